What follows belongs to an exercise in optimizing a design on an open flow for small area and a short achievable clock period; a production flow would make more cautious choices.
RTL that was checked went through simulation tests only; none was proved equivalent to the original.
Runs are listed by start time; runs that overlapped did not see each other's results, and the first one shown may already differ from the original design.
Some runs may be left out. An edit can pass the tests and still lose a function that they never use.
The RTL of runs 29, 30 and 32 was laid out without a check of its function.
The clock cells of runs 27 to 36 come from the design's own scripts or RTL, not from TritonCTS.
The flow treats the clock pin as an ideal source. Dropping or thinning the clock tree relies on that and would not hold on a real chip.

==> design.v <==
module Conway(
    input clk,
    input load,
    input [255:0] data,
    output reg [255:0] q
);
reg [15:0] q_2d[15:0];
reg [255:0] q_rt;
integer i, j;
integer cnt;
integer u, d, l, r;
always @(*) begin
    for (i = 0; i < 16; i = i + 1)
        q_2d[i] = q[16*i +: 16];
    for (i = 0; i < 16; i = i + 1)
        for (j = 0; j < 16; j = j + 1) begin
            u = i == 15 ? 0 : i + 1;
            d = i == 0 ? 15 : i - 1;
            l = j == 15 ? 0 : j + 1;
            r = j == 0 ? 15 : j - 1;
            cnt = q_2d[u][l] + q_2d[u][j] + q_2d[u][r] +
                  q_2d[i][l] +            + q_2d[i][r] +
                  q_2d[d][l] + q_2d[d][j] + q_2d[d][r];
            case (cnt)
                2: q_rt[16*i+j] = q_2d[i][j];
                3: q_rt[16*i+j] = 1;
                default: q_rt[16*i+j] = 0;
            endcase
        end
end
always @(posedge clk)
    if (load) q <= data;
    else q <= q_rt;
endmodule
==> run.sh <==
#!/bin/bash
# synth_recipe.tcl (not shown) runs the flow's synth.tcl, then flattens the netlist and writes it again
# the make line also repeats each setting of config.mk as NAME=value (left out here)
make -C /OpenROAD-flow-scripts/flow DESIGN_CONFIG=/design/flow/config.mk WORK_HOME=/design/flow/orfs CLKGATE_MAP_FILE= SYNTH_SCRIPT=/design/flow/synth_recipe.tcl finish
==> config.mk <==
export PLATFORM = sky130hd
export DESIGN_NAME = Conway
export DESIGN_NICKNAME = Conway
export VERILOG_FILES = /design/flow/design.v
export SDC_FILE = /design/flow/constraint.sdc
export NUM_CORES = 4
export LEC_CHECK = 0
export CAP_MARGIN = 20
export CORE_MARGIN = 2
export CORE_UTILIZATION = 40
export SLEW_MARGIN = 20
==> constraint.sdc <==
create_clock -name core_clock -period 5.0 [get_ports {clk}]
set_input_delay 1.0000 -clock core_clock [delete_from_list [all_inputs] [get_ports {clk}]]
set_output_delay 1.0000 -clock core_clock [all_outputs]
set_load 0.01 [all_outputs]
==> summary.txt, run 1 <==
Syn Nets=7496; WL/cell=20.2 um; Max FO, Critical Path=6; Routed Antenna Nets=0; largest net degree at the start of global routing=129; port bufs=513; clock buffer count from CTS=43; Worst setup EP type=flip-flop; fin crit period=4.12 ns; Largest Register=q; share of the core filled with cells=46.6%; routing usage on met3=5.83%; CTS H-Tree Depth=2; Sink Count=256; Yosys reg bits=256; Max Root-Sink Buffers=3; DR iter-0 viols=2064; CTS root buf=clkbuf_16; final hold vios=0; share of the synthesized area in the top cell type=37.4%; GPL Wtd Cong=0.850; Worst-path clk slew=0.06 ns; gr usage total=23.0%; Fillers=12700; largest registers=q x256; grt ovf=0; RSZ-0062 raised after global routing=no; most frequent cells in the layout=inv_1 (1279), fa_1 (1023), ha_1 (768), clkdlybuf4s50_1 (512), nand2_1 (500); period utilization=82.4%; Syn Area/Cell=10.0 um^2; synthesized area=0.0547 mm^2; vias in the first global route=41700; Ys Warns=2; vias per inst=5.10; outcome=no timing/DRC/antenna violations; CP startpoint=q[13]; Die Y-Extent=374 um; most common cell after layout, fill and taps aside=inv_1; Setup Viol. Count Final=0; core footprint=0.136 mm^2; total number of vias=39700; Clock Latency Late Sink=0.63 ns; drt first pass iters=7; GR Util met1=30.2%; fin. max-slew vios=0; Starting Density=40.3%; area delta synth->final=15.5%; IO Count=514; WS Path Type=reg -> reg; HP Class=reg -> reg; Startpoint Class=flip-flop; fmax=243 MHz; first-pass GRT wire length=244 mm; hpwl dp=134 mm; max FFs per register=256; # diodes=0; RR Startpoint=q[13]; nets=8011; Residual DRC=0; area leader, netlist=fa_1; Routed WL=157 mm; design area=0.0632 mm^2; Area contributors post-synth=fa_1 (37%), ha_1 (18%), edfxtp_1 (14%); Hold WS=0.764 ns; gr busiest metal=met2; Die W=374 um; fraction of final layout cells sized beyond drive strength 1=1.77%; Hold Path Origin=q[179]; Max transition margin=38.3%; Sum Neg Setup Slack=0 ns; worst clock skew=0.0172 ns; Die Area=0.140 mm^2; count of cell types in the netlist=20; cts hold-fix bufs=0; FP Rows=135; max_cap viols=0; Critical Path RT=5.37 ns; Post-Synthesis Cells=5447; Seq/Total Area, Yosys=14.1%; Slew @ Worst Pin=0.925 ns; Critical Path AT=4.49 ns; post-CTS setup buffers=0; CTS tree=yes; Post-DP Area=0.0619 mm^2; post-CTS sizing=0; grt met2 use=37.5%; antenna violations before repair=4
-- area by class of cell --
cell class	instances	area [um^2]	area share, %
tap	1781	2230	3.53
timing repair buffer	554	5540	8.76
clock inverter	16	95.1	0.151
inverter	1279	4800	7.60
multi-input combinational	3828	41600	65.9
clock buffer	62	1190	1.88
sequential	256	7690	12.2
-- worst max-delay path, stage by stage, from the launching register on --
cell	delay [ns]
edfxtp_1	0.56
inv_1	0.51
fa_1	0.54
fa_1	0.46
fa_1	0.49
inv_1	0.04
ha_1	0.20
fa_1	0.38
nor2_1	0.12
a21oi_1	0.06
or4b_1	0.50
-- per-stage QoR --
| stage | std cells | setup WS (ns) |
|---|---|---|
| after CTS | 7776 | 0.861 |
| after global routing | 7776 | 0.690 |
| final | 7776 | 0.882 |
| after global placement | 7698 | 0.922 |
| after floorplan | 5447 | 1.34 |
| after detailed placement | 7698 | 0.888 |
-- cells in the mapped netlist --
cell type,count
inv_1,1279
fa_1,1023
ha_1,768
nand2_1,500
a21oi_1,490
edfxtp_1,256
and2_1,245
nor2_1,245
or4b_1,245
o31ai_1,244
buf_2,44
buf_6,21
nand3b_1,12
o21ai_0,12
a21o_1,11
a32o_1,11
nor2b_1,11
or2_2,11
buf_4,10
clkbuf_1,9
-- kinds of logic after synthesis --
family	synth area share, %
AOI/OAI and AO/OA	8.30
buffers and inverters	9.81
DFF	14.1
and+or+nand+nor	12.8
adders and majority gates	55.0
-- per-layer routing --
layer / up-vias / share of wire [%]
li1: 18700 / -
met1: 19800 / 43
met2: 924 / 46
met3: 223 / 7.3
met4: 4 / 3.4
met5: - / 0.013
-- path summary, 6_finish.rpt --
kind,to,slack (ns),depth (start not counted)
min,q[194],0.76,2
min reg2reg,q[194],0.76,2
max reg2reg,q[253],0.88,10
max,q[253],0.88,10
Power of run 1 is not shown: default switching activity piles up to over one toggle a cycle in this logic, so the estimate is an artifact.
==> run 2: changes to the inputs <==
==> design.v (replaced) <==
module Conway(
    input clk,
    input load,
    input [255:0] data,
    output reg [255:0] q
);
wire [255:0] vs, vc, nxt;
genvar i, j;
generate
for (i = 0; i < 16; i = i + 1) begin : row
    for (j = 0; j < 16; j = j + 1) begin : col
        conway_fa fv (.a(q[16*((i+15)%16) + j]), .b(q[16*i + j]), .c(q[16*((i+1)%16) + j]),
                      .s(vs[16*i+j]), .co(vc[16*i+j]));
    end
end
for (i = 0; i < 16; i = i + 1) begin : row2
    for (j = 0; j < 16; j = j + 1) begin : col2
        wire t0, t1, n0, t2, e0, e1;
        conway_fa f1 (.a(vs[16*i + (j+15)%16]), .b(vs[16*i + (j+1)%16]), .c(q[16*((i+15)%16) + j]), .s(t0), .co(t1));
        conway_ha h1 (.a(t0), .b(q[16*((i+1)%16) + j]), .s(n0), .co(t2));
        conway_fa f2 (.a(vc[16*i + (j+15)%16]), .b(vc[16*i + (j+1)%16]), .c(t1), .s(e0), .co(e1));
        conway_glue g (.n0(n0), .e0(e0), .e1(e1), .t2(t2), .x(q[16*i+j]), .load(load), .d(data[16*i+j]), .y(nxt[16*i+j]));
    end
end
endgenerate
always @(posedge clk) q <= nxt;
endmodule
module conway_fa(input a, input b, input c, output s, output co);
    assign {co, s} = a + b + c;
endmodule
module conway_ha(input a, input b, output s, output co);
    assign {co, s} = a + b;
endmodule
module conway_glue(input n0, input e0, input e1, input t2, input x, input load, input d, output y);
    wire life = ~e1 & (e0 ^ t2) & (n0 | x);
    assign y = load ? d : life;
endmodule
--- a/config.mk
+++ b/config.mk
@@ -9,3 +9,5 @@
 export CORE_MARGIN = 2
 export CORE_UTILIZATION = 40
 export SLEW_MARGIN = 20
+export SYNTH_HIERARCHICAL = 1
+export SYNTH_MINIMUM_KEEP_SIZE = 0
==> run 2 against run 1 <==
Effect of this change:
- synthesized cell count fell by 58%
- global-route usage rose by 2.8 points
- design area fell by 37%
- hold slack got worse by 0.047 ns
- sequential share of layout area rose by 0.68 points
- register-to-register slack improved by 1.3 ns
- first-iteration DRC count fell by 56%
- highest routed layer unchanged
==> summary.txt, run 2 <==
grt ovf=0 (unchanged); hpwl dp=87.4 mm (was 134 mm); DR top layer=met5 (unchanged); outcome=no timing/DRC/antenna violations (unchanged); fin crit period=2.97 ns (was 4.12 ns); Post-Synthesis Cells=2304 (was 5447); GPL Wtd Cong=0.897 (was 0.850); max incr delay on CP=0.73 ns (was 0.56 ns); Yosys reg bits=256 (unchanged); Routed Antenna Nets=0 (unchanged); Routed WL=103 mm (was 157 mm); R2R Setup Slk=2.22 ns (was 0.88 ns); Async SR Flop Fraction=0% (unchanged); Max Root-Sink Buffers=3 (unchanged); Max transition margin=37.5% (was 38.3%); Worst setup EP type=output port (was flip-flop); Ys Warns=7 (was 2); met3 WL=6.52 mm (was 11.4 mm); RSZ-0062 raised after global routing=no (unchanged); fraction of final layout cells sized beyond drive strength 1=11.3% (was 1.77%); CP bufs+invs=1 (was 2); largest net degree at the start of global routing=88 (was 129); HP Class=reg -> reg (unchanged); Critical Path AT=1.97 ns (was 4.49 ns); max_cap viols=0 (unchanged); clock buffer count from CTS=40 (was 43); Syn Area/Cell=13.9 um^2 (was 10.0 um^2); first-pass GRT wire length=158 mm (was 244 mm); post-CTS sizing=0 (unchanged); FP Rows=103 (was 135); most frequent cells in the layout=fa_1 (768), clkdlybuf4s50_1 (512) (was inv_1 (1279), fa_1 (1023), ha_1 (768), clkdlybuf4s50_1 (512), nand2_1 (500)); Die W=287 um (was 374 um); Startpoint Class=flip-flop (unchanged); drt first pass iters=5 (was 7); total number of vias=21400 (was 39700); port bufs=513 (unchanged); cts hold-fix bufs=0 (unchanged); Seq/Total Area, Yosys=16.0% (was 14.1%); Die Y-Extent=287 um (was 374 um); Critical Path RT=4.00 ns (was 5.37 ns); # diodes=0 (unchanged); final hold vios=0 (unchanged); max FFs per register=256 (unchanged); Top FF cell, synth=dfxtp_1 (was edfxtp_1); slowest CP cell=dfxtp_1 (was edfxtp_1); most common cell after layout, fill and taps aside=fa_1 (was inv_1); CTS H-Tree Depth=2 (unchanged); WL/cell=26.1 um (was 20.2 um); CTS root buf=clkbuf_16 (unchanged); met2 wire len=50.4 mm (was 72.4 mm); crit-path cells=clkdlybuf4s50_1 (was inv_1, fa_1, fa_1, fa_1, inv_1, ha_1, fa_1, nor2_1, a21oi_1, or4b_1); fin. max-slew vios=0 (unchanged); Post-synth EDFFs=0 (was 256); synthesized area=0.0320 mm^2 (was 0.0547 mm^2); Syn Nets=3586 (was 7496); WS Path Type=reg -> out (was reg -> reg); Sink Count=256 (unchanged); Sum Neg Setup Slack=0 ns (unchanged); gr usage total=25.9% (was 23.0%); Fillers=6838 (was 12700); DR iter-0 viols=905 (was 2064); fmax=336 MHz (was 243 MHz); Worst-path clk slew=0.05 ns (was 0.06 ns); period utilization=59.5% (was 82.4%); area leader, netlist=fa_1 (unchanged); largest registers=q x256 (unchanged); count of cell types in the netlist=7 (was 20); IO Count=514 (unchanged); Area contributors post-synth=fa_1 (48%), dfxtp_1 (16%), o41ai_2 (13%) (was fa_1 (37%), ha_1 (18%), edfxtp_1 (14%)); vias in the first global route=25400 (was 41700); share of the synthesized area in the top cell type=48.0% (was 37.4%); area delta synth->final=24.5% (was 15.5%); antenna violations before repair=7 (was 4); top-count cell post-synth=fa_1 (was inv_1); Metal-1 WL=42.0 mm (was 68.2 mm); Largest Register=q (unchanged); nets=4152 (was 8011); Die Area=0.0824 mm^2 (was 0.140 mm^2); worst clock skew=0.00807 ns (was 0.0172 ns); vias per inst=5.42 (was 5.10); Starting Density=40.5% (was 40.3%); CTS tree=yes (unchanged); Setup Viol. Count Final=0 (unchanged); Clock Latency Late Sink=0.56 ns (was 0.63 ns); post-CTS setup buffers=0 (unchanged); Crit path max-delay family=flip-flops (was adder cells); core footprint=0.0791 mm^2 (was 0.136 mm^2); Slew @ Worst Pin=0.938 ns (was 0.925 ns); Residual DRC=0 (unchanged); Max FO, Critical Path=7 (was 6)
## run 2: cell types whose count changed in the layout (fill, tap and decap cells not counted), sizes merged, moves of 255 or more
cell,previous run,this run
a21oi,490,0
dfxtp,0,256
edfxtp,256,0
fa,1023,768
ha,768,256
inv,1279,0
o41ai,0,256
xnor2,0,256
## run 2: Yosys stat by module, one instance, submodules excluded
module | cells inside | area (um^2) | flops+latches
conway_fa | 1 | 20.0 | 0
conway_glue | 4 | 32.5 | 0
conway_ha | 1 | 12.5 | 0
Conway | 256 | 5120 | 256
## run 2: kinds of logic (layout without fill, tap and decap cells)
logic type               Yosys count  in the layout  share of synthesized area, %
adder cells (fa/ha/maj)         1024           1024                          58.0
AND/OR/NAND/NOR                  512            512                          6.00
AO/OA/AOI/OAI                    256            256                          13.0
XOR/XNOR                         256            256                          7.00
flip-flops                       256            256                          16.0
buffers and inverters              0            592                             0
## run 2: path summary, 6_finish.rpt
| check | start | end | cells past startpoint |
|---|---|---|---|
| setup reg to reg | q[163] | q[148] | 5 |
| hold reg to reg | q[9] | q[9] | 2 |
| hold / removal | q[9] | q[9] | 2 |
| setup / recovery | q[69] | q[69] | 1 |
## run 2: metrics by stage
stage	hold slack (ns)	setup WS (ns)	util, %	instances	area (um^2)
after floorplan	0.677	2.58	-	2304	32000
after global placement	0.704	2.30	48.8	3878	38600
after detailed placement	0.722	2.23	48.8	3878	38600
after CTS	0.720	2.01	50.4	3946	39900
after global routing	0.761	1.96	50.4	3946	39900
final	0.717	2.03	50.4	3946	39900
## run 2: layout make-up
type                       count  area (um^2)  area share, %
clock inverter                 6         30.0         0.0753
multi-input combinational   2048        26900           67.5
clock buffer                  62         1210           3.05
timing repair buffer         524         5290           13.3
sequential                   256         5120           12.9
tap                         1050         1310           3.29
## run 2: layer usage
layer / vias up / track usage, %
met1: 11400 / 32.8
met2: 599 / 43.2
li1: 9193 / -
met4: 14 / 9.38
met3: 200 / 6.06
met5: - / 0
Power of run 2 is left out for the same reason.
==> run 3: changes to the inputs <==
==> flow/run.sh (new file) <==
#!/bin/bash
# Standard ORFS layout, except that the port buffers are plain buf_1 cells
# instead of the delay-buffer cells buffer_ports picks by default.
set -euo pipefail
export BUFFER_PORTS_ARGS="-buffer_cell sky130_fd_sc_hd__buf_1"
bash standard.sh > standard.log 2>&1
==> standard.sh (new file) <==
#!/bin/bash
# synth_recipe.tcl (not shown) runs the flow's synth.tcl, then flattens the netlist and writes it again
# the make line also repeats each setting of config.mk as NAME=value (left out here)
make -C /OpenROAD-flow-scripts/flow DESIGN_CONFIG=/design/flow/config.mk WORK_HOME=/design/flow/orfs CLKGATE_MAP_FILE= SYNTH_SCRIPT=/design/flow/synth_recipe.tcl "${@:-finish}"
removed: run.sh
==> run 3 against run 2 <==
Effect of this change:
- non-clock buffer count decreased by 1
- synthesized cell count unchanged
- die area unchanged
- critical path depth increased by 4
- utilization decreased by 4.2 points
- sequential share of layout area increased by 1.2 points
- hold slack got worse by 0.098 ns
- design area decreased by 8.2%
- critical path type is now reg -> reg
==> summary.txt, run 3 <==
final hold vios=0 (unchanged); clock buffer count from CTS=38 (was 40); Post-synth EDFFs=0 (unchanged); area delta synth->final=14.2% (was 24.5%); first-pass GRT wire length=158 mm (about the same); Hold WS=0.619 ns (was 0.717 ns); Critical Path RT=5.46 ns (was 4.00 ns); HP Class=in -> reg (was reg -> reg); Worst-path clk slew=0.06 ns (was 0.05 ns); WS Path Type=reg -> reg (was reg -> out); Max FO, Critical Path=7 (unchanged); Critical Path AT=3.21 ns (was 1.97 ns); Startpoint Class=flip-flop (unchanged); area leader, netlist=fa_1 (unchanged); FP Rows=103 (unchanged); largest net degree at the start of global routing=117 (was 88); r2r worst-path depth=5 (unchanged); most frequent cells in the layout=fa_1 (768), buf_1 (512) (was fa_1 (768), clkdlybuf4s50_1 (512)); Area contributors post-synth=fa_1 (48%), dfxtp_1 (16%), o41ai_2 (13%) (unchanged); CTS H-Tree Depth=2 (unchanged); Slew @ Worst Pin=0.868 ns (was 0.938 ns); port bufs=513 (unchanged); Die W=287 um (unchanged); post-CTS setup buffers=0 (unchanged); dpl cells=3877 (was 3878); Fillers=7245 (was 6838); share of the synthesized area in the top cell type=48.0% (unchanged); Sink Count=256 (unchanged); Starting Density=40.5% (unchanged); hpwl dp=86.4 mm (was 87.4 mm); Syn Area/Cell=13.9 um^2 (unchanged); antenna violations before repair=3 (was 7); total number of vias=21800 (was 21400); most common cell after layout, fill and taps aside=fa_1 (unchanged); worst clock skew=0.0117 ns (was 0.00807 ns); Routed WL=102 mm (was 103 mm); synthesized area=0.0320 mm^2 (unchanged); vias in the first global route=25800 (was 25400); hold depth=3 (was 2); hold path endpoint=q[198] (was q[9]); GPL Wtd Cong=0.911 (was 0.897); RSZ-0062 raised after global routing=no (unchanged); Yosys reg bits=256 (unchanged); Routed Antenna Nets=0 (unchanged); Die Area=0.0824 mm^2 (unchanged); top-count cell post-synth=fa_1 (unchanged); Sum Neg Setup Slack=0 ns (unchanged); RR Startpoint=q[44] (was q[163]); largest registers=q x256 (unchanged); post-CTS sizing=0 (unchanged); Residual DRC=0 (unchanged); Async SR Flop Fraction=0% (unchanged); DR iter-0 viols=1160 (was 905); Setup Viol. Count Final=0 (unchanged); period utilization=55.1% (was 59.5%); core footprint=0.0791 mm^2 (unchanged); Largest Register=q (unchanged); Ys Warns=7 (unchanged); IO Count=514 (unchanged); Seq/Total Area, Yosys=16.0% (unchanged); max_cap viols=0 (unchanged); fin crit period=2.75 ns (was 2.97 ns); share of the core filled with cells=46.2% (was 50.4%); Syn Nets=3586 (unchanged); R2R Setup Slk=2.25 ns (was 2.22 ns); Max Root-Sink Buffers=3 (unchanged); cts hold-fix bufs=0 (unchanged); # diodes=0 (unchanged); fmax=363 MHz (was 336 MHz); Hold Path Origin=data[198] (was q[9]); RR Endpoint=q[45] (was q[148]); CTS root buf=clkbuf_16 (unchanged); drt first pass iters=5 (unchanged); Max transition margin=42.1% (was 37.5%); vias per inst=5.53 (was 5.42); outcome=no timing/DRC/antenna violations (unchanged); fin. max-slew vios=0 (unchanged); Worst setup EP type=flip-flop (was output port); Final Non-Filler Cells=3938 (was 3946); CTS tree=yes (unchanged); max FFs per register=256 (unchanged); Post-Synthesis Cells=2304 (unchanged); Top FF cell, synth=dfxtp_1 (unchanged); Clock Latency Late Sink=0.57 ns (was 0.56 ns); count of cell types in the netlist=7 (unchanged); grt ovf=0 (unchanged); WL/cell=25.9 um (was 26.1 um); nets=4149 (was 4152); fraction of final layout cells sized beyond drive strength 1=11.0% (was 11.3%); gr usage total=25.6% (was 25.9%); Die Y-Extent=287 um (unchanged)
==> run 3: routing by layer <==
| layer | vias to the layer above | GRT usage, % | part of all wire, % |
|---|---|---|---|
| li1 | 9195 | - | - |
| met3 | 205 | 5.46 | 6.6 |
| met2 | 756 | 43.0 | 49 |
| met1 | 11600 | 32.3 | 40 |
| met5 | - | 0 | 0.038 |
| met4 | 6 | 9.86 | 4.1 |
==> run 3: final cells by class <==
type | count | area [um^2] | area share (%)
multi-input combinational | 2048 | 26900 | 73.5
sequential | 256 | 5120 | 14.0
timing repair buffer | 523 | 2040 | 5.58
tap | 1050 | 1310 | 3.59
clock buffer | 60 | 1200 | 3.27
clock inverter | 1 | 5.00 | 0.0137
==> run 3: stage by stage <==
step                      area, um^2  setup WS, ns
after floorplan                32000          2.58
after global placement         35400          2.21
after detailed placement       35400          2.18
after CTS                      36600          2.21
after global routing           36600          2.11
final                          36600          2.25
==> run 3: Yosys stat by module (local to each module, per instance) <==
module	cells	times used
conway_fa	1	768
conway_ha	1	256
conway_glue	4	256
Conway	256	1
==> run 3: worst max-delay path, stage by stage (launching register included) <==
cell and delay [ns]:
dfxtp_1 0.67, fa_1 0.58, fa_1 0.46, fa_1 0.47, xnor2_1 0.16, o41ai_2 0.31
==> run 3: how the worst max path moves through the flow <==
stage | end | cells past startpoint | from
after floorplan | q[0] | 5 | q[31]
after global routing | q[154] | 5 | q[153]
final | q[45] | 5 | q[44]
after global placement | q[64] | 4 | load
after detailed placement | q[73] | 4 | load
after CTS | q[162] | 5 | q[163]
==> run 3: logic make-up after synthesis <==
group	count (synthesis)	share of synthesized area, %
fa+ha+maj	1024	58.0
xor+xnor	256	7.00
flops	256	16.0
simple gates	512	6.00
compound gates	256	13.0
Power of run 3 is left out for the same reason.
==> run 4: changes to the inputs <==
--- a/config.mk
+++ b/config.mk
@@ -8,6 +8,7 @@
 export CAP_MARGIN = 20
 export CORE_MARGIN = 2
 export CORE_UTILIZATION = 40
+export SETUP_SLACK_MARGIN = 2.5
 export SLEW_MARGIN = 20
 export SYNTH_HIERARCHICAL = 1
 export SYNTH_MINIMUM_KEEP_SIZE = 0
==> run 4 against run 3 <==
Effect of this change:
- setup slack improved by 0.28 ns
- non-clock buffer count rose by 42
- synthesized area stayed put
- via count grew 0.30%
- die area stayed put
- final cell count up 1.1%
- clock skew rose by 0.0011 ns
- still clean
- critical path depth unchanged
- sequential share of layout area increased by 1.9 points
- critical endpoint is now q[251]
- routed wire length is 1.5% higher
- first-iteration DRC count increased by 1.3%
==> summary.txt, run 4 <==
vias per inst=5.49 (was 5.53); area delta synth->final=19.3% (was 14.2%); share of the synthesized area in the top cell type=48.0% (unchanged); RR Endpoint=q[251] (was q[45]); IO Count=514 (unchanged); RSZ-0062 raised after global routing=yes (was no); CP startpoint=q[236] (was q[44]); gr usage total=25.7% (was 25.6%); Post-Synthesis Cells=2304 (unchanged); Startpoint Class=flip-flop (unchanged); outcome=no timing/DRC/antenna violations (unchanged); R2R Setup Slk=2.53 ns (was 2.25 ns); WL/cell=26.0 um (was 25.9 um); Routed WL=104 mm (was 102 mm); fmax=404 MHz (was 363 MHz); HP Class=in -> reg (unchanged); Sum Neg Setup Slack=0 ns (unchanged); CTS tree=yes (unchanged); slowest CP cell=fa_2 (was dfxtp_1); crit-path cells=fa_2, fa_1, fa_1, xnor2_1, o41ai_2 (was fa_1, fa_1, fa_1, xnor2_1, o41ai_2); Fillers=7068 (was 7245); CTS root buf=clkbuf_16 (unchanged); vias in the first global route=25900 (was 25800); fraction of final layout cells sized beyond drive strength 1=25.6% (was 11.0%); Die Area=0.0824 mm^2 (unchanged); WS Path Type=reg -> reg (unchanged); fin crit period=2.47 ns (was 2.75 ns); period utilization=49.5% (was 55.1%); grt ovf=0 (unchanged); Worst setup EP type=flip-flop (unchanged); hpwl dp=86.4 mm (unchanged); Die Y-Extent=287 um (unchanged); CTS H-Tree Depth=2 (unchanged); area leader, netlist=fa_1 (unchanged); Die W=287 um (unchanged); register area=0.00609 mm^2 (was 0.00512 mm^2); max FFs per register=256 (unchanged); most common cell after layout, fill and taps aside=fa_1 (unchanged); Ys Warns=7 (unchanged); clock buffer count from CTS=38 (unchanged); DR iter-0 viols=1175 (was 1160); Max FO, Critical Path=7 (unchanged); Syn Area/Cell=13.9 um^2 (unchanged); Seq/Total Area, Yosys=16.0% (unchanged); Area contributors post-synth=fa_1 (48%), dfxtp_1 (16%), o41ai_2 (13%) (unchanged); r2r worst-path depth=5 (unchanged); Worst path most repeated cell=fa_1 (unchanged); FP Rows=103 (unchanged); Async SR Flop Fraction=0% (unchanged); CP bufs+invs=0 (unchanged); Post-synth EDFFs=0 (unchanged); core footprint=0.0791 mm^2 (unchanged); fin. max-slew vios=0 (unchanged); Worst-path clk slew=0.06 ns (about the same); antenna violations before repair=3 (unchanged); met2 wire len=51.5 mm (was 50.3 mm); Slew @ Worst Pin=0.893 ns (was 0.868 ns); Yosys reg bits=256 (unchanged); largest registers=q x256 (unchanged); Crit path max-delay family=adder cells (unchanged); largest net degree at the start of global routing=117 (unchanged); met3 WL=6.48 mm (was 6.76 mm); most frequent cells in the layout=fa_1 (636), buf_1 (512) (was fa_1 (768), buf_1 (512)); Residual DRC=0 (unchanged); Setup Viol. Count Final=0 (unchanged); Syn Nets=3586 (unchanged); Sink Count=256 (unchanged); drt first pass iters=5 (unchanged); CP Capture Point=q[251] (was q[45]); port bufs=513 (unchanged); Clock Latency Late Sink=0.57 ns (about the same); Critical Path RT=5.44 ns (was 5.46 ns); nets=4191 (was 4149); top-count cell post-synth=fa_1 (unchanged); total number of vias=21800 (about the same); DR top layer=met5 (unchanged); count of cell types in the netlist=7 (unchanged); worst clock skew=0.0128 ns (was 0.0117 ns); Max transition margin=40.5% (was 42.1%); Top FF cell, synth=dfxtp_1 (unchanged); hold depth=3 (unchanged); RR Startpoint=q[236] (was q[44]); Routed Antenna Nets=0 (unchanged); Critical Path AT=2.91 ns (was 3.21 ns); Multi-input gate area=0.0272 mm^2 (was 0.0269 mm^2); GPL Wtd Cong=0.911 (unchanged); Metal-1 WL=41.4 mm (was 40.7 mm); WP depth=5 (unchanged); Starting Density=40.5% (unchanged); max_cap viols=0 (unchanged); synthesized area=0.0320 mm^2 (unchanged); Max Root-Sink Buffers=3 (unchanged); Largest Register=q (unchanged); first-pass GRT wire length=159 mm (was 158 mm); final hold vios=0 (unchanged); max incr delay on CP=0.50 ns (was 0.67 ns)
==> run 4: layout make-up <==
class / instances / area share [%]
repair buffers: 565 / 6.17
diodes: 1 / 0.00655
clock inverters: 1 / 0.0131
multi-input cells: 2048 / 71.3
flip-flops and latches: 256 / 15.9
well taps: 1050 / 3.44
clock buffers: 60 / 3.13
==> run 4: through the flow <==
step           utilization [%]  setup slack [ns]  instances  cell area, um^2  hold slack (ns)
5_1_grt                   48.3              2.44       3980            38200            0.612
6_report                  48.3              2.53       3981            38200            0.618
3_5_place_dp              44.7              2.18       3877            35400            0.731
2_1_floorplan                -              2.58       2304            32000            0.677
3_3_place_gp              44.7              2.21       3877            35400            0.710
4_1_cts                   46.9              2.44       3938            37100            0.589
==> run 4: repair_timing <==
item                       4_1_cts  5_1_grt
gates cloned                     0        0
setup endpoints to repair      289      253
hold buffers                     0        0
buffers inserted                 0       42
pin swaps                        0       16
gates resized for setup        323      321
==> run 4: kinds of logic (layout without fill, tap and decap cells) <==
logic type      after synthesis  count (layout)  share of synthesized area, %
fa+ha+maj                  1024            1024                          58.0
xor+xnor                    256             256                          7.00
simple gates                512             512                          6.00
buf+inv                       0             626                             0
flops                       256             256                          16.0
compound gates              256             256                          13.0
other cells                   0               1                             0
==> run 4: worst min path at each step <==
stage,slack [ns],to,from
6_report,0.62,q[198],data[198]
2_1_floorplan,0.68,q[0],q[0]
4_1_cts,0.59,q[46],data[46]
5_1_grt,0.61,q[229],data[229]
3_5_place_dp,0.73,q[72],q[72]
3_3_place_gp,0.71,q[57],q[57]
==> run 4: per-module statistics from Yosys (local to each module, per instance) <==
module / cell area, um^2 / times used / flops+latches / cells
Conway: 5120 / 1 / 256 / 256
conway_fa: 20.0 / 768 / 0 / 1
conway_glue: 32.5 / 256 / 0 / 4
conway_ha: 12.5 / 256 / 0 / 1
==> run 4: metal layers <==
layer / vias to the layer above / GRT usage (%)
li1: 9320 / -
met1: 11600 / 32.3
met4: 6 / 9.64
met2: 676 / 43.3
met5: - / 0
met3: 209 / 5.61
==> run 4: worst register-to-register path: cells and delay by family (launching register included) <==
family          cells  cell delay (ns)
xor+xnor            1             0.16
compound gates      1             0.34
fa+ha+maj           3             1.40
flops               1             0.44
Power of run 4 is left out for the same reason.
==> run 5: changes to the inputs <==
--- a/config.mk
+++ b/config.mk
@@ -8,7 +8,7 @@
 export CAP_MARGIN = 20
 export CORE_MARGIN = 2
 export CORE_UTILIZATION = 40
-export SETUP_SLACK_MARGIN = 2.5
+export SETUP_SLACK_MARGIN = 3.0
 export SLEW_MARGIN = 20
 export SYNTH_HIERARCHICAL = 1
 export SYNTH_MINIMUM_KEEP_SIZE = 0
==> run 5 against run 4 <==
Effect of this change:
- critical path depth did not move
- sequential share of layout area fell by 3.1 points
- register-to-register slack improved by 0.06 ns
- maximum frequency rose by 2.3%
- design area increased by 24%
- critical path type unchanged
- highest routed layer unchanged
==> summary.txt, run 5 <==
Startpoint Class=flip-flop (unchanged); vias per inst=5.39 (was 5.49); synthesized area=0.0320 mm^2 (unchanged); Setup Viol. Count Final=0 (unchanged); outcome=no timing/DRC/antenna violations (unchanged); Residual DRC=0 (unchanged); Seq/Total Area, Yosys=16.0% (unchanged); Critical Path AT=2.84 ns (was 2.91 ns); crit-path cells=fa_2, fa_2, fa_1, xnor2_1, o41ai_2 (was fa_2, fa_1, fa_1, xnor2_1, o41ai_2); fmax=414 MHz (was 404 MHz); area delta synth->final=47.7% (was 19.3%); final hold vios=0 (unchanged); max FFs per register=256 (unchanged); Post-Synthesis Cells=2304 (unchanged); max_cap viols=0 (unchanged); top-count cell post-synth=fa_1 (unchanged); antenna violations before repair=6 (was 3); Worst path most repeated cell=fa_2 (was fa_1); Fillers=5970 (was 7068); Starting Density=40.5% (unchanged); Max Root-Sink Buffers=3 (unchanged); Post-DP Area=0.0354 mm^2 (about the same); total number of vias=24800 (was 21800); Async SR Flop Fraction=0% (unchanged); Critical Path RT=5.43 ns (was 5.44 ns); share of the synthesized area in the top cell type=48.0% (unchanged); worst clock skew=0.0130 ns (was 0.0128 ns); RR Endpoint=q[21] (was q[251]); slowest CP cell=fa_2 (unchanged); Crit path max-delay family=adder cells (unchanged); CP startpoint=q[38] (was q[236]); RR Startpoint=q[38] (was q[236]); R2R Setup Slk=2.58 ns (was 2.53 ns); nets=4796 (was 4191); Worst-path clk slew=0.06 ns (about the same); Post-synth EDFFs=0 (unchanged); WP depth=5 (unchanged); Top FF cell, synth=dfxtp_1 (unchanged); drt first pass iters=7 (was 5); Worst setup EP type=flip-flop (unchanged); cts hold-fix bufs=0 (unchanged); Die Y-Extent=287 um (unchanged); count of cell types in the netlist=7 (unchanged); port bufs=513 (unchanged); largest registers=q x256 (unchanged); gr usage total=27.7% (was 25.7%); core footprint=0.0791 mm^2 (unchanged); Yosys reg bits=256 (unchanged); Clock Latency Late Sink=0.56 ns (was 0.57 ns); fin crit period=2.42 ns (was 2.47 ns); period utilization=48.3% (was 49.5%); WL/cell=25.4 um (was 26.0 um); most common cell after layout, fill and taps aside=fa_2 (was fa_1); Max FO, Critical Path=6 (was 7); design area=0.0473 mm^2 (was 0.0382 mm^2); Syn Area/Cell=13.9 um^2 (unchanged); CTS tree=yes (unchanged); Die Area=0.0824 mm^2 (unchanged); Multi-input gate area=0.0287 mm^2 (was 0.0272 mm^2); Sink Count=256 (unchanged); Slew @ Worst Pin=0.711 ns (was 0.893 ns); register area=0.00609 mm^2 (unchanged); fraction of final layout cells sized beyond drive strength 1=58.5% (was 25.6%); Die W=287 um (unchanged); WS Path Type=reg -> reg (unchanged); CP Capture Point=q[21] (was q[251]); Syn Nets=3586 (unchanged); GPL Wtd Cong=0.898 (was 0.911); first-pass GRT wire length=170 mm (was 159 mm); Routed WL=117 mm (was 104 mm); IO Count=514 (unchanged); HP Class=in -> reg (unchanged); grt ovf=0 (unchanged); most frequent cells in the layout=fa_2 (517), buf_6 (488), buf_4 (399) (was fa_1 (636), buf_1 (512)); Sum Neg Setup Slack=0 ns (unchanged); largest net degree at the start of global routing=111 (was 117); Area contributors post-synth=fa_1 (48%), dfxtp_1 (16%), o41ai_2 (13%) (unchanged); r2r worst-path depth=5 (unchanged); CTS root buf=clkbuf_16 (unchanged); Ys Warns=7 (unchanged); vias in the first global route=27900 (was 25900); area leader, netlist=fa_1 (unchanged); clock buffer count from CTS=39 (was 38); fin. max-slew vios=0 (unchanged); Largest Register=q (unchanged); DR iter-0 viols=1355 (was 1175); hpwl dp=85.3 mm (was 86.4 mm); FP Rows=103 (unchanged); CTS H-Tree Depth=2 (unchanged); Max transition margin=52.6% (was 40.5%); CP bufs+invs=0 (unchanged); max incr delay on CP=0.50 ns (about the same); RSZ-0062 raised after global routing=yes (unchanged); Routed Antenna Nets=0 (unchanged)
## run 5: cell types whose count changed in the layout (fill, tap and decap cells not counted), moves of 2 or more
cell,delta
xnor2_1,-71
diode_2,+2
buf_6,+488
fa_1,-385
clkbuf_8,-4
buf_1,-256
xnor2_2,+71
buf_4,+350
buf_12,+22
clkinv_2,+11
fa_2,+385
## run 5: metrics by stage
step                      util, %  cells  worst slack (ns)  hold slack [ns]
after floorplan                 -   2304              2.58            0.677
after global placement       44.7   3878              2.12            0.709
after detailed placement     44.7   3878              2.06            0.714
after CTS                    56.3   4340              2.65            0.581
after global routing         59.8   4592              2.56            0.612
final                        59.8   4593              2.58            0.617
## run 5: cell type report
class	count	share of cell area, %
Clock buffer	54	2.38
Clock inverter	13	0.190
Antenna cell	3	0.0159
Sequential cell	256	12.9
Tap cell	1050	2.78
Multi-Input combinational cell	2048	60.7
Timing Repair Buffer	1169	21.1
## run 5: worst min path at each step
stage | start | end | slack [ns] | cells after the start
2_1_floorplan | q[0] | q[0] | 0.68 | 2
3_3_place_gp | q[53] | q[53] | 0.71 | 2
3_5_place_dp | q[53] | q[53] | 0.71 | 2
4_1_cts | data[179] | q[179] | 0.58 | 3
5_1_grt | data[224] | q[224] | 0.61 | 3
6_report | data[179] | q[179] | 0.62 | 3
## run 5: per-module statistics from Yosys (local to each module, per instance)
| module | cells inside | flip-flops and latches |
|---|---|---|
| Conway | 256 | 256 |
| conway_glue | 4 | 0 |
| conway_fa | 1 | 0 |
| conway_ha | 1 | 0 |
## run 5: worst min-delay path, delay by kind of cell
family	cells	cell delay, ns
AO/OA/AOI/OAI	1	0.04
buffers and inverters	1	0.06
AND/OR/NAND/NOR	1	0.05
## run 5: cells by family (layout without fill, tap and decap cells)
| kind of cell | Yosys count | in the layout | share of synthesized area [%] |
|---|---|---|---|
| AND/OR/NAND/NOR | 512 | 512 | 6.00 |
| flip-flops | 256 | 256 | 16.0 |
| AO/OA/AOI/OAI | 256 | 256 | 13.0 |
| adder cells (fa/ha/maj) | 1024 | 1024 | 58.0 |
| other | 0 | 3 | 0 |
| buffers and inverters | 0 | 1236 | 0 |
| XOR/XNOR | 256 | 256 | 7.00 |
## run 5: repair_timing
action | 4_1_cts | 5_1_grt
pin swaps | 1024 | 474
setup endpoints to repair | 512 | 512
gates resized for setup | 1803 | 159
buffers inserted | 395 | 250
## run 5: metal layers
layer	up-vias	wire length (um)	share of wire, %	global-route usage [%]
li1	10500	-	-	-
met2	916	57600	49	46.5
met1	13100	45300	39	34.2
met4	6	5580	4.8	11.9
met3	257	7930	6.8	6.51
met5	-	41	0.035	0
Power of run 5 is left out for the same reason.
==> run 6: changes to the inputs <==
==> design.v (replaced) <==
module Conway(
    input clk,
    input load,
    input [255:0] data,
    output reg [255:0] q
);
wire [255:0] vs, vc, nxt;
genvar i, j;
generate
for (i = 0; i < 16; i = i + 1) begin : row
    for (j = 0; j < 16; j = j + 1) begin : col
        conway_fa fv (.a(q[16*((i+15)%16) + j]), .b(q[16*i + j]), .c(q[16*((i+1)%16) + j]),
                      .s(vs[16*i+j]), .co(vc[16*i+j]));
    end
end
for (i = 0; i < 16; i = i + 1) begin : row2
    for (j = 0; j < 16; j = j + 1) begin : col2
        wire p, g, n0, k, e0, e1;
        conway_ha h1 (.a(q[16*((i+15)%16) + j]), .b(q[16*((i+1)%16) + j]), .s(p), .co(g));
        conway_fa f1 (.a(vs[16*i + (j+15)%16]), .b(vs[16*i + (j+1)%16]), .c(p), .s(n0), .co(k));
        conway_fa f2 (.a(vc[16*i + (j+15)%16]), .b(vc[16*i + (j+1)%16]), .c(g), .s(e0), .co(e1));
        conway_glue gl (.n0(n0), .k(k), .e0(e0), .e1(e1), .x(q[16*i+j]), .load(load), .d(data[16*i+j]), .y(nxt[16*i+j]));
    end
end
endgenerate
always @(posedge clk) q <= nxt;
endmodule
module conway_fa(input a, input b, input c, output s, output co);
    assign {co, s} = a + b + c;
endmodule
module conway_ha(input a, input b, output s, output co);
    assign {co, s} = a + b;
endmodule
module conway_glue(input n0, input k, input e0, input e1, input x, input load, input d, output y);
    wire life = ~e1 & (e0 ^ k) & (n0 | x);
    assign y = load ? d : life;
endmodule
--- a/config.mk
+++ b/config.mk
@@ -8,7 +8,6 @@
 export CAP_MARGIN = 20
 export CORE_MARGIN = 2
 export CORE_UTILIZATION = 40
-export SETUP_SLACK_MARGIN = 3.0
 export SLEW_MARGIN = 20
 export SYNTH_HIERARCHICAL = 1
 export SYNTH_MINIMUM_KEEP_SIZE = 0
==> run 6 against run 5 <==
Effect of this change:
- still clean
- flip-flop and latch count is the same
- hold slack better by 0.012 ns
- global-route usage shrank 1.9 points
- utilization decreased by 13 points
- synthesized area stayed put
- final cell count is 14% lower
- maximum frequency decreased by 3.7%
- routed wire length is 11% lower
- critical endpoint is now q[90]
==> summary.txt, run 6 <==
final hold vios=0 (unchanged); Largest Register=q (unchanged); most common cell after layout, fill and taps aside=fa_1 (was fa_2); outcome=no timing/DRC/antenna violations (unchanged); gr usage total=25.7% (was 27.7%); max incr delay on CP=0.63 ns (was 0.50 ns); CTS H-Tree Depth=2 (unchanged); count of cell types in the netlist=7 (unchanged); area leader, netlist=fa_1 (unchanged); fin. max-slew vios=0 (unchanged); most frequent cells in the layout=fa_1 (768), buf_1 (512) (was fa_2 (517), buf_6 (488), buf_4 (399)); Setup Viol. Count Final=0 (unchanged); slowest CP cell=dfxtp_1 (was fa_2); Ys Warns=7 (unchanged); fraction of final layout cells sized beyond drive strength 1=11.1% (was 58.5%); largest net degree at the start of global routing=130 (was 111); Residual DRC=0 (unchanged); Max transition margin=36.9% (was 52.6%); RR Startpoint=q[71] (was q[38]); vias in the first global route=25700 (was 27900); IO Count=514 (unchanged); Syn Area/Cell=13.9 um^2 (unchanged); synthesized area=0.0320 mm^2 (unchanged); Hold WS=0.629 ns (was 0.617 ns); Syn Nets=3586 (unchanged); max FFs per register=256 (unchanged); fmax=398 MHz (was 414 MHz); Critical Path AT=1.51 ns (was 2.84 ns); Die W=287 um (unchanged); area delta synth->final=14.4% (was 47.7%); cts hold-fix bufs=0 (unchanged); Post-synth EDFFs=0 (unchanged); Critical Path RT=4.00 ns (was 5.43 ns); fin crit period=2.51 ns (was 2.42 ns); Sum Neg Setup Slack=0 ns (unchanged); port bufs=513 (unchanged); CP bufs+invs=1 (was 0); Crit path max-delay family=flip-flops (was adder cells); Clock Latency Late Sink=0.56 ns (about the same); Die Area=0.0824 mm^2 (unchanged); CTS tree=yes (unchanged); drt first pass iters=5 (was 7); Max Root-Sink Buffers=3 (unchanged); Sink Count=256 (unchanged); Top FF cell, synth=dfxtp_1 (unchanged); worst clock skew=0.0128 ns (was 0.0130 ns); Max FO, Critical Path=7 (was 6); HP Class=in -> reg (unchanged); core footprint=0.0791 mm^2 (unchanged); hpwl dp=87.6 mm (was 85.3 mm); GPL Wtd Cong=0.919 (was 0.898); hold depth=3 (unchanged); post-CTS setup buffers=0 (was 395); RSZ-0062 raised after global routing=no (was yes); Worst-path clk slew=0.06 ns (about the same); grt ovf=0 (unchanged); post-CTS sizing=0 (was 1803); top-count cell post-synth=fa_1 (unchanged); nets=4155 (was 4796); Fillers=7222 (was 5970); r2r worst-path depth=4 (was 5); Post-Synthesis Cells=2304 (unchanged); Die Y-Extent=287 um (unchanged); CTS root buf=clkbuf_16 (unchanged); Hold Path Origin=data[209] (was data[179]); clock buffer count from CTS=38 (was 39); Starting Density=40.5% (unchanged); RR Endpoint=q[54] (was q[21]); largest registers=q x256 (unchanged); WS Path Type=reg -> out (was reg -> reg); crit-path cells=buf_1 (was fa_2, fa_2, fa_1, xnor2_1, o41ai_2); Yosys reg bits=256 (unchanged); Routed Antenna Nets=0 (unchanged); total number of vias=22000 (was 24800); Startpoint Class=flip-flop (unchanged); max_cap viols=0 (unchanged); Seq/Total Area, Yosys=16.0% (unchanged); DR iter-0 viols=1192 (was 1355); Area contributors post-synth=fa_1 (48%), dfxtp_1 (16%), o41ai_2 (13%) (unchanged); period utilization=50.2% (was 48.3%); antenna violations before repair=6 (unchanged); Routed WL=103 mm (was 117 mm); Async SR Flop Fraction=0% (unchanged); share of the synthesized area in the top cell type=48.0% (unchanged); vias per inst=5.56 (was 5.39); Worst setup EP type=output port (was flip-flop); hold path endpoint=q[209] (was q[179]); first-pass GRT wire length=159 mm (was 170 mm); FP Rows=103 (unchanged); R2R Setup Slk=2.69 ns (was 2.58 ns); Slew @ Worst Pin=0.946 ns (was 0.711 ns); WL/cell=26.1 um (was 25.4 um)
## run 6: cell counts after synthesis
Identical to the previous run, type by type.
## run 6: area by class of cell
type	count	area, um^2	share of cell area (%)
antenna	5	12.5	0.0341
clock buffer	61	1160	3.17
clock inverter	2	35.0	0.0956
multi-input combinational	2048	26900	73.4
sequential	256	5120	14.0
tap	1050	1310	3.58
timing repair buffer	529	2100	5.73
## run 6: Yosys stat by module, one instance, submodules excluded
module | copies in the design | cells inside | flops+latches
conway_fa | 768 | 1 | 0
Conway | 1 | 256 | 256
conway_glue | 256 | 4 | 0
conway_ha | 256 | 1 | 0
## run 6: per-stage QoR
step	setup slack (ns)	area [um^2]	utilization, %	std cells
after detailed placement	2.05	35400	44.8	3883
after CTS	2.43	36600	46.3	3946
final	2.49	36700	46.3	3951
after global placement	2.14	35400	44.8	3883
after floorplan	3.04	32000	-	2304
after global routing	2.40	36700	46.3	3951
## run 6: per-layer routing
metal / global-route usage [%] / vias to the layer above / wire length (um)
met5: 0 / - / 13
met4: 10.9 / 2 / 4740
met3: 4.97 / 208 / 6260
met2: 42.7 / 782 / 50400
met1: 32.9 / 11800 / 41700
li1: - / 9217 / -
## run 6: worst max-delay path by stage
stage	depth (start not counted)	slack (ns)	start	to
after CTS	1	2.43	q[90]	q[90]
after global placement	5	2.14	load	q[91]
final	1	2.49	q[90]	q[90]
after detailed placement	5	2.05	load	q[0]
after floorplan	4	3.04	q[31]	q[0]
after global routing	1	2.40	q[90]	q[90]
## run 6: logic make-up after synthesis
logic type / count (synthesis) / share of synthesized area, %
fa+ha+maj: 1024 / 58.0
compound gates: 256 / 13.0
xor+xnor: 256 / 7.00
flops: 256 / 16.0
simple gates: 512 / 6.00
Power of run 6 is left out for the same reason.
==> run 7: changes to the inputs <==
--- a/config.mk
+++ b/config.mk
@@ -7,7 +7,8 @@
 export LEC_CHECK = 0
 export CAP_MARGIN = 20
 export CORE_MARGIN = 2
-export CORE_UTILIZATION = 40
+export CORE_UTILIZATION = 65
+export SETUP_SLACK_MARGIN = 2.7
 export SLEW_MARGIN = 20
 export SYNTH_HIERARCHICAL = 1
 export SYNTH_MINIMUM_KEEP_SIZE = 0
==> run 7 against run 6 <==
Effect of this change:
- design area is 0.46% lower
- setup slack better by 0.22 ns
- routed wire length is 5.9% lower
- first-iteration DRC count is 24% higher
- critical path depth stayed put
- still clean on timing, DRC and antenna
- die area is 38% lower
- clock-buffer cell count is 2 lower
- non-clock buffer count is 9 lower
==> summary.txt, run 7 <==
outcome=no timing/DRC/antenna violations (unchanged); most frequent cells in the layout=fa_1 (768), buf_1 (488) (was fa_1 (768), buf_1 (512)); Async SR Flop Fraction=0% (unchanged); top-count cell post-synth=fa_1 (unchanged); fin crit period=2.29 ns (was 2.51 ns); drt first pass iters=5 (unchanged); most common cell after layout, fill and taps aside=fa_1 (unchanged); cts hold-fix bufs=0 (unchanged); max FFs per register=256 (unchanged); Largest Register=q (unchanged); Die Area=0.0511 mm^2 (was 0.0824 mm^2); RSZ-0062 raised after global routing=no (unchanged); Clock Latency Late Sink=0.56 ns (about the same); antenna violations before repair=25 (was 6); Routed Antenna Nets=0 (unchanged); IO Count=514 (unchanged); WL/cell=27.2 um (was 26.1 um); Worst setup EP type=output port (unchanged); met3 WL=7.77 mm (was 6.26 mm); Yosys reg bits=256 (unchanged); Max transition margin=44.6% (was 36.9%); area delta synth->final=13.9% (was 14.4%); grt ovf=0 (unchanged); clock buffer count from CTS=37 (was 38); vias in the first global route=25500 (was 25700); core footprint=0.0487 mm^2 (was 0.0791 mm^2); FP Rows=81 (was 103); vias per inst=6.32 (was 5.56); first-pass GRT wire length=149 mm (was 159 mm); Sum Neg Setup Slack=0 ns (unchanged); CTS root buf=clkbuf_16 (unchanged); Fillers=3323 (was 7222); Sink Count=256 (unchanged); Crit path max-delay family=flip-flops (unchanged); port bufs=513 (unchanged); fraction of final layout cells sized beyond drive strength 1=20.6% (was 11.1%); Critical Path AT=1.29 ns (was 1.51 ns); Seq/Total Area, Yosys=16.0% (unchanged); Metal-1 WL=37.0 mm (was 41.7 mm); Die Y-Extent=226 um (was 287 um); Residual DRC=0 (unchanged); count of cell types in the netlist=7 (unchanged); slowest CP cell=dfxtp_2 (was dfxtp_1); Startpoint Class=flip-flop (unchanged); worst clock skew=0.0186 ns (was 0.0128 ns); Setup Viol. Count Final=0 (unchanged); Syn Nets=3586 (unchanged); Top FF cell, synth=dfxtp_1 (unchanged); met2 wire len=47.0 mm (was 50.4 mm); Ys Warns=7 (unchanged); Syn Area/Cell=13.9 um^2 (unchanged); Post-Synthesis Cells=2304 (unchanged); Critical Path RT=4.00 ns (about the same); Slew @ Worst Pin=0.831 ns (was 0.946 ns); gr usage total=39.6% (was 25.7%); Worst-path clk slew=0.05 ns (was 0.06 ns); max incr delay on CP=0.47 ns (was 0.63 ns); final hold vios=0 (unchanged); Multi-input gate area=0.0269 mm^2 (unchanged); hpwl dp=81.2 mm (was 87.6 mm); synthesized area=0.0320 mm^2 (unchanged); total number of vias=22500 (was 22000); period utilization=45.8% (was 50.2%); Max FO, Critical Path=7 (unchanged); nets=4145 (was 4155); crit-path cells=buf_1 (unchanged); DR iter-0 viols=1481 (was 1192); fmax=436 MHz (was 398 MHz); largest registers=q x256 (unchanged); largest net degree at the start of global routing=114 (was 130); area leader, netlist=fa_1 (unchanged); max_cap viols=0 (unchanged); Max Root-Sink Buffers=3 (unchanged); fin. max-slew vios=0 (unchanged); WS Path Type=reg -> out (unchanged); post-CTS setup buffers=0 (unchanged); HP Class=in -> reg (unchanged); Routed WL=97.0 mm (was 103 mm); share of the synthesized area in the top cell type=48.0% (unchanged); Starting Density=65.7% (was 40.5%); CP bufs+invs=1 (unchanged); register area=0.00548 mm^2 (was 0.00512 mm^2); Area contributors post-synth=fa_1 (48%), dfxtp_1 (16%), o41ai_2 (13%) (unchanged); Post-synth EDFFs=0 (unchanged); Die W=226 um (was 287 um); CTS tree=yes (unchanged); DR top layer=met5 (unchanged); CTS H-Tree Depth=2 (unchanged); GPL Wtd Cong=0.966 (was 0.919)
-- run 7: changes by cell type in the layout (fill, tap and decap cells not counted), moves of 10 or more --
cell / change
dfxtp_1: -256
dfxtp_2: +242
buf_1: -24
buf_2: +17
dfxtp_4: +14
diode_2: +10
-- run 7: metrics by stage --
stage	utilization [%]	instance area (um^2)	setup slack [ns]	hold slack (ns)	cells
after floorplan	-	32000	3.04	0.670	2304
after CTS	74.7	36400	2.68	0.603	3552
after global routing	74.8	36500	2.70	0.629	3564
after detailed placement	71.6	34900	2.18	0.702	3488
final	74.8	36500	2.71	0.621	3567
after global placement	71.6	34900	2.28	0.690	3488
-- run 7: worst paths after layout --
kind | startpoint | endpoint | slack [ns] | cells after the start
worst max register to register | q[205] | q[190] | 2.88 | 4
worst min-delay path | data[81] | q[81] | 0.62 | 3
worst max-delay path | q[154] | q[154] | 2.71 | 1
worst min register to register | q[236] | q[236] | 0.63 | 2
-- run 7: cell type report --
| class | instances | share of cell area (%) |
|---|---|---|
| flip-flops and latches | 256 | 15.0 |
| clock buffers | 59 | 3.07 |
| well taps | 664 | 2.28 |
| clock inverters | 5 | 0.147 |
| multi-input cells | 2048 | 73.7 |
| repair buffers | 520 | 5.63 |
| diodes | 15 | 0.103 |
-- run 7: routing by layer --
layer	global-route usage, %	vias to the layer above
met5	0	-
met2	63.2	1064
met1	51.6	12000
met3	8.57	286
met4	19.8	20
li1	-	9194
-- run 7: tightest hold or removal path: stages --
cell and delay [ns]:
buf_1 0.06, nand2_1 0.05, o41ai_2 0.04
-- run 7: cells by family after synthesis --
kind of cell	Yosys count	share of synthesized area (%)
flip-flops	256	16.0
AO/OA/AOI/OAI	256	13.0
AND/OR/NAND/NOR	512	6.00
adder cells (fa/ha/maj)	1024	58.0
XOR/XNOR	256	7.00
-- run 7: repair_timing --
action                                  CTS  global route
cloned                                    0             0
gates resized for setup                 279            16
endpoints found under the setup margin  259            27
pin swaps                                 0             0
-- run 7: modules after synthesis, one instance, submodules excluded --
module	copies in the design	area [um^2]	cells inside	flops+latches
conway_ha	256	12.5	1	0
conway_fa	768	20.0	1	0
conway_glue	256	32.5	4	0
Conway	1	5120	256	256
Power of run 7 is left out for the same reason.
==> run 8: changes to the inputs <==
--- a/config.mk
+++ b/config.mk
@@ -8,7 +8,6 @@
 export CAP_MARGIN = 20
 export CORE_MARGIN = 2
 export CORE_UTILIZATION = 65
-export SETUP_SLACK_MARGIN = 2.7
 export SLEW_MARGIN = 20
 export SYNTH_HIERARCHICAL = 1
 export SYNTH_MINIMUM_KEEP_SIZE = 0
==> run 8 against run 7 <==
Effect of this change:
- via count is 0.47% lower
- global-route usage down 0.22 points
- design area down 1.1%
- register-to-register slack worse by 0.26 ns
- critical path depth is the same
- first-iteration DRC count decreased by 6.2%
- synthesized cell count stayed put
- sequential share of layout area fell by 0.82 points
- hold slack worse by 0.0030 ns
- clock skew hardly changed
- setup slack worse by 0.24 ns
- critical endpoint is now q[83]
==> summary.txt, run 8 <==
HP Class=in -> reg (unchanged); vias in the first global route=25400 (was 25500); IO Count=514 (unchanged); Residual DRC=0 (unchanged); period utilization=50.7% (was 45.8%); CTS root buf=clkbuf_16 (unchanged); max incr delay on CP=0.75 ns (was 0.47 ns); drt first pass iters=5 (unchanged); Die Area=0.0511 mm^2 (unchanged); Max Root-Sink Buffers=3 (unchanged); Syn Nets=3586 (unchanged); post-CTS sizing=0 (was 279); post-CTS setup buffers=0 (unchanged); Yosys reg bits=256 (unchanged); Crit path max-delay family=flip-flops (unchanged); Starting Density=65.7% (unchanged); CP bufs+invs=1 (unchanged); fin. max-slew vios=0 (unchanged); first-pass GRT wire length=148 mm (was 149 mm); total number of vias=22400 (was 22500); max FFs per register=256 (unchanged); Sum Neg Setup Slack=0 ns (unchanged); largest net degree at the start of global routing=114 (unchanged); Largest Register=q (unchanged); Async SR Flop Fraction=0% (unchanged); top-count cell post-synth=fa_1 (unchanged); worst clock skew=0.0186 ns (about the same); nets=4145 (unchanged); Top FF cell, synth=dfxtp_1 (unchanged); Area contributors post-synth=fa_1 (48%), dfxtp_1 (16%), o41ai_2 (13%) (unchanged); max_cap viols=0 (unchanged); FP Rows=81 (unchanged); Max transition margin=45.4% (was 44.6%); Seq/Total Area, Yosys=16.0% (unchanged); antenna violations before repair=26 (was 25); Setup Viol. Count Final=0 (unchanged); synthesized area=0.0320 mm^2 (unchanged); Routed WL=96.6 mm (was 97.0 mm); Routed Antenna Nets=0 (unchanged); count of cell types in the netlist=7 (unchanged); clock buffer count from CTS=37 (unchanged); grt ovf=0 (unchanged); CTS tree=yes (unchanged); fin crit period=2.54 ns (was 2.29 ns); fmax=394 MHz (was 436 MHz); vias per inst=6.29 (was 6.32); WS Path Type=reg -> out (unchanged); Max FO, Critical Path=7 (unchanged); cts hold-fix bufs=0 (unchanged); Clock Latency Late Sink=0.57 ns (was 0.56 ns); area delta synth->final=12.7% (was 13.9%); most common cell after layout, fill and taps aside=fa_1 (unchanged); Post-Synthesis Cells=2304 (unchanged); RSZ-0062 raised after global routing=no (unchanged); hpwl dp=81.2 mm (unchanged); GPL Wtd Cong=0.966 (unchanged); DR iter-0 viols=1389 (was 1481); Sink Count=256 (unchanged); Critical Path AT=1.54 ns (was 1.29 ns); Die Y-Extent=226 um (unchanged); Post-synth EDFFs=0 (unchanged); gr usage total=39.3% (was 39.6%); Slew @ Worst Pin=0.819 ns (was 0.831 ns); Startpoint Class=flip-flop (unchanged); port bufs=513 (unchanged); Worst setup EP type=output port (unchanged); area leader, netlist=fa_1 (unchanged); slowest CP cell=dfxtp_1 (was dfxtp_2); WL/cell=27.1 um (was 27.2 um); Worst-path clk slew=0.06 ns (was 0.05 ns); share of the synthesized area in the top cell type=48.0% (unchanged); most frequent cells in the layout=fa_1 (768), buf_1 (512) (was fa_1 (768), buf_1 (488)); core footprint=0.0487 mm^2 (unchanged); outcome=no timing/DRC/antenna violations (unchanged); CTS H-Tree Depth=2 (unchanged); crit-path cells=buf_1 (unchanged); Die W=226 um (unchanged); Syn Area/Cell=13.9 um^2 (unchanged); Critical Path RT=4.00 ns (about the same); fraction of final layout cells sized beyond drive strength 1=10.9% (was 20.6%); final hold vios=0 (unchanged); Ys Warns=7 (unchanged); largest registers=q x256 (unchanged); Fillers=3365 (was 3323)
[run 8: final timing paths]
kind | from | endpoint | slack, ns | depth (start not counted)
setup / recovery | q[83] | q[83] | 2.46 | 1
hold / removal | data[70] | q[70] | 0.62 | 3
setup reg to reg | q[83] | q[84] | 2.62 | 4
hold reg to reg | q[250] | q[250] | 0.72 | 2
[run 8: metal layers]
metal | global-route usage (%) | vias up | part of all wire (%)
met3 | 8.55 | 272 | 7.6
li1 | - | 9197 | -
met2 | 62.9 | 989 | 48
met1 | 51.4 | 11900 | 38
met5 | 0 | - | 0.12
met4 | 19.2 | 20 | 5.3
[run 8: layout make-up]
cell class | count | area (um^2) | area share [%]
diodes | 15 | 37.5 | 0.104
clock buffers | 59 | 1120 | 3.11
clock inverters | 5 | 53.8 | 0.149
multi-input cells | 2048 | 26900 | 74.5
flip-flops and latches | 256 | 5120 | 14.2
well taps | 664 | 831 | 2.30
repair buffers | 520 | 2020 | 5.60
[run 8: stage by stage]
stage,cells,cell area (um^2),worst slack [ns],utilization (%),hold slack (ns)
2_1_floorplan,2304,32000,3.04,-,0.670
5_1_grt,3565,36100,2.45,74.0,0.627
6_report,3567,36100,2.46,74.0,0.619
3_3_place_gp,3488,34900,2.28,71.6,0.690
4_1_cts,3552,36100,2.47,74.0,0.603
3_5_place_dp,3488,34900,2.18,71.6,0.702
[run 8: logic make-up after synthesis]
group	after synthesis	synth area share, %
flip-flops	256	16.0
adder cells (fa/ha/maj)	1024	58.0
XOR/XNOR	256	7.00
AO/OA/AOI/OAI	256	13.0
AND/OR/NAND/NOR	512	6.00
[run 8: per-module statistics from Yosys, one instance, submodules excluded]
module	flip-flops and latches	cells	times used	cell area (um^2)
Conway	256	256	1	5120
conway_fa	0	1	768	20.0
conway_glue	0	4	256	32.5
conway_ha	0	1	256	12.5
Power of run 8 is left out for the same reason.
==> run 9: changes to the inputs <==
--- a/config.mk
+++ b/config.mk
@@ -8,6 +8,9 @@
 export CAP_MARGIN = 20
 export CORE_MARGIN = 2
 export CORE_UTILIZATION = 65
+export CTS_CLUSTER_DIAMETER = 100
+export CTS_CLUSTER_SIZE = 32
+export SETUP_SLACK_MARGIN = 2.7
 export SLEW_MARGIN = 20
 export SYNTH_HIERARCHICAL = 1
 export SYNTH_MINIMUM_KEEP_SIZE = 0
==> run 9 against run 8 <==
Effect of this change:
- still clean on timing, DRC and antenna
- largest cell class unchanged
- clock skew up 0.00052 ns
- setup slack better by 0.26 ns
- register-to-register slack better by 0.25 ns
- utilization down 0.26 points
- routed wire length down 0.41%
- first-iteration DRC count up 8.7%
- via count down 1.2%
- flip-flop and latch count unchanged
- hold slack better by 0.019 ns
- critical path type unchanged
==> summary.txt, run 9 <==
Routed Antenna Nets=0 (unchanged); Max FO, Critical Path=7 (unchanged); period utilization=45.6% (was 50.7%); Post-Synth XOR/XNOR Area=7.00% (unchanged); Die Y-Extent=226 um (unchanged); grt ovf=0 (unchanged); RSZ-0062 raised after global routing=no (unchanged); fin. max-slew vios=0 (unchanged); Yosys reg bits=256 (unchanged); largest net degree at the start of global routing=114 (unchanged); CTS H-Tree Depth=1 (was 2); hpwl dp=81.2 mm (unchanged); total number of vias=22200 (was 22400); fmax=439 MHz (was 394 MHz); WS Path Type=reg -> out (unchanged); Max transition margin=45.2% (was 45.4%); Async SR Flop Fraction=0% (unchanged); Ys Warns=7 (unchanged); worst clock skew=0.0191 ns (was 0.0186 ns); vias in the first global route=25200 (was 25400); vias per inst=6.27 (was 6.29); Worst setup EP type=output port (unchanged); HP Class=reg -> reg (was in -> reg); Routed WL=96.2 mm (was 96.6 mm); drt first pass iters=5 (unchanged); gr usage total=39.1% (was 39.3%); max_cap viols=0 (unchanged); Die W=226 um (unchanged); Worst-path clk slew=0.10 ns (was 0.06 ns); r2r worst-path depth=4 (unchanged); slowest CP cell=dfxtp_2 (was dfxtp_1); Clock Latency Late Sink=0.54 ns (was 0.57 ns); Top FF cell, synth=dfxtp_1 (unchanged); post-CTS setup buffers=0 (unchanged); max incr delay on CP=0.48 ns (was 0.75 ns); fin crit period=2.28 ns (was 2.54 ns); synthesized area=0.0320 mm^2 (unchanged); Critical Path RT=4.00 ns (about the same); RR Startpoint=q[82] (was q[83]); area leader, netlist=fa_1 (unchanged); Slew @ Worst Pin=0.822 ns (was 0.819 ns); cts hold-fix bufs=0 (unchanged); Post-Synthesis Cells=2304 (unchanged); most frequent cells in the layout=fa_1 (768), buf_1 (498) (was fa_1 (768), buf_1 (512)); Die Area=0.0511 mm^2 (unchanged); clock buffer count from CTS=18 (was 37); Residual DRC=0 (unchanged); Critical Path AT=1.28 ns (was 1.54 ns); Sum Neg Setup Slack=0 ns (unchanged); CTS root buf=clkbuf_16 (unchanged); complex-gate fraction of the synthesized area=13.0% (unchanged); R2R Setup Slk=2.87 ns (was 2.62 ns); Seq/Total Area, Yosys=16.0% (unchanged); DR iter-0 viols=1510 (was 1389); WL/cell=27.2 um (was 27.1 um); mux contribution to synthesized area=0% (unchanged); Largest Register=q (unchanged); GPL Wtd Cong=0.966 (unchanged); Hold WS=0.638 ns (was 0.619 ns); hold depth=2 (was 3); top-count cell post-synth=fa_1 (unchanged); area delta synth->final=12.3% (was 12.7%); Multi-input gate area=0.0269 mm^2 (unchanged); Sink Count=256 (unchanged); RR Endpoint=q[67] (was q[84]); largest registers=q x256 (unchanged); outcome=no timing/DRC/antenna violations (unchanged); Fillers=3417 (was 3365); port bufs=513 (unchanged); fraction of final layout cells sized beyond drive strength 1=19.8% (was 10.9%); IO Count=514 (unchanged); fraction of the mapped netlist area in adder cells=58.0% (unchanged); Hold Path Origin=q[175] (was data[70]); final hold vios=0 (unchanged); nets=4126 (was 4145); FP Rows=81 (unchanged); largest family of logic cells by synthesized area=adder cells (unchanged); CTS tree=yes (unchanged); CP bufs+invs=1 (unchanged); crit-path cells=buf_1 (unchanged); Syn Area/Cell=13.9 um^2 (unchanged); Crit path max-delay family=flip-flops (unchanged); hold path endpoint=q[175] (was q[70]); share of the synthesized area in the top cell type=48.0% (unchanged); most common cell after layout, fill and taps aside=fa_1 (unchanged); Syn Nets=3586 (unchanged); first-pass GRT wire length=148 mm (about the same); Area contributors post-synth=fa_1 (48%), dfxtp_1 (16%), o41ai_2 (13%) (unchanged); Post-synth EDFFs=0 (unchanged); count of cell types in the netlist=7 (unchanged); core footprint=0.0487 mm^2 (unchanged); register area=0.00550 mm^2 (was 0.00512 mm^2); Max Root-Sink Buffers=3 (unchanged); antenna violations before repair=25 (was 26); simple-gate share of the synthesized area=6.00% (unchanged); Starting Density=65.7% (unchanged); Setup Viol. Count Final=0 (unchanged); Startpoint Class=flip-flop (unchanged); max FFs per register=256 (unchanged); post-CTS sizing=266 (was 0)
[run 9: cell counts after synthesis]
No cell type changed its count.
[run 9: per-module statistics from Yosys, one instance, submodules excluded]
module	cell area [um^2]	copies in the design	flops+latches
Conway	5120	1	256
conway_glue	32.5	256	0
conway_fa	20.0	768	0
conway_ha	12.5	256	0
[run 9: worst max path at each step]
stage	start	to	slack, ns	depth (start not counted)
after floorplan	q[31]	q[0]	3.04	4
after global placement	load	q[93]	2.28	4
after detailed placement	load	q[105]	2.18	4
after CTS	q[70]	q[70]	2.70	1
after global routing	q[176]	q[176]	2.70	1
final	q[223]	q[223]	2.72	1
[run 9: kinds of logic after synthesis]
logic type | after synthesis
AO/OA/AOI/OAI | 256
XOR/XNOR | 256
adder cells (fa/ha/maj) | 1024
flip-flops | 256
AND/OR/NAND/NOR | 512
[run 9: cell type report]
type / instances / share of cell area (%)
multi-input combinational: 2048 / 74.8
sequential: 256 / 15.3
antenna: 13 / 0.0905
timing repair buffer: 520 / 5.67
clock buffer: 23 / 1.45
tap: 664 / 2.31
clock inverter: 9 / 0.376
[run 9: routing by layer]
metal,wire (um),track usage (%),vias to the layer above
met4,4440,16.7,22
met3,7150,8.12,236
met2,47400,64.0,934
li1,-,-,9154
met1,37100,51.1,11800
met5,134,0,-
[run 9: stage by stage]
| stage | instances | instance area [um^2] | util [%] | setup slack (ns) |
|---|---|---|---|---|
| finish | 3533 | 36000 | 73.8 | 2.72 |
| global placement | 3488 | 34900 | 71.6 | 2.28 |
| global route | 3532 | 36000 | 73.8 | 2.70 |
| detailed placement | 3488 | 34900 | 71.6 | 2.18 |
| CTS | 3520 | 35900 | 73.6 | 2.70 |
| floorplan | 2304 | 32000 | - | 3.04 |
Power of run 9 is left out for the same reason.
==> run 10: changes to the inputs <==
==> flow/run.sh (replaced) <==
#!/bin/bash
# Standard ORFS layout with two changes:
#  - port buffers are plain buf_1 cells instead of the delay-buffer cells
#    buffer_ports picks by default;
#  - before floorplanning, combinational cells are set to drive strength 1
#    (flow/downsize.tcl); timing repair upsizes where needed.
set -euo pipefail
here=$(pwd)
export BUFFER_PORTS_ARGS="-buffer_cell sky130_fd_sc_hd__buf_1"
export PRE_FLOORPLAN_TCL="$here/flow/downsize.tcl"
bash standard.sh > standard.log 2>&1
==> flow/downsize.tcl (new file) <==
# Before floorplanning: give every combinational cell that synthesis mapped at
# a drive strength above 1 its _1 variant, when the library has one. Timing
# repair later upsizes again where a path needs it.
set db [ord::get_db]
set n 0
foreach inst [[ord::get_db_block] getInsts] {
  set master [$inst getMaster]
  set name [$master getName]
  if {[$master isSequential]} { continue }
  if {[regexp {^(sky130_fd_sc_hd__[a-z0-9]+)_([2-9]|1[0-9])$} $name -> base drive]} {
    set small [$db findMaster ${base}_1]
    if {$small ne "NULL" && $small ne ""} {
      $inst swapMaster $small
      incr n
    }
  }
}
puts "downsize: $n cells set to drive strength 1"
--- a/config.mk
+++ b/config.mk
@@ -10,7 +10,7 @@
 export CORE_UTILIZATION = 65
 export CTS_CLUSTER_DIAMETER = 100
 export CTS_CLUSTER_SIZE = 32
-export SETUP_SLACK_MARGIN = 2.7
+export SETUP_SLACK_MARGIN = 2.9
 export SLEW_MARGIN = 20
 export SYNTH_HIERARCHICAL = 1
 export SYNTH_MINIMUM_KEEP_SIZE = 0
==> run 10 against run 9 <==
Effect of this change:
- the run now fails in global routing
- synthesized cell count unchanged
==> summary.txt, run 10 <==
outcome=aborted with a tool error (was no timing/DRC/antenna violations); Fail Step=global routing; Error=[ERROR GRT-0232] Routing congestion too high. Check the congestion heatmap in the GUI.; largest net degree at the start of global routing=191; Post-DP Area=0.0329 mm^2 (was 0.0349 mm^2); clock buffer count from CTS=16 (was 18); gr usage total=79.8%; IO Count=514 (unchanged); GPL Wtd Cong=0.960 (was 0.966); FP Rows=78 (was 81); GR repair worst EP=q[16]$_DFF_P_/D; cts hold-fix bufs=0 (unchanged); CTS root buf=clkbuf_16 (unchanged); Die W=219 um (was 226 um); CTS H-Tree Depth=1 (unchanged); Post-Synthesis Cells=2304 (unchanged); hpwl dp=78.1 mm (was 81.2 mm); kind of the worst endpoint=register data pin; Ys Warns=7 (unchanged); Die Y-Extent=219 um (was 226 um); pre-CTS setup slack=2.36 ns (was 2.18 ns); Starting Density=66.1% (was 65.7%); grt ovf=27; port bufs=513 (unchanged); Max Root-Sink Buffers=3 (unchanged); Syn Nets=3586 (unchanged)
-- run 10: worst max path at each step --
stage          endpoint  depth (start not counted)
2_1_floorplan      q[0]                          4
3_3_place_gp     q[149]                          3
3_5_place_dp     q[169]                          4
4_1_cts          q[180]                          5
-- run 10: per-layer routing --
layer	GRT overflow	track usage [%]
met3	7	70.0
met5	3	39.0
met1	0	78.0
met4	13	78.0
met2	4	94.1
-- run 10: timing repair --
item / 4_1_cts
hold endpoints to repair: 0
resized for setup: 1029
buffers inserted: 513
setup endpoints to repair: 512
pin swaps: 5
-- run 10: stage by stage --
step                      cells  utilization, %
after floorplan            2304               -
after global placement     3422            72.1
after detailed placement   3422            72.1
after CTS                  3963            88.3
==> run 11: changes to the inputs <==
--- a/config.mk
+++ b/config.mk
@@ -8,9 +8,7 @@
 export CAP_MARGIN = 20
 export CORE_MARGIN = 2
 export CORE_UTILIZATION = 65
-export CTS_CLUSTER_DIAMETER = 100
-export CTS_CLUSTER_SIZE = 32
-export SETUP_SLACK_MARGIN = 2.9
+export SETUP_SLACK_MARGIN = 2.7
 export SLEW_MARGIN = 20
 export SYNTH_HIERARCHICAL = 1
 export SYNTH_MINIMUM_KEEP_SIZE = 0
==> run 11 against run 10 <==
Effect of this change:
- the run now finishes clean
- synthesized cell count did not move
==> summary.txt, run 11 <==
outcome=no timing/DRC/antenna violations (was aborted with a tool error); Max Root-Sink Buffers=3 (unchanged); antenna violations before repair=13; Crit path max-delay family=flip-flops; max_cap viols=0; WL/cell=27.1 um; largest net degree at the start of global routing=191; first-pass GRT wire length=146 mm; gr usage total=41.3%; CTS root buf=clkbuf_16 (unchanged); DR iter-0 viols=2026; Startpoint Class=flip-flop; design area=0.0344 mm^2; cts hold-fix bufs=0 (unchanged); Clock Latency Late Sink=0.56 ns; max FFs per register=256; GPL Wtd Cong=0.960 (unchanged); HP Class=reg -> reg; Sink Count=256; Max transition margin=40.3%; total number of vias=22400; max incr delay on CP=0.51 ns; nets=4142; RSZ-0062 raised after global routing=no; CTS tree=yes; Die Y-Extent=219 um (unchanged); grt ovf=0; Residual DRC=0; post-CTS setup buffers=0 (was 513); drt first pass iters=6; Hold WS=0.595 ns; vias per inst=6.43; Die W=219 um (unchanged); core footprint=0.0456 mm^2; period utilization=45.8%; Starting Density=66.1% (unchanged); Post-DP Area=0.0329 mm^2 (unchanged); vias in the first global route=25000; Worst-path clk slew=0.06 ns; FP Rows=78 (unchanged); largest registers=q x256; Die Area=0.0481 mm^2; CP bufs+invs=1; Worst setup EP type=output port; slowest CP cell=dfxtp_2; Post-Synthesis Cells=2304 (unchanged); hpwl dp=78.1 mm (unchanged); fraction of final layout cells sized beyond drive strength 1=11.3%; fin. max-slew vios=0; final hold vios=0; fmax=437 MHz; CTS H-Tree Depth=2 (was 1); Max FO, Critical Path=7; Largest Register=q; Ys Warns=7 (unchanged); clock buffer count from CTS=36 (was 16); Routed WL=94.6 mm; most frequent cells in the layout=fa_1 (768), buf_1 (495); Critical Path RT=4.00 ns; Slew @ Worst Pin=0.896 ns; port bufs=513 (unchanged); Syn Nets=3586 (unchanged); crit-path cells=buf_1; Routed Antenna Nets=0; IO Count=514 (unchanged); Sum Neg Setup Slack=0 ns; fin crit period=2.29 ns; Critical Path AT=1.29 ns; WS Path Type=reg -> out; Setup Viol. Count Final=0; worst clock skew=0.0226 ns; most common cell after layout, fill and taps aside=fa_1
==> run 11: per-layer routing <==
metal | track usage (%) | wire length, um | vias up
met3 | 10.2 | 9500 | 284
met1 | 54.6 | 35700 | 11700
li1 | - | - | 9189
met2 | 64.5 | 44400 | 1266
met4 | 20.3 | 5020 | 6
met5 | 0 | 36 | -
==> run 11: area by class of cell <==
type / count / area [um^2]
multi-input cells: 2048 / 25000
fillers: 3037 / 11200
flip-flops and latches: 256 / 5490
repair buffers: 518 / 2030
clock buffers: 56 / 1050
well taps: 600 / 751
clock inverters: 4 / 47.5
diodes: 11 / 27.5
==> run 11: final timing paths <==
path	end	slack, ns	cells after the start	startpoint
max	q[60]	2.71	1	q[60]
min	q[201]	0.59	2	q[201]
max reg2reg	q[34]	2.81	4	q[33]
min reg2reg	q[201]	0.59	2	q[201]
==> run 11: metrics by stage <==
stage          std cells  setup slack, ns  util [%]
2_1_floorplan       2304             3.03         -
3_3_place_gp        3422             2.45      72.1
3_5_place_dp        3422             2.36      72.1
4_1_cts             3482             2.67      75.2
5_1_grt             3489             2.70      75.4
6_report            3493             2.71      75.4
==> run 11: repair_timing <==
action                     in CTS  in global routing
gates cloned                    0                  0
setup endpoints to repair     273                 27
gates resized for setup       263                 27
Power of run 11 is left out for the same reason.
==> run 12: changes to the inputs <==
--- a/config.mk
+++ b/config.mk
@@ -8,7 +8,7 @@
 export CAP_MARGIN = 20
 export CORE_MARGIN = 2
 export CORE_UTILIZATION = 65
-export SETUP_SLACK_MARGIN = 2.7
+export SETUP_SLACK_MARGIN = 2.8
 export SLEW_MARGIN = 20
 export SYNTH_HIERARCHICAL = 1
 export SYNTH_MINIMUM_KEEP_SIZE = 0
==> run 12 against run 11 <==
Effect of this change:
- die area unchanged
- maximum frequency is 3.3% higher
- via count is 0.51% higher
- clock skew about the same
- register-to-register slack better by 0.02 ns
- utilization up 2.3 points
- hold slack worse by 0.012 ns
- synthesized cell count did not move
- first-iteration DRC count rose by 1.8%
- final cell count up 0.77%
- flip-flop and latch count unchanged
- critical endpoint is now q[16]
==> summary.txt, run 12 <==
outcome=no timing/DRC/antenna violations (unchanged); Post-DP Area=0.0329 mm^2 (unchanged); final hold vios=0 (unchanged); Max transition margin=41.2% (was 40.3%); Sink Count=256 (unchanged); hpwl dp=78.1 mm (unchanged); most common cell after layout, fill and taps aside=fa_1 (unchanged); gr usage total=41.8% (was 41.3%); Clock Latency Late Sink=0.56 ns (about the same); Die Y-Extent=219 um (unchanged); max FFs per register=256 (unchanged); antenna violations before repair=13 (unchanged); pre-CTS setup slack=2.36 ns (unchanged); Largest Register=q (unchanged); CTS H-Tree Depth=2 (unchanged); Sum Neg Setup Slack=0 ns (unchanged); R2R Setup Slk=2.83 ns (was 2.81 ns); dpl cells=3422 (unchanged); Worst setup EP type=output port (unchanged); CP bufs+invs=1 (unchanged); Startpoint Class=flip-flop (unchanged); CP startpoint=q[16] (was q[60]); fraction of final layout cells sized beyond drive strength 1=16.5% (was 11.3%); Residual DRC=0 (unchanged); fin. max-slew vios=0 (unchanged); max_cap viols=0 (unchanged); Setup Viol. Count Final=0 (unchanged); period utilization=44.3% (was 45.8%); first-pass GRT wire length=148 mm (was 146 mm); Routed WL=96.0 mm (was 94.6 mm); max incr delay on CP=0.48 ns (was 0.51 ns); fin crit period=2.22 ns (was 2.29 ns); Starting Density=66.1% (unchanged); design area=0.0354 mm^2 (was 0.0344 mm^2); largest net degree at the start of global routing=191 (unchanged); core footprint=0.0456 mm^2 (unchanged); IO Count=514 (unchanged); Max Root-Sink Buffers=3 (unchanged); CTS tree=yes (unchanged); RSZ-0062 raised after global routing=yes (was no); clock buffer count from CTS=36 (unchanged); fmax=451 MHz (was 437 MHz); grt ovf=0 (unchanged); most frequent cells in the layout=fa_1 (762), buf_1 (380) (was fa_1 (768), buf_1 (495)); worst clock skew=0.0224 ns (was 0.0226 ns); Slew @ Worst Pin=0.882 ns (was 0.896 ns); Routed Antenna Nets=0 (unchanged); Die Area=0.0481 mm^2 (unchanged); RR Startpoint=q[232] (was q[33]); port bufs=513 (unchanged); vias per inst=6.41 (was 6.43); Hold Path Origin=q[201] (unchanged); Critical Path AT=1.22 ns (was 1.29 ns); Post-Synthesis Cells=2304 (unchanged); drt first pass iters=5 (was 6); HP Class=reg -> reg (unchanged); Ys Warns=7 (unchanged); WL/cell=27.3 um (was 27.1 um); setup slack after layout=2.78 ns (was 2.71 ns); FP Rows=78 (unchanged); Critical Path RT=4.00 ns (about the same); Max FO, Critical Path=7 (unchanged); crit-path cells=buf_1 (unchanged); largest registers=q x256 (unchanged); total number of vias=22600 (was 22400); Syn Nets=3586 (unchanged); CTS root buf=clkbuf_16 (unchanged); slowest CP cell=dfxtp_4 (was dfxtp_2); GPL Wtd Cong=0.960 (unchanged); vias in the first global route=25300 (was 25000); DR iter-0 viols=2063 (was 2026); Die W=219 um (unchanged); Crit path max-delay family=flip-flops (unchanged); nets=4170 (was 4142); WS Path Type=reg -> out (unchanged); Worst-path clk slew=0.05 ns (was 0.06 ns); Final Non-Filler Cells=3520 (was 3493)
run 12: area by class of cell:
type	instances	area, um^2
antenna	10	25.0
fill	2878	10200
clock buffer	56	1050
sequential	256	6080
clock inverter	4	47.5
multi-input combinational	2048	25000
tap	600	751
timing repair buffer	546	2420
run 12: routing by layer:
metal	wire length, um	track usage [%]
met5	52	0
met4	4660	19.3
met3	9200	10.6
met2	46100	66.6
met1	36000	54.4
run 12: final timing paths:
check	end	cells after the start
worst max-delay path	q[16]	1
worst min-delay path	q[201]	2
worst max register to register	q[249]	4
worst min register to register	q[201]	2
run 12: per-stage QoR:
step,hold slack [ns],utilization [%]
after floorplan,0.638,-
after global placement,0.647,72.1
after detailed placement,0.662,72.1
after CTS,0.587,77.2
after global routing,0.613,77.7
final,0.583,77.7
run 12: what timing repair did:
| item | 4_1_cts | 5_1_grt |
|---|---|---|
| gates resized for setup | 610 | 45 |
| buffers inserted | 19 | 9 |
| hold buffers | 0 | 0 |
| cloned | 0 | 0 |
| endpoints found under the setup margin | 396 | 58 |
Power of run 12 is left out for the same reason.
==> run 13: changes to the inputs <==
--- a/config.mk
+++ b/config.mk
@@ -7,8 +7,8 @@
 export LEC_CHECK = 0
 export CAP_MARGIN = 20
 export CORE_MARGIN = 2
-export CORE_UTILIZATION = 65
-export SETUP_SLACK_MARGIN = 2.8
+export CORE_UTILIZATION = 75
+export SETUP_SLACK_MARGIN = 2.7
 export SLEW_MARGIN = 20
 export SYNTH_HIERARCHICAL = 1
 export SYNTH_MINIMUM_KEEP_SIZE = 0
==> run 13 against run 12 <==
Effect of this change:
- setup slack lost 0.29 ns
- register-to-register slack lost 0.34 ns
- first-iteration DRC count grew 55%
- clock skew shrank 0.0063 ns
- critical path depth increased by 3
- design area down 2.8%
- final cell count shrank 2.5%
- utilization up 9.2 points
- synthesized cell count stayed put
- global-route usage grew 9.6 points
- clock-buffer cell count decreased by 1
- non-clock buffer count shrank 29
==> summary.txt, run 13 <==
Critical Path AT=2.96 ns (was 1.22 ns); Slew @ Worst Pin=0.746 ns (was 0.882 ns); routing usage on met3=17.5% (was 10.6%); DR iter-0 viols=3188 (was 2063); Die Area=0.0418 mm^2 (was 0.0481 mm^2); GPL Wtd Cong=0.956 (was 0.960); port bufs=513 (unchanged); Routed WL=108 mm (was 96.0 mm); CTS root buf=clkbuf_16 (unchanged); hpwl dp=81.0 mm (was 78.1 mm); most frequent cells in the layout=fa_1 (766), buf_1 (481) (was fa_1 (762), buf_1 (380)); worst clock skew=0.0161 ns (was 0.0224 ns); Worst-path clk slew=0.06 ns (was 0.05 ns); CTS H-Tree Depth=2 (unchanged); IO Count=514 (unchanged); vias per inst=7.21 (was 6.41); Residual DRC=0 (unchanged); grt ovf=0 (unchanged); vias in the first global route=27000 (was 25300); max FFs per register=256 (unchanged); nets=4140 (was 4170); Largest Register=q (unchanged); Fillers=1852 (was 2878); Ys Warns=7 (unchanged); period utilization=50.2% (was 44.3%); Die Y-Extent=204 um (was 219 um); largest net degree at the start of global routing=179 (was 191); total number of vias=24800 (was 22600); Hold WS=0.600 ns (was 0.583 ns); grt met2 use=80.7% (was 66.6%); CTS tree=yes (unchanged); share of the core filled with cells=86.9% (was 77.7%); WL/cell=31.5 um (was 27.3 um); gr usage total=51.4% (was 41.8%); RSZ-0062 raised after global routing=no (was yes); cts hold-fix bufs=0 (unchanged); Critical Path RT=5.45 ns (was 4.00 ns); fmax=398 MHz (was 451 MHz); max_cap viols=0 (unchanged); drt first pass iters=6 (was 5); Syn Nets=3586 (unchanged); Max FO, Critical Path=7 (unchanged); Clock Latency Late Sink=0.58 ns (was 0.56 ns); Max transition margin=50.2% (was 41.2%); Startpoint Class=flip-flop (unchanged); outcome=no timing/DRC/antenna violations (unchanged); FP Rows=73 (was 78); most common cell after layout, fill and taps aside=fa_1 (unchanged); Routed Antenna Nets=0 (unchanged); clock buffer count from CTS=35 (was 36); WS Path Type=reg -> reg (was reg -> out); antenna violations before repair=29 (was 13); fin crit period=2.51 ns (was 2.22 ns); gr busiest metal=met2 (unchanged); first-pass GRT wire length=157 mm (was 148 mm); largest registers=q x256 (unchanged); Starting Density=76.0% (was 66.1%); Setup Viol. Count Final=0 (unchanged); fraction of final layout cells sized beyond drive strength 1=12.2% (was 16.5%); Worst setup EP type=flip-flop (was output port); fin. max-slew vios=0 (unchanged); Post-Synthesis Cells=2304 (unchanged); Die W=204 um (was 219 um); core footprint=0.0396 mm^2 (was 0.0456 mm^2); Sink Count=256 (unchanged); Sum Neg Setup Slack=0 ns (unchanged); GR Util met1=61.5% (was 54.4%); HP Class=reg -> reg (unchanged); Max Root-Sink Buffers=3 (unchanged); final hold vios=0 (unchanged)
run 13: metrics by stage:
| step | area (um^2) | setup slack (ns) | cells |
|---|---|---|---|
| 4_1_cts | 34300 | 2.68 | 3408 |
| 2_1_floorplan | 30100 | 3.03 | 2304 |
| 3_3_place_gp | 32800 | 2.39 | 3346 |
| 3_5_place_dp | 32800 | 2.31 | 3346 |
| 5_1_grt | 34400 | 2.46 | 3425 |
| 6_report | 34400 | 2.49 | 3432 |
run 13: routing by layer:
layer | vias up | wire length, um
li1 | 9180 | -
met1 | 12300 | 33600
met2 | 2479 | 49500
met3 | 815 | 15400
met4 | 16 | 9640
met5 | - | 111
run 13: worst max-delay path, stage by stage (launching register included):
cell,delay [ns]
dfxtp_4,0.46
fa_2,0.61
fa_1,0.69
xnor2_1,0.23
o41ai_1,0.38
run 13: final cells by class:
| type | count | area (um^2) | share of cell area, % |
|---|---|---|---|
| repair buffers | 517 | 2060 | 5.97 |
| clock buffers | 55 | 1060 | 3.08 |
| well taps | 525 | 657 | 1.91 |
| diodes | 24 | 60.1 | 0.174 |
| flip-flops and latches | 256 | 5500 | 16.0 |
| clock inverters | 7 | 71.3 | 0.207 |
| multi-input cells | 2048 | 25000 | 72.7 |
run 13: worst paths after layout:
| kind | from | to | slack (ns) | cells after the start |
|---|---|---|---|---|
| worst min register to register | q[184] | q[184] | 0.60 | 2 |
| worst max-delay path | q[223] | q[208] | 2.49 | 4 |
| worst max register to register | q[223] | q[208] | 2.49 | 4 |
| worst min-delay path | q[184] | q[184] | 0.60 | 2 |
run 13: repair_timing:
action                     CTS  global route
cloned                       0             0
setup endpoints to repair  284            38
buffers inserted             0             0
pin swaps                    0             0
gates resized for setup    275            42
Power of run 13 is left out for the same reason.
==> run 14: changes to the inputs <==
--- a/flow/run.sh
+++ b/flow/run.sh
@@ -8,4 +8,5 @@
 here=$(pwd)
 export BUFFER_PORTS_ARGS="-buffer_cell sky130_fd_sc_hd__buf_1"
 export PRE_FLOORPLAN_TCL="$here/flow/downsize.tcl"
+export CTS_ARGS="-sink_clustering_enable -repair_clock_nets -sink_clustering_size 16 -sink_clustering_max_diameter 60 -sink_clustering_levels 1"
 bash standard.sh > standard.log 2>&1
--- a/config.mk
+++ b/config.mk
@@ -7,8 +7,8 @@
 export LEC_CHECK = 0
 export CAP_MARGIN = 20
 export CORE_MARGIN = 2
-export CORE_UTILIZATION = 75
-export SETUP_SLACK_MARGIN = 2.7
+export CORE_UTILIZATION = 65
+export SETUP_SLACK_MARGIN = 2.8
 export SLEW_MARGIN = 20
 export SYNTH_HIERARCHICAL = 1
 export SYNTH_MINIMUM_KEEP_SIZE = 0
==> run 14 against run 13 <==
Effect of this change:
- routed wire length fell by 8.6%
- clock skew rose by 0.0015 ns
- maximum frequency rose by 12%
- die area rose by 15%
- sequential share of layout area rose by 0.72 points
- hold slack got worse by 0.015 ns
- final cell count rose by 5.1%
- global-route usage fell by 9.1 points
- non-clock buffer count rose by 106
- via count fell by 6.1%
- critical endpoint is now q[149]
- largest cell class unchanged
- highest routed layer unchanged
==> summary.txt, run 14 <==
Sum Neg Setup Slack=0 ns (unchanged); Sink Count=256 (unchanged); grt met2 use=66.2% (was 80.7%); antenna violations before repair=13 (was 29); Slew @ Worst Pin=0.876 ns (was 0.746 ns); outcome=no timing/DRC/antenna violations (unchanged); fin crit period=2.25 ns (was 2.51 ns); vias per inst=6.44 (was 7.21); core footprint=0.0456 mm^2 (was 0.0396 mm^2); crit-path cells=buf_4, fa_1, fa_1, xnor2_1, o41ai_1 (was fa_2, fa_1, xnor2_1, o41ai_1); Critical Path AT=2.68 ns (was 2.96 ns); fraction of final layout cells sized beyond drive strength 1=21.0% (was 12.2%); GR Util met1=55.2% (was 61.5%); Max Root-Sink Buffers=3 (unchanged); FP Rows=78 (was 73); HP Class=reg -> reg (unchanged); Starting Density=66.1% (was 76.0%); most frequent cells in the layout=fa_1 (762), buf_1 (333) (was fa_1 (766), buf_1 (481)); slowest CP cell=fa_1 (unchanged); clock buffer count from CTS=39 (was 35); fmax=445 MHz (was 398 MHz); Fillers=2705 (was 1852); final hold vios=0 (unchanged); Worst path most repeated cell=fa_1; gr usage total=42.3% (was 51.4%); cts hold-fix bufs=0 (unchanged); Startpoint Class=flip-flop (unchanged); CTS H-Tree Depth=2 (unchanged); IO Count=514 (unchanged); period utilization=44.9% (was 50.2%); Largest Register=q (unchanged); Worst-path clk slew=0.06 ns (about the same); Die Y-Extent=219 um (was 204 um); largest net degree at the start of global routing=191 (was 179); CTS root buf=clkbuf_16 (unchanged); Setup Viol. Count Final=0 (unchanged); Clock Latency Late Sink=0.57 ns (was 0.58 ns); max incr delay on CP=0.55 ns (was 0.69 ns); gr busiest metal=met2 (unchanged); fin. max-slew vios=0 (unchanged); CTS tree=yes (unchanged); Max FO, Critical Path=6 (was 7); most common cell after layout, fill and taps aside=fa_1 (unchanged); worst clock skew=0.0176 ns (was 0.0161 ns); RSZ-0062 raised after global routing=yes (was no); max FFs per register=256 (unchanged); WL/cell=27.4 um (was 31.5 um); Max transition margin=41.6% (was 50.2%); first-pass GRT wire length=150 mm (was 157 mm); GPL Wtd Cong=0.960 (was 0.956); largest registers=q x256 (unchanged); Ys Warns=7 (unchanged); Crit path max-delay family=adder cells (unchanged); drt first pass iters=5 (was 6); Routed WL=98.9 mm (was 108 mm); nets=4250 (was 4140); CP bufs+invs=1 (was 0); port bufs=513 (unchanged); grt ovf=0 (unchanged); Routed Antenna Nets=0 (unchanged); DR iter-0 viols=2173 (was 3188); Post-Synthesis Cells=2304 (unchanged); WS Path Type=reg -> reg (unchanged); vias in the first global route=25400 (was 27000); routing usage on met3=11.6% (was 17.5%); hpwl dp=78.1 mm (was 81.0 mm); total number of vias=23200 (was 24800); Syn Nets=3586 (unchanged); Die Area=0.0481 mm^2 (was 0.0418 mm^2); Critical Path RT=5.43 ns (was 5.45 ns); max_cap viols=0 (unchanged); Worst setup EP type=flip-flop (unchanged); Die W=219 um (was 204 um); Residual DRC=0 (unchanged)
[run 14: layout make-up]
type                            instances  area [um^2]  area share, %
Antenna cell                           11         27.5         0.0754
Tap cell                              600          751           2.06
Timing Repair Buffer                  623         3190           8.75
Clock buffer                           49         1110           3.03
Multi-Input combinational cell       2048        25100           68.7
Sequential cell                       256         6090           16.7
Clock inverter                         21          255          0.700
[run 14: final timing paths]
path,startpoint,end,slack [ns],cells after the start
worst max register to register,q[148],q[149],2.75,5
worst min register to register,q[54],q[54],0.58,2
worst min-delay path,q[54],q[54],0.58,2
worst max-delay path,q[148],q[149],2.75,5
[run 14: tightest hold or removal path, cell delays in order, from the launching register on]
cell and delay, ns:
dfxtp_4 0.38, nor2_1 0.11, o41ai_1 0.06
[run 14: timing repair]
action | CTS | global route
buffers inserted | 29 | 76
endpoints found under the hold margin | 0 | 0
gates resized for setup | 637 | 78
endpoints found under the setup margin | 398 | 120
[run 14: layer usage]
metal | vias up | part of all wire, %
met1 | 12100 | 37
met3 | 333 | 11
met4 | 6 | 5.7
met5 | - | 0.036
li1 | 9452 | -
met2 | 1371 | 47
[run 14: stage by stage]
stage / hold slack (ns) / worst slack [ns] / instance area, um^2 / utilization (%) / instances
after floorplan: 0.638 / 3.03 / 30100 / - / 2304
after global placement: 0.647 / 2.45 / 32900 / 72.1 / 3422
after detailed placement: 0.662 / 2.36 / 32900 / 72.1 / 3422
after CTS: 0.588 / 2.76 / 35600 / 78.1 / 3521
after global routing: 0.590 / 2.66 / 36500 / 80.0 / 3604
final: 0.585 / 2.75 / 36500 / 80.1 / 3608
Power of run 14 is left out for the same reason.
==> run 15: changes to the inputs <==
--- a/flow/run.sh
+++ b/flow/run.sh
@@ -8,5 +8,5 @@
 here=$(pwd)
 export BUFFER_PORTS_ARGS="-buffer_cell sky130_fd_sc_hd__buf_1"
 export PRE_FLOORPLAN_TCL="$here/flow/downsize.tcl"
-export CTS_ARGS="-sink_clustering_enable -repair_clock_nets -sink_clustering_size 16 -sink_clustering_max_diameter 60 -sink_clustering_levels 1"
+export CTS_ARGS="-sink_clustering_enable -repair_clock_nets -sink_clustering_size 20 -sink_clustering_max_diameter 80"
 bash standard.sh > standard.log 2>&1
==> run 15 against run 14 <==
Effect of this change:
- synthesized cell count unchanged
- routed wire length up 11%
- critical path depth unchanged
- first-iteration DRC count up 27%
- utilization up 4.2 points
- critical endpoint is now q[51]
- register-to-register slack worse by 0.30 ns
- highest routed layer unchanged
- final cell count up 6.2%
==> summary.txt, run 15 <==
Setup Viol. Count Final=0 (unchanged); Final Non-Filler Cells=3833 (was 3608); Die Y-Extent=219 um (unchanged); fin. max-slew vios=0 (unchanged); crit-path cells=buf_4, fa_2, fa_1, xnor2_1, o41ai_2 (was buf_4, fa_1, fa_1, xnor2_1, o41ai_1); Worst setup EP type=flip-flop (unchanged); most common cell after layout, fill and taps aside=fa_1 (unchanged); Max transition margin=36.5% (was 41.6%); FP Rows=78 (unchanged); Slew @ Worst Pin=0.953 ns (was 0.876 ns); vias in the first global route=26900 (was 25400); CTS root buf=clkbuf_16 (unchanged); HP Class=reg -> reg (unchanged); Ys Warns=7 (unchanged); fmax=393 MHz (was 445 MHz); dpl cells=3422 (unchanged); Die Area=0.0481 mm^2 (unchanged); r2r worst-path depth=5 (unchanged); fin crit period=2.54 ns (was 2.25 ns); max incr delay on CP=0.54 ns (was 0.55 ns); Startpoint Class=flip-flop (unchanged); period utilization=50.8% (was 44.9%); Largest Register=q (unchanged); fraction of final layout cells sized beyond drive strength 1=29.5% (was 21.0%); hold depth=2 (unchanged); nets=4480 (was 4250); Sum Neg Setup Slack=0 ns (unchanged); GPL Wtd Cong=0.960 (unchanged); Routed WL=110 mm (was 98.9 mm); Worst-path clk slew=0.08 ns (was 0.06 ns); CTS H-Tree Depth=1 (was 2); WL/cell=28.6 um (was 27.4 um); CTS tree=yes (unchanged); Post-Synthesis Cells=2304 (unchanged); outcome=no timing/DRC/antenna violations (unchanged); Residual DRC=0 (unchanged); worst clock skew=0.0329 ns (was 0.0176 ns); final hold vios=0 (unchanged); Max FO, Critical Path=3 (was 6); first-pass GRT wire length=160 mm (was 150 mm); largest net degree at the start of global routing=191 (unchanged); max FFs per register=256 (unchanged); drt first pass iters=5 (unchanged); gr usage total=45.4% (was 42.3%); Syn Nets=3586 (unchanged); Routed Antenna Nets=0 (unchanged); max_cap viols=0 (unchanged); vias per inst=6.59 (was 6.44); largest registers=q x256 (unchanged); port bufs=513 (unchanged); slowest CP cell=fa_2 (was fa_1); Die W=219 um (unchanged); grt ovf=0 (unchanged); clock buffer count from CTS=26 (was 39); Starting Density=66.1% (unchanged); Clock Latency Late Sink=0.61 ns (was 0.57 ns); most frequent cells in the layout=fa_1 (682), buf_1 (354), buf_4 (344) (was fa_1 (762), buf_1 (333)); core footprint=0.0456 mm^2 (unchanged); DR iter-0 viols=2768 (was 2173); Critical Path RT=5.43 ns (about the same); Sink Count=256 (unchanged); IO Count=514 (unchanged); Critical Path AT=2.97 ns (was 2.68 ns); WS Path Type=reg -> reg (unchanged); Max Root-Sink Buffers=3 (unchanged); antenna violations before repair=15 (was 13); RSZ-0062 raised after global routing=yes (unchanged); hpwl dp=78.1 mm (unchanged); total number of vias=25300 (was 23200)
-- run 15: cell count changes in the layout (fill, tap and decap cells not counted), moves of 5 or more --
cell       previous run  this run
buf_1               333       354
clkbuf_2             53         6
fa_2                  6        86
clkbuf_16            41        26
clkinv_2              7         1
fa_1                762       682
o41ai_2               9        49
o41ai_1             247       207
buf_12               14        21
buf_2               119       138
bufinv_16             5         0
inv_6                 0         8
buf_4               101       344
-- run 15: worst max-delay path, delay by kind of cell (launching register included) --
family,cells,cell delay [ns]
flops,1,0.38
compound gates,1,0.52
xor+xnor,1,0.22
buf+inv,1,0.20
fa+ha+maj,2,1.03
-- run 15: final timing paths --
check              from  slack [ns]    end
setup / recovery  q[50]        2.46  q[51]
hold / removal    q[80]        0.55  q[80]
hold reg to reg   q[80]        0.55  q[80]
setup reg to reg  q[50]        2.46  q[51]
-- run 15: through the flow --
step / utilization [%] / hold WS [ns] / setup WS (ns) / instance area [um^2]
finish: 84.3 / 0.546 / 2.46 / 38400
detailed placement: 72.1 / 0.662 / 2.36 / 32900
global placement: 72.1 / 0.647 / 2.45 / 32900
global route: 84.2 / 0.584 / 2.55 / 38400
CTS: 82.2 / 0.550 / 2.73 / 37400
floorplan: - / 0.638 / 3.03 / 30100
-- run 15: area by class of cell --
class	count	area, um^2
multi-input cells	2048	25600
fillers	2342	7160
flip-flops and latches	256	6090
repair buffers	866	5100
well taps	600	751
clock buffers	31	709
clock inverters	17	166
diodes	15	37.5
-- run 15: routing by layer --
metal	share of wire [%]	vias to the layer above	global-route usage (%)
met5	0.033	-	0
li1	-	9904	-
met1	35	12900	58.4
met3	12	489	13.0
met4	6.6	6	24.0
met2	46	1928	70.7
-- run 15: what timing repair did --
| item | in CTS | in global routing |
|---|---|---|
| resized for setup | 673 | 149 |
| hold buffers | 0 | 0 |
| setup buffers | 314 | 34 |
| setup endpoints to repair | 405 | 144 |
| pin swaps | 0 | 1 |
Power of run 15 is left out for the same reason.
==> run 16: changes to the inputs <==
==> design.v (replaced) <==
module Conway(
    input clk,
    input load,
    input [255:0] data,
    output reg [255:0] q
);
wire [255:0] p, g, vs, vc, nxt;
genvar i, j;
generate
for (i = 0; i < 16; i = i + 1) begin : row
    for (j = 0; j < 16; j = j + 1) begin : col
        conway_ha hv (.a(q[16*((i+15)%16) + j]), .b(q[16*((i+1)%16) + j]),
                      .s(p[16*i+j]), .co(g[16*i+j]));
        conway_vsum vsum (.p(p[16*i+j]), .g(g[16*i+j]), .x(q[16*i+j]),
                          .s(vs[16*i+j]), .c(vc[16*i+j]));
    end
end
for (i = 0; i < 16; i = i + 1) begin : row2
    for (j = 0; j < 16; j = j + 1) begin : col2
        wire n0, k, e0, e1;
        conway_fa f1 (.a(vs[16*i + (j+15)%16]), .b(vs[16*i + (j+1)%16]), .c(p[16*i+j]), .s(n0), .co(k));
        conway_fa f2 (.a(vc[16*i + (j+15)%16]), .b(vc[16*i + (j+1)%16]), .c(g[16*i+j]), .s(e0), .co(e1));
        conway_glue gl (.n0(n0), .k(k), .e0(e0), .e1(e1), .x(q[16*i+j]), .load(load), .d(data[16*i+j]), .y(nxt[16*i+j]));
    end
end
endgenerate
always @(posedge clk) q <= nxt;
endmodule
module conway_fa(input a, input b, input c, output s, output co);
    assign {co, s} = a + b + c;
endmodule
module conway_ha(input a, input b, output s, output co);
    assign {co, s} = a + b;
endmodule
module conway_vsum(input p, input g, input x, output s, output c);
    conway_xor sx (.a(p), .b(x), .y(s));
    conway_ao  cx (.a(p), .b(x), .c(g), .y(c));
endmodule
module conway_xor(input a, input b, output y);
    assign y = a ^ b;
endmodule
module conway_ao(input a, input b, input c, output y);
    assign y = (a & b) | c;
endmodule
module conway_glue(input n0, input k, input e0, input e1, input x, input load, input d, output y);
    wire life = ~e1 & (e0 ^ k) & (n0 | x);
    assign y = load ? d : life;
endmodule
--- a/flow/run.sh
+++ b/flow/run.sh
@@ -8,5 +8,4 @@
 here=$(pwd)
 export BUFFER_PORTS_ARGS="-buffer_cell sky130_fd_sc_hd__buf_1"
 export PRE_FLOORPLAN_TCL="$here/flow/downsize.tcl"
-export CTS_ARGS="-sink_clustering_enable -repair_clock_nets -sink_clustering_size 20 -sink_clustering_max_diameter 80"
 bash standard.sh > standard.log 2>&1
--- a/config.mk
+++ b/config.mk
@@ -8,7 +8,7 @@
 export CAP_MARGIN = 20
 export CORE_MARGIN = 2
 export CORE_UTILIZATION = 65
-export SETUP_SLACK_MARGIN = 2.8
+export SETUP_SLACK_MARGIN = 2.7
 export SLEW_MARGIN = 20
 export SYNTH_HIERARCHICAL = 1
 export SYNTH_MINIMUM_KEEP_SIZE = 0
==> run 16 against run 15 <==
Effect of this change:
- die area shrank 3.1%
- hold slack gained 0.018 ns
- critical path depth shrank 4
- routed wire length shrank 15%
- global-route usage shrank 4.7 points
- setup slack gained 0.26 ns
- via count shrank 7.7%
- maximum frequency grew 11%
- critical endpoint is now q[58]
- highest routed layer unchanged
==> summary.txt, run 16 <==
outcome=no timing/DRC/antenna violations (unchanged); Die W=216 um (was 219 um); routing usage on met3=12.6% (was 13.0%); slowest CP cell=dfxtp_1 (was fa_2); WL/cell=24.9 um (was 28.6 um); R2R Setup Slk=2.71 ns (was 2.46 ns); gr usage total=40.7% (was 45.4%); largest registers=q x256 (unchanged); grt met2 use=65.4% (was 70.7%); cts hold-fix bufs=0 (unchanged); Hold WS=0.565 ns (was 0.546 ns); core footprint=0.0442 mm^2 (was 0.0456 mm^2); clock buffer count from CTS=36 (was 26); fin. max-slew vios=0 (unchanged); pre-CTS setup slack=2.28 ns (was 2.36 ns); RR Endpoint=q[166] (was q[51]); Max FO, Critical Path=6 (was 3); Die Area=0.0466 mm^2 (was 0.0481 mm^2); WS Path Type=reg -> out (was reg -> reg); Starting Density=65.9% (was 66.1%); Worst setup EP type=output port (was flip-flop); Ys Warns=7 (unchanged); Post-Synthesis Cells=2560 (was 2304); Critical Path RT=4.00 ns (was 5.43 ns); hpwl dp=77.8 mm (was 78.1 mm); max_cap viols=0 (unchanged); final hold vios=0 (unchanged); total number of vias=23300 (was 25300); WP depth=1 (was 5); max FFs per register=256 (unchanged); fmax=438 MHz (was 393 MHz); CTS root buf=clkbuf_16 (unchanged); most common cell after layout, fill and taps aside=fa_1 (unchanged); Max transition margin=39.1% (was 36.5%); Slew @ Worst Pin=0.914 ns (was 0.953 ns); GPL Wtd Cong=1.02 (was 0.960); drt first pass iters=5 (unchanged); period utilization=45.7% (was 50.8%); CP bufs+invs=1 (unchanged); vias in the first global route=25200 (was 26900); Final Non-Filler Cells=3748 (was 3833); r2r worst-path depth=5 (unchanged); Largest Register=q (unchanged); HP Class=reg -> reg (unchanged); Setup Viol. Count Final=0 (unchanged); port bufs=513 (unchanged); CP startpoint=q[58] (was q[50]); grt ovf=0 (unchanged); Fillers=3177 (was 2342); setup slack after layout=2.71 ns (was 2.46 ns); FP Rows=77 (was 78); crit-path cells=buf_1 (was buf_4, fa_2, fa_1, xnor2_1, o41ai_2); Startpoint Class=flip-flop (unchanged); antenna violations before repair=30 (was 15); Critical Path AT=1.29 ns (was 2.97 ns); first-pass GRT wire length=144 mm (was 160 mm); max incr delay on CP=0.53 ns (was 0.54 ns); Max Root-Sink Buffers=3 (unchanged); Residual DRC=0 (unchanged); Clock Latency Late Sink=0.56 ns (was 0.61 ns); IO Count=514 (unchanged); Routed Antenna Nets=0 (unchanged); RR Startpoint=q[183] (was q[50]); CTS H-Tree Depth=2 (was 1); nets=4142 (was 4480); Crit path max-delay family=flip-flops (was adder cells); most frequent cells in the layout=fa_1 (512), buf_1 (483) (was fa_1 (682), buf_1 (354), buf_4 (344)); fin crit period=2.29 ns (was 2.54 ns); Sink Count=256 (unchanged); Routed WL=93.4 mm (was 110 mm); largest net degree at the start of global routing=123 (was 191); DR iter-0 viols=1537 (was 2768); fraction of final layout cells sized beyond drive strength 1=8.26% (was 29.5%); Sum Neg Setup Slack=0 ns (unchanged); gr busiest metal=met2 (unchanged); Worst-path clk slew=0.06 ns (was 0.08 ns); Die Y-Extent=216 um (was 219 um); GR Util met1=50.7% (was 58.4%); RSZ-0062 raised after global routing=no (was yes); worst clock skew=0.00935 ns (was 0.0329 ns); CP Capture Point=q[58] (was q[51]); vias per inst=6.22 (was 6.59); CTS tree=yes (unchanged); Syn Nets=3586 (unchanged); dpl cells=3670 (was 3422)
==> run 16: area by class of cell <==
type | count | area [um^2] | share of cell area, %
diodes | 19 | 47.5 | 0.142
clock buffers | 53 | 1100 | 3.28
clock inverters | 6 | 55.1 | 0.165
multi-input cells | 2304 | 24000 | 72.0
flip-flops and latches | 256 | 5350 | 16.0
well taps | 592 | 741 | 2.22
repair buffers | 518 | 2050 | 6.15
==> run 16: worst min-delay path by stage <==
stage          slack [ns]      to  cells after the start  startpoint
2_1_floorplan        0.59    q[0]                      2        q[0]
3_3_place_gp         0.59  q[121]                      2      q[121]
3_5_place_dp         0.61    q[4]                      2        q[4]
4_1_cts              0.59  q[123]                      2      q[123]
5_1_grt              0.60  q[123]                      2      q[123]
6_report             0.56    q[7]                      2        q[7]
==> run 16: timing repair <==
action | 4_1_cts | 5_1_grt
endpoints found under the setup margin | 155 | 91
buffers inserted | 0 | 0
gates resized for setup | 132 | 74
==> run 16: through the flow <==
| step | instance area, um^2 | util [%] |
|---|---|---|
| floorplan | 29100 | - |
| global placement | 31900 | 72.2 |
| detailed placement | 31900 | 72.2 |
| CTS | 33200 | 75.1 |
| global route | 33400 | 75.4 |
| finish | 33400 | 75.5 |
==> run 16: layer usage <==
layer / up-vias / part of all wire (%)
met5: - / 0.15
met4: 22 / 4.5
met3: 279 / 9.7
met2: 1001 / 47
met1: 11800 / 39
li1: 10300 / -
Power of run 16 is left out for the same reason.
==> run 17: changes to the inputs <==
--- a/config.mk
+++ b/config.mk
@@ -8,7 +8,7 @@
 export CAP_MARGIN = 20
 export CORE_MARGIN = 2
 export CORE_UTILIZATION = 65
-export SETUP_SLACK_MARGIN = 2.7
+export SETUP_SLACK_MARGIN = 2.8
 export SLEW_MARGIN = 20
 export SYNTH_HIERARCHICAL = 1
 export SYNTH_MINIMUM_KEEP_SIZE = 0
==> run 17 against run 16 <==
Effect of this change:
- still clean on timing, DRC and antenna
- global-route usage rose by 0.24 points
- via count rose by 0.69%
- flip-flop and latch count did not move
- non-clock buffer count rose by 3
- setup slack improved by 0.087 ns
- final cell count barely moved
- maximum frequency rose by 3.9%
- clock skew rose by 0.0021 ns
- routed wire length rose by 1.2%
- first-iteration DRC count rose by 12%
- hold slack barely moved
- critical endpoint is now q[64]
==> summary.txt, run 17 <==
Routed Antenna Nets=0 (unchanged); Starting Density=65.9% (unchanged); nets=4145 (was 4142); Ys Warns=7 (unchanged); fraction of final layout cells sized beyond drive strength 1=13.4% (was 8.26%); CTS root buf=clkbuf_16 (unchanged); slowest CP cell=dfxtp_4 (was dfxtp_1); grt ovf=0 (unchanged); vias in the first global route=25300 (was 25200); Crit path max-delay family=flip-flops (unchanged); RSZ-0062 raised after global routing=yes (was no); Sink Count=256 (unchanged); Sum Neg Setup Slack=0 ns (unchanged); Setup Viol. Count Final=0 (unchanged); Worst-path clk slew=0.05 ns (was 0.06 ns); total number of vias=23500 (was 23300); period utilization=44.0% (was 45.7%); Max Root-Sink Buffers=3 (unchanged); Syn Nets=3586 (unchanged); gr usage total=40.9% (was 40.7%); Clock Latency Late Sink=0.56 ns (about the same); Post-Synthesis Cells=2560 (unchanged); first-pass GRT wire length=145 mm (was 144 mm); Startpoint Class=flip-flop (unchanged); largest net degree at the start of global routing=123 (unchanged); crit-path cells=buf_1 (unchanged); cts hold-fix bufs=0 (unchanged); Worst setup EP type=output port (unchanged); vias per inst=6.26 (was 6.22); Residual DRC=0 (unchanged); clock buffer count from CTS=36 (unchanged); port bufs=513 (unchanged); CTS H-Tree Depth=2 (unchanged); WL/cell=25.2 um (was 24.9 um); Multi-input gate area=0.0243 mm^2 (was 0.0240 mm^2); hpwl dp=77.8 mm (unchanged); CP startpoint=q[64] (was q[58]); worst clock skew=0.0114 ns (was 0.00935 ns); CTS tree=yes (unchanged); R2R Setup Slk=2.82 ns (was 2.71 ns); Die Y-Extent=216 um (unchanged); register area=0.00561 mm^2 (was 0.00535 mm^2); IO Count=514 (unchanged); antenna violations before repair=29 (was 30); max incr delay on CP=0.45 ns (was 0.53 ns); WS Path Type=reg -> out (unchanged); core footprint=0.0442 mm^2 (unchanged); most common cell after layout, fill and taps aside=fa_1 (unchanged); GPL Wtd Cong=1.02 (unchanged); final hold vios=0 (unchanged); max_cap viols=0 (unchanged); fin crit period=2.20 ns (was 2.29 ns); outcome=no timing/DRC/antenna violations (unchanged); RR Startpoint=q[193] (was q[183]); max FFs per register=256 (unchanged); Slew @ Worst Pin=0.701 ns (was 0.914 ns); FP Rows=77 (unchanged); Routed WL=94.5 mm (was 93.4 mm); Hold Path Origin=q[142] (was q[7]); Fillers=3068 (was 3177); CP bufs+invs=1 (unchanged); largest registers=q x256 (unchanged); Critical Path RT=4.00 ns (about the same); most frequent cells in the layout=fa_1 (512), buf_1 (440) (was fa_1 (512), buf_1 (483)); fin. max-slew vios=0 (unchanged); Max FO, Critical Path=6 (unchanged); Die Area=0.0466 mm^2 (unchanged); drt first pass iters=5 (unchanged); Critical Path AT=1.20 ns (was 1.29 ns); DR iter-0 viols=1722 (was 1537); Largest Register=q (unchanged); Max transition margin=53.3% (was 39.1%); Die W=216 um (unchanged); HP Class=reg -> reg (unchanged); fmax=455 MHz (was 438 MHz)
## run 17: worst paths after layout
| path | endpoint | cells past startpoint |
|---|---|---|
| setup / recovery | q[64] | 1 |
| setup reg to reg | q[176] | 5 |
| hold / removal | q[142] | 2 |
| hold reg to reg | q[142] | 2 |
## run 17: worst min-delay path: cells and delay by family (launching register included)
family           cells  cell delay, ns
AND/OR/NAND/NOR      1            0.11
AO/OA/AOI/OAI        1            0.06
flip-flops           1            0.36
## run 17: cell type report
type                       count  share of cell area (%)
timing repair buffer         521                    6.39
clock inverter                 6                   0.162
tap                          592                    2.18
sequential                   256                    16.5
clock buffer                  53                    3.22
multi-input combinational   2304                    71.4
antenna                       19                   0.140
## run 17: metal layers
layer / share of wire (%) / track usage, % / wire (um)
met2: 47 / 65.9 / 44500
met4: 4.6 / 18.3 / 4300
met3: 10 / 12.5 / 9520
met5: 0.14 / 0 / 131
met1: 38 / 51.1 / 36100
## run 17: metrics by stage
step / util (%) / hold slack, ns / worst slack, ns / std cells / instance area, um^2
2_1_floorplan: - / 0.589 / 3.04 / 2560 / 29100
3_3_place_gp: 72.2 / 0.593 / 2.32 / 3670 / 31900
3_5_place_dp: 72.2 / 0.607 / 2.28 / 3670 / 31900
4_1_cts: 76.0 / 0.567 / 2.77 / 3731 / 33600
5_1_grt: 76.8 / 0.587 / 2.74 / 3743 / 34000
6_report: 76.9 / 0.564 / 2.80 / 3751 / 34000
## run 17: timing repair
item,4_1_cts,5_1_grt
resized for setup,374,56
setup buffers,2,1
pin swaps,0,4
setup endpoints to repair,383,122
Power of run 17 is left out for the same reason.
==> run 18: changes to the inputs <==
--- a/config.mk
+++ b/config.mk
@@ -7,8 +7,8 @@
 export LEC_CHECK = 0
 export CAP_MARGIN = 20
 export CORE_MARGIN = 2
-export CORE_UTILIZATION = 65
-export SETUP_SLACK_MARGIN = 2.8
+export CORE_UTILIZATION = 55
+export SETUP_SLACK_MARGIN = 2.9
 export SLEW_MARGIN = 20
 export SYNTH_HIERARCHICAL = 1
 export SYNTH_MINIMUM_KEEP_SIZE = 0
==> run 18 against run 17 <==
Effect of this change:
- still clean
- utilization rose by 0.49 points
- final cell count rose by 10%
- sequential share of layout area fell by 1.5 points
- die area rose by 18%
- critical path type is now reg -> reg
- critical endpoint is now q[191]
- highest routed layer unchanged
==> summary.txt, run 18 <==
Max FO, Critical Path=4 (was 6); max_cap viols=0 (unchanged); vias per inst=5.98 (was 6.26); WS Path Type=reg -> reg (was reg -> out); port bufs=513 (unchanged); worst clock skew=0.0199 ns (was 0.0114 ns); slowest CP cell=fa_1 (was dfxtp_4); DR iter-0 viols=1591 (was 1722); Die Y-Extent=234 um (was 216 um); max FFs per register=256 (unchanged); GPL Wtd Cong=0.963 (was 1.02); Sum Neg Setup Slack=0 ns (unchanged); fin. max-slew vios=0 (unchanged); gr usage total=37.3% (was 40.9%); fraction of final layout cells sized beyond drive strength 1=30.6% (was 13.4%); Residual DRC=0 (unchanged); Fillers=3459 (was 3068); drt first pass iters=7 (was 5); R2R Setup Slk=2.78 ns (was 2.82 ns); fmax=450 MHz (was 455 MHz); first-pass GRT wire length=153 mm (was 145 mm); Clock Latency Late Sink=0.57 ns (was 0.56 ns); period utilization=44.4% (was 44.0%); antenna violations before repair=23 (was 29); Largest Register=q (unchanged); Starting Density=55.6% (was 65.9%); Syn Nets=3586 (unchanged); Worst setup EP type=flip-flop (was output port); total number of vias=24800 (was 23500); clock buffer count from CTS=37 (was 36); CTS tree=yes (unchanged); Critical Path RT=5.40 ns (was 4.00 ns); IO Count=514 (unchanged); hold depth=2 (unchanged); Routed WL=106 mm (was 94.5 mm); Worst-path clk slew=0.06 ns (was 0.05 ns); Slew @ Worst Pin=0.630 ns (was 0.701 ns); Die W=234 um (was 216 um); HP Class=reg -> reg (unchanged); core footprint=0.0524 mm^2 (was 0.0442 mm^2); vias in the first global route=26100 (was 25300); most common cell after layout, fill and taps aside=fa_1 (unchanged); outcome=no timing/DRC/antenna violations (unchanged); Ys Warns=7 (unchanged); Sink Count=256 (unchanged); Startpoint Class=flip-flop (unchanged); nets=4439 (was 4145); Die Area=0.0549 mm^2 (was 0.0466 mm^2); crit-path cells=ha_1, a21o_1, fa_1, xnor2_1, o41ai_1 (was buf_1); hpwl dp=81.9 mm (was 77.8 mm); grt ovf=0 (unchanged); CTS H-Tree Depth=2 (unchanged); FP Rows=84 (was 77); RSZ-0062 raised after global routing=yes (unchanged); largest registers=q x256 (unchanged); Routed Antenna Nets=0 (unchanged); CTS root buf=clkbuf_16 (unchanged); WL/cell=25.5 um (was 25.2 um); Max transition margin=58.0% (was 53.3%); largest net degree at the start of global routing=105 (was 123); final hold vios=0 (unchanged); max incr delay on CP=0.52 ns (was 0.45 ns); cts hold-fix bufs=0 (unchanged); Setup Viol. Count Final=0 (unchanged); Max Root-Sink Buffers=3 (unchanged); r2r worst-path depth=5 (unchanged); Critical Path AT=2.63 ns (was 1.20 ns); fin crit period=2.22 ns (was 2.20 ns); most frequent cells in the layout=fa_1 (512), buf_4 (268) (was fa_1 (512), buf_1 (440)); Post-Synthesis Cells=2560 (unchanged)
## run 18: cell count changes in the layout (fill, tap and decap cells not counted), sizes merged
cell    previous run  this run
clkbuf            62        60
diode             19        14
buf              512       813
inv                0         1
## run 18: critical path: cells and delay by family, from the launching register on
family                     cells  cell delay (ns)
adders and majority gates      2             0.88
AOI/OAI and AO/OA              2             0.64
DFF                            1             0.37
xor gates and xnor gates       1             0.17
## run 18: metrics by stage
stage                     hold slack, ns  instance area (um^2)  setup slack (ns)  instances  utilization, %
after global routing               0.592                 40600              2.71       4142            77.3
after detailed placement           0.608                 32000              2.12       3767            61.1
after CTS                          0.569                 37700              2.85       4042            71.9
after floorplan                    0.589                 29100              3.04       2560               -
final                              0.575                 40600              2.78       4142            77.3
after global placement             0.599                 32000              2.18       3767            61.1
## run 18: path summary, 6_finish.rpt
| path | start | to |
|---|---|---|
| worst min register to register | q[149] | q[149] |
| worst max-delay path | q[174] | q[191] |
| worst min-delay path | q[149] | q[149] |
| worst max register to register | q[174] | q[191] |
## run 18: per-layer routing
layer | GRT usage (%) | part of all wire, % | vias to the layer above
met1 | 48.6 | 40 | 12600
met5 | 0 | 0.10 | -
met4 | 16.7 | 4.5 | 18
met2 | 59.3 | 47 | 920
li1 | - | - | 10900
met3 | 8.97 | 8.1 | 289
## run 18: layout make-up
class / instances / area [um^2] / area share, %
Multi-Input combinational cell: 2304 / 25900 / 63.8
Tap cell: 688 / 861 / 2.12
Clock inverter: 7 / 63.8 / 0.157
Antenna cell: 14 / 35.0 / 0.0864
Timing Repair Buffer: 814 / 6520 / 16.1
Sequential cell: 256 / 6090 / 15.0
Clock buffer: 59 / 1130 / 2.79
## run 18: timing repair
item / 4_1_cts / 5_1_grt
buffers inserted: 209 / 86
pin swaps: 18 / 210
endpoints found under the setup margin: 510 / 308
resized for setup: 1110 / 187
Power of run 18 is left out for the same reason.
==> run 19: changes to the inputs <==
--- a/config.mk
+++ b/config.mk
@@ -7,8 +7,8 @@
 export LEC_CHECK = 0
 export CAP_MARGIN = 20
 export CORE_MARGIN = 2
-export CORE_UTILIZATION = 55
-export SETUP_SLACK_MARGIN = 2.9
+export CORE_UTILIZATION = 65
+export SETUP_SLACK_MARGIN = 2.85
 export SLEW_MARGIN = 20
 export SYNTH_HIERARCHICAL = 1
 export SYNTH_MINIMUM_KEEP_SIZE = 0
==> run 19 against run 18 <==
Effect of this change:
- still clean
- setup slack improved by 0.033 ns
- sequential share of layout area is 2.0 points higher
- non-clock buffer count is 274 lower
- die area is 15% lower
- clock skew is 0.011 ns lower
- final cell count shrank 9.0%
- flip-flop and latch count is the same
- design area decreased by 13%
- largest cell class unchanged
==> summary.txt, run 19 <==
outcome=no timing/DRC/antenna violations (unchanged); Slew @ Worst Pin=0.647 ns (was 0.630 ns); Residual DRC=0 (unchanged); slowest CP cell=dfxtp_4 (was fa_1); CP startpoint=q[193] (was q[174]); final hold vios=0 (unchanged); gr usage total=41.3% (was 37.3%); Max FO, Critical Path=5 (was 4); Crit path max-delay family=flip-flops (was adder cells); Critical Path AT=1.19 ns (was 2.63 ns); Max Root-Sink Buffers=3 (unchanged); largest net degree at the start of global routing=123 (was 105); nets=4164 (was 4439); Worst-path clk slew=0.05 ns (was 0.06 ns); cts hold-fix bufs=0 (unchanged); core footprint=0.0442 mm^2 (was 0.0524 mm^2); RSZ-0062 raised after global routing=yes (unchanged); Metal-1 WL=36.5 mm (was 42.1 mm); fin crit period=2.19 ns (was 2.22 ns); clock buffer count from CTS=36 (was 37); max incr delay on CP=0.49 ns (was 0.52 ns); GPL Wtd Cong=1.02 (was 0.963); most common cell after layout, fill and taps aside=fa_1 (unchanged); grt ovf=0 (unchanged); Setup Viol. Count Final=0 (unchanged); R2R Setup Slk=2.82 ns (was 2.78 ns); hold depth=2 (unchanged); port bufs=513 (unchanged); Fillers=2824 (was 3459); fmax=457 MHz (was 450 MHz); CP Capture Point=q[193] (was q[191]); crit-path cells=buf_6 (was ha_1, a21o_1, fa_1, xnor2_1, o41ai_1); IO Count=514 (unchanged); total number of vias=23700 (was 24800); WP depth=1 (was 5); setup slack after layout=2.81 ns (was 2.78 ns); Clock Latency Late Sink=0.56 ns (was 0.57 ns); max FFs per register=256 (unchanged); fraction of final layout cells sized beyond drive strength 1=19.3% (was 30.6%); Die Y-Extent=216 um (was 234 um); Die Area=0.0466 mm^2 (was 0.0549 mm^2); HP Class=reg -> reg (unchanged); Sum Neg Setup Slack=0 ns (unchanged); vias per inst=6.29 (was 5.98); Worst setup EP type=output port (was flip-flop); fin. max-slew vios=0 (unchanged); Routed WL=96.3 mm (was 106 mm); met3 WL=9.70 mm (was 8.53 mm); period utilization=43.8% (was 44.4%); RR Startpoint=q[206] (was q[174]); RR Endpoint=q[191] (unchanged); Max transition margin=56.9% (was 58.0%); Post-Synthesis Cells=2560 (unchanged); Sink Count=256 (unchanged); worst clock skew=0.00880 ns (was 0.0199 ns); first-pass GRT wire length=147 mm (was 153 mm); FP Rows=77 (was 84); Die W=216 um (was 234 um); r2r worst-path depth=5 (unchanged); Starting Density=65.9% (was 55.6%); DR iter-0 viols=1673 (was 1591); antenna violations before repair=30 (was 23); Largest Register=q (unchanged); most frequent cells in the layout=fa_1 (512), buf_1 (338) (was fa_1 (512), buf_4 (268)); Ys Warns=7 (unchanged); WS Path Type=reg -> out (was reg -> reg); Routed Antenna Nets=0 (unchanged); Syn Nets=3586 (unchanged); drt first pass iters=5 (was 7); largest registers=q x256 (unchanged); pre-CTS setup slack=2.28 ns (was 2.12 ns); CP bufs+invs=1 (was 0); hpwl dp=77.8 mm (was 81.9 mm); CTS root buf=clkbuf_16 (unchanged); max_cap viols=0 (unchanged); CTS tree=yes (unchanged); vias in the first global route=25500 (was 26100); CTS H-Tree Depth=2 (unchanged); met2 wire len=45.5 mm (was 50.0 mm); Critical Path RT=4.00 ns (was 5.40 ns); DR top layer=met5 (unchanged); WL/cell=25.5 um (about the same); Startpoint Class=flip-flop (unchanged)
-- run 19: changes by cell type in the layout (fill, tap and decap cells not counted), moves of 4 or more --
cell	previous run	this run
buf_4	268	47
buf_6	223	16
buf_2	20	129
buf_1	256	338
ha_4	93	15
ha_1	163	240
buf_12	46	6
dfxtp_2	0	26
dfxtp_4	256	230
clkbuf_1	12	5
diode_2	14	19
a21o_1	252	256
a21o_4	4	0
-- run 19: worst min path at each step --
stage | from | end | slack (ns)
floorplan | q[0] | q[0] | 0.59
global placement | q[121] | q[121] | 0.59
detailed placement | q[4] | q[4] | 0.61
CTS | q[142] | q[142] | 0.57
global route | q[102] | q[102] | 0.59
finish | q[142] | q[142] | 0.57
-- run 19: layout make-up --
type,instances,area [um^2],area share (%)
Timing Repair Buffer,540,2600,7.34
Multi-Input combinational cell,2304,24800,70.2
Sequential cell,256,6020,17.0
Antenna cell,19,47.5,0.134
Tap cell,592,741,2.09
Clock inverter,6,55.1,0.156
Clock buffer,53,1100,3.10
-- run 19: metal layers --
layer,up-vias,global-route usage (%)
met2,1063,66.8
met3,308,13.5
met4,24,18.2
li1,10300,-
met1,12000,50.9
met5,-,0
-- run 19: through the flow --
step           instances  cell area [um^2]  utilization (%)  hold WS [ns]
6_report            3770             35400             80.0         0.565
5_1_grt             3761             35400             80.0         0.589
4_1_cts             3745             34400             77.8         0.567
3_5_place_dp        3670             31900             72.2         0.607
3_3_place_gp        3670             31900             72.2         0.593
2_1_floorplan       2560             29100                -         0.589
-- run 19: repair_timing --
action | CTS | global route
pin swaps | 2 | 29
buffers inserted | 16 | 6
resized for setup | 678 | 126
endpoints found under the setup margin | 470 | 146
-- run 19: tightest hold or removal path, stage by stage (launching register included) --
cell     delay (ns)
dfxtp_2        0.36
nor2_1         0.11
o41ai_1        0.06
Power of run 19 is left out for the same reason.
==> run 20: changes to the inputs <==
--- a/config.mk
+++ b/config.mk
@@ -8,7 +8,8 @@
 export CAP_MARGIN = 20
 export CORE_MARGIN = 2
 export CORE_UTILIZATION = 65
-export SETUP_SLACK_MARGIN = 2.85
+export SETUP_SLACK_MARGIN = 2.9
 export SLEW_MARGIN = 20
 export SYNTH_HIERARCHICAL = 1
 export SYNTH_MINIMUM_KEEP_SIZE = 0
+export TNS_END_PERCENT = 0
==> run 20 against run 19 <==
Effect of this change:
- flip-flop and latch count stayed put
- clock-buffer cell count stayed put
- hold slack worse by 0.0015 ns
- design area is 3.7% lower
- register-to-register slack worse by 0.03 ns
- first-iteration DRC count is 4.0% lower
- final cell count is 0.37% lower
- utilization is 3.0 points lower
- highest routed layer unchanged
- setup slack worse by 0.025 ns
==> summary.txt, run 20 <==
Routed WL=94.2 mm (was 96.3 mm); DR iter-0 viols=1606 (was 1673); most common cell after layout, fill and taps aside=fa_1 (unchanged); fin. max-slew vios=0 (unchanged); port bufs=513 (unchanged); clock buffer count from CTS=36 (unchanged); CTS root buf=clkbuf_16 (unchanged); drt first pass iters=5 (unchanged); fin crit period=2.21 ns (was 2.19 ns); Worst setup EP type=flip-flop (was output port); nets=4150 (was 4164); slowest CP cell=fa_1 (was dfxtp_4); max incr delay on CP=0.51 ns (was 0.49 ns); core footprint=0.0442 mm^2 (unchanged); Die Area=0.0466 mm^2 (unchanged); CP bufs+invs=0 (was 1); Sink Count=256 (unchanged); Critical Path AT=2.64 ns (was 1.19 ns); FP Rows=77 (unchanged); RSZ-0062 raised after global routing=yes (unchanged); outcome=no timing/DRC/antenna violations (unchanged); grt ovf=0 (unchanged); Max FO, Critical Path=6 (was 5); crit-path cells=ha_1, a21o_1, fa_1, xnor2_1, o41ai_2 (was buf_6); vias in the first global route=25400 (was 25500); max_cap viols=0 (unchanged); Crit path max-delay family=adder cells (was flip-flops); Residual DRC=0 (unchanged); Startpoint Class=flip-flop (unchanged); Routed Antenna Nets=0 (unchanged); final hold vios=0 (unchanged); fmax=452 MHz (was 457 MHz); fraction of final layout cells sized beyond drive strength 1=13.8% (was 19.3%); max FFs per register=256 (unchanged); largest net degree at the start of global routing=123 (unchanged); Max Root-Sink Buffers=3 (unchanged); Largest Register=q (unchanged); WS Path Type=reg -> reg (was reg -> out); Worst-path clk slew=0.06 ns (was 0.05 ns); cts hold-fix bufs=0 (unchanged); Slew @ Worst Pin=0.666 ns (was 0.647 ns); Ys Warns=7 (unchanged); largest registers=q x256 (unchanged); IO Count=514 (unchanged); HP Class=reg -> reg (unchanged); Critical Path RT=5.43 ns (was 4.00 ns); gr usage total=41.1% (was 41.3%); Syn Nets=3586 (unchanged); worst clock skew=0.00809 ns (was 0.00880 ns); GPL Wtd Cong=1.02 (unchanged); period utilization=44.3% (was 43.8%); CTS H-Tree Depth=2 (unchanged); Max transition margin=55.6% (was 56.9%); CTS tree=yes (unchanged); hpwl dp=77.8 mm (unchanged); total number of vias=23500 (was 23700); Post-Synthesis Cells=2560 (unchanged); Starting Density=65.9% (unchanged); WL/cell=25.1 um (was 25.5 um); antenna violations before repair=30 (unchanged); Sum Neg Setup Slack=0 ns (unchanged); most frequent cells in the layout=fa_1 (512), buf_1 (415) (was fa_1 (512), buf_1 (338)); first-pass GRT wire length=146 mm (was 147 mm); Die W=216 um (unchanged); Setup Viol. Count Final=0 (unchanged); Die Y-Extent=216 um (unchanged); vias per inst=6.25 (was 6.29); Clock Latency Late Sink=0.56 ns (about the same)
[run 20: cell types whose count changed in the layout (fill, tap and decap cells not counted), sizes merged]
cell	change
buf	-10
clkbuf	-4
[run 20: area by class of cell]
type / count / area, um^2
Sequential cell: 256 / 5750
Clock buffer: 53 / 1100
Timing Repair Buffer: 526 / 2250
Tap cell: 592 / 741
Multi-Input combinational cell: 2304 / 24100
Clock inverter: 6 / 55.1
Antenna cell: 19 / 47.5
Fill cell: 3090 / 10200
[run 20: what timing repair did]
item | 4_1_cts | 5_1_grt
gates resized for setup | 482 | 16
buffers inserted | 8 | 0
endpoints found under the setup margin | 512 | 488
pin swaps | 0 | 3
[run 20: layer usage]
layer | wire length [um] | GRT usage, % | vias to the layer above
met3 | 9870 | 12.8 | 271
met2 | 44500 | 66.6 | 1025
met5 | 132 | 0 | -
li1 | - | - | 10300
met1 | 35600 | 51.0 | 11900
met4 | 4100 | 17.7 | 20
[run 20: worst min-delay path, cell delays in order, from the launching register on]
cell and delay, ns:
dfxtp_2 0.35, nor2_1 0.11, o41ai_1 0.06
[run 20: worst paths after layout]
path	from	endpoint	slack, ns	cells past startpoint
worst max register to register	q[206]	q[191]	2.79	5
worst min register to register	q[9]	q[9]	0.56	2
worst min-delay path	q[9]	q[9]	0.56	2
worst max-delay path	q[206]	q[191]	2.79	5
[run 20: through the flow]
step           utilization, %  area (um^2)  instances  hold slack, ns  setup WS, ns
2_1_floorplan               -        29100       2560           0.589          3.04
3_3_place_gp             72.2        31900       3670           0.593          2.32
3_5_place_dp             72.2        31900       3670           0.607          2.28
4_1_cts                  76.7        33900       3737           0.567          2.82
5_1_grt                  77.0        34000       3747           0.589          2.73
6_report                 77.0        34100       3756           0.564          2.79
Power of run 20 is left out for the same reason.
==> run 21: changes to the inputs <==
--- a/config.mk
+++ b/config.mk
@@ -8,7 +8,7 @@
 export CAP_MARGIN = 20
 export CORE_MARGIN = 2
 export CORE_UTILIZATION = 65
-export SETUP_SLACK_MARGIN = 2.9
+export SETUP_SLACK_MARGIN = 2.8
 export SLEW_MARGIN = 20
 export SYNTH_HIERARCHICAL = 1
 export SYNTH_MINIMUM_KEEP_SIZE = 0
==> run 21 against run 20 <==
Effect of this change:
- still clean on timing, DRC and antenna
- final cell count down 0.19%
- critical path depth down 4
- clock skew up 0.0020 ns
- sequential share of layout area down 0.99 points
- non-clock buffer count down 8
- setup slack worse by 0.10 ns
- utilization down 1.7 points
- critical path type is now reg -> out
==> summary.txt, run 21 <==
outcome=no timing/DRC/antenna violations (unchanged); Syn Nets=3586 (unchanged); WL/cell=24.8 um (was 25.1 um); first-pass GRT wire length=144 mm (was 146 mm); final hold vios=0 (unchanged); period utilization=46.3% (was 44.3%); post-CTS setup buffers=0 (was 8); nets=4142 (was 4150); most frequent cells in the layout=fa_1 (512), buf_1 (492) (was fa_1 (512), buf_1 (415)); fin crit period=2.32 ns (was 2.21 ns); Max FO, Critical Path=6 (unchanged); antenna violations before repair=29 (was 30); IO Count=514 (unchanged); max FFs per register=256 (unchanged); most common cell after layout, fill and taps aside=fa_1 (unchanged); Critical Path RT=4.00 ns (was 5.43 ns); CTS tree=yes (unchanged); Post-Synthesis Cells=2560 (unchanged); Clock Latency Late Sink=0.56 ns (about the same); Worst setup EP type=output port (was flip-flop); Setup Viol. Count Final=0 (unchanged); register area=0.00529 mm^2 (was 0.00575 mm^2); fin. max-slew vios=0 (unchanged); largest net degree at the start of global routing=123 (unchanged); Slew @ Worst Pin=0.908 ns (was 0.666 ns); Die Y-Extent=216 um (unchanged); Critical Path AT=1.32 ns (was 2.64 ns); slowest CP cell=dfxtp_1 (was fa_1); Max transition margin=39.5% (was 55.6%); Routed Antenna Nets=0 (unchanged); Sum Neg Setup Slack=0 ns (unchanged); hold path endpoint=q[7] (was q[9]); worst clock skew=0.0101 ns (was 0.00809 ns); Starting Density=65.9% (unchanged); total number of vias=23300 (was 23500); max incr delay on CP=0.51 ns (about the same); crit-path cells=buf_1 (was ha_1, a21o_1, fa_1, xnor2_1, o41ai_2); fmax=432 MHz (was 452 MHz); cts hold-fix bufs=0 (unchanged); CP bufs+invs=1 (was 0); Hold Path Origin=q[7] (was q[9]); r2r worst-path depth=5 (unchanged); WP depth=1 (was 5); Die Area=0.0466 mm^2 (unchanged); Startpoint Class=flip-flop (unchanged); grt ovf=0 (unchanged); design area=0.0333 mm^2 (was 0.0341 mm^2); core footprint=0.0442 mm^2 (unchanged); vias in the first global route=25200 (was 25400); RR Endpoint=q[166] (was q[191]); max_cap viols=0 (unchanged); GPL Wtd Cong=1.02 (unchanged); Max Root-Sink Buffers=3 (unchanged); RR Startpoint=q[183] (was q[206]); CTS root buf=clkbuf_16 (unchanged); clock buffer count from CTS=36 (unchanged); vias per inst=6.22 (was 6.25); Worst-path clk slew=0.06 ns (about the same); Post-DP Area=0.0319 mm^2 (unchanged); gr usage total=40.7% (was 41.1%); Die W=216 um (unchanged); hold depth=2 (unchanged); drt first pass iters=7 (was 5); DR iter-0 viols=1682 (was 1606); CTS H-Tree Depth=2 (unchanged); Sink Count=256 (unchanged); largest registers=q x256 (unchanged); WS Path Type=reg -> out (was reg -> reg); Crit path max-delay family=flip-flops (was adder cells); FP Rows=77 (unchanged); HP Class=reg -> reg (unchanged); Ys Warns=7 (unchanged); fraction of final layout cells sized beyond drive strength 1=6.50% (was 13.8%); Multi-input gate area=0.0240 mm^2 (was 0.0241 mm^2); hpwl dp=77.8 mm (unchanged); port bufs=513 (unchanged); Routed WL=93.1 mm (was 94.2 mm); Fillers=3182 (was 3090); RSZ-0062 raised after global routing=yes (unchanged); Residual DRC=0 (unchanged); Largest Register=q (unchanged); R2R Setup Slk=2.70 ns (was 2.79 ns)
run 21: worst max path at each step:
stage,from,end
after floorplan,q[31],q[0]
after global placement,load,q[0]
after detailed placement,load,q[42]
after CTS,q[13],q[13]
after global routing,q[172],q[172]
final,q[236],q[236]
run 21: layout make-up:
cell class | instances | share of cell area, %
clock buffers | 53 | 3.29
flip-flops and latches | 256 | 15.9
repair buffers | 518 | 6.13
clock inverters | 6 | 0.165
well taps | 592 | 2.22
diodes | 20 | 0.150
multi-input cells | 2304 | 72.2
run 21: repair_timing:
| item | in CTS | in global routing |
|---|---|---|
| pin swaps | 0 | 0 |
| endpoints found under the setup margin | 383 | 487 |
| endpoints found under the hold margin | 0 | 0 |
| resized for setup | 83 | 67 |
run 21: per-stage QoR:
step                cells  setup slack, ns  utilization, %  hold slack [ns]
floorplan            2560             3.04               -            0.589
global placement     3670             2.32            72.2            0.593
detailed placement   3670             2.28            72.2            0.607
CTS                  3729             2.68            75.0            0.595
global route         3739             2.68            75.3            0.597
finish               3749             2.68            75.3            0.565
run 21: routing by layer:
layer | GRT usage (%) | part of all wire (%) | wire, um
met1 | 50.7 | 38 | 35700
met2 | 65.2 | 47 | 43500
met3 | 12.6 | 10 | 9450
met4 | 18.4 | 4.7 | 4420
met5 | 0 | 0.14 | 129
Power of run 21 is left out for the same reason.
==> run 22: changes to the inputs <==
--- a/design.v
+++ b/design.v
@@ -18,8 +18,8 @@
 for (i = 0; i < 16; i = i + 1) begin : row2
     for (j = 0; j < 16; j = j + 1) begin : col2
         wire n0, k, e0, e1;
-        conway_fa f1 (.a(vs[16*i + (j+15)%16]), .b(vs[16*i + (j+1)%16]), .c(p[16*i+j]), .s(n0), .co(k));
-        conway_fa f2 (.a(vc[16*i + (j+15)%16]), .b(vc[16*i + (j+1)%16]), .c(g[16*i+j]), .s(e0), .co(e1));
+        conway_fa f1 (.a(p[16*i+j]), .b(vs[16*i + (j+15)%16]), .c(vs[16*i + (j+1)%16]), .s(n0), .co(k));
+        conway_fa f2 (.a(g[16*i+j]), .b(vc[16*i + (j+15)%16]), .c(vc[16*i + (j+1)%16]), .s(e0), .co(e1));
         conway_glue gl (.n0(n0), .k(k), .e0(e0), .e1(e1), .x(q[16*i+j]), .load(load), .d(data[16*i+j]), .y(nxt[16*i+j]));
     end
 end
--- a/config.mk
+++ b/config.mk
@@ -8,8 +8,7 @@
 export CAP_MARGIN = 20
 export CORE_MARGIN = 2
 export CORE_UTILIZATION = 65
-export SETUP_SLACK_MARGIN = 2.8
+export SETUP_SLACK_MARGIN = 2.7
 export SLEW_MARGIN = 20
 export SYNTH_HIERARCHICAL = 1
 export SYNTH_MINIMUM_KEEP_SIZE = 0
-export TNS_END_PERCENT = 0
==> run 22 against run 21 <==
Effect of this change:
- register-to-register slack improved by 0.07 ns
- non-clock buffer count fell by 2
- die area did not move
- critical path type unchanged
==> summary.txt, run 22 <==
setup slack after layout=2.71 ns (was 2.68 ns); Setup Viol. Count Final=0 (unchanged); Die Y-Extent=216 um (unchanged); Max FO, Critical Path=6 (unchanged); fin. max-slew vios=0 (unchanged); GPL Wtd Cong=1.03 (was 1.02); slowest CP cell=dfxtp_1 (unchanged); Hold WS=0.579 ns (was 0.565 ns); final hold vios=0 (unchanged); port bufs=513 (unchanged); max_cap viols=0 (unchanged); vias in the first global route=25400 (was 25200); nets=4140 (was 4142); Worst setup EP type=output port (unchanged); post-CTS setup buffers=0 (unchanged); Ys Warns=7 (unchanged); Worst-path clk slew=0.06 ns (about the same); drt first pass iters=5 (was 7); CP Capture Point=q[153] (was q[236]); RSZ-0062 raised after global routing=no (was yes); HP Class=reg -> reg (unchanged); Starting Density=65.9% (unchanged); Die W=216 um (unchanged); Routed WL=94.9 mm (was 93.1 mm); CP startpoint=q[153] (was q[236]); IO Count=514 (unchanged); CTS tree=yes (unchanged); WS Path Type=reg -> out (unchanged); Residual DRC=0 (unchanged); Crit path max-delay family=flip-flops (unchanged); Slew @ Worst Pin=0.847 ns (was 0.908 ns); Clock Latency Late Sink=0.56 ns (about the same); R2R Setup Slk=2.77 ns (was 2.70 ns); CTS root buf=clkbuf_16 (unchanged); period utilization=45.9% (was 46.3%); first-pass GRT wire length=146 mm (was 144 mm); r2r worst-path depth=5 (unchanged); fin crit period=2.29 ns (was 2.32 ns); Max transition margin=43.5% (was 39.5%); gr usage total=41.3% (was 40.7%); total number of vias=23600 (was 23300); Critical Path RT=4.00 ns (about the same); largest net degree at the start of global routing=152 (was 123); hold depth=2 (unchanged); Startpoint Class=flip-flop (unchanged); Max Root-Sink Buffers=3 (unchanged); fmax=436 MHz (was 432 MHz); outcome=no timing/DRC/antenna violations (unchanged); Sink Count=256 (unchanged); DR iter-0 viols=1859 (was 1682); hpwl dp=79.2 mm (was 77.8 mm); Routed Antenna Nets=0 (unchanged); fraction of final layout cells sized beyond drive strength 1=8.42% (was 6.50%); RR Endpoint=q[107] (was q[166]); antenna violations before repair=28 (was 29); RR Startpoint=q[90] (was q[183]); FP Rows=77 (unchanged); WL/cell=25.3 um (was 24.8 um); share of the core filled with cells=75.3% (about the same); most common cell after layout, fill and taps aside=fa_1 (unchanged); Critical Path AT=1.29 ns (was 1.32 ns); CP bufs+invs=1 (unchanged); clock buffer count from CTS=36 (unchanged); WP depth=1 (unchanged); grt ovf=0 (unchanged); core footprint=0.0442 mm^2 (unchanged); cts hold-fix bufs=0 (unchanged); Post-Synthesis Cells=2560 (unchanged); Syn Nets=3586 (unchanged); most frequent cells in the layout=fa_1 (512), buf_1 (480) (was fa_1 (512), buf_1 (492)); vias per inst=6.31 (was 6.22); Largest Register=q (unchanged); worst clock skew=0.0191 ns (was 0.0101 ns); max incr delay on CP=0.54 ns (was 0.51 ns); Die Area=0.0466 mm^2 (unchanged); max FFs per register=256 (unchanged); Sum Neg Setup Slack=0 ns (unchanged); CTS H-Tree Depth=2 (unchanged); crit-path cells=buf_1 (unchanged); pre-CTS setup slack=2.27 ns (was 2.28 ns); largest registers=q x256 (unchanged)
==> run 22: layout make-up <==
type / instances / area, um^2
Multi-Input combinational cell: 2304 / 24000
Fill cell: 3167 / 10900
Sequential cell: 256 / 5350
Timing Repair Buffer: 516 / 2030
Clock buffer: 56 / 1060
Tap cell: 592 / 741
Clock inverter: 4 / 45.0
Antenna cell: 18 / 45.0
==> run 22: worst min-delay path by stage <==
stage          startpoint      to  slack (ns)
5_1_grt            q[183]  q[183]        0.60
2_1_floorplan        q[0]    q[0]        0.59
3_5_place_dp       q[132]  q[132]        0.60
6_report           q[183]  q[183]        0.58
3_3_place_gp       q[183]  q[183]        0.59
4_1_cts            q[163]  q[163]        0.58
==> run 22: tightest hold or removal path, stage by stage, from the launching register on <==
cell,delay [ns]
dfxtp_2,0.36
nor2_1,0.11
o41ai_1,0.07
==> run 22: metrics by stage <==
step                instances  area [um^2]
detailed placement       3668        31900
CTS                      3728        33100
finish                   3746        33300
global placement         3668        31900
floorplan                2560        29100
global route             3741        33300
==> run 22: repair_timing <==
action,CTS,global route
setup endpoints to repair,130,95
pin swaps,0,0
resized for setup,129,85
==> run 22: layer usage <==
metal  up-vias  GRT usage, %  wire [um]
li1      10300             -          -
met1     11900          52.6      36700
met2      1098          65.2      44000
met3       299          11.8       9010
met4        22          19.8       4980
met5         -             0        138
Power of run 22 is left out for the same reason.
==> run 23: changes to the inputs <==
--- a/config.mk
+++ b/config.mk
@@ -8,7 +8,8 @@
 export CAP_MARGIN = 20
 export CORE_MARGIN = 2
 export CORE_UTILIZATION = 65
-export SETUP_SLACK_MARGIN = 2.7
+export CTS_BUF_LIST = sky130_fd_sc_hd__clkbuf_8
+export SETUP_SLACK_MARGIN = 2.8
 export SLEW_MARGIN = 20
 export SYNTH_HIERARCHICAL = 1
 export SYNTH_MINIMUM_KEEP_SIZE = 0
==> run 23 against run 22 <==
Effect of this change:
- still clean on timing, DRC and antenna
- via count is 26% higher
- critical path type is now reg -> reg
- clock skew is 0.023 ns higher
- die area stayed put
- utilization is 15 points higher
- hold slack worse by 0.098 ns
==> summary.txt, run 23 <==
period utilization=59.5% (was 45.9%); Largest Register=q (unchanged); Critical Path AT=3.49 ns (was 1.29 ns); Sum Neg Setup Slack=0 ns (unchanged); grt ovf=0 (unchanged); vias in the first global route=28300 (was 25400); GPL Wtd Cong=1.03 (unchanged); core footprint=0.0442 mm^2 (unchanged); nets=4478 (was 4140); port bufs=513 (unchanged); outcome=no timing/DRC/antenna violations (unchanged); total number of vias=29800 (was 23600); antenna violations before repair=35 (was 28); fmax=336 MHz (was 436 MHz); Die W=216 um (unchanged); Startpoint Class=flip-flop (unchanged); most common cell after layout, fill and taps aside=fa_1 (unchanged); fraction of final layout cells sized beyond drive strength 1=34.8% (was 8.42%); Post-Synthesis Cells=2560 (unchanged); Sink Count=256 (unchanged); CTS root buf=clkbuf_8 (was clkbuf_16); IO Count=514 (unchanged); Ys Warns=7 (unchanged); drt first pass iters=7 (was 5); Clock Latency Late Sink=0.71 ns (was 0.56 ns); register area=0.00609 mm^2 (was 0.00535 mm^2); Routed WL=138 mm (was 94.9 mm); Setup Viol. Count Final=0 (unchanged); hpwl dp=79.2 mm (unchanged); final hold vios=0 (unchanged); gr usage total=47.9% (was 41.3%); Worst setup EP type=flip-flop (was output port); fin. max-slew vios=0 (unchanged); r2r worst-path depth=6 (was 5); Residual DRC=0 (unchanged); Worst-path clk slew=0.07 ns (was 0.06 ns); CTS H-Tree Depth=2 (unchanged); Starting Density=65.9% (unchanged); WS Path Type=reg -> reg (was reg -> out); largest net degree at the start of global routing=152 (unchanged); RSZ-0062 raised after global routing=yes (was no); FP Rows=77 (unchanged); Fillers=1707 (was 3167); max FFs per register=256 (unchanged); Max FO, Critical Path=5 (was 6); HP Class=in -> reg (was reg -> reg); worst clock skew=0.0423 ns (was 0.0191 ns); Max Root-Sink Buffers=3 (unchanged); Syn Nets=3586 (unchanged); Die Y-Extent=216 um (unchanged); fin crit period=2.98 ns (was 2.29 ns); Routed Antenna Nets=0 (unchanged); DR iter-0 viols=4445 (was 1859); CTS tree=yes (unchanged); vias per inst=7.26 (was 6.31); Critical Path RT=5.51 ns (was 4.00 ns); hold depth=3 (was 2); clock buffer count from CTS=52 (was 36); Die Area=0.0466 mm^2 (unchanged); first-pass GRT wire length=167 mm (was 146 mm); largest registers=q x256 (unchanged); Slew @ Worst Pin=1.09 ns (was 0.847 ns); Max transition margin=26.9% (was 43.5%); most frequent cells in the layout=fa_1 (512), buf_4 (391) (was fa_1 (512), buf_1 (480)); WL/cell=33.6 um (was 25.3 um); Multi-input gate area=0.0267 mm^2 (was 0.0240 mm^2); max_cap viols=0 (unchanged)
==> run 23: changes by cell type in the layout (fill, tap and decap cells not counted), moves of 84 or more <==
cell / before / now
buf_1: 480 / 256
buf_2: 27 / 138
buf_4: 1 / 391
dfxtp_2: 181 / 0
dfxtp_4: 0 / 256
ha_1: 256 / 59
ha_4: 0 / 138
o41ai_1: 256 / 172
o41ai_2: 0 / 84
==> run 23: path summary, 6_finish.rpt <==
path	from	end	slack, ns
max reg2reg	q[109]	q[94]	2.02
max	q[109]	q[94]	2.02
min	data[159]	q[159]	0.48
min reg2reg	q[231]	q[231]	0.59
==> run 23: metal layers <==
metal	global-route usage (%)	vias up	part of all wire, %	wire [um]
met5	0	-	0.29	397
met4	27.0	34	11	14900
met2	75.6	3188	42	58000
met1	58.9	14400	32	43500
li1	-	10900	-	-
met3	14.4	1294	15	21100
==> run 23: critical path, cell delays in order, from the launching register on <==
cell and delay, ns:
dfxtp_4 0.34, buf_4 0.17, ha_2 0.42, xor2_1 0.33
fa_1 0.50, nor2_1 0.77, o41ai_1 0.25
==> run 23: layout make-up <==
type / instances / share of cell area, %
timing repair buffer: 838 / 13.2
clock buffer: 66 / 2.28
sequential: 256 / 15.3
tap: 592 / 1.86
multi-input combinational: 2304 / 67.1
antenna: 25 / 0.157
clock inverter: 20 / 0.195
==> run 23: repair_timing <==
item / 4_1_cts / 5_1_grt
endpoints found under the setup margin: 295 / 245
hold buffers: 0 / 0
pin swaps: 0 / 133
setup buffers: 316 / 6
gates resized for setup: 907 / 340
==> run 23: per-stage QoR <==
stage                     std cells  util, %  area (um^2)  hold slack (ns)  setup slack, ns
final                          4101     90.1        39900            0.481             2.02
after global routing           4093     90.1        39800            0.496             2.17
after CTS                      4070     83.6        37000            0.479             2.74
after detailed placement       3668     72.1        31900            0.602             2.27
after global placement         3668     72.1        31900            0.590             2.34
after floorplan                2560        -        29100            0.589             3.06
Power of run 23 is left out for the same reason.
==> run 24: changes to the inputs <==
--- a/config.mk
+++ b/config.mk
@@ -8,8 +8,7 @@
 export CAP_MARGIN = 20
 export CORE_MARGIN = 2
 export CORE_UTILIZATION = 65
-export CTS_BUF_LIST = sky130_fd_sc_hd__clkbuf_8
-export SETUP_SLACK_MARGIN = 2.8
+export SETUP_SLACK_MARGIN = 2.9
 export SLEW_MARGIN = 20
 export SYNTH_HIERARCHICAL = 1
 export SYNTH_MINIMUM_KEEP_SIZE = 0
==> run 24 against run 23 <==
Effect of this change:
- still clean
- flip-flop and latch count is the same
- final cell count shrank 2.6%
- maximum frequency grew 16%
- critical path depth shrank 1
- clock skew shrank 0.018 ns
- routed wire length shrank 11%
- non-clock buffer count shrank 78
- design area shrank 1.7%
- global-route usage shrank 3.4 points
- largest cell class unchanged
==> summary.txt, run 24 <==
outcome=no timing/DRC/antenna violations (unchanged); hpwl dp=79.2 mm (unchanged); GPL Wtd Cong=1.03 (unchanged); CP bufs+invs=0 (was 1); Critical Path AT=2.99 ns (was 3.49 ns); total number of vias=27700 (was 29800); WL/cell=30.7 um (was 33.6 um); Max FO, Critical Path=5 (unchanged); Setup Viol. Count Final=0 (unchanged); IO Count=514 (unchanged); cts hold-fix bufs=0 (unchanged); fraction of final layout cells sized beyond drive strength 1=30.4% (was 34.8%); vias in the first global route=27300 (was 28300); Residual DRC=0 (unchanged); fmax=389 MHz (was 336 MHz); Worst-path clk slew=0.06 ns (was 0.07 ns); slowest CP cell=nor2_1 (unchanged); Routed Antenna Nets=0 (unchanged); Max transition margin=46.2% (was 26.9%); FP Rows=77 (unchanged); Largest Register=q (unchanged); period utilization=51.4% (was 59.5%); max_cap viols=0 (unchanged); core footprint=0.0442 mm^2 (unchanged); DR iter-0 viols=3078 (was 4445); grt ovf=0 (unchanged); Die Area=0.0466 mm^2 (unchanged); clock buffer count from CTS=36 (was 52); WS Path Type=reg -> reg (unchanged); Slew @ Worst Pin=0.807 ns (was 1.09 ns); final hold vios=0 (unchanged); routing usage on met3=12.5% (was 14.4%); vias per inst=6.93 (was 7.26); Die W=216 um (unchanged); fin crit period=2.57 ns (was 2.98 ns); Startpoint Class=flip-flop (unchanged); largest net degree at the start of global routing=152 (unchanged); Starting Density=65.9% (unchanged); worst clock skew=0.0247 ns (was 0.0423 ns); largest registers=q x256 (unchanged); most frequent cells in the layout=fa_1 (512), buf_4 (283) (was fa_1 (512), buf_4 (391)); max incr delay on CP=0.54 ns (was 0.77 ns); crit-path cells=ha_2, xor2_1, fa_1, nor2_1, o41ai_2 (was buf_4, ha_2, xor2_1, fa_1, nor2_1, o41ai_1); Syn Nets=3586 (unchanged); Worst setup EP type=flip-flop (unchanged); CTS root buf=clkbuf_16 (was clkbuf_8); grt met2 use=71.1% (was 75.6%); CTS H-Tree Depth=2 (unchanged); Routed WL=122 mm (was 138 mm); first-pass GRT wire length=157 mm (was 167 mm); CTS tree=yes (unchanged); Crit path max-delay family=adder cells (unchanged); HP Class=reg -> reg (was in -> reg); antenna violations before repair=24 (was 35); nets=4384 (was 4478); Clock Latency Late Sink=0.58 ns (was 0.71 ns); gr usage total=44.5% (was 47.9%); Die Y-Extent=216 um (unchanged); gr busiest metal=met2 (unchanged); fin. max-slew vios=0 (unchanged); Sum Neg Setup Slack=0 ns (unchanged); Ys Warns=7 (unchanged); port bufs=513 (unchanged); GR Util met1=54.3% (was 58.9%); Critical Path RT=5.42 ns (was 5.51 ns); drt first pass iters=8 (was 7); Max Root-Sink Buffers=3 (unchanged); most common cell after layout, fill and taps aside=fa_1 (unchanged); max FFs per register=256 (unchanged); Sink Count=256 (unchanged); Post-Synthesis Cells=2560 (unchanged); RSZ-0062 raised after global routing=yes (unchanged)
## run 24: timing repair
item	4_1_cts	5_1_grt
endpoints found under the hold margin	0	0
pin swaps	2	75
resized for setup	1001	261
setup endpoints to repair	501	287
setup buffers	188	56
## run 24: area by class of cell
cell class | instances | area, um^2
flip-flops and latches | 256 | 6090
diodes | 22 | 55.1
clock buffers | 56 | 1060
repair buffers | 760 | 5450
well taps | 592 | 741
fillers | 1921 | 5030
clock inverters | 4 | 45.0
multi-input cells | 2304 | 25800
## run 24: path summary, 6_finish.rpt
check           end  startpoint  cells after the start  slack, ns
max          q[158]      q[143]                      5       2.43
min           q[23]       q[23]                      2       0.57
max reg2reg  q[158]      q[143]                      5       2.43
min reg2reg   q[23]       q[23]                      2       0.57
## run 24: worst register-to-register path: stages (launching register included)
cell and delay, ns:
dfxtp_4 0.39, ha_2 0.40, xor2_1 0.41, fa_1 0.51, nor2_1 0.54, o41ai_2 0.17
## run 24: per-layer routing
metal	wire, um	vias to the layer above	share of wire, %
met5	104	-	0.085
met4	11600	16	9.5
met3	16200	938	13
met2	54200	2401	44
met1	40300	13500	33
li1	-	10800	-
## run 24: through the flow
stage | instances | instance area (um^2) | worst slack (ns) | util [%] | hold WS [ns]
final | 3994 | 39200 | 2.43 | 88.6 | 0.567
after global routing | 3985 | 39200 | 2.35 | 88.6 | 0.595
after CTS | 3916 | 36700 | 2.84 | 82.9 | 0.567
after detailed placement | 3668 | 31900 | 2.27 | 72.1 | 0.602
after global placement | 3668 | 31900 | 2.34 | 72.1 | 0.590
after floorplan | 2560 | 29100 | 3.06 | - | 0.589
Power of run 24 is left out for the same reason.
==> run 25: changes to the inputs <==
--- a/config.mk
+++ b/config.mk
@@ -8,7 +8,7 @@
 export CAP_MARGIN = 20
 export CORE_MARGIN = 2
 export CORE_UTILIZATION = 65
-export SETUP_SLACK_MARGIN = 2.9
+export SETUP_SLACK_MARGIN = 2.8
 export SLEW_MARGIN = 20
 export SYNTH_HIERARCHICAL = 1
 export SYNTH_MINIMUM_KEEP_SIZE = 0
==> run 25 against run 24 <==
Effect of this change:
- still clean on timing, DRC and antenna
- sequential share of layout area increased by 0.98 points
- critical path depth down 4
- design area decreased by 14%
- synthesized cell count unchanged
- die area unchanged
- register-to-register slack better by 0.42 ns
- first-iteration DRC count shrank 41%
- routed wire length fell by 22%
- global-route usage fell by 3.0 points
- highest routed layer unchanged
==> summary.txt, run 25 <==
Post-Synthesis Cells=2560 (unchanged); Sink Count=256 (unchanged); r2r worst-path depth=5 (unchanged); CP bufs+invs=1 (was 0); Crit path max-delay family=flip-flops (was adder cells); Syn Nets=3586 (unchanged); DR iter-0 viols=1830 (was 3078); RR Endpoint=q[113] (was q[158]); nets=4140 (was 4384); Residual DRC=0 (unchanged); first-pass GRT wire length=146 mm (was 157 mm); Setup Viol. Count Final=0 (unchanged); hold depth=2 (unchanged); vias per inst=6.33 (was 6.93); R2R Setup Slk=2.85 ns (was 2.43 ns); CTS root buf=clkbuf_16 (unchanged); Routed Antenna Nets=0 (unchanged); CTS H-Tree Depth=2 (unchanged); Hold WS=0.568 ns (was 0.567 ns); core footprint=0.0442 mm^2 (unchanged); Die W=216 um (unchanged); WS Path Type=reg -> out (was reg -> reg); drt first pass iters=7 (was 8); fmax=457 MHz (was 389 MHz); Ys Warns=7 (unchanged); Critical Path RT=4.00 ns (was 5.42 ns); hold path endpoint=q[102] (was q[23]); GPL Wtd Cong=1.03 (unchanged); crit-path cells=buf_1 (was ha_2, xor2_1, fa_1, nor2_1, o41ai_2); Max FO, Critical Path=6 (was 5); fin crit period=2.19 ns (was 2.57 ns); Fillers=3077 (was 1921); fraction of final layout cells sized beyond drive strength 1=14.0% (was 30.4%); port bufs=513 (unchanged); gr usage total=41.5% (was 44.5%); Die Y-Extent=216 um (unchanged); cts hold-fix bufs=0 (unchanged); Routed WL=95.6 mm (was 122 mm); HP Class=reg -> reg (unchanged); most common cell after layout, fill and taps aside=fa_1 (unchanged); Final Non-Filler Cells=3748 (was 3994); Max Root-Sink Buffers=3 (unchanged); Sum Neg Setup Slack=0 ns (unchanged); dpl cells=3668 (unchanged); WL/cell=25.5 um (was 30.7 um); max FFs per register=256 (unchanged); largest registers=q x256 (unchanged); total number of vias=23700 (was 27700); Die Area=0.0466 mm^2 (unchanged); clock buffer count from CTS=36 (unchanged); antenna violations before repair=27 (was 24); largest net degree at the start of global routing=152 (unchanged); outcome=no timing/DRC/antenna violations (unchanged); hpwl dp=79.2 mm (unchanged); Worst-path clk slew=0.05 ns (was 0.06 ns); grt ovf=0 (unchanged); Critical Path AT=1.19 ns (was 2.99 ns); Worst setup EP type=output port (was flip-flop); fin. max-slew vios=0 (unchanged); Clock Latency Late Sink=0.56 ns (was 0.58 ns); IO Count=514 (unchanged); FP Rows=77 (unchanged); RR Startpoint=q[96] (was q[143]); max incr delay on CP=0.46 ns (was 0.54 ns); slowest CP cell=dfxtp_2 (was nor2_1); period utilization=43.8% (was 51.4%); Hold Path Origin=q[102] (was q[23]); Largest Register=q (unchanged); RSZ-0062 raised after global routing=no (was yes); most frequent cells in the layout=fa_1 (512), buf_1 (400) (was fa_1 (512), buf_4 (283)); Starting Density=65.9% (unchanged); setup slack after layout=2.81 ns (was 2.43 ns); worst clock skew=0.0182 ns (was 0.0247 ns); vias in the first global route=25400 (was 27300); Slew @ Worst Pin=0.739 ns (was 0.807 ns); max_cap viols=0 (unchanged); Max transition margin=50.8% (was 46.2%); Startpoint Class=flip-flop (unchanged); final hold vios=0 (unchanged); CTS tree=yes (unchanged); pre-CTS setup slack=2.27 ns (unchanged); post-CTS setup buffers=0 (was 188)
run 25: stage by stage:
stage                     cell area, um^2  util (%)
final                               33800      76.4
after global routing                33700      76.3
after CTS                           33500      75.7
after detailed placement            31900      72.1
after global placement              31900      72.1
after floorplan                     29100         -
run 25: area by class of cell:
| type | count | area [um^2] | share of cell area (%) |
|---|---|---|---|
| repair buffers | 516 | 2130 | 6.32 |
| flip-flops and latches | 256 | 5570 | 16.5 |
| clock buffers | 56 | 1060 | 3.13 |
| well taps | 592 | 741 | 2.19 |
| diodes | 20 | 50.0 | 0.148 |
| clock inverters | 4 | 45.0 | 0.133 |
| multi-input cells | 2304 | 24200 | 71.6 |
run 25: timing repair:
action / 4_1_cts / 5_1_grt
setup endpoints to repair: 304 / 254
resized for setup: 368 / 72
gates cloned: 0 / 0
pin swaps: 0 / 0
run 25: per-layer routing:
metal / global-route usage [%] / up-vias / routed length [um]
met4: 19.3 / 20 / 4800
met3: 11.6 / 278 / 9220
met5: 0 / - / 122
met1: 52.9 / 12000 / 36700
li1: - / 10300 / -
met2: 65.9 / 1139 / 44800
run 25: worst max-delay path by stage:
stage                from  endpoint  slack [ns]  depth (start not counted)
finish              q[80]     q[80]        2.81                          1
global route        q[58]     q[58]        2.80                          1
CTS                 q[28]     q[28]        2.77                          1
detailed placement   load    q[137]        2.27                          4
global placement     load    q[203]        2.34                          3
floorplan           q[31]      q[0]        3.06                          5
Power of run 25 is left out for the same reason.
==> run 26: changes to the inputs <==
==> flow/run.sh (replaced) <==
#!/bin/bash
# Standard ORFS layout with three changes:
#  - port buffers are plain buf_1 cells instead of the delay-buffer cells
#    buffer_ports picks by default;
#  - before floorplanning, combinational cells are set to drive strength 1
#    (flow/downsize.tcl); timing repair upsizes where needed;
#  - the clock tree is a balanced two-level tree (flow/my_cts.tcl: one root
#    buffer, one leaf buffer per group of about 21 registers) instead of
#    TritonCTS's three levels, for a shorter insertion delay.
set -euo pipefail
here=$(pwd)
export BUFFER_PORTS_ARGS="-buffer_cell sky130_fd_sc_hd__buf_1"
export PRE_FLOORPLAN_TCL="$here/flow/downsize.tcl"
export PRE_CTS_TCL="$here/flow/pre_cts.tcl"
bash standard.sh > standard.log 2>&1
==> flow/my_cts.tcl (new file) <==
# Two-level clock tree: the clock port drives one root buffer at the centre of
# the registers, which drives one leaf buffer per group of registers; the
# registers are split into nx x ny groups of equal size by position.
set nx 2
set ny 6
set leaf_master sky130_fd_sc_hd__clkbuf_16
set root_master sky130_fd_sc_hd__clkbuf_16
set db [ord::get_db]
set block [ord::get_db_block]
set clk_net [$block findNet clk]
set sinks {}
foreach it [$clk_net getITerms] {
  set inst [$it getInst]
  lassign [$inst getLocation] x y
  set m [$inst getMaster]
  lappend sinks [list $it [expr {$x + [$m getWidth]/2}] [expr {$y + [$m getHeight]/2}]]
}
set n [llength $sinks]
puts "my_cts: $n sinks"
# split by x into nx columns, each column by y into ny groups
set byx [lsort -integer -index 1 $sinks]
set groups {}
set per_col [expr {double($n) / $nx}]
for {set c 0} {$c < $nx} {incr c} {
  set col [lrange $byx [expr {int(round($c*$per_col))}] [expr {int(round(($c+1)*$per_col))-1}]]
  set col [lsort -integer -index 2 $col]
  set m [llength $col]
  set per [expr {double($m) / $ny}]
  for {set r 0} {$r < $ny} {incr r} {
    lappend groups [lrange $col [expr {int(round($r*$per))}] [expr {int(round(($r+1)*$per))-1}]]
  }
}
set lm [$db findMaster $leaf_master]
set rm [$db findMaster $root_master]
set root_net [odb::dbNet_create $block clknet_root]
$root_net setSigType CLOCK
set k 0
set sx 0; set sy 0
foreach grp $groups {
  set cx 0; set cy 0
  foreach s $grp { incr cx [lindex $s 1]; incr cy [lindex $s 2] }
  set cx [expr {$cx / [llength $grp]}]
  set cy [expr {$cy / [llength $grp]}]
  set leaf [odb::dbInst_create $block $lm clkbuf_leaf_$k]
  $leaf setLocation [expr {$cx - [$lm getWidth]/2}] [expr {$cy - [$lm getHeight]/2}]
  $leaf setPlacementStatus PLACED
  set net [odb::dbNet_create $block clknet_leaf_$k]
  $net setSigType CLOCK
  foreach s $grp {
    set it [lindex $s 0]
    $it disconnect
    $it connect $net
  }
  [$leaf findITerm X] connect $net
  [$leaf findITerm A] connect $root_net
  incr sx $cx; incr sy $cy
  puts "my_cts: leaf $k at ($cx, $cy) drives [llength $grp] sinks"
  incr k
}
set rx [expr {$sx / $k}]
set ry [expr {$sy / $k}]
set root [odb::dbInst_create $block $rm clkbuf_root]
$root setLocation [expr {$rx - [$rm getWidth]/2}] [expr {$ry - [$rm getHeight]/2}]
$root setPlacementStatus PLACED
[$root findITerm A] connect $clk_net
[$root findITerm X] connect $root_net
puts "my_cts: root at ($rx, $ry) drives $k leaves"
==> flow/pre_cts.tcl (new file) <==
# Build the two-level clock tree of my_cts.tcl in place of TritonCTS; the rest
# of ORFS's CTS step (legalisation, timing repair) runs as usual.
source [file join [file dirname [info script]] my_cts.tcl]
rename clock_tree_synthesis tritoncts_unused
proc clock_tree_synthesis {args} {
  puts "my_cts: clock tree built by my_cts.tcl, TritonCTS not run"
}
--- a/config.mk
+++ b/config.mk
@@ -8,7 +8,7 @@
 export CAP_MARGIN = 20
 export CORE_MARGIN = 2
 export CORE_UTILIZATION = 65
-export SETUP_SLACK_MARGIN = 2.8
+export SETUP_SLACK_MARGIN = 3.0
 export SLEW_MARGIN = 20
 export SYNTH_HIERARCHICAL = 1
 export SYNTH_MINIMUM_KEEP_SIZE = 0
==> run 26 against run 25 <==
Effect of this change:
- the flow now stops in global routing
- synthesized cell count unchanged
==> summary.txt, run 26 <==
gr usage total=82.4%; dpl cells=3668 (unchanged); Ys Warns=7 (unchanged); FP Rows=77 (unchanged); post-CTS setup buffers=0 (unchanged); largest net degree at the start of global routing=41; hpwl dp=79.2 mm (unchanged); Error=[ERROR GRT-0232] Routing congestion too high. Check the congestion heatmap in the GUI.; grt ovf=40; outcome=aborted with a tool error (was no timing/DRC/antenna violations); antenna violations before repair=39; Die W=216 um (unchanged); Die Y-Extent=216 um (unchanged); Post-DP Area=0.0319 mm^2 (unchanged); port bufs=513 (unchanged); Fail Step=global routing; Syn Nets=3586 (unchanged); Starting Density=65.9% (unchanged); GPL Wtd Cong=1.03 (unchanged); IO Count=514 (unchanged); kind of the worst endpoint=primary output; Post-Synthesis Cells=2560 (unchanged); GR repair worst EP=q[229]
[run 26: what timing repair did]
item                                    in CTS
endpoints found under the setup margin     256
gates resized for setup                    634
hold buffers                                 0
pin swaps                                   20
gates cloned                                17
[run 26: worst max-delay path by stage]
| stage | end | start | slack [ns] | cells past startpoint |
|---|---|---|---|---|
| after floorplan | q[0] | q[31] | 3.06 | 5 |
| after global placement | q[203] | load | 2.34 | 3 |
| after detailed placement | q[137] | load | 2.27 | 4 |
| after CTS | q[105] | q[120] | 2.96 | 5 |
[run 26: per-stage QoR]
stage          worst slack [ns]  hold WS (ns)
2_1_floorplan              3.06         0.589
3_3_place_gp               2.34         0.590
3_5_place_dp               2.27         0.602
4_1_cts                    2.96         0.561
[run 26: metal layers]
layer / global-route usage, % / GRT overflow
met1: 80.3 / 0
met2: 95.4 / 7
met3: 73.8 / 15
met4: 81.8 / 13
met5: 46.1 / 5
==> run 27: changes to the inputs <==
--- a/config.mk
+++ b/config.mk
@@ -8,7 +8,7 @@
 export CAP_MARGIN = 20
 export CORE_MARGIN = 2
 export CORE_UTILIZATION = 65
-export SETUP_SLACK_MARGIN = 3.0
+export SETUP_SLACK_MARGIN = 2.9
 export SLEW_MARGIN = 20
 export SYNTH_HIERARCHICAL = 1
 export SYNTH_MINIMUM_KEEP_SIZE = 0
==> run 27 against run 26 <==
Effect of this change:
- the run now finishes clean
- synthesized cell count is the same
==> summary.txt, run 27 <==
fmax=433 MHz; vias in the first global route=25600; antenna violations before repair=28; max incr delay on CP=0.52 ns; Starting Density=65.9% (unchanged); pre-CTS setup slack=2.27 ns (unchanged); max FFs per register=256; GPL Wtd Cong=1.03 (unchanged); Slew @ Worst Pin=0.538 ns; hold path endpoint=q[23]; port bufs=513 (unchanged); hold depth=2; Critical Path AT=2.63 ns; Largest Register=q; gr usage total=42.3%; core footprint=0.0442 mm^2; HP Class=reg -> reg; fraction of final layout cells sized beyond drive strength 1=21.6%; Sum Neg Setup Slack=0 ns; RR Endpoint=q[158]; Setup Viol. Count Final=0; DR iter-0 viols=2175; Hold Path Origin=q[23]; nets=4153; r2r worst-path depth=5; outcome=no timing/DRC/antenna violations (was aborted with a tool error); RSZ-0062 raised after global routing=yes; Syn Nets=3586 (unchanged); FP Rows=77 (unchanged); most common cell after layout, fill and taps aside=fa_1; share of the core filled with cells=81.5%; Routed WL=105 mm; Startpoint Class=flip-flop; WL/cell=28.0 um; setup slack after layout=2.69 ns; final hold vios=0; IO Count=514 (unchanged); Die Area=0.0466 mm^2; Worst setup EP type=flip-flop; Die Y-Extent=216 um (unchanged); R2R Setup Slk=2.69 ns; fin. max-slew vios=0; crit-path cells=ha_1, a21o_1, fa_1, xnor2_1, o41ai_1; vias per inst=6.64; drt first pass iters=5; hpwl dp=79.2 mm (unchanged); largest registers=q x256; Ys Warns=7 (unchanged); Critical Path RT=5.32 ns; Max transition margin=64.0%; grt ovf=0; first-pass GRT wire length=150 mm; WS Path Type=reg -> reg; Routed Antenna Nets=0; total number of vias=24800; RR Startpoint=q[141]; most frequent cells in the layout=fa_1 (512), buf_1 (389); worst clock skew=0.0141 ns; slowest CP cell=fa_1; CP bufs+invs=0; largest net degree at the start of global routing=44; Max FO, Critical Path=6; Die W=216 um (unchanged); Post-Synthesis Cells=2560 (unchanged); Residual DRC=0; max_cap viols=0; fin crit period=2.31 ns; Crit path max-delay family=adder cells; Fillers=2577; cts hold-fix bufs=0 (unchanged); Clock Latency Late Sink=0.47 ns; Worst-path clk slew=0.11 ns; period utilization=46.2%
-- run 27: how the worst max path moves through the flow --
stage / startpoint / endpoint / cells past startpoint
2_1_floorplan: q[31] / q[0] / 5
3_3_place_gp: load / q[203] / 3
3_5_place_dp: load / q[137] / 4
4_1_cts: load / q[190] / 3
5_1_grt: q[180] / q[197] / 5
6_report: q[141] / q[158] / 5
-- run 27: what timing repair did --
item | 4_1_cts | 5_1_grt
setup endpoints to repair | 255 | 453
cloned | 11 | 0
resized for setup | 250 | 605
setup buffers | 0 | 25
pin swaps | 0 | 35
-- run 27: routing by layer --
layer  routed length (um)  track usage (%)
met4                 5540             18.7
met5                   94                0
met2                49900             67.7
met3                10500             10.6
met1                38700             54.9
-- run 27: layout make-up --
class / count / area, um^2 / area share, %
well taps: 592 / 741 / 2.05
repair buffers: 552 / 2700 / 7.49
flip-flops and latches: 256 / 6000 / 16.6
multi-input cells: 2304 / 26200 / 72.8
diodes: 21 / 52.6 / 0.146
plain buffers: 13 / 325 / 0.902
-- run 27: stage by stage --
| stage | cells | cell area [um^2] | hold WS (ns) |
|---|---|---|---|
| finish | 3738 | 36100 | 0.586 |
| global route | 3733 | 36000 | 0.602 |
| CTS | 3692 | 32900 | 0.569 |
| detailed placement | 3668 | 31900 | 0.602 |
| global placement | 3668 | 31900 | 0.590 |
| floorplan | 2560 | 29100 | 0.589 |
-- run 27: worst register-to-register path: stages (launching register included) --
cell,delay (ns)
dfxtp_4,0.40
ha_1,0.38
a21o_1,0.26
fa_1,0.52
xnor2_1,0.18
o41ai_1,0.44
Power of run 27 is left out for the same reason.
==> run 28: changes to the inputs <==
--- a/config.mk
+++ b/config.mk
@@ -8,7 +8,7 @@
 export CAP_MARGIN = 20
 export CORE_MARGIN = 2
 export CORE_UTILIZATION = 65
-export SETUP_SLACK_MARGIN = 2.9
+export SETUP_SLACK_MARGIN = 2.8
 export SLEW_MARGIN = 20
 export SYNTH_HIERARCHICAL = 1
 export SYNTH_MINIMUM_KEEP_SIZE = 0
==> run 28 against run 27 <==
Effect of this change:
- setup slack better by 0.12 ns
- first-iteration DRC count shrank 11%
- flip-flop and latch count unchanged
- final cell count fell by 0.83%
- design area shrank 8.6%
- maximum frequency is 5.6% higher
- hold slack worse by 0.0080 ns
- critical path type is now reg -> out
==> summary.txt, run 28 <==
core footprint=0.0442 mm^2 (unchanged); Hold Path Origin=q[183] (was q[23]); vias in the first global route=25200 (was 25600); fin. max-slew vios=0 (unchanged); vias per inst=6.42 (was 6.64); WL/cell=26.2 um (was 28.0 um); Sum Neg Setup Slack=0 ns (unchanged); max_cap viols=0 (unchanged); HP Class=reg -> reg (unchanged); Worst setup EP type=output port (was flip-flop); Crit path max-delay family=flip-flops (was adder cells); gr usage total=41.6% (was 42.3%); hpwl dp=79.2 mm (unchanged); largest net degree at the start of global routing=79 (was 44); Fillers=3212 (was 2577); Routed WL=97.1 mm (was 105 mm); Starting Density=65.9% (unchanged); largest registers=q x256 (unchanged); WS Path Type=reg -> out (was reg -> reg); Residual DRC=0 (unchanged); period utilization=43.8% (was 46.2%); grt ovf=0 (unchanged); FP Rows=77 (unchanged); DR iter-0 viols=1932 (was 2175); Max FO, Critical Path=6 (unchanged); RR Startpoint=q[131] (was q[141]); post-CTS setup buffers=0 (unchanged); Ys Warns=7 (unchanged); first-pass GRT wire length=148 mm (was 150 mm); Metal-1 WL=37.0 mm (was 38.7 mm); Slew @ Worst Pin=0.527 ns (was 0.538 ns); CP bufs+invs=1 (was 0); antenna violations before repair=30 (was 28); final hold vios=0 (unchanged); Die Area=0.0466 mm^2 (unchanged); met2 wire len=46.1 mm (was 49.9 mm); Clock Latency Late Sink=0.46 ns (was 0.47 ns); outcome=no timing/DRC/antenna violations (unchanged); hold path endpoint=q[183] (was q[23]); RSZ-0062 raised after global routing=yes (unchanged); Critical Path AT=1.19 ns (was 2.63 ns); Largest Register=q (unchanged); most frequent cells in the layout=fa_1 (512), buf_1 (507) (was fa_1 (512), buf_1 (389)); worst clock skew=0.0147 ns (was 0.0141 ns); cts hold-fix bufs=0 (unchanged); fin crit period=2.19 ns (was 2.31 ns); max incr delay on CP=0.44 ns (was 0.52 ns); slowest CP cell=dfxtp_2 (was fa_1); Post-Synthesis Cells=2560 (unchanged); Die W=216 um (unchanged); port bufs=513 (unchanged); hold depth=2 (unchanged); DR top layer=met5 (unchanged); fmax=457 MHz (was 433 MHz); Syn Nets=3586 (unchanged); crit-path cells=buf_1 (was ha_1, a21o_1, fa_1, xnor2_1, o41ai_1); r2r worst-path depth=5 (unchanged); Max transition margin=64.8% (was 64.0%); CP startpoint=q[100] (was q[141]); Setup Viol. Count Final=0 (unchanged); IO Count=514 (unchanged); met3 WL=9.52 mm (was 10.5 mm); total number of vias=23800 (was 24800); Routed Antenna Nets=0 (unchanged); R2R Setup Slk=2.81 ns (was 2.69 ns); drt first pass iters=5 (unchanged); max FFs per register=256 (unchanged); RR Endpoint=q[148] (was q[158]); fraction of final layout cells sized beyond drive strength 1=9.63% (was 21.6%); Critical Path RT=4.00 ns (was 5.32 ns); nets=4123 (was 4153); Startpoint Class=flip-flop (unchanged); most common cell after layout, fill and taps aside=fa_1 (unchanged); Worst-path clk slew=0.10 ns (was 0.11 ns); Die Y-Extent=216 um (unchanged); GPL Wtd Cong=1.03 (unchanged)
## run 28: cell types whose count changed in the layout (fill, tap and decap cells not counted), moves of 117 or more
cell	previous run	this run
buf_1	389	507
ha_4	123	0
clkbuf_2	122	5
dfxtp_2	36	242
dfxtp_4	220	12
ha_1	90	256
## run 28: what timing repair did
item | in CTS | in global routing
resized for setup | 35 | 262
cloned | 6 | 0
pin swaps | 0 | 0
setup endpoints to repair | 229 | 448
## run 28: layer usage
layer  GRT usage [%]  vias up
met5               0        -
met2            67.0     1222
li1                -    10200
met3            10.1      262
met1            54.3    12100
met4            16.6       22
## run 28: area by class of cell
cell class                 count  area [um^2]  area share, %
antenna                       20         50.0          0.152
buffer                        13          325          0.988
tap                          592          741           2.25
sequential                   256         5470           16.6
timing repair buffer         522         2210           6.70
multi-input combinational   2304        24100           73.3
## run 28: how the worst max path moves through the flow
stage,to,cells after the start
after CTS,q[113],5
after global placement,q[203],3
after detailed placement,q[137],4
after floorplan,q[0],5
after global routing,q[52],5
final,q[100],1
## run 28: per-stage QoR
step	hold WS, ns	std cells	util (%)	worst slack [ns]	cell area, um^2
6_report	0.578	3707	74.5	2.81	32900
5_1_grt	0.605	3703	74.5	2.73	32900
4_1_cts	0.590	3687	73.4	2.73	32400
3_5_place_dp	0.602	3668	72.1	2.27	31900
3_3_place_gp	0.590	3668	72.1	2.34	31900
2_1_floorplan	0.589	2560	-	3.06	29100
Power of run 28 is left out for the same reason.
==> run 29: changes to the inputs <==
--- a/design.v
+++ b/design.v
@@ -11,8 +11,9 @@
     for (j = 0; j < 16; j = j + 1) begin : col
         conway_ha hv (.a(q[16*((i+15)%16) + j]), .b(q[16*((i+1)%16) + j]),
                       .s(p[16*i+j]), .co(g[16*i+j]));
-        conway_vsum vsum (.p(p[16*i+j]), .g(g[16*i+j]), .x(q[16*i+j]),
-                          .s(vs[16*i+j]), .c(vc[16*i+j]));
+        conway_xor sx (.a(p[16*i+j]), .b(q[16*i+j]), .y(vs[16*i+j]));
+        conway_maj cx (.a(q[16*((i+15)%16) + j]), .b(q[16*i + j]), .c(q[16*((i+1)%16) + j]),
+                       .y(vc[16*i+j]));
     end
 end
 for (i = 0; i < 16; i = i + 1) begin : row2
@@ -32,15 +33,11 @@
 module conway_ha(input a, input b, output s, output co);
     assign {co, s} = a + b;
 endmodule
-module conway_vsum(input p, input g, input x, output s, output c);
-    conway_xor sx (.a(p), .b(x), .y(s));
-    conway_ao  cx (.a(p), .b(x), .c(g), .y(c));
-endmodule
 module conway_xor(input a, input b, output y);
     assign y = a ^ b;
 endmodule
-module conway_ao(input a, input b, input c, output y);
-    assign y = (a & b) | c;
+module conway_maj(input a, input b, input c, output y);
+    assign y = (a & b) | (a & c) | (b & c);
 endmodule
 module conway_glue(input n0, input k, input e0, input e1, input x, input load, input d, output y);
     wire life = ~e1 & (e0 ^ k) & (n0 | x);
==> run 29 against run 28 <==
Effect of this change:
- still clean
- final cell count about the same
- flip-flop and latch count did not move
- design area is 1.4% higher
- setup slack got worse by 0.013 ns
- first-iteration DRC count is 13% lower
- synthesized cell count is the same
- maximum frequency is 0.57% lower
- die area rose by 2.2%
- global-route usage is 1.2 points lower
- utilization shrank 0.72 points
- critical path type unchanged
- largest cell class unchanged
==> summary.txt, run 29 <==
outcome=no timing/DRC/antenna violations (unchanged); HP Class=reg -> reg (unchanged); Setup Viol. Count Final=0 (unchanged); Crit path max-delay family=flip-flops (unchanged); Routed WL=95.1 mm (was 97.1 mm); hpwl dp=78.5 mm (was 79.2 mm); Die Y-Extent=218 um (was 216 um); port bufs=513 (unchanged); grt ovf=0 (unchanged); core footprint=0.0453 mm^2 (was 0.0442 mm^2); GPL Wtd Cong=0.973 (was 1.03); FP Rows=78 (was 77); GR Util met1=52.9% (was 54.3%); max_cap viols=0 (unchanged); Worst setup EP type=output port (unchanged); fmax=454 MHz (was 457 MHz); Startpoint Class=flip-flop (unchanged); largest registers=q x256 (unchanged); total number of vias=23600 (was 23800); Worst-path clk slew=0.11 ns (was 0.10 ns); WL/cell=25.7 um (was 26.2 um); Critical Path RT=4.00 ns (about the same); Die W=218 um (was 216 um); max incr delay on CP=0.46 ns (was 0.44 ns); antenna violations before repair=19 (was 30); Routed Antenna Nets=0 (unchanged); post-CTS setup buffers=0 (unchanged); largest net degree at the start of global routing=92 (was 79); Starting Density=65.8% (was 65.9%); period utilization=44.1% (was 43.8%); Ys Warns=7 (unchanged); fin crit period=2.20 ns (was 2.19 ns); Critical Path AT=1.20 ns (was 1.19 ns); Die Area=0.0476 mm^2 (was 0.0466 mm^2); fraction of final layout cells sized beyond drive strength 1=10.0% (was 9.63%); Post-Synthesis Cells=2560 (unchanged); nets=4122 (was 4123); Slew @ Worst Pin=0.541 ns (was 0.527 ns); Max FO, Critical Path=8 (was 6); WS Path Type=reg -> out (unchanged); DR iter-0 viols=1690 (was 1932); Max transition margin=63.8% (was 64.8%); slowest CP cell=dfxtp_2 (unchanged); routing usage on met3=7.77% (was 10.1%); most common cell after layout, fill and taps aside=fa_1 (unchanged); Largest Register=q (unchanged); final hold vios=0 (unchanged); max FFs per register=256 (unchanged); Syn Nets=3586 (unchanged); first-pass GRT wire length=147 mm (was 148 mm); gr busiest metal=met2 (unchanged); CP startpoint=q[168] (was q[100]); crit-path cells=buf_1 (unchanged); worst clock skew=0.0164 ns (was 0.0147 ns); cts hold-fix bufs=0 (unchanged); Sum Neg Setup Slack=0 ns (unchanged); Residual DRC=0 (unchanged); drt first pass iters=5 (unchanged); gr usage total=40.4% (was 41.6%); IO Count=514 (unchanged); Hold Path Origin=q[135] (was q[183]); Clock Latency Late Sink=0.47 ns (was 0.46 ns); most frequent cells in the layout=fa_1 (512), buf_1 (480) (was fa_1 (512), buf_1 (507)); RR Startpoint=q[25] (was q[131]); vias per inst=6.35 (was 6.42); RSZ-0062 raised after global routing=yes (unchanged); CP bufs+invs=1 (unchanged); grt met2 use=65.6% (was 67.0%); vias in the first global route=25400 (was 25200); fin. max-slew vios=0 (unchanged)
## run 29: final timing paths
check	endpoint	slack, ns	depth (start not counted)
max	q[168]	2.80	1
min	q[135]	0.60	2
max reg2reg	q[10]	2.89	5
min reg2reg	q[135]	0.60	2
## run 29: repair_timing
item / CTS / global route
endpoints found under the setup margin: 232 / 474
cloned: 2 / 0
gates resized for setup: 14 / 297
## run 29: final cells by class
| cell class | count | area (um^2) |
|---|---|---|
| flip-flops and latches | 256 | 5490 |
| plain buffers | 13 | 325 |
| well taps | 600 | 751 |
| diodes | 14 | 35.0 |
| fillers | 3330 | 11900 |
| repair buffers | 521 | 2140 |
| multi-input cells | 2304 | 24700 |
## run 29: metal layers
| layer | vias to the layer above | wire [um] |
|---|---|---|
| li1 | 10200 | - |
| met1 | 12000 | 36700 |
| met2 | 1141 | 45100 |
| met3 | 261 | 8350 |
| met4 | 10 | 4940 |
| met5 | - | 69 |
## run 29: stage by stage
stage	utilization, %	instances	hold slack (ns)	area (um^2)	worst slack (ns)
3_3_place_gp	71.9	3679	0.629	32600	2.34
4_1_cts	72.8	3694	0.622	33000	2.77
6_report	73.8	3708	0.596	33400	2.80
5_1_grt	73.8	3706	0.618	33400	2.74
3_5_place_dp	71.9	3679	0.645	32600	2.28
2_1_floorplan	-	2560	0.616	29800	3.11
Power of run 29 is left out for the same reason.
==> run 30: changes to the inputs <==
==> flow/run.sh (replaced) <==
#!/bin/bash
# Standard ORFS layout with four changes:
#  - port buffers are plain buf_1 cells instead of the delay-buffer cells
#    buffer_ports picks by default;
#  - before floorplanning, combinational cells are set to drive strength 1
#    (flow/downsize.tcl); timing repair upsizes where needed;
#  - the clock tree is a balanced two-level tree (flow/my_cts.tcl: one root
#    buffer, one leaf buffer per group of about 21 registers) instead of
#    TritonCTS's three levels, for a shorter insertion delay;
#  - the output port buffers are buf_2 (flow/outbuf.tcl, before resizing).
set -euo pipefail
here=$(pwd)
export BUFFER_PORTS_ARGS="-buffer_cell sky130_fd_sc_hd__buf_1"
export PRE_FLOORPLAN_TCL="$here/flow/downsize.tcl"
export PRE_CTS_TCL="$here/flow/pre_cts.tcl"
export PRE_RESIZE_TCL="$here/flow/outbuf.tcl"
bash standard.sh > standard.log 2>&1
--- a/flow/my_cts.tcl
+++ b/flow/my_cts.tcl
@@ -1,8 +1,8 @@
 # Two-level clock tree: the clock port drives one root buffer at the centre of
 # the registers, which drives one leaf buffer per group of registers; the
 # registers are split into nx x ny groups of equal size by position.
-set nx 2
-set ny 6
+set nx 3
+set ny 4
 set leaf_master sky130_fd_sc_hd__clkbuf_16
 set root_master sky130_fd_sc_hd__clkbuf_16
 set db [ord::get_db]
==> flow/outbuf.tcl (new file) <==
# After global placement: the buffer on each output port drives the wire to
# the die edge; give it drive strength 2 instead of buffer_ports' buf_1.
set db [ord::get_db]
set b2 [$db findMaster sky130_fd_sc_hd__buf_2]
set n 0
foreach bt [[ord::get_db_block] getBTerms] {
  if {[$bt getIoType] ne "OUTPUT"} { continue }
  set net [$bt getNet]
  foreach it [$net getITerms] {
    if {[$it isOutputSignal]} {
      set inst [$it getInst]
      if {[[$inst getMaster] getName] eq "sky130_fd_sc_hd__buf_1"} {
        $inst swapMaster $b2
        incr n
      }
    }
  }
}
puts "outbuf: $n output port buffers set to buf_2"
==> run 30 against run 29 <==
Effect of this change:
- still clean on timing, DRC and antenna
- flip-flop and latch count is the same
- die area stayed put
- via count is 0.23% higher
- sequential share of layout area down 0.17 points
- critical path depth unchanged
- setup slack got worse by 0.022 ns
- hold slack lost 0.0025 ns
- design area grew 0.84%
- maximum frequency shrank 0.99%
- first-iteration DRC count is 3.0% higher
- utilization increased by 0.62 points
- register-to-register slack worse by 0.07 ns
- largest cell class unchanged
==> summary.txt, run 30 <==
Sum Neg Setup Slack=0 ns (unchanged); Max FO, Critical Path=8 (unchanged); max FFs per register=256 (unchanged); hpwl dp=78.6 mm (was 78.5 mm); Largest Register=q (unchanged); worst clock skew=0.0199 ns (was 0.0164 ns); fmax=450 MHz (was 454 MHz); GPL Wtd Cong=0.973 (unchanged); outcome=no timing/DRC/antenna violations (unchanged); Die W=218 um (unchanged); RR Endpoint=q[113] (was q[10]); Post-DP Area=0.0329 mm^2 (was 0.0326 mm^2); hold path endpoint=q[168] (was q[135]); Critical Path AT=1.22 ns (was 1.20 ns); RSZ-0062 raised after global routing=yes (unchanged); total number of vias=23600 (about the same); grt ovf=0 (unchanged); IO Count=514 (unchanged); slowest CP cell=dfxtp_2 (unchanged); Post-Synthesis Cells=2560 (unchanged); gr usage total=40.4% (about the same); Worst-path clk slew=0.11 ns (about the same); final hold vios=0 (unchanged); Ys Warns=7 (unchanged); CP bufs+invs=1 (unchanged); Routed Antenna Nets=0 (unchanged); fin crit period=2.22 ns (was 2.20 ns); Setup Viol. Count Final=0 (unchanged); HP Class=reg -> reg (unchanged); Slew @ Worst Pin=0.530 ns (was 0.541 ns); Critical Path RT=4.00 ns (about the same); hold depth=2 (unchanged); period utilization=44.5% (was 44.1%); crit-path cells=buf_2 (was buf_1); Residual DRC=0 (unchanged); Syn Nets=3586 (unchanged); Clock Latency Late Sink=0.49 ns (was 0.47 ns); r2r worst-path depth=5 (unchanged); design area=0.0337 mm^2 (was 0.0334 mm^2); most common cell after layout, fill and taps aside=fa_1 (unchanged); vias per inst=6.36 (was 6.35); WS Path Type=reg -> out (unchanged); Die Y-Extent=218 um (unchanged); max incr delay on CP=0.53 ns (was 0.46 ns); first-pass GRT wire length=146 mm (was 147 mm); drt first pass iters=5 (unchanged); Crit path max-delay family=flip-flops (unchanged); RR Startpoint=q[96] (was q[25]); post-CTS setup buffers=0 (unchanged); largest net degree at the start of global routing=92 (unchanged); R2R Setup Slk=2.82 ns (was 2.89 ns); fraction of final layout cells sized beyond drive strength 1=17.3% (was 10.0%); Hold Path Origin=q[168] (was q[135]); WL/cell=25.8 um (was 25.7 um); Routed WL=95.9 mm (was 95.1 mm); nets=4122 (unchanged); max_cap viols=0 (unchanged); port bufs=513 (unchanged); antenna violations before repair=24 (was 19); Die Area=0.0476 mm^2 (unchanged); Startpoint Class=flip-flop (unchanged); vias in the first global route=25300 (was 25400); Worst setup EP type=output port (unchanged); Starting Density=65.8% (unchanged); Max transition margin=64.6% (was 63.8%); largest registers=q x256 (unchanged); FP Rows=78 (unchanged); core footprint=0.0453 mm^2 (unchanged); WP depth=1 (unchanged); DR iter-0 viols=1740 (was 1690); fin. max-slew vios=0 (unchanged)
-- run 30: metal layers --
layer / wire, um / vias to the layer above / global-route usage, %
li1: - / 10200 / -
met1: 36700 / 12000 / 52.1
met2: 45900 / 1168 / 66.5
met3: 8370 / 255 / 7.68
met4: 4840 / 16 / 18.2
met5: 106 / - / 0
-- run 30: worst max-delay path by stage --
stage	endpoint	slack (ns)	startpoint
after floorplan	q[0]	3.11	q[31]
after global placement	q[178]	2.34	load
after detailed placement	q[158]	2.28	load
after CTS	q[222]	2.79	load
after global routing	q[55]	2.78	q[55]
final	q[55]	2.78	q[55]
-- run 30: area by class of cell --
class | instances | area, um^2
fillers | 3307 | 11600
plain buffers | 13 | 325
flip-flops and latches | 256 | 5480
well taps | 600 | 751
multi-input cells | 2304 | 24700
repair buffers | 521 | 2420
diodes | 18 | 45.0
-- run 30: through the flow --
stage / worst slack [ns] / hold slack [ns] / cells / utilization, %
2_1_floorplan: 3.11 / 0.616 / 2560 / -
3_3_place_gp: 2.34 / 0.629 / 3679 / 71.9
3_5_place_dp: 2.28 / 0.643 / 3679 / 72.6
4_1_cts: 2.79 / 0.616 / 3694 / 73.5
5_1_grt: 2.78 / 0.621 / 3710 / 74.4
6_report: 2.78 / 0.594 / 3712 / 74.4
-- run 30: worst min-delay path, delay by kind of cell, from the launching register on --
| kind | cells | cell delay [ns] |
|---|---|---|
| and+or+nand+nor | 1 | 0.12 |
| AOI/OAI and AO/OA | 1 | 0.06 |
| DFF | 1 | 0.39 |
-- run 30: timing repair --
action / in CTS / in global routing
endpoints found under the setup margin: 231 / 462
gates cloned: 2 / 0
gates resized for setup: 12 / 263
hold buffers: 0 / 0
Power of run 30 is left out for the same reason.
==> run 31: changes to the inputs <==
--- a/design.v
+++ b/design.v
@@ -11,9 +11,8 @@
     for (j = 0; j < 16; j = j + 1) begin : col
         conway_ha hv (.a(q[16*((i+15)%16) + j]), .b(q[16*((i+1)%16) + j]),
                       .s(p[16*i+j]), .co(g[16*i+j]));
-        conway_xor sx (.a(p[16*i+j]), .b(q[16*i+j]), .y(vs[16*i+j]));
-        conway_maj cx (.a(q[16*((i+15)%16) + j]), .b(q[16*i + j]), .c(q[16*((i+1)%16) + j]),
-                       .y(vc[16*i+j]));
+        conway_vsum vsum (.p(p[16*i+j]), .g(g[16*i+j]), .x(q[16*i+j]),
+                          .s(vs[16*i+j]), .c(vc[16*i+j]));
     end
 end
 for (i = 0; i < 16; i = i + 1) begin : row2
@@ -33,11 +32,15 @@
 module conway_ha(input a, input b, output s, output co);
     assign {co, s} = a + b;
 endmodule
+module conway_vsum(input p, input g, input x, output s, output c);
+    conway_xor sx (.a(p), .b(x), .y(s));
+    conway_ao  cx (.a(p), .b(x), .c(g), .y(c));
+endmodule
 module conway_xor(input a, input b, output y);
     assign y = a ^ b;
 endmodule
-module conway_maj(input a, input b, input c, output y);
-    assign y = (a & b) | (a & c) | (b & c);
+module conway_ao(input a, input b, input c, output y);
+    assign y = (a & b) | c;
 endmodule
 module conway_glue(input n0, input k, input e0, input e1, input x, input load, input d, output y);
     wire life = ~e1 & (e0 ^ k) & (n0 | x);
==> flow/run.sh (replaced) <==
#!/bin/bash
# Standard ORFS layout with three changes:
#  - port buffers are plain buf_1 cells instead of the delay-buffer cells
#    buffer_ports picks by default;
#  - before floorplanning, combinational cells are set to drive strength 1
#    (flow/downsize.tcl); timing repair upsizes where needed;
#  - the clock tree is a balanced two-level tree (flow/my_cts.tcl: one root
#    buffer, one leaf buffer per group of about 21 registers) instead of
#    TritonCTS's three levels, for a shorter insertion delay.
set -euo pipefail
here=$(pwd)
export BUFFER_PORTS_ARGS="-buffer_cell sky130_fd_sc_hd__buf_1"
export PRE_FLOORPLAN_TCL="$here/flow/downsize.tcl"
export PRE_CTS_TCL="$here/flow/pre_cts.tcl"
bash standard.sh > standard.log 2>&1
removed: flow/outbuf.tcl
==> run 31 against run 30 <==
Effect of this change:
- critical endpoint is now q[26]
- highest routed layer unchanged
- critical path type unchanged
- final cell count fell by 0.22%
- sequential share of layout area rose by 0.38 points
- first-iteration DRC count rose by 14%
==> summary.txt, run 31 <==
FP Rows=77 (was 78); outcome=no timing/DRC/antenna violations (unchanged); core footprint=0.0442 mm^2 (was 0.0453 mm^2); HP Class=reg -> reg (unchanged); most common cell after layout, fill and taps aside=fa_1 (unchanged); slowest CP cell=dfxtp_2 (unchanged); WS Path Type=reg -> out (unchanged); Worst-path clk slew=0.11 ns (about the same); Sum Neg Setup Slack=0 ns (unchanged); Max transition margin=65.7% (was 64.6%); period utilization=44.2% (was 44.5%); GR Util met1=54.1% (was 52.1%); Setup Viol. Count Final=0 (unchanged); max incr delay on CP=0.46 ns (was 0.53 ns); DR iter-0 viols=1992 (was 1740); gr usage total=41.0% (was 40.4%); most frequent cells in the layout=fa_1 (512), buf_1 (496); max_cap viols=0 (unchanged); R2R Setup Slk=2.84 ns (was 2.82 ns); WP depth=1 (unchanged); RSZ-0062 raised after global routing=yes (unchanged); Critical Path RT=4.00 ns (about the same); gr busiest metal=met2 (unchanged); GPL Wtd Cong=1.03 (was 0.973); hpwl dp=79.2 mm (was 78.6 mm); Startpoint Class=flip-flop (unchanged); WL/cell=25.9 um (was 25.8 um); fmax=452 MHz (was 450 MHz); antenna violations before repair=29 (was 24); fraction of final layout cells sized beyond drive strength 1=9.90% (was 17.3%); share of the core filled with cells=74.3% (was 74.4%); nets=4120 (was 4122); Ys Warns=7 (unchanged); CP Capture Point=q[26] (was q[55]); Clock Latency Late Sink=0.50 ns (was 0.49 ns); post-CTS setup buffers=0 (unchanged); worst clock skew=0.0104 ns (was 0.0199 ns); Die Y-Extent=216 um (was 218 um); vias per inst=6.39 (was 6.36); Multi-input gate area=0.0241 mm^2 (was 0.0247 mm^2); Critical Path AT=1.21 ns (was 1.22 ns); Die Area=0.0466 mm^2 (was 0.0476 mm^2); port bufs=513 (unchanged); total number of vias=23700 (was 23600); Routed WL=95.8 mm (was 95.9 mm); Fillers=3237 (was 3307); cts hold-fix bufs=0 (unchanged); Residual DRC=0 (unchanged); fin crit period=2.21 ns (was 2.22 ns); Crit path max-delay family=flip-flops (unchanged); largest registers=q x256 (unchanged); vias in the first global route=25100 (was 25300); grt met2 use=65.4% (was 66.5%); routing usage on met3=9.15% (was 7.68%); Syn Nets=3586 (unchanged); IO Count=514 (unchanged); Die W=216 um (was 218 um); crit-path cells=buf_1 (was buf_2); first-pass GRT wire length=146 mm (about the same); Post-Synthesis Cells=2560 (unchanged); r2r worst-path depth=5 (unchanged); Max FO, Critical Path=6 (was 8); CP startpoint=q[26] (was q[55]); Largest Register=q (unchanged); grt ovf=0 (unchanged); RR Startpoint=q[32] (was q[96]); register area=0.00547 mm^2 (was 0.00548 mm^2); Starting Density=65.9% (was 65.8%); largest net degree at the start of global routing=77 (was 92); drt first pass iters=5 (unchanged); Routed Antenna Nets=0 (unchanged); final hold vios=0 (unchanged); CP bufs+invs=1 (unchanged); RR Endpoint=q[31] (was q[113]); Worst setup EP type=output port (unchanged); max FFs per register=256 (unchanged); fin. max-slew vios=0 (unchanged); Slew @ Worst Pin=0.512 ns (was 0.530 ns)
==> run 31: how the worst min path moves through the flow <==
stage                  end   start  cells after the start
finish              q[132]  q[132]                      2
global route        q[227]  q[227]                      2
CTS                 q[130]  q[130]                      2
detailed placement  q[132]  q[132]                      2
global placement    q[183]  q[183]                      2
floorplan             q[0]    q[0]                      2
==> run 31: timing repair <==
item,4_1_cts,5_1_grt
endpoints found under the setup margin,227,463
gates cloned,3,0
resized for setup,35,269
==> run 31: cell type report <==
| cell class | instances | share of cell area [%] |
|---|---|---|
| repair buffers | 519 | 6.49 |
| multi-input cells | 2304 | 73.5 |
| plain buffers | 13 | 0.990 |
| well taps | 592 | 2.25 |
| diodes | 20 | 0.152 |
| flip-flops and latches | 256 | 16.6 |
==> run 31: per-layer routing <==
layer / share of wire [%] / vias to the layer above
met5: 0.13 / -
met4: 5.3 / 20
met3: 9.4 / 277
met2: 47 / 1195
met1: 38 / 12000
li1: - / 10200
==> run 31: stage by stage <==
stage / hold slack [ns] / setup WS, ns / cells / cell area (um^2)
floorplan: 0.589 / 3.06 / 2560 / 29100
global placement: 0.590 / 2.34 / 3668 / 31900
detailed placement: 0.602 / 2.27 / 3668 / 31900
CTS: 0.578 / 2.78 / 3684 / 32400
global route: 0.606 / 2.73 / 3700 / 32800
finish: 0.579 / 2.79 / 3704 / 32900
Power of run 31 is left out for the same reason.
==> run 32: changes to the inputs <==
--- a/design.v
+++ b/design.v
@@ -11,8 +11,9 @@
     for (j = 0; j < 16; j = j + 1) begin : col
         conway_ha hv (.a(q[16*((i+15)%16) + j]), .b(q[16*((i+1)%16) + j]),
                       .s(p[16*i+j]), .co(g[16*i+j]));
-        conway_vsum vsum (.p(p[16*i+j]), .g(g[16*i+j]), .x(q[16*i+j]),
-                          .s(vs[16*i+j]), .c(vc[16*i+j]));
+        conway_xor sx (.a(p[16*i+j]), .b(q[16*i+j]), .y(vs[16*i+j]));
+        conway_maj cx (.a(q[16*((i+15)%16) + j]), .b(q[16*i + j]), .c(q[16*((i+1)%16) + j]),
+                       .y(vc[16*i+j]));
     end
 end
 for (i = 0; i < 16; i = i + 1) begin : row2
@@ -32,15 +33,11 @@
 module conway_ha(input a, input b, output s, output co);
     assign {co, s} = a + b;
 endmodule
-module conway_vsum(input p, input g, input x, output s, output c);
-    conway_xor sx (.a(p), .b(x), .y(s));
-    conway_ao  cx (.a(p), .b(x), .c(g), .y(c));
-endmodule
 module conway_xor(input a, input b, output y);
     assign y = a ^ b;
 endmodule
-module conway_ao(input a, input b, input c, output y);
-    assign y = (a & b) | c;
+module conway_maj(input a, input b, input c, output y);
+    assign y = (a & b) | (a & c) | (b & c);
 endmodule
 module conway_glue(input n0, input k, input e0, input e1, input x, input load, input d, output y);
     wire life = ~e1 & (e0 ^ k) & (n0 | x);
==> flow/run.sh (replaced) <==
#!/bin/bash
# Standard ORFS layout with four changes:
#  - port buffers are plain buf_1 cells instead of the delay-buffer cells
#    buffer_ports picks by default;
#  - before floorplanning, combinational cells are set to drive strength 1
#    (flow/downsize.tcl); timing repair upsizes where needed;
#  - the clock tree is a balanced two-level tree (flow/my_cts.tcl: one root
#    buffer, one leaf buffer per group of about 21 registers) instead of
#    TritonCTS's three levels, for a shorter insertion delay;
#  - the output port buffers are buf_2 (flow/outbuf.tcl, before resizing).
set -euo pipefail
here=$(pwd)
export BUFFER_PORTS_ARGS="-buffer_cell sky130_fd_sc_hd__buf_1"
export PRE_FLOORPLAN_TCL="$here/flow/downsize.tcl"
export PRE_CTS_TCL="$here/flow/pre_cts.tcl"
export PRE_RESIZE_TCL="$here/flow/outbuf.tcl"
bash standard.sh > standard.log 2>&1
==> flow/outbuf.tcl (new file) <==
# After global placement: the buffer on each output port drives the wire to
# the die edge; give it drive strength 2 instead of buffer_ports' buf_1.
set db [ord::get_db]
set b2 [$db findMaster sky130_fd_sc_hd__buf_2]
set n 0
foreach bt [[ord::get_db_block] getBTerms] {
  if {[$bt getIoType] ne "OUTPUT"} { continue }
  set net [$bt getNet]
  foreach it [$net getITerms] {
    if {[$it isOutputSignal]} {
      set inst [$it getInst]
      if {[[$inst getMaster] getName] eq "sky130_fd_sc_hd__buf_1"} {
        $inst swapMaster $b2
        incr n
      }
    }
  }
}
puts "outbuf: $n output port buffers set to buf_2"
--- a/config.mk
+++ b/config.mk
@@ -8,7 +8,7 @@
 export CAP_MARGIN = 20
 export CORE_MARGIN = 2
 export CORE_UTILIZATION = 65
-export SETUP_SLACK_MARGIN = 2.8
+export SETUP_SLACK_MARGIN = 2.9
 export SLEW_MARGIN = 20
 export SYNTH_HIERARCHICAL = 1
 export SYNTH_MINIMUM_KEEP_SIZE = 0
==> run 32 against run 31 <==
Effect of this change:
- first-iteration DRC count shrank 12%
- utilization grew 4.8 points
- sequential share of layout area grew 0.35 points
- hold slack lost 0.0028 ns
- final cell count grew 3.3%
- flip-flop and latch count is the same
- synthesized cell count is the same
- clock skew grew 0.011 ns
- register-to-register slack gained 0.03 ns
- setup slack gained 0.081 ns
- routed wire length grew 5.0%
- maximum frequency grew 3.8%
- highest routed layer unchanged
==> summary.txt, run 32 <==
Routed WL=101 mm (was 95.8 mm); FP Rows=78 (was 77); max FFs per register=256 (unchanged); first-pass GRT wire length=150 mm (was 146 mm); hpwl dp=78.6 mm (was 79.2 mm); drt first pass iters=5 (unchanged); Hold WS=0.577 ns (was 0.579 ns); gr usage total=41.5% (was 41.0%); port bufs=513 (unchanged); largest net degree at the start of global routing=68 (was 77); Max transition margin=66.5% (was 65.7%); Starting Density=65.8% (was 65.9%); outcome=no timing/DRC/antenna violations (unchanged); vias in the first global route=25700 (was 25100); Fillers=2960 (was 3237); Largest Register=q (unchanged); Die Area=0.0476 mm^2 (was 0.0466 mm^2); WL/cell=26.3 um (was 25.9 um); period utilization=42.6% (was 44.2%); HP Class=reg -> reg (unchanged); Critical Path AT=2.48 ns (was 1.21 ns); fraction of final layout cells sized beyond drive strength 1=20.7% (was 9.90%); Syn Nets=3586 (unchanged); slowest CP cell=fa_1 (was dfxtp_2); Worst setup EP type=flip-flop (was output port); total number of vias=24600 (was 23700); Max FO, Critical Path=6 (unchanged); fmax=469 MHz (was 452 MHz); DR iter-0 viols=1749 (was 1992); Startpoint Class=flip-flop (unchanged); register area=0.00609 mm^2 (was 0.00547 mm^2); Post-Synthesis Cells=2560 (unchanged); Routed Antenna Nets=0 (unchanged); worst clock skew=0.0216 ns (was 0.0104 ns); max_cap viols=0 (unchanged); fin. max-slew vios=0 (unchanged); Multi-input gate area=0.0248 mm^2 (was 0.0241 mm^2); Crit path max-delay family=adder cells (was flip-flops); GPL Wtd Cong=0.973 (was 1.03); Sum Neg Setup Slack=0 ns (unchanged); Worst-path clk slew=0.11 ns (about the same); largest registers=q x256 (unchanged); grt ovf=0 (unchanged); fin crit period=2.13 ns (was 2.21 ns); Critical Path RT=5.35 ns (was 4.00 ns); Die Y-Extent=218 um (was 216 um); RSZ-0062 raised after global routing=yes (unchanged); crit-path cells=buf_4, ha_1, xor2_1, fa_1, xnor2_1, o41ai_1 (was buf_1); Ys Warns=7 (unchanged); CP bufs+invs=1 (unchanged); final hold vios=0 (unchanged); antenna violations before repair=23 (was 29); WS Path Type=reg -> reg (was reg -> out); max incr delay on CP=0.43 ns (was 0.46 ns); Slew @ Worst Pin=0.501 ns (was 0.512 ns); Residual DRC=0 (unchanged); most common cell after layout, fill and taps aside=fa_1 (unchanged); Clock Latency Late Sink=0.49 ns (was 0.50 ns); nets=4237 (was 4120); Die W=218 um (was 216 um); vias per inst=6.43 (was 6.39); Setup Viol. Count Final=0 (unchanged); core footprint=0.0453 mm^2 (was 0.0442 mm^2); IO Count=514 (unchanged)
[run 32: cell count changes in the layout (fill, tap and decap cells not counted), moves of 16 or more]
| cell | change |
|---|---|
| buf_1 | -240 |
| clkbuf_2 | -16 |
| buf_2 | +177 |
| dfxtp_2 | -245 |
| buf_4 | +142 |
| a21o_1 | -256 |
| dfxtp_4 | +246 |
| maj3_1 | +256 |
| buf_6 | +42 |
[run 32: worst paths after layout]
check	to	cells past startpoint	start	slack, ns
worst max-delay path	q[89]	6	q[72]	2.87
worst min-delay path	q[230]	2	q[230]	0.58
worst max register to register	q[89]	6	q[72]	2.87
worst min register to register	q[230]	2	q[230]	0.58
[run 32: worst reg2reg max path, stage by stage (launching register included)]
cell and delay (ns):
dfxtp_4 0.40, buf_4 0.15, ha_1 0.33, xor2_1 0.20, fa_1 0.43, xnor2_1 0.14, o41ai_1 0.35
[run 32: cell type report]
class,instances,area share [%]
Multi-Input combinational cell,2304,69.2
Timing Repair Buffer,636,10.7
Buffer,13,0.909
Sequential cell,256,17.0
Tap cell,600,2.10
Antenna cell,17,0.119
[run 32: metrics by stage]
step                      util [%]  instances  area (um^2)  setup WS [ns]
after global placement        71.9       3679        32600           2.34
final                         79.1       3826        35800           2.87
after detailed placement      72.6       3679        32900           2.28
after CTS                     74.3       3699        33700           2.87
after floorplan                  -       2560        29800           3.11
after global routing          79.0       3823        35800           2.82
[run 32: layer usage]
layer / wire length, um / up-vias / global-route usage [%]
met5: 114 / - / 0
met4: 5750 / 18 / 20.0
met3: 9480 / 320 / 8.47
met2: 47900 / 1285 / 67.9
met1: 37400 / 12500 / 52.9
li1: - / 10500 / -
[run 32: what timing repair did]
action	in CTS	in global routing
pin swaps	0	0
hold buffers	0	0
setup endpoints to repair	256	472
resized for setup	176	446
buffers inserted	0	110
cloned	7	0
Power of run 32 is left out for the same reason.
==> run 33: changes to the inputs <==
--- a/design.v
+++ b/design.v
@@ -11,9 +11,8 @@
     for (j = 0; j < 16; j = j + 1) begin : col
         conway_ha hv (.a(q[16*((i+15)%16) + j]), .b(q[16*((i+1)%16) + j]),
                       .s(p[16*i+j]), .co(g[16*i+j]));
-        conway_xor sx (.a(p[16*i+j]), .b(q[16*i+j]), .y(vs[16*i+j]));
-        conway_maj cx (.a(q[16*((i+15)%16) + j]), .b(q[16*i + j]), .c(q[16*((i+1)%16) + j]),
-                       .y(vc[16*i+j]));
+        conway_vsum vsum (.p(p[16*i+j]), .g(g[16*i+j]), .x(q[16*i+j]),
+                          .s(vs[16*i+j]), .c(vc[16*i+j]));
     end
 end
 for (i = 0; i < 16; i = i + 1) begin : row2
@@ -33,11 +32,15 @@
 module conway_ha(input a, input b, output s, output co);
     assign {co, s} = a + b;
 endmodule
+module conway_vsum(input p, input g, input x, output s, output c);
+    conway_xor sx (.a(p), .b(x), .y(s));
+    conway_ao  cx (.a(p), .b(x), .c(g), .y(c));
+endmodule
 module conway_xor(input a, input b, output y);
     assign y = a ^ b;
 endmodule
-module conway_maj(input a, input b, input c, output y);
-    assign y = (a & b) | (a & c) | (b & c);
+module conway_ao(input a, input b, input c, output y);
+    assign y = (a & b) | c;
 endmodule
 module conway_glue(input n0, input k, input e0, input e1, input x, input load, input d, output y);
     wire life = ~e1 & (e0 ^ k) & (n0 | x);
==> flow/run.sh (replaced) <==
#!/bin/bash
# Standard ORFS layout with three changes:
#  - port buffers are plain buf_1 cells instead of the delay-buffer cells
#    buffer_ports picks by default;
#  - before floorplanning, combinational cells are set to drive strength 1
#    (flow/downsize.tcl); timing repair upsizes where needed;
#  - the clock tree is a balanced two-level tree (flow/my_cts.tcl: one root
#    buffer, one leaf buffer per group of about 21 registers) instead of
#    TritonCTS's three levels, for a shorter insertion delay.
set -euo pipefail
here=$(pwd)
export BUFFER_PORTS_ARGS="-buffer_cell sky130_fd_sc_hd__buf_1"
export PRE_FLOORPLAN_TCL="$here/flow/downsize.tcl"
export PRE_CTS_TCL="$here/flow/pre_cts.tcl"
bash standard.sh > standard.log 2>&1
--- a/config.mk
+++ b/config.mk
@@ -7,8 +7,8 @@
 export LEC_CHECK = 0
 export CAP_MARGIN = 20
 export CORE_MARGIN = 2
-export CORE_UTILIZATION = 65
-export SETUP_SLACK_MARGIN = 2.9
+export CORE_UTILIZATION = 60
+export SETUP_SLACK_MARGIN = 2.8
 export SLEW_MARGIN = 20
 export SYNTH_HIERARCHICAL = 1
 export SYNTH_MINIMUM_KEEP_SIZE = 0
removed: flow/outbuf.tcl
==> run 33 against run 32 <==
Effect of this change:
- via count shrank 5.1%
- setup slack got worse by 0.13 ns
- synthesized cell count unchanged
- critical path type is now reg -> out
- clock skew down 0.0095 ns
- routed wire length fell by 3.8%
- global-route usage shrank 3.0 points
- die area increased by 5.9%
- final cell count is 2.8% lower
- utilization shrank 10 points
- flip-flop and latch count is the same
- register-to-register slack lost 0.09 ns
- first-iteration DRC count is 8.4% lower
==> summary.txt, run 33 <==
Max transition margin=62.7% (was 66.5%); grt ovf=0 (unchanged); cts hold-fix bufs=0 (unchanged); Die W=224 um (was 218 um); max_cap viols=0 (unchanged); RR Startpoint=q[73] (was q[72]); fraction of final layout cells sized beyond drive strength 1=9.90% (was 20.7%); Residual DRC=0 (unchanged); HP Class=reg -> reg (unchanged); Sum Neg Setup Slack=0 ns (unchanged); hold path endpoint=q[66] (was q[230]); Critical Path AT=1.26 ns (was 2.48 ns); first-pass GRT wire length=147 mm (was 150 mm); Worst-path clk slew=0.10 ns (was 0.11 ns); worst clock skew=0.0120 ns (was 0.0216 ns); Largest Register=q (unchanged); outcome=no timing/DRC/antenna violations (unchanged); DR iter-0 viols=1602 (was 1749); fin. max-slew vios=0 (unchanged); Syn Nets=3586 (unchanged); WS Path Type=reg -> out (was reg -> reg); hpwl dp=80.3 mm (was 78.6 mm); vias in the first global route=24500 (was 25700); max incr delay on CP=0.57 ns (was 0.43 ns); FP Rows=80 (was 78); Post-Synthesis Cells=2560 (unchanged); period utilization=45.2% (was 42.6%); GPL Wtd Cong=1.01 (was 0.973); Crit path max-delay family=flip-flops (was adder cells); total number of vias=23300 (was 24600); R2R Setup Slk=2.78 ns (was 2.87 ns); largest net degree at the start of global routing=117 (was 68); Starting Density=60.9% (was 65.8%); Slew @ Worst Pin=0.560 ns (was 0.501 ns); post-CTS setup buffers=0 (unchanged); Hold Path Origin=q[66] (was q[230]); crit-path cells=buf_1 (was buf_4, ha_1, xor2_1, fa_1, xnor2_1, o41ai_1); drt first pass iters=5 (unchanged); Routed WL=96.8 mm (was 101 mm); IO Count=514 (unchanged); largest registers=q x256 (unchanged); Die Y-Extent=224 um (was 218 um); antenna violations before repair=20 (was 23); nets=4120 (was 4237); Routed Antenna Nets=0 (unchanged); Die Area=0.0504 mm^2 (was 0.0476 mm^2); RR Endpoint=q[58] (was q[89]); Max FO, Critical Path=6 (unchanged); final hold vios=0 (unchanged); max FFs per register=256 (unchanged); most common cell after layout, fill and taps aside=fa_1 (unchanged); Ys Warns=7 (unchanged); Clock Latency Late Sink=0.50 ns (was 0.49 ns); most frequent cells in the layout=fa_1 (512), buf_1 (491); CP startpoint=q[73] (was q[72]); Worst setup EP type=output port (was flip-flop); Startpoint Class=flip-flop (unchanged); Setup Viol. Count Final=0 (unchanged); r2r worst-path depth=5 (was 6); hold depth=2 (unchanged); RSZ-0062 raised after global routing=yes (unchanged); fmax=442 MHz (was 469 MHz); Critical Path RT=4.00 ns (was 5.35 ns); WL/cell=26.0 um (was 26.3 um); core footprint=0.0478 mm^2 (was 0.0453 mm^2); slowest CP cell=dfxtp_1 (was fa_1); fin crit period=2.26 ns (was 2.13 ns); port bufs=513 (unchanged); vias per inst=6.27 (was 6.43); CP bufs+invs=1 (unchanged); gr usage total=38.5% (was 41.5%)
run 33: layout make-up:
cell class | instances | area [um^2]
Fill cell | 3847 | 15000
Sequential cell | 256 | 5520
Buffer | 13 | 325
Timing Repair Buffer | 519 | 2140
Multi-Input combinational cell | 2304 | 24100
Antenna cell | 13 | 32.5
Tap cell | 615 | 769
run 33: repair_timing:
action	4_1_cts	5_1_grt
cloned	3	0
gates resized for setup	62	262
setup endpoints to repair	244	452
run 33: routing by layer:
layer	global-route usage [%]	wire length (um)
met1	51.1	38300
met2	62.1	45900
met3	8.10	7980
met4	15.5	4490
met5	0	137
run 33: metrics by stage:
step | hold slack [ns] | setup slack [ns] | area [um^2] | instances | utilization (%)
2_1_floorplan | 0.589 | 3.06 | 29100 | 2560 | -
3_5_place_dp | 0.608 | 2.37 | 31900 | 3691 | 66.7
5_1_grt | 0.599 | 2.71 | 32900 | 3716 | 68.7
6_report | 0.572 | 2.74 | 32900 | 3720 | 68.7
4_1_cts | 0.576 | 2.78 | 32400 | 3707 | 67.8
3_3_place_gp | 0.593 | 2.42 | 31900 | 3691 | 66.7
run 33: tightest hold or removal path: stages, from the launching register on:
cell,delay [ns]
dfxtp_2,0.37
nor2_1,0.11
o41ai_1,0.06
run 33: worst max path at each step:
| stage | cells past startpoint | end | slack, ns |
|---|---|---|---|
| floorplan | 5 | q[0] | 3.06 |
| global placement | 3 | q[186] | 2.42 |
| detailed placement | 4 | q[182] | 2.37 |
| CTS | 3 | q[207] | 2.78 |
| global route | 5 | q[56] | 2.71 |
| finish | 1 | q[73] | 2.74 |
Power of run 33 is left out for the same reason.
==> run 34: changes to the inputs <==
--- a/config.mk
+++ b/config.mk
@@ -7,7 +7,7 @@
 export LEC_CHECK = 0
 export CAP_MARGIN = 20
 export CORE_MARGIN = 2
-export CORE_UTILIZATION = 60
+export CORE_UTILIZATION = 70
 export SETUP_SLACK_MARGIN = 2.8
 export SLEW_MARGIN = 20
 export SYNTH_HIERARCHICAL = 1
==> run 34 against run 33 <==
Effect of this change:
- still clean
- via count is 3.0% higher
- maximum frequency is 2.4% higher
- final cell count decreased by 2.2%
- sequential share of layout area shrank 0.063 points
- setup slack improved by 0.054 ns
- routed wire length down 1.3%
- hold slack better by 0.0027 ns
- critical path depth is 4 higher
- die area down 14%
- first-iteration DRC count increased by 44%
- utilization up 11 points
- synthesized cell count unchanged
- critical endpoint is now q[212]
- highest routed layer unchanged
==> summary.txt, run 34 <==
Hold WS=0.575 ns (was 0.572 ns); most frequent cells in the layout=fa_1 (512), buf_1 (501) (was fa_1 (512), buf_1 (491)); Die Y-Extent=208 um (was 224 um); drt first pass iters=5 (unchanged); largest net degree at the start of global routing=115 (was 117); Max transition margin=62.6% (was 62.7%); Starting Density=71.2% (was 60.9%); Fillers=2521 (was 3847); worst clock skew=0.00924 ns (was 0.0120 ns); DR iter-0 viols=2313 (was 1602); Sum Neg Setup Slack=0 ns (unchanged); routing usage on met3=9.93% (was 8.10%); max_cap viols=0 (unchanged); port bufs=513 (unchanged); max FFs per register=256 (unchanged); outcome=no timing/DRC/antenna violations (unchanged); Multi-input gate area=0.0242 mm^2 (was 0.0241 mm^2); Die Area=0.0433 mm^2 (was 0.0504 mm^2); Setup Viol. Count Final=0 (unchanged); Ys Warns=7 (unchanged); RSZ-0062 raised after global routing=yes (unchanged); FP Rows=74 (was 80); GR Util met1=56.4% (was 51.1%); WS Path Type=reg -> reg (was reg -> out); max incr delay on CP=0.51 ns (was 0.57 ns); Max FO, Critical Path=6 (unchanged); Startpoint Class=flip-flop (unchanged); Clock Latency Late Sink=0.49 ns (was 0.50 ns); Post-Synthesis Cells=2560 (unchanged); final hold vios=0 (unchanged); nets=4119 (was 4120); core footprint=0.0409 mm^2 (was 0.0478 mm^2); vias in the first global route=25300 (was 24500); Die W=208 um (was 224 um); IO Count=514 (unchanged); WL/cell=26.3 um (was 26.0 um); hold path endpoint=q[127] (was q[66]); Routed Antenna Nets=0 (unchanged); first-pass GRT wire length=146 mm (was 147 mm); antenna violations before repair=22 (was 20); r2r worst-path depth=5 (unchanged); cts hold-fix bufs=0 (unchanged); fmax=453 MHz (was 442 MHz); crit-path cells=ha_1, a21o_1, fa_1, xnor2_1, o41ai_1 (was buf_1); slowest CP cell=fa_1 (was dfxtp_1); fraction of final layout cells sized beyond drive strength 1=10.1% (was 9.90%); Routed WL=95.6 mm (was 96.8 mm); Slew @ Worst Pin=0.559 ns (was 0.560 ns); RR Endpoint=q[212] (was q[58]); Worst setup EP type=flip-flop (was output port); fin. max-slew vios=0 (unchanged); R2R Setup Slk=2.79 ns (was 2.78 ns); grt met2 use=70.2% (was 62.1%); Residual DRC=0 (unchanged); gr usage total=43.6% (was 38.5%); total number of vias=24000 (was 23300); Hold Path Origin=q[127] (was q[66]); Largest Register=q (unchanged); grt ovf=0 (unchanged); GPL Wtd Cong=1.01 (about the same); most common cell after layout, fill and taps aside=fa_1 (unchanged); period utilization=44.2% (was 45.2%); fin crit period=2.21 ns (was 2.26 ns); Critical Path AT=2.57 ns (was 1.26 ns); register area=0.00549 mm^2 (was 0.00552 mm^2); gr busiest metal=met2 (unchanged); HP Class=reg -> reg (unchanged); RR Startpoint=q[195] (was q[73]); hold depth=2 (unchanged); largest registers=q x256 (unchanged); Critical Path RT=5.36 ns (was 4.00 ns); Syn Nets=3586 (unchanged); Worst-path clk slew=0.10 ns (about the same); vias per inst=6.61 (was 6.27); hpwl dp=78.6 mm (was 80.3 mm)
## run 34: worst max path at each step
stage                     endpoint  depth (start not counted)  slack, ns    from
final                       q[212]                          5       2.79  q[195]
after detailed placement    q[129]                          4       2.23    load
after floorplan               q[0]                          5       3.06   q[31]
after global routing        q[209]                          5       2.74  q[192]
after global placement      q[199]                          3       2.31    load
after CTS                    q[10]                          3       2.76    load
## run 34: critical path: cells and delay by family (launching register included)
family / cells / cell delay, ns
adders and majority gates: 2 / 0.89
AOI/OAI and AO/OA: 2 / 0.64
DFF: 1 / 0.41
xor gates and xnor gates: 1 / 0.15
## run 34: metal layers
layer	routed length, um	vias to the layer above
met5	78	-
met4	5580	12
met3	9920	315
met2	44500	1413
met1	35500	12100
li1	-	10200
## run 34: timing repair
item,4_1_cts,5_1_grt
pin swaps,0,1
buffers inserted,0,0
endpoints found under the setup margin,240,426
gates resized for setup,59,256
cloned,1,0
## run 34: area by class of cell
cell class                 instances  area share [%]
multi-input combinational       2304            73.8
sequential                       256            16.7
timing repair buffer             518            6.35
tap                              532            2.03
buffer                            13           0.991
antenna                           16           0.122
## run 34: per-stage QoR
| stage | setup WS (ns) | utilization (%) | cell area, um^2 | cells |
|---|---|---|---|---|
| final | 2.79 | 80.2 | 32800 | 3639 |
| after global routing | 2.74 | 80.2 | 32800 | 3636 |
| after CTS | 2.76 | 78.9 | 32300 | 3623 |
| after detailed placement | 2.23 | 77.8 | 31800 | 3609 |
| after global placement | 2.31 | 77.8 | 31800 | 3609 |
| after floorplan | 3.06 | - | 29100 | 2560 |
Power of run 34 is left out for the same reason.
==> run 35: changes to the inputs <==
--- a/config.mk
+++ b/config.mk
@@ -7,7 +7,8 @@
 export LEC_CHECK = 0
 export CAP_MARGIN = 20
 export CORE_MARGIN = 2
-export CORE_UTILIZATION = 70
+export CORE_UTILIZATION = 65
+export GPL_ROUTABILITY_DRIVEN = 0
 export SETUP_SLACK_MARGIN = 2.8
 export SLEW_MARGIN = 20
 export SYNTH_HIERARCHICAL = 1
==> run 35 against run 34 <==
Effect of this change:
- still clean
- clock skew rose by 0.0012 ns
- die area rose by 7.5%
- register-to-register slack barely moved
- utilization fell by 6.1 points
- setup slack got worse by 0.0087 ns
- final cell count rose by 1.7%
- via count fell by 2.7%
- global-route usage fell by 3.4 points
- flip-flop and latch count did not move
- maximum frequency fell by 0.39%
- highest routed layer unchanged
==> summary.txt, run 35 <==
FP Rows=77 (was 74); Setup Viol. Count Final=0 (unchanged); antenna violations before repair=25 (was 22); Die W=216 um (was 208 um); outcome=no timing/DRC/antenna violations (unchanged); RSZ-0062 raised after global routing=yes (unchanged); drt first pass iters=5 (unchanged); fin crit period=2.22 ns (was 2.21 ns); Slew @ Worst Pin=0.555 ns (was 0.559 ns); Hold Path Origin=q[3] (was q[127]); RR Startpoint=q[215] (was q[195]); WL/cell=25.3 um (was 26.3 um); grt ovf=0 (unchanged); vias per inst=6.32 (was 6.61); port bufs=513 (unchanged); total number of vias=23400 (was 24000); Startpoint Class=flip-flop (unchanged); most common cell after layout, fill and taps aside=fa_1 (unchanged); Multi-input gate area=0.0241 mm^2 (was 0.0242 mm^2); WS Path Type=reg -> reg (unchanged); final hold vios=0 (unchanged); Critical Path RT=5.35 ns (was 5.36 ns); Routed Antenna Nets=0 (unchanged); DR iter-0 viols=1860 (was 2313); Routed WL=93.5 mm (was 95.6 mm); Ys Warns=7 (unchanged); cts hold-fix bufs=0 (unchanged); first-pass GRT wire length=144 mm (was 146 mm); worst clock skew=0.0104 ns (was 0.00924 ns); Largest Register=q (unchanged); fin. max-slew vios=0 (unchanged); r2r worst-path depth=5 (unchanged); Syn Nets=3586 (unchanged); Die Y-Extent=216 um (was 208 um); Max transition margin=63.0% (was 62.6%); hold depth=2 (unchanged); max FFs per register=256 (unchanged); max_cap viols=0 (unchanged); Die Area=0.0466 mm^2 (was 0.0433 mm^2); period utilization=44.3% (was 44.2%); Critical Path AT=2.57 ns (about the same); Residual DRC=0 (unchanged); hold path endpoint=q[3] (was q[127]); fmax=451 MHz (was 453 MHz); core footprint=0.0442 mm^2 (was 0.0409 mm^2); pre-CTS setup slack=2.45 ns (was 2.23 ns); nets=4120 (was 4119); most frequent cells in the layout=fa_1 (512), buf_1 (481) (was fa_1 (512), buf_1 (501)); R2R Setup Slk=2.78 ns (was 2.79 ns); Starting Density=65.9% (was 71.2%); largest net degree at the start of global routing=100 (was 115); Post-Synthesis Cells=2560 (unchanged); largest registers=q x256 (unchanged); Fillers=3291 (was 2521); gr usage total=40.2% (was 43.6%); Worst setup EP type=flip-flop (unchanged); setup slack after layout=2.78 ns (was 2.79 ns); Max FO, Critical Path=6 (unchanged); HP Class=reg -> reg (unchanged); RR Endpoint=q[200] (was q[212]); post-CTS setup buffers=0 (unchanged); register area=0.00547 mm^2 (was 0.00549 mm^2); Clock Latency Late Sink=0.50 ns (was 0.49 ns); IO Count=514 (unchanged); Sum Neg Setup Slack=0 ns (unchanged); hpwl dp=77.5 mm (was 78.6 mm); fraction of final layout cells sized beyond drive strength 1=10.2% (was 10.1%); Worst-path clk slew=0.11 ns (was 0.10 ns); vias in the first global route=24700 (was 25300)
run 35: cell types whose count changed in the layout (fill, tap and decap cells not counted), sizes merged:
cell | before | now
buf | 506 | 485
diode | 16 | 17
bufbuf | 0 | 2
clkbuf | 25 | 45
run 35: what timing repair did:
action	4_1_cts	5_1_grt
setup endpoints to repair	238	475
gates cloned	2	0
gates resized for setup	19	288
run 35: worst max-delay path by stage:
stage | start | end | slack, ns | cells past startpoint
CTS | load | q[178] | 2.74 | 4
floorplan | q[31] | q[0] | 3.06 | 5
global route | q[18] | q[1] | 2.75 | 5
finish | q[215] | q[200] | 2.78 | 5
detailed placement | load | q[16] | 2.45 | 3
global placement | load | q[14] | 2.50 | 3
run 35: metal layers:
metal  track usage, %  up-vias  routed length, um
li1                 -    10200                  -
met1             54.0    11800              36600
met2             63.9     1102              43600
met3             8.30      244               8460
met4             16.5       16               4650
met5                0        -                 93
run 35: final cells by class:
type                       instances  area share (%)
tap                              592            2.26
multi-input combinational       2304            73.5
antenna                           17           0.130
sequential                       256            16.7
buffer                            13           0.992
timing repair buffer             519            6.49
run 35: worst max-delay path: stages, from the launching register on:
cell and delay (ns):
dfxtp_4 0.41, ha_1 0.35, a21o_1 0.26, fa_1 0.49, xnor2_1 0.15, o41ai_1 0.42
run 35: metrics by stage:
stage	hold slack, ns	util (%)	instance area, um^2	instances
detailed placement	0.609	72.1	31900	3669
finish	0.575	74.1	32800	3701
floorplan	0.589	-	29100	2560
global placement	0.587	72.1	31900	3669
CTS	0.584	73.1	32300	3684
global route	0.592	74.1	32800	3699
Power of run 35 is left out for the same reason.
==> run 36: changes to the inputs <==
--- a/config.mk
+++ b/config.mk
@@ -8,7 +8,7 @@
 export CAP_MARGIN = 20
 export CORE_MARGIN = 2
 export CORE_UTILIZATION = 65
-export GPL_ROUTABILITY_DRIVEN = 0
+export GPL_TIMING_DRIVEN = 0
 export SETUP_SLACK_MARGIN = 2.8
 export SLEW_MARGIN = 20
 export SYNTH_HIERARCHICAL = 1
==> run 36 against run 35 <==
Effect of this change:
- still clean on timing, DRC and antenna
- register-to-register slack better by 0.02 ns
- synthesized cell count stayed put
- design area is 1.7% higher
- via count is 0.56% higher
- critical path depth is 4 lower
- clock skew is 0.0019 ns higher
- critical path type is now reg -> out
==> summary.txt, run 36 <==
Post-Synthesis Cells=2560 (unchanged); IO Count=514 (unchanged); most frequent cells in the layout=fa_1 (512), buf_1 (495) (was fa_1 (512), buf_1 (481)); Die W=216 um (unchanged); vias in the first global route=25000 (was 24700); Fillers=3089 (was 3291); antenna violations before repair=24 (was 25); max incr delay on CP=0.55 ns (was 0.49 ns); Final Non-Filler Cells=3714 (was 3701); Syn Nets=3586 (unchanged); Routed WL=94.9 mm (was 93.5 mm); slowest CP cell=dfxtp_1 (was fa_1); vias per inst=6.33 (was 6.32); FP Rows=77 (unchanged); outcome=no timing/DRC/antenna violations (unchanged); fin crit period=2.24 ns (was 2.22 ns); CP bufs+invs=1 (was 0); Ys Warns=7 (unchanged); Crit path max-delay family=flip-flops (was adder cells); Setup Viol. Count Final=0 (unchanged); Worst setup EP type=output port (was flip-flop); total number of vias=23500 (was 23400); fin. max-slew vios=0 (unchanged); core footprint=0.0442 mm^2 (unchanged); max FFs per register=256 (unchanged); Worst-path clk slew=0.10 ns (was 0.11 ns); WS Path Type=reg -> out (was reg -> reg); dpl cells=3678 (was 3669); crit-path cells=buf_1 (was ha_1, a21o_1, fa_1, xnor2_1, o41ai_1); Slew @ Worst Pin=0.524 ns (was 0.555 ns); GPL Wtd Cong=1.01; gr usage total=40.9% (was 40.2%); first-pass GRT wire length=146 mm (was 144 mm); Die Area=0.0466 mm^2 (unchanged); Largest Register=q (unchanged); Critical Path AT=1.24 ns (was 2.57 ns); Starting Density=65.9% (unchanged); max_cap viols=0 (unchanged); final hold vios=0 (unchanged); nets=4135 (was 4120); Critical Path RT=4.00 ns (was 5.35 ns); largest net degree at the start of global routing=46 (was 100); Clock Latency Late Sink=0.50 ns (about the same); largest registers=q x256 (unchanged); fraction of final layout cells sized beyond drive strength 1=11.1% (was 10.2%); Startpoint Class=flip-flop (unchanged); worst clock skew=0.0123 ns (was 0.0104 ns); WL/cell=25.5 um (was 25.3 um); Max transition margin=64.9% (was 63.0%); period utilization=44.8% (was 44.3%); Residual DRC=0 (unchanged); Max FO, Critical Path=6 (unchanged); fmax=447 MHz (was 451 MHz); HP Class=reg -> reg (unchanged); most common cell after layout, fill and taps aside=fa_1 (unchanged); RSZ-0062 raised after global routing=yes (unchanged); drt first pass iters=5 (unchanged); grt ovf=0 (unchanged); Routed Antenna Nets=0 (unchanged); hpwl dp=80.2 mm (was 77.5 mm); DR iter-0 viols=2068 (was 1860); port bufs=513 (unchanged); Die Y-Extent=216 um (unchanged)
## run 36: metal layers
metal / vias to the layer above / GRT usage, % / part of all wire, %
li1: 10200 / - / -
met1: 11900 / 54.2 / 39
met2: 1108 / 66.8 / 47
met3: 220 / 8.64 / 9.1
met4: 18 / 14.7 / 4.3
met5: - / 0 / 0.12
## run 36: stage by stage
stage                     setup TNS, ns  util, %  area [um^2]  worst slack (ns)  hold slack, ns
after floorplan                       0        -        29100              3.06           0.589
after global routing                  0     75.3        33300              2.71           0.590
after CTS                             0     74.4        32900              2.77           0.582
after global placement         -3303.70     71.9        31800            -13.88           0.585
final                                 0     75.4        33300              2.76           0.576
after detailed placement              0     72.6        32100              2.29           0.602
## run 36: timing repair
action | CTS | global route
setup endpoints to repair | 192 | 459
gates cloned | 4 | 0
buffers inserted | 4 | 0
pin swaps | 0 | 0
hold buffers | 0 | 0
gates resized for setup | 70 | 263
## run 36: path summary, 6_finish.rpt
check                             from     end  slack [ns]  depth (start not counted)
worst min register to register    q[5]    q[5]        0.58                          2
worst max register to register   q[80]   q[79]        2.80                          5
worst min-delay path              q[5]    q[5]        0.58                          2
worst max-delay path            q[172]  q[172]        2.76                          1
## run 36: layout make-up
cell class,instances,area (um^2),area share (%)
Tap cell,592,741,2.22
Sequential cell,256,5470,16.4
Buffer,13,325,0.976
Multi-Input combinational cell,2304,24300,73.0
Timing Repair Buffer,534,2430,7.29
Antenna cell,15,37.5,0.113
Power of run 36 is left out for the same reason.

## port drivers added, routing unchanged
No port has a modelled driver above. Below, the same layouts with a new extraction and two added sets of constraints.
Step 1 (the two cells are an assumption about what drives the block):
set clk [get_ports {clk}]
set_driving_cell -lib_cell sky130_fd_sc_hd__clkbuf_16 $clk
set_driving_cell -lib_cell sky130_fd_sc_hd__buf_2 [delete_from_list [all_inputs] $clk]
Step 2 adds t to the input delays and takes it off the output delays; t is the mean of the earliest and latest rising clock arrival at the registers after step 1. Input paths then give back, and output paths get back, about the clock's delay inside the block.
a / b / c = no drivers / after step 1 / after step 2; a / b = the first two.
run | t, ns | setup WS [ns] | clock arrival spread, ns | slew at the worst register clock pin (ns) | worst slew at a driven data input, ns
run 1 | 0.698 | 0.882 / 0.882 / 0.882 | 0.026 / 0.026 | 0.06 / 0.06 | 0.16
run 2 | 0.625 | 2.026 / 1.961 / 2.221 | 0.011 / 0.010 | 0.06 / 0.06 | 0.11
run 3 | 0.629 | 2.246 / 2.246 / 2.150 | 0.018 / 0.017 | 0.06 / 0.06 | 0.12
run 4 | 0.627 | 2.527 / 2.522 / 2.114 | 0.021 / 0.021 | 0.06 / 0.06 | 0.13
run 5 | 0.623 | 2.583 / 2.583 / 2.245 | 0.020 / 0.020 | 0.07 / 0.07 | 0.14
run 6 | 0.620 | 2.490 / 2.426 / 2.056 | 0.016 / 0.016 | 0.06 / 0.06 | 0.12
run 7 | 0.618 | 2.708 / 2.643 / 2.288 | 0.022 / 0.022 | 0.06 / 0.06 | 0.12
run 8 | 0.621 | 2.464 / 2.398 / 2.148 | 0.027 / 0.026 | 0.06 / 0.06 | 0.12
run 9 | 0.595 | 2.721 / 2.659 / 2.286 | 0.020 / 0.019 | 0.10 / 0.10 | 0.11
run 11 | 0.611 | 2.712 / 2.651 / 2.196 | 0.027 / 0.027 | 0.07 / 0.07 | 0.13
run 12 | 0.612 | 2.785 / 2.724 / 2.308 | 0.026 / 0.026 | 0.06 / 0.06 | 0.12
run 13 | 0.631 | 2.490 / 2.490 / 2.199 | 0.024 / 0.025 | 0.06 / 0.06 | 0.18
run 14 | 0.623 | 2.755 / 2.750 / 2.248 | 0.021 / 0.021 | 0.06 / 0.06 | 0.12
run 15 | 0.653 | 2.458 / 2.458 / 2.203 | 0.035 / 0.035 | 0.08 / 0.08 | 0.13
run 16 | 0.617 | 2.715 / 2.652 / 2.263 | 0.012 / 0.012 | 0.06 / 0.06 | 0.12
run 17 | 0.614 | 2.802 / 2.740 / 2.391 | 0.014 / 0.014 | 0.06 / 0.06 | 0.11
run 18 | 0.625 | 2.778 / 2.778 / 2.443 | 0.022 / 0.023 | 0.06 / 0.06 | 0.13
run 19 | 0.613 | 2.811 / 2.749 / 2.395 | 0.009 / 0.009 | 0.06 / 0.06 | 0.11
run 20 | 0.615 | 2.785 / 2.749 / 2.445 | 0.011 / 0.011 | 0.06 / 0.06 | 0.11
run 21 | 0.612 | 2.684 / 2.624 / 2.283 | 0.016 / 0.016 | 0.06 / 0.06 | 0.12
run 22 | 0.619 | 2.707 / 2.640 / 2.227 | 0.019 / 0.019 | 0.06 / 0.06 | 0.12
run 23 | 0.744 | 2.023 / 2.023 / 2.023 | 0.051 / 0.052 | 0.07 / 0.07 | 0.20
run 24 | 0.629 | 2.430 / 2.430 / 2.228 | 0.025 / 0.026 | 0.06 / 0.06 | 0.16
run 25 | 0.615 | 2.810 / 2.746 / 2.351 | 0.020 / 0.020 | 0.06 / 0.06 | 0.14
run 27 | 0.520 | 2.688 / 2.688 / 2.648 | 0.022 / 0.023 | 0.12 / 0.12 | 0.13
run 28 | 0.520 | 2.810 / 2.748 / 2.705 | 0.017 / 0.017 | 0.11 / 0.11 | 0.15
run 29 | 0.522 | 2.797 / 2.736 / 2.680 | 0.017 / 0.017 | 0.11 / 0.11 | 0.12
run 30 | 0.544 | 2.775 / 2.715 / 2.656 | 0.021 / 0.022 | 0.11 / 0.11 | 0.13
run 31 | 0.550 | 2.788 / 2.728 / 2.716 | 0.013 / 0.013 | 0.11 / 0.11 | 0.13
run 32 | 0.542 | 2.870 / 2.838 / 2.667 | 0.021 / 0.021 | 0.11 / 0.11 | 0.17
run 33 | 0.551 | 2.738 / 2.678 / 2.681 | 0.014 / 0.014 | 0.11 / 0.11 | 0.13
run 34 | 0.542 | 2.791 / 2.738 / 2.604 | 0.011 / 0.011 | 0.11 / 0.11 | 0.10
run 35 | 0.554 | 2.783 / 2.743 / 2.609 | 0.011 / 0.010 | 0.11 / 0.11 | 0.13
run 36 | 0.556 | 2.761 / 2.698 / 2.643 | 0.013 / 0.014 | 0.11 / 0.11 | 0.12
After both steps every run listed still meets setup and hold. For run 11, which loses most, drivers alone change the setup slack by -0.061 ns; drivers and shift together by -0.516 ns.
